Source: an optimization exercise on an open RTL-to-GDS flow (aim: small area). Production flows keep margins and buffers that such runs may drop.
At most, simulation tests tie the RTL to the original design; equivalence was not proved.
Order is by start time. A run may have started before the one above it ended, and the first run may already hold edits.
Not every run is shown, and edits may drop behaviour that the tests do not exercise.
Function not checked in run 6: the RTL went through the layout flow alone.

<file path="flow/config.mk">
export PLATFORM = sky130hd
export DESIGN_NAME = PongCore
export DESIGN_NICKNAME = PongCore
export VERILOG_FILES = /design/flow/design.v
export SDC_FILE = /design/flow/constraint.sdc
export NUM_CORES = 4
export LEC_CHECK = 0
export CAP_MARGIN = 20
export CORE_MARGIN = 2
export CORE_UTILIZATION = 40
export SLEW_MARGIN = 20
</file>
<file path="flow/constraint.sdc">
create_clock -name core_clock -period 20.0 [get_ports {i_clk}]
set_input_delay 4.0000 -clock core_clock [delete_from_list [all_inputs] [get_ports {i_clk}]]
set_output_delay 4.0000 -clock core_clock [all_outputs]
set_load 0.01 [all_outputs]
</file>
<file path="flow/design.v">
module Lfsr(
	input i_clk,
	input i_rst,
	output reg [2:0] o_data);
	wire w_xnor;
	always @(posedge i_clk)
		if (i_rst)
			o_data <= 3'b000;
		else
			o_data <= {o_data[1:0], w_xnor};
	assign w_xnor = o_data[2] ^~ o_data[1];
endmodule
module BinaryToSevSeg(
	input i_clk,
	input [3:0] i_bin_num,
	output reg [6:0] o_sevseg);
	always @(posedge i_clk)
	begin
		case (i_bin_num)
		4'd0:
			o_sevseg <= ~(7'b0111111);
		4'd1:
			o_sevseg <= ~(7'b0000110);
		4'd2:
			o_sevseg <= ~(7'b1011011);
		4'd3:
			o_sevseg <= ~(7'b1001111);
		4'd4:
			o_sevseg <= ~(7'b1100110);
		4'd5:
			o_sevseg <= ~(7'b1101101);
		4'd6:
			o_sevseg <= ~(7'b1111101);
		4'd7:
			o_sevseg <= ~(7'b0000111);
		4'd8:
			o_sevseg <= ~(7'b1111111);
		4'd9:
			o_sevseg <= ~(7'b1101111);
		4'hA:
			o_sevseg <= ~(7'b1110111);
		4'hF:
			o_sevseg <= ~(7'b1110001);
		default:
			o_sevseg <= ~(7'b0000000);
		endcase
	end
endmodule
module PongStateMachine #(GAME_LIMIT = 11)(
	input i_clk,
	input i_rst,
	input [1:0] i_sw,
	input i_pb,
	input i_frame_tick,
	output [3:0] o_score_p1d1,
	output [3:0] o_score_p1d2,
	output [3:0] o_score_p2d1,
	output [3:0] o_score_p2d2,
	output reg signed [10:0] o_ball_x,
	output reg signed [10:0] o_ball_y,
	output reg signed [10:0] o_paddle1_y,
	output reg signed [10:0] o_paddle2_y,
	output reg o_finish);
	localparam RESET = 3'd0;
	localparam SERVE = 3'd1;
	localparam PLAY = 3'd2;
	localparam INCR_SCORE = 3'd3;
	localparam FINISH = 3'd4;
	localparam SCREEN_WIDTH = 632;
	localparam SCREEN_HEIGHT = 480;
	localparam BALL_WIDTH = 8;
	localparam PADDLE_WIDTH = 8;
	localparam PADDLE_HEIGHT = 80;
	localparam PADDLE1_X = 16;
	localparam PADDLE2_X = 608;
	localparam PADDLE_VEL = 4;
	reg [2:0] r_state;
	reg [($clog2(GAME_LIMIT + 1)):0] r_p1score, r_p2score;
	reg r_pb, r_posedge_pb, r_frame_tick, r_posedge_ftick;
	reg signed [4:0] r_velx;
	reg signed [4:0] r_vely;
	wire [2:0] w_lfsr;
	reg r_scorer;
	reg [5:0] r_blink_counter;
	Lfsr lfsr_inst(
	.i_clk(i_clk),
	.i_rst(i_rst),
	.o_data(w_lfsr));
	always @(posedge i_clk)
	begin
		if (i_rst)
		begin
			r_state <= RESET;
			o_finish <= 1'b0;
			r_p1score <= 0;
			r_p2score <= 0;
			r_velx <= 0;
			r_vely <= 0;
			r_blink_counter <= 0;
			o_ball_x <= (SCREEN_WIDTH - BALL_WIDTH) >> 1;
			o_ball_y <= (SCREEN_HEIGHT - BALL_WIDTH) >> 1;
			o_paddle1_y <= (SCREEN_HEIGHT - PADDLE_HEIGHT) >> 1;
			o_paddle2_y <= (SCREEN_HEIGHT - PADDLE_HEIGHT) >> 1;
		end
		else if(r_posedge_pb && r_state != RESET)
			r_state <= RESET;
		else if (r_posedge_pb && r_state == RESET)
		begin
			r_state <= SERVE;
			r_velx <= w_lfsr[0] ? 3 : -3;
			case (w_lfsr[2:1])
			2'b00: r_vely <=  2;
			2'b01: r_vely <=  1;
			2'b10: r_vely <= -2;
			2'b11: r_vely <= -1;
			endcase
		end
		else
		begin
			case (r_state)
			RESET:
			begin
				o_finish <= 1'b0;
				r_p1score <= 0;
				r_p2score <= 0;
				if (r_posedge_ftick)
				begin
					o_ball_x <= (SCREEN_WIDTH - BALL_WIDTH) >> 1;
					o_ball_y <= (SCREEN_HEIGHT - BALL_WIDTH) >> 1;
					o_paddle1_y <= (SCREEN_HEIGHT - PADDLE_HEIGHT) >> 1;
					o_paddle2_y <= (SCREEN_HEIGHT - PADDLE_HEIGHT) >> 1;
				end
			end
			SERVE:
			begin
				if (r_posedge_ftick)
				begin
					o_ball_x <= (SCREEN_WIDTH - BALL_WIDTH) >> 1;
					o_ball_y <= (SCREEN_HEIGHT - BALL_WIDTH) >> 1;
					r_state <= PLAY;
				end
			end
			PLAY:
			begin
				if (o_ball_x + BALL_WIDTH <= 0)
				begin
					r_p2score <= r_p2score + 1;
					r_state <= INCR_SCORE;
				end
				else if (o_ball_x >= SCREEN_WIDTH)
				begin
					r_p1score <= r_p1score + 1;
					r_state <= INCR_SCORE;
				end
				else if ((o_ball_y <= 0 && r_vely < 0) || (o_ball_y + BALL_WIDTH >= SCREEN_HEIGHT && r_vely > 0))
					r_vely <= -r_vely;
				else if (r_velx < 0 && o_ball_x < PADDLE1_X + PADDLE_WIDTH && o_ball_x + BALL_WIDTH >= PADDLE1_X && o_ball_y + BALL_WIDTH > o_paddle1_y && o_ball_y < o_paddle1_y + PADDLE_HEIGHT)
				begin
					if (o_ball_y  + BALL_WIDTH - o_paddle1_y > 2 && o_paddle1_y + PADDLE_HEIGHT - o_ball_y > 2)
					begin
						r_vely <= (o_ball_y - o_paddle1_y - ((PADDLE_HEIGHT - BALL_WIDTH) / 2)) / 5;
						r_velx <= -r_velx;
					end
				end
				else if (r_velx > 0 && o_ball_x < PADDLE2_X + PADDLE_WIDTH && o_ball_x + BALL_WIDTH >= PADDLE2_X && o_ball_y + BALL_WIDTH > o_paddle2_y && o_ball_y < o_paddle2_y + PADDLE_HEIGHT)
				begin
					if (o_ball_y  + BALL_WIDTH - o_paddle2_y > 2 && o_paddle2_y + PADDLE_HEIGHT - o_ball_y > 2)
					begin
						r_vely <= (o_ball_y - o_paddle2_y - ((PADDLE_HEIGHT - BALL_WIDTH) / 2)) / 5;
						r_velx <= -r_velx;
					end
				end
				if (r_posedge_ftick)
				begin
					o_ball_x <= o_ball_x + r_velx;
					o_ball_y <= o_ball_y + r_vely;
					if (!i_sw[1])
					begin
						if (o_paddle1_y + PADDLE_HEIGHT < SCREEN_HEIGHT)
							o_paddle1_y <= o_paddle1_y + PADDLE_VEL;
						else
							o_paddle1_y <= SCREEN_HEIGHT - PADDLE_HEIGHT;
					end
					if (i_sw[1])
					begin
						if (o_paddle1_y > 0 && o_paddle1_y - PADDLE_VEL >= 0)
							o_paddle1_y <= o_paddle1_y - PADDLE_VEL;
						else
							o_paddle1_y <= 0;
					end
					if (!i_sw[0])
					begin
						if (o_paddle2_y + PADDLE_HEIGHT < SCREEN_HEIGHT)
							o_paddle2_y <= o_paddle2_y + PADDLE_VEL;
						else
							o_paddle2_y <= SCREEN_HEIGHT - PADDLE_HEIGHT;
					end
					if (i_sw[0])
					begin
						if (o_paddle2_y > 0 && o_paddle2_y - PADDLE_VEL >= 0)
							o_paddle2_y <= o_paddle2_y - PADDLE_VEL;
						else
							o_paddle2_y <= 0;
					end
				end
			end
			INCR_SCORE:
			begin
				if (r_p1score == GAME_LIMIT || r_p2score == GAME_LIMIT)
					r_state <= FINISH;
				else
				begin
					if (r_posedge_ftick)
					begin
						r_blink_counter <= r_blink_counter + 1;
						if (r_blink_counter >= 60)
						begin
							r_state <= SERVE;
							r_blink_counter <= 0;
						end
					end
				end
			end
			FINISH:
			begin
				if (r_posedge_ftick)
				begin
					r_blink_counter <= r_blink_counter + 1;
					if (r_blink_counter >= 30)
					begin
						o_finish <= ~o_finish;
						r_blink_counter <= 0;
					end
				end
			end
			endcase
		end
	end
	always @(posedge i_clk)
	begin
		if (i_rst)
		begin
			r_pb <= 1'b0;
			r_posedge_pb <= 1'b0;
			r_frame_tick <= 1'b0;
			r_posedge_ftick <= 1'b0;
		end
		else
		begin
		r_pb <= i_pb;
		if (!r_pb && i_pb)
			r_posedge_pb <= 1'b1;
		else
			r_posedge_pb <= 1'b0;
		r_frame_tick <= i_frame_tick;
		if (!r_frame_tick && i_frame_tick)
			r_posedge_ftick <= 1'b1;
		else
			r_posedge_ftick <= 1'b0;
		end
	end	
	assign o_score_p1d1 = r_p1score / 10;
	assign o_score_p1d2 = r_p1score % 10;
	assign o_score_p2d1 = r_p2score / 10;
	assign o_score_p2d2 = r_p2score % 10;
endmodule
module PongCore(
	input i_clk,
	input i_rst,
	input [1:0] i_sw,
	input i_pb,
	input i_frame_tick,
	output [6:0] o_sevseg_p1d1,
	output [6:0] o_sevseg_p1d2,
	output [6:0] o_sevseg_p2d1,
	output [6:0] o_sevseg_p2d2,
	output signed [10:0] o_ball_x,
	output signed [10:0] o_ball_y,
	output signed [10:0] o_paddle1_y,
	output signed [10:0] o_paddle2_y,
	output o_finish);
	localparam GAME_LIMIT = 5;
	wire [3:0] w_score_p1d1;
	wire [3:0] w_score_p1d2;
	wire [3:0] w_score_p2d1;
	wire [3:0] w_score_p2d2;
	BinaryToSevSeg sevseg_p1d1_inst(
		.i_clk(i_clk),
		.i_bin_num(w_score_p1d1),
		.o_sevseg(o_sevseg_p1d1));
	BinaryToSevSeg sevseg_p1d2_inst(
		.i_clk(i_clk),
		.i_bin_num(w_score_p1d2),
		.o_sevseg(o_sevseg_p1d2));
	BinaryToSevSeg sevseg_p2d1_inst(
		.i_clk(i_clk),
		.i_bin_num(w_score_p2d1),
		.o_sevseg(o_sevseg_p2d1));
	BinaryToSevSeg sevseg_p2d2_inst(
		.i_clk(i_clk),
		.i_bin_num(w_score_p2d2),
		.o_sevseg(o_sevseg_p2d2));
	PongStateMachine #(.GAME_LIMIT(GAME_LIMIT)) statemachine_inst(
		.i_clk(i_clk),
		.i_rst(i_rst),
		.i_sw(i_sw),
		.i_pb(i_pb),
		.i_frame_tick(i_frame_tick),
		.o_score_p1d1(w_score_p1d1),
		.o_score_p1d2(w_score_p1d2),
		.o_score_p2d1(w_score_p2d1),
		.o_score_p2d2(w_score_p2d2),
		.o_ball_x(o_ball_x),
		.o_ball_y(o_ball_y),
		.o_paddle1_y(o_paddle1_y),
		.o_paddle2_y(o_paddle2_y),
		.o_finish(o_finish));
endmodule
</file>
<file path="flow/run.sh">
#!/bin/bash
# synth_recipe.tcl (not shown) runs the flow's synth.tcl, then flattens the netlist and writes it again
# the make line also repeats each setting of config.mk as NAME=value (left out here)
make -C /OpenROAD-flow-scripts/flow DESIGN_CONFIG=/design/flow/config.mk WORK_HOME=/design/flow/orfs CLKGATE_MAP_FILE= SYNTH_SCRIPT=/design/flow/synth_recipe.tcl finish
</file>
==> flow_summary.yaml, run 1 <==
outcome:
  status: "complete, no violations"
synth:
  netlist_top_cells_count: "197 x nor2_1, 140 x ha_1, 139 x nand2_1"
  syn_inst: 1959
  netlist-cell-type-count: 119
  async_reset_ff_share_pct: 0
  ys_warn_count: 3
  ys_seq_elements: 91
  synth_edf_count: 0
  syn_area_sq_um: 14600
  synth_top_cell_area_share_pct: 12.5
  synth_ff_type: "dfxtp_1"
  ys_seq_area_share_pct: 12.5
  synthTopCellsByArea: "dfxtp_1 12%, ha_1 12%, xnor2_1 5.5%"
  synth.most_common_cell: "nor2_1"
  yosysTopAreaCell: "dfxtp_1"
  syn_avg_cell_area_sq_um: 7.45
grt:
  grt_pass1_wl_um: 70800
  grt_usage_pct: 22.3
  antenna_found_initial: 0
  grt-ovfl-total: 0
  grt_max_degree: 48
  grt_pass1_vias: 13900
clock_tree:
  clock_latency_ns: 0.37
  cts-root-buf: "clkbuf_16"
  cts_sinks: 91
  clk_path_buf_depth: 2
  clk_pin_slew_ns: 0.07
  cts-buffers-inserted: 9
  ctsHoldBuffers: 0
  cts_tree: "yes"
  htreeDepth: 3
placed_design:
  finalWeightedCongestion: 0.944
  place_ws_ns: 1.04
  post-dp-hpwl_um: 34300
  port_buffers: 68
routing:
  wl_per_cell_um: 17.9
  drc_errors: 0
  drt_first_pass_iters: 5
  final_antenna_net_count: 0
  vias_per_cell: 6.09
  drt-total-wl_um: 43700
  dr_total_vias: 14900
  first_iter_violations: 1305
final_layout:
  drive_above_1_share_pct: 6.25
  antenna-diode-count: 0
  utilization_pct: 44.7
  fillers: 3634
  nets: 2155
  syn_to_final_growth_pct: 9.36
timing:
  fin_setup_tns_ns: 0
  hold_slack_ns: 0.388
  finalHoldViolations: 0
  finalMaxSlewViolations: 0
  period_share_pct: 93.5
  setup_viol: 0
  max_slew_margin_pct: 24.4
  finClkSkew_ns: 0.0112
  max_slew.worst_pin.slew_ns: 1.12
  finalCriticalPeriod_ns: 18.69
  setup_ws_ns: 1.31
  fmax_mhz: 53.5
  rsz0062_at_grt: "no"
run:
  timing.max_cap.violations: 0
floorplanning:
  boundaryPins: 79
  fp-row-count: 69
  design.core.area_sq_um: 35700
  die_h_um: 195
  initial_utilization_pct: 40.9
  fp.dieArea_sq_um: 38100
  die_x_um: 195
worst_setup_path:
  worst-setup-path-type: "flip-flop to flip-flop"
  path_max_fanout: 15
  end_kind: "flip-flop"
  cp_common_cell: "a21o_1"
  arrival_ns: 18.97
  crit_required_ns: 20.28
  setup.worst_path.start_class: "flip-flop"
  critPathSlowestCell: "or4_1"
  critPathMaxStageDelay_ns: 0.71
min_path:
  hp-class: "flip-flop to flip-flop"
-- worst paths after layout --
kind	from	end	slack, ns	cells after the start
min	statemachine_inst.r_frame_tick	statemachine_inst.r_posedge_ftick	0.39	1
max reg2reg	statemachine_inst.o_ball_y[2]	statemachine_inst.r_vely[2]	1.31	71
min reg2reg	statemachine_inst.r_frame_tick	statemachine_inst.r_posedge_ftick	0.39	1
max	statemachine_inst.o_ball_y[2]	statemachine_inst.r_vely[2]	1.31	71
-- worst max-delay path: cells and delay by family, from the launching register on --
kind,cells,cell delay (ns)
buf+inv,3,0.26
simple gates,21,5.72
mux,5,1.83
xor+xnor,5,1.09
fa+ha+maj,6,1.99
flops,1,0.52
compound gates,31,7.18
-- cell families (layout without fill, tap and decap cells) --
kind of cell,Yosys count,in the layout,share of synthesized area [%]
simple gates,723,723,24.9
compound gates,602,602,29.7
buf+inv,202,218,6.07
fa+ha+maj,169,169,15.9
xor+xnor,133,133,8.13
flops,91,91,12.5
mux,37,37,2.69
other cells,2,12,0.0514
-- registers in the layout, summed over array words and instances (netlist names), 4 cells and up --
name	cells
sevseg_p1d2_inst.o_sevseg	7
statemachine_inst.o_paddle2_y	9
statemachine_inst.o_paddle1_y	9
sevseg_p2d2_inst.o_sevseg	7
statemachine_inst.r_p2score	4
statemachine_inst.r_blink_counter	6
statemachine_inst.o_ball_y	11
statemachine_inst.r_vely	5
statemachine_inst.r_velx	5
statemachine_inst.o_ball_x	11
statemachine_inst.r_p1score	4
-- cell type report --
cell class	instances	area, sq um	area share (%)
Inverter	108	405	2.54
Clock inverter	4	57.6	0.360
Multi-Input combinational cell	1676	12000	75.0
Sequential cell	91	1820	11.4
Clock buffer	11	253	1.58
Timing Repair Buffer	95	878	5.50
Tap cell	461	577	3.61
-- placed cells by master, fill, tap and decap left out, types with 34 or more instances in the layout --
| master | count |
|---|---|
| ha_1 | 140 |
| xnor2_1 | 90 |
| o21ai_0 | 94 |
| clkdlybuf4s50_1 | 67 |
| a21oi_1 | 124 |
| nor2_1 | 197 |
| nand3_1 | 79 |
| inv_1 | 104 |
| xor2_1 | 39 |
| dfxtp_1 | 91 |
| nor3_1 | 72 |
| nand2b_1 | 36 |
| nand2_1 | 139 |
| nand4_1 | 34 |
| a21o_1 | 35 |
-- through the flow --
| step | area, sq um | std cells |
|---|---|---|
| 2_1_floorplan | 14600 | 1969 |
| 5_1_grt | 16000 | 2446 |
| 3_5_place_dp | 15600 | 2423 |
| 6_report | 16000 | 2446 |
| 3_3_place_gp | 15600 | 2423 |
| 4_1_cts | 15900 | 2438 |
-- per-layer routing --
metal	part of all wire [%]	wire [um]	GRT usage, %	vias up
li1	-	-	-	7330
met1	46	20000	28.8	7099
met2	47	20500	38.1	385
met3	4.1	1770	2.44	79
met4	3.3	1420	8.57	0
met5	0	0	0	-
-- repair_timing --
item                                    4_1_cts  5_1_grt
endpoints found under the setup margin        0        5
resized for setup                             0        6
buffers inserted                              0        8
Power of run 1 is not shown: the default activity estimate is doubtful for this run.
==> run 2, diff against run 1 <==
==> flow/design.v (replaced) <==
module Lfsr(
	input i_clk,
	input i_rst,
	output reg [2:0] o_data);
	always @(posedge i_clk)
		if (i_rst)
			o_data <= 3'b000;
		else
			o_data <= {o_data[1:0], o_data[2] ^~ o_data[1]};
endmodule
module BinaryToSevSeg(
	input [2:0] i_bin_num,
	output reg [6:0] o_sevseg);
	always @(*)
		case (i_bin_num)
		3'd0: o_sevseg = ~(7'b0111111);
		3'd1: o_sevseg = ~(7'b0000110);
		3'd2: o_sevseg = ~(7'b1011011);
		3'd3: o_sevseg = ~(7'b1001111);
		3'd4: o_sevseg = ~(7'b1100110);
		3'd5: o_sevseg = ~(7'b1101101);
		default: o_sevseg = 7'bxxxxxxx;
		endcase
endmodule
module PongStateMachine(
	input i_clk,
	input i_rst,
	input [1:0] i_sw,
	input i_pb,
	input i_frame_tick,
	output reg [2:0] o_disp1,
	output reg [2:0] o_disp2,
	output signed [10:0] o_ball_x,
	output signed [10:0] o_ball_y,
	output signed [10:0] o_paddle1_y,
	output signed [10:0] o_paddle2_y,
	output reg o_finish);
	localparam RESET = 3'd0;
	localparam SERVE = 3'd1;
	localparam PLAY = 3'd2;
	localparam INCR_SCORE = 3'd3;
	localparam FINISH = 3'd4;
	reg [2:0] r_state;
	reg [2:0] r_p1score, r_p2score;
	reg r_pb, r_pb_q, r_ftick, r_ftick_q;
	reg r_vxneg;
	reg signed [4:0] r_vely;
	reg [5:0] r_blink_counter;
	reg [10:0] r_bx;
	reg [9:0] r_by;
	reg [6:0] r_p1, r_p2;
	wire [2:0] w_lfsr;
	Lfsr lfsr_inst(
		.i_clk(i_clk),
		.i_rst(i_rst),
		.o_data(w_lfsr));
	wire w_pe_pb = r_pb & ~r_pb_q;
	wire w_tick = r_ftick & ~r_ftick_q;
	assign o_ball_x = r_bx;
	assign o_ball_y = {r_by[9], r_by};
	assign o_paddle1_y = {2'b00, r_p1, 2'b00};
	assign o_paddle2_y = {2'b00, r_p2, 2'b00};
	wire w_out_l = r_bx[10] & ~r_bx[3];
	wire w_out_r = ~r_bx[10] & r_bx[9] & r_bx[6] & r_bx[5] & r_bx[4] & r_bx[3];
	wire w_top = r_by[9] | (r_by == 10'd0);
	wire w_bot = ~r_by[9] & (r_by[8:0] >= 9'd472);
	wire w_vy_neg = r_vely[4];
	wire w_vy_pos = ~r_vely[4] & (r_vely[3:0] != 4'd0);
	wire w_wall = (w_top & w_vy_neg) | (w_bot & w_vy_pos);
	wire w_zone1 = ~r_bx[10] & (r_bx[9:0] >= 10'd8) & (r_bx[9:0] <= 10'd23);
	wire w_zone2 = ~r_bx[10] & (r_bx[9:0] >= 10'd600) & (r_bx[9:0] <= 10'd615);
	wire w_zone = r_vxneg ? w_zone1 : w_zone2;
	wire [6:0] w_psel = r_vxneg ? r_p1 : r_p2;
	wire signed [10:0] w_d = {r_by[9], r_by} - {2'b00, w_psel, 2'b00};
	wire w_hit_ok = (w_d >= -11'sd5) & (w_d <= 11'sd77);
	reg signed [4:0] w_hit_vy;
	always @(*)
		case (w_d[6:0] + 7'd5)
		7'd0, 7'd1: w_hit_vy = -5'sd8;
		7'd2, 7'd3, 7'd4, 7'd5, 7'd6: w_hit_vy = -5'sd7;
		7'd7, 7'd8, 7'd9, 7'd10, 7'd11: w_hit_vy = -5'sd6;
		7'd12, 7'd13, 7'd14, 7'd15, 7'd16: w_hit_vy = -5'sd5;
		7'd17, 7'd18, 7'd19, 7'd20, 7'd21: w_hit_vy = -5'sd4;
		7'd22, 7'd23, 7'd24, 7'd25, 7'd26: w_hit_vy = -5'sd3;
		7'd27, 7'd28, 7'd29, 7'd30, 7'd31: w_hit_vy = -5'sd2;
		7'd32, 7'd33, 7'd34, 7'd35, 7'd36: w_hit_vy = -5'sd1;
		7'd37, 7'd38, 7'd39, 7'd40, 7'd41, 7'd42, 7'd43, 7'd44, 7'd45: w_hit_vy = 5'sd0;
		7'd46, 7'd47, 7'd48, 7'd49, 7'd50: w_hit_vy = 5'sd1;
		7'd51, 7'd52, 7'd53, 7'd54, 7'd55: w_hit_vy = 5'sd2;
		7'd56, 7'd57, 7'd58, 7'd59, 7'd60: w_hit_vy = 5'sd3;
		7'd61, 7'd62, 7'd63, 7'd64, 7'd65: w_hit_vy = 5'sd4;
		7'd66, 7'd67, 7'd68, 7'd69, 7'd70: w_hit_vy = 5'sd5;
		7'd71, 7'd72, 7'd73, 7'd74, 7'd75: w_hit_vy = 5'sd6;
		7'd76, 7'd77, 7'd78, 7'd79, 7'd80: w_hit_vy = 5'sd7;
		7'd81, 7'd82: w_hit_vy = 5'sd8;
		default: w_hit_vy = 5'bxxxxx;
		endcase
	function [6:0] paddle_move(input [6:0] p, input up);
		if (up)
			paddle_move = (p == 7'd0) ? 7'd0 : p - 7'd1;
		else
			paddle_move = (p == 7'd100) ? 7'd100 : p + 7'd1;
	endfunction
	always @(posedge i_clk)
	begin
		r_pb_q <= r_pb;
		r_ftick_q <= r_ftick;
		o_disp1 <= r_p1score;
		o_disp2 <= r_p2score;
		if (i_rst)
		begin
			r_pb <= 1'b0;
			r_ftick <= 1'b0;
		end
		else
		begin
			r_pb <= i_pb;
			r_ftick <= i_frame_tick;
		end
	end
	always @(posedge i_clk)
	begin
		if (i_rst)
		begin
			r_state <= RESET;
			o_finish <= 1'b0;
			r_p1score <= 0;
			r_p2score <= 0;
			r_blink_counter <= 0;
			r_bx <= 11'd312;
			r_by <= 10'd236;
			r_p1 <= 7'd50;
			r_p2 <= 7'd50;
		end
		else if (w_pe_pb && r_state != RESET)
			r_state <= RESET;
		else if (w_pe_pb && r_state == RESET)
		begin
			r_state <= SERVE;
			r_vxneg <= ~w_lfsr[0];
			r_vely <= {{3{w_lfsr[2]}}, w_lfsr[2] | ~w_lfsr[1], w_lfsr[1]};
		end
		else
		begin
			case (r_state)
			RESET:
			begin
				o_finish <= 1'b0;
				r_p1score <= 0;
				r_p2score <= 0;
				if (w_tick)
				begin
					r_bx <= 11'd312;
					r_by <= 10'd236;
					r_p1 <= 7'd50;
					r_p2 <= 7'd50;
				end
			end
			SERVE:
			begin
				if (w_tick)
				begin
					r_bx <= 11'd312;
					r_by <= 10'd236;
					r_state <= PLAY;
				end
			end
			PLAY:
			begin
				if (w_out_l)
				begin
					r_p2score <= r_p2score + 1;
					r_state <= INCR_SCORE;
				end
				else if (w_out_r)
				begin
					r_p1score <= r_p1score + 1;
					r_state <= INCR_SCORE;
				end
				else if (w_wall)
					r_vely <= -r_vely;
				else if (w_zone && w_hit_ok)
				begin
					r_vely <= w_hit_vy;
					r_vxneg <= ~r_vxneg;
				end
				if (w_tick)
				begin
					r_bx <= r_bx + (r_vxneg ? -11'sd3 : 11'sd3);
					r_by <= r_by + {{5{r_vely[4]}}, r_vely};
					r_p1 <= paddle_move(r_p1, i_sw[1]);
					r_p2 <= paddle_move(r_p2, i_sw[0]);
				end
			end
			INCR_SCORE:
			begin
				if (r_p1score == 3'd5 || r_p2score == 3'd5)
					r_state <= FINISH;
				else if (w_tick)
				begin
					r_blink_counter <= r_blink_counter + 1;
					if (r_blink_counter >= 60)
					begin
						r_state <= SERVE;
						r_blink_counter <= 0;
					end
				end
			end
			FINISH:
			begin
				if (w_tick)
				begin
					r_blink_counter <= r_blink_counter + 1;
					if (r_blink_counter >= 30)
					begin
						o_finish <= ~o_finish;
						r_blink_counter <= 0;
					end
				end
			end
			default: ;
			endcase
		end
	end
endmodule
module PongCore(
	input i_clk,
	input i_rst,
	input [1:0] i_sw,
	input i_pb,
	input i_frame_tick,
	output [6:0] o_sevseg_p1d1,
	output [6:0] o_sevseg_p1d2,
	output [6:0] o_sevseg_p2d1,
	output [6:0] o_sevseg_p2d2,
	output signed [10:0] o_ball_x,
	output signed [10:0] o_ball_y,
	output signed [10:0] o_paddle1_y,
	output signed [10:0] o_paddle2_y,
	output o_finish);
	wire [2:0] w_disp1, w_disp2;
	assign o_sevseg_p1d1 = ~(7'b0111111);
	assign o_sevseg_p2d1 = ~(7'b0111111);
	BinaryToSevSeg sevseg_p1d2_inst(
		.i_bin_num(w_disp1),
		.o_sevseg(o_sevseg_p1d2));
	BinaryToSevSeg sevseg_p2d2_inst(
		.i_bin_num(w_disp2),
		.o_sevseg(o_sevseg_p2d2));
	PongStateMachine statemachine_inst(
		.i_clk(i_clk),
		.i_rst(i_rst),
		.i_sw(i_sw),
		.i_pb(i_pb),
		.i_frame_tick(i_frame_tick),
		.o_disp1(w_disp1),
		.o_disp2(w_disp2),
		.o_ball_x(o_ball_x),
		.o_ball_y(o_ball_y),
		.o_paddle1_y(o_paddle1_y),
		.o_paddle2_y(o_paddle2_y),
		.o_finish(o_finish));
endmodule
==> run 2 against run 1 <==
Net effect:
- non-clock buffer count fell by 36
- critical path depth fell by 70
- clock skew fell by 0.0041 ns
- global-route usage fell by 2.3 points
- maximum frequency rose to 3.3 times the previous value
- cell count fell by 62%
- sequential share of layout area rose by 11 points
- hold slack got worse by 0.021 ns
- worst setup slack improved by 13 ns
- synthesized area fell by 62%
- die area fell by 61%
- largest cell class unchanged
==> flow_summary.yaml, run 2 <==
placed_design:
  port_buffers: 56
  placed_area_sq_um: 6070
  post-dp-hpwl_um: 10300
  finalWeightedCongestion: 0.884
synth:
  synthTopCellsByArea: "dfxtp_1 23%, ha_1 10%, a21oi_1 5.5%"
  netlist-cell-type-count: 77
  async_reset_ff_share_pct: 0
  syn_area_sq_um: 5510
  ys_seq_elements: 70
  syn_inst: 703
  yosysTopAreaCell: "dfxtp_1"
  synth_ff_type: "dfxtp_1"
  synth.most_common_cell: "nor2_1"
  ys_warn_count: 3
  synth_top_cell_area_share_pct: 23.3
  ys_seq_area_share_pct: 26.5
  syn_avg_cell_area_sq_um: 7.84
  netlist_top_cells_count: "75 x nor2_1, 64 x dfxtp_1, 61 x a21oi_1"
  synth_edf_count: 6
timing:
  fin_setup_tns_ns: 0
  finalHoldViolations: 0
  fmax_mhz: 178
  max_slew.worst_pin.slew_ns: 0.918
  period_share_pct: 28.1
  max_slew_margin_pct: 38.8
  rsz0062_at_grt: "no"
  setup_viol: 0
  finalCriticalPeriod_ns: 5.61
  finClkSkew_ns: 0.00710
  finalMaxSlewViolations: 0
outcome:
  status: "complete, no violations"
floorplanning:
  die_h_um: 121
  initial_utilization_pct: 41.3
  design.core.area_sq_um: 13300
  die_x_um: 121
  fp-row-count: 42
  fp.dieArea_sq_um: 14700
  boundaryPins: 79
clock_tree:
  ctsHoldBuffers: 0
  cts_tree: "yes"
  postCtsSetupRepairBufs: 0
  clock_latency_ns: 0.34
  clk_path_buf_depth: 2
  cts_sinks: 70
  cts-buffers-inserted: 9
  htreeDepth: 3
  clk_pin_slew_ns: 0.06
  cts-root-buf: "clkbuf_16"
  cts_resized: 0
worst_setup_path:
  path_max_fanout: 14
  end_kind: "output port"
  crit_chain: "clkdlybuf4s50_1"
  worst-setup-path-type: "flip-flop to output port"
  setup.worst_path.start_class: "flip-flop"
  critPathMaxStageDelay_ns: 0.64
  critPathBufInv: 1
  arrival_ns: 1.61
  path_delay_family: "flip-flops"
  crit_required_ns: 16.00
  critPathSlowestCell: "dfxtp_1"
grt:
  grt-ovfl-total: 0
  grt_usage_pct: 20.0
  grt_pass1_vias: 4890
  grt_pass1_wl_um: 23900
  grt_max_degree: 64
  antenna_found_initial: 0
final_layout:
  antenna-diode-count: 0
  final_area_sq_um: 6390
  final_cell_mix: "75 x nor2_1, 64 x dfxtp_1, 61 x a21oi_1"
  largest_reg_flops: 11
  syn_to_final_growth_pct: 16.0
  fillers: 1325
  reg_top3: "statemachine_inst.r_bx (11), statemachine_inst.r_by (10)"
  nets: 791
  drive_above_1_share_pct: 5.11
  top_register: "statemachine_inst.r_bx"
  final_common_cell: "nor2_1"
routing:
  drt_first_pass_iters: 5
  drt-total-wl_um: 14000
  dr_total_vias: 5156
  vias_per_cell: 5.61
  final_antenna_net_count: 0
  first_iter_violations: 391
  drc_errors: 0
  wl_per_cell_um: 15.3
min_path:
  hp-class: "flip-flop to flip-flop"
run:
  timing.max_cap.violations: 0
[run 2: cell count changes in the layout (fill, tap and decap cells not counted), sizes merged, moves of 26 or more]
cell,before,now
xnor2,93,17
nor3,75,30
dfxtp,91,64
xor2,40,14
nand4,34,7
nor2,197,76
inv,109,26
o211ai,30,4
nand2,140,51
o21ai,108,34
nand3,79,10
ha,140,44
a21o,35,8
a21oi,128,63
[run 2: worst paths after layout]
| path | from | end | slack, ns | cells after the start |
|---|---|---|---|---|
| min reg2reg | statemachine_inst.r_ftick | statemachine_inst.r_ftick_q | 0.37 | 0 |
| max | statemachine_inst.r_p2[2] | o_paddle2_y[4] | 14.39 | 1 |
| max reg2reg | statemachine_inst.r_vxneg | statemachine_inst.r_vely[3] | 15.81 | 11 |
| min | statemachine_inst.r_ftick | statemachine_inst.r_ftick_q | 0.37 | 0 |
[run 2: per-stage QoR]
| stage | instances | hold slack [ns] | setup slack [ns] | utilization [%] |
|---|---|---|---|---|
| after global placement | 903 | 0.358 | 14.19 | 45.5 |
| after detailed placement | 903 | 0.364 | 14.15 | 45.5 |
| after floorplan | 723 | 0.345 | 14.74 | - |
| after CTS | 919 | 0.372 | 14.39 | 47.9 |
| final | 919 | 0.366 | 14.39 | 47.9 |
| after global routing | 919 | 0.384 | 14.32 | 47.9 |
[run 2: layout make-up]
| cell class | count | area [sq um] | share of cell area [%] |
|---|---|---|---|
| clock inverter | 7 | 96.3 | 1.51 |
| sequential | 70 | 1460 | 22.9 |
| multi-input combinational | 573 | 3720 | 58.2 |
| tap | 176 | 220 | 3.44 |
| inverter | 25 | 93.8 | 1.47 |
| clock buffer | 9 | 225 | 3.52 |
| timing repair buffer | 59 | 578 | 9.04 |
[run 2: cell families after synthesis]
family,Yosys count,synth area share [%]
AOI/OAI and AO/OA,192,22.5
xor gates and xnor gates,31,5.06
adders and majority gates,47,11.1
buffers and inverters,80,7.38
DFF,70,26.5
muxes,11,2.02
other,2,0.136
and+or+nand+nor,270,25.2
[run 2: routing by layer]
layer | vias to the layer above | part of all wire, % | GRT usage, %
li1 | 2577 | - | -
met1 | 2424 | 48 | 27.2
met2 | 134 | 47 | 32.2
met3 | 21 | 4.0 | 3.05
met4 | 0 | 1.7 | 6.97
met5 | - | 0 | 0
Power of run 2 is not shown: the default activity estimate is doubtful for this run.
==> run 3, diff against run 2 <==
==> flow/flow/run.sh (new file) <==
#!/bin/bash
# Standard ORFS layout, with small port buffers and a small clock tree.
set -euo pipefail
export BUFFER_PORTS_ARGS="-buffer_cell sky130_fd_sc_hd__buf_1"
export CTS_ARGS="-sink_clustering_enable -repair_clock_nets -buf_list sky130_fd_sc_hd__clkbuf_8 -root_buf sky130_fd_sc_hd__clkbuf_8 -dont_use_dummy_load"
bash standard.sh > standard.log 2>&1
==> flow/standard.sh (new file) <==
#!/bin/bash
# synth_recipe.tcl (not shown) runs the flow's synth.tcl, then flattens the netlist and writes it again
# the make line also repeats each setting of config.mk as NAME=value (left out here)
make -C /OpenROAD-flow-scripts/flow DESIGN_CONFIG=/design/flow/config.mk WORK_HOME=/design/flow/orfs CLKGATE_MAP_FILE= SYNTH_SCRIPT=/design/flow/synth_recipe.tcl "${@:-finish}"
removed: flow/run.sh
==> run 3 against run 2 <==
Net effect:
- still clean on timing, DRC and antenna
- critical path depth up 3
- via count down 1.4%
- cell count down 0.65%
- final area down 8.4%
- count of clock-buffer cells in the layout unchanged
- utilization down 4.0 points
- clock skew up 0.018 ns
- global-route usage down 0.59 points
- register-to-register slack better by 0.18 ns
- maximum frequency up 7.3%
- non-clock buffer count up 1
==> flow_summary.yaml, run 3 <==
timing:
  finalCriticalPeriod_ns: 5.23
  setup_ws_ns: 14.77
  finalHoldViolations: 0
  period_share_pct: 26.2
  fin_setup_tns_ns: 0
  fmax_mhz: 191
  max_slew_margin_pct: 43.0
  finalMaxSlewViolations: 0
  hold_slack_ns: 0.342
  finClkSkew_ns: 0.0251
  max_slew.worst_pin.slew_ns: 0.853
  rsz0062_at_grt: "no"
  setup_viol: 0
synth:
  async_reset_ff_share_pct: 0
  yosysTopAreaCell: "dfxtp_1"
  synth_top_cell_area_share_pct: 23.3
  synth_edf_count: 6
  netlist-cell-type-count: 77
  synth_ff_type: "dfxtp_1"
  synthTopCellsByArea: "dfxtp_1 23%, ha_1 10%, a21oi_1 5.5%"
  ys_seq_elements: 70
  netlist_top_cells_count: "75 x nor2_1, 64 x dfxtp_1, 61 x a21oi_1"
  ys_seq_area_share_pct: 26.5
  ys_warn_count: 3
  synth.most_common_cell: "nor2_1"
  syn_inst: 703
  syn_area_sq_um: 5510
  syn_avg_cell_area_sq_um: 7.84
floorplanning:
  design.core.area_sq_um: 13300
  fp.dieArea_sq_um: 14700
  die_h_um: 121
  boundaryPins: 79
  initial_utilization_pct: 41.3
  fp-row-count: 42
  die_x_um: 121
worst_setup_path:
  reg2reg_slack_ns: 15.99
  path_max_fanout: 63
  worst-setup-path-type: "input pin to flip-flop"
  crit_chain: "clkbuf_2 > buf_4 > a21oi_1 > a21boi_0"
  critPathBufInv: 2
  critPathMaxStageDelay_ns: 0.52
  end_kind: "flip-flop"
  crit_required_ns: 19.97
  arrival_ns: 5.20
  setup.worst_path.start_class: "input pin"
  critPathSlowestCell: "a21boi_0"
  path_delay_family: "compound AO/OA/AOI/OAI gates"
clock_tree:
  ctsHoldBuffers: 0
  cts_sinks: 70
  cts-buffers-inserted: 9
  htreeDepth: 3
  cts-root-buf: "clkbuf_8"
  postCtsSetupRepairBufs: 0
  cts_resized: 0
  clk_pin_slew_ns: 0.09
  cts_tree: "yes"
  clk_path_buf_depth: 2
  clock_latency_ns: 0.35
routing:
  final_antenna_net_count: 0
  drt-total-wl_um: 14100
  drt_first_pass_iters: 5
  drc_errors: 0
  dr_total_vias: 5082
  vias_per_cell: 5.57
  first_iter_violations: 338
  wl_per_cell_um: 15.4
grt:
  grt_max_degree: 64
  grt_pass1_wl_um: 23000
  grt_pass1_vias: 4625
  grt_usage_pct: 19.4
  grt-ovfl-total: 0
  antenna_found_initial: 0
final_layout:
  antenna-diode-count: 0
  reg_top3: "statemachine_inst.r_bx (11), statemachine_inst.r_by (10)"
  largest_reg_flops: 11
  multi_input_area_sq_um: 3720
  final-seq-area_sq_um: 1460
  final_common_cell: "nor2_1"
  nets: 792
  drive_above_1_share_pct: 4.34
  fillers: 1358
  utilization_pct: 43.9
  syn_to_final_growth_pct: 6.31
  final_cell_mix: "75 x nor2_1, 64 x dfxtp_1, 61 x a21oi_1"
  top_register: "statemachine_inst.r_bx"
placed_design:
  post-dp-hpwl_um: 10300
  finalWeightedCongestion: 0.814
  port_buffers: 56
  place_ws_ns: 14.42
min_path:
  hp-class: "flip-flop to flip-flop"
run:
  timing.max_cap.violations: 0
outcome:
  status: "complete, no violations"
-- run 3: through the flow --
step	cells	instance area, sq um
after floorplan	723	5590
after global placement	904	5730
after detailed placement	904	5730
after CTS	913	5860
after global routing	913	5860
final	913	5860
-- run 3: path summary, 6_finish.rpt --
path	startpoint	end	depth (start not counted)
worst max-delay path	i_rst	statemachine_inst.r_vely[4]	4
worst min-delay path	statemachine_inst.r_pb	statemachine_inst.r_pb_q	0
worst max register to register	statemachine_inst.r_vxneg	statemachine_inst.r_vely[4]	10
worst min register to register	statemachine_inst.r_pb	statemachine_inst.r_pb_q	0
-- run 3: cell families (layout without fill, tap and decap cells) --
logic type,Yosys count,count (layout),share of synthesized area [%]
AOI/OAI and AO/OA,192,192,22.5
xor gates and xnor gates,31,31,5.06
adders and majority gates,47,47,11.1
buffers and inverters,80,94,7.38
DFF,70,70,26.5
muxes,11,11,2.02
other,2,22,0.136
and+or+nand+nor,270,270,25.2
-- run 3: metal layers --
metal,share of wire (%),track usage (%),vias to the layer above
li1,-,-,2564
met5,0,0,-
met1,49,26.4,2421
met4,0.43,4.89,0
met2,47,32.2,92
met3,3.6,2.96,5
-- run 3: final cells by class --
type	count	share of cell area, %
Sequential cell	70	24.9
Inverter	25	1.60
Timing Repair Buffer	60	4.12
Tap cell	176	3.76
Clock buffer	9	2.11
Multi-Input combinational cell	573	63.5
Power of run 3 is not shown: the default activity estimate is doubtful for this run.
==> run 4, diff against run 3 <==
==> flow/flow/run.sh (replaced) <==
#!/bin/bash
# Layout flow: the standard synthesis, then an area-oriented re-mapping of the
# combinational logic between the registers (the registers keep their names
# and cell types), then the standard ORFS layout with small port buffers and
# a small clock tree.
set -euo pipefail
HERE=$(pwd)
LIB=$FLOW_HOME/platforms/sky130hd/lib/sky130_fd_sc_hd__tt_025C_1v80.lib
RES=$HERE/orfs/results/sky130hd/PongCore/base
YOSYS=$(command -v yosys || echo "$FLOW_HOME/../tools/install/yosys/bin/yosys")

export BUFFER_PORTS_ARGS="-buffer_cell sky130_fd_sc_hd__buf_1"
export REMOVE_ABC_BUFFERS=1
export CTS_ARGS="-sink_clustering_enable -repair_clock_nets -buf_list sky130_fd_sc_hd__clkbuf_8 -root_buf sky130_fd_sc_hd__clkbuf_8 -dont_use_dummy_load"

bash standard.sh synth > synth.log 2>&1
cp "$RES/1_2_yosys.v" "$HERE/standard_synth.v"

DONT_USE=$(sed -n '/export DONT_USE_CELLS/,/^$/p' "$FLOW_HOME/platforms/sky130hd/config.mk" | tr -d '\\' | tr ' ' '\n' | grep sky130 | sed 's/^/-dont_use /' | tr '\n' ' ')
sed "s#@LIB@#$LIB#g; s#@IN@#$HERE/standard_synth.v#; s#@OUT@#$RES/1_2_yosys.v#; s#@DONT_USE@#$DONT_USE#; s#@SCRIPT@#$HERE/flow/area.abc#" \
	flow/reopt.ys.in > reopt.ys
"$YOSYS" -l reopt.log -q reopt.ys > /dev/null 2>&1

bash standard.sh do-1_synth > synth_odb.log 2>&1
bash standard.sh > standard.log 2>&1
==> flow/flow/area.abc (new file) <==
strash
balance -l
resub -K 6 -l
rewrite -l
resub -K 6 -N 2 -l
refactor -l
resub -K 8 -l
balance -l
resub -K 8 -N 2 -l
rewrite -l
resub -K 10 -l
rewrite -z -l
resub -K 10 -N 2 -l
balance -l
resub -K 12 -l
refactor -z -l
resub -K 12 -N 2 -l
rewrite -z -l
balance -l
dch -f
amap
topo
==> flow/flow/reopt.ys.in (new file) <==
read_liberty -ignore_miss_func @LIB@
read_verilog @IN@
hierarchy -top PongCore
setattr -mod -set keep_hierarchy 1 sky130_fd_sc_hd__*df*
flatten
rename -hide w:_*_.*
opt_clean -purge
abc -liberty @LIB@ @DONT_USE@ -script @SCRIPT@ PongCore
opt_clean
hilomap -hicell sky130_fd_sc_hd__conb_1 HI -locell sky130_fd_sc_hd__conb_1 LO PongCore
opt_clean -purge
insbuf -buf sky130_fd_sc_hd__buf_1 A X PongCore
opt_clean -purge
tee -o @OUT@.stat stat -liberty @LIB@ PongCore
select PongCore
write_verilog -noattr -noexpr -nohex -nodec -selected @OUT@
==> run 4 against run 3 <==
Net effect:
- register-to-register slack worse by 0.72 ns
- sequential cell count unchanged
- synthesized cell count is 5.0% lower
- die area down 20%
- first-iteration DRC count shrank 20%
- via count down 6.9%
- critical endpoint is now statemachine_inst.r_by[4]
==> flow_summary.yaml, run 4 <==
outcome:
  status: "complete, no violations"
worst_setup_path:
  setup.worst_path.start_class: "input pin"
  setup.worst_path.start: "i_rst"
  worst-setup-path-type: "input pin to flip-flop"
  arrival_ns: 5.86
  end_kind: "flip-flop"
  crit_required_ns: 20.28
  path_max_fanout: 30
  r2r_start: "statemachine_inst.r_state[2]"
  reg2reg_slack_ns: 15.27
clock_tree:
  cts_resized: 0
  cts-root-buf: "clkbuf_8"
  clock_latency_ns: 0.36
  cts_tree: "yes"
  cts_sinks: 70
  htreeDepth: 3
  postCtsSetupRepairBufs: 0
  clk_pin_slew_ns: 0.08
  ctsHoldBuffers: 0
  clk_path_buf_depth: 2
  cts-buffers-inserted: 9
routing:
  drt-total-wl_um: 12600
  vias_per_cell: 5.47
  drt_first_pass_iters: 5
  first_iter_violations: 269
  wl_per_cell_um: 14.5
  dr_total_vias: 4729
  drc_errors: 0
  final_antenna_net_count: 0
floorplanning:
  fp.dieArea_sq_um: 11700
  die_h_um: 108
  design.core.area_sq_um: 10700
  die_x_um: 108
  boundaryPins: 79
  fp-row-count: 38
  initial_utilization_pct: 40.6
grt:
  grt_usage_pct: 22.8
  grt_pass1_wl_um: 21100
  antenna_found_initial: 0
  grt_pass1_vias: 4482
  grt-ovfl-total: 0
  grt_max_degree: 31
synth:
  ys_warn_count: 3
  syn_inst: 668
  syn_avg_cell_area_sq_um: 6.51
  syn_area_sq_um: 4350
min_path:
  hp-class: "flip-flop to flip-flop"
  worst_hold_startpoint: "statemachine_inst.r_pb"
timing:
  fmax_mhz: 179
  finalHoldViolations: 0
  rsz0062_at_grt: "no"
  max_slew.worst_pin.slew_ns: 0.759
  finalCriticalPeriod_ns: 5.58
  finClkSkew_ns: 0.0253
  max_slew_margin_pct: 49.2
  fin_setup_tns_ns: 0
  setup_viol: 0
  finalMaxSlewViolations: 0
  period_share_pct: 27.9
final_layout:
  largest_reg_flops: 11
  final_cell_mix: "141 x nor2_1, 82 x clkinv_1, 64 x dfxtp_1"
  nets: 733
  final_common_cell: "nor2_1"
  syn_to_final_growth_pct: 11.3
  top_register: "statemachine_inst.r_bx"
  drive_above_1_share_pct: 1.66
  antenna-diode-count: 0
  reg_top3: "statemachine_inst.r_bx (11), statemachine_inst.r_by (10)"
  fillers: 1144
placed_design:
  finalWeightedCongestion: 0.884
  post-dp-hpwl_um: 9700
  port_buffers: 56
run:
  timing.max_cap.violations: 0
run 4: cell types whose count changed in the layout (fill, tap and decap cells not counted), moves of 9 or more:
cell      delta
nor2b_1     -10
mux2i_1     -10
nand2b_1    -16
a21oi_1      -9
inv_1       -25
xnor2_1     -17
ha_1        -44
clkinv_1    +82
xor2_1      -13
o21ai_0     +24
nor2_1      +66
run 4: area by class of cell:
class	count	area [sq um]	area share [%]
multi-input combinational	505	2530	52.4
clock buffer	9	124	2.56
sequential	70	1460	30.2
inverter	82	308	6.36
tap	140	175	3.62
timing repair buffer	59	233	4.81
run 4: metal layers:
layer / wire, um / GRT usage (%) / vias up
li1: - / - / 2417
met1: 5660 / 28.6 / 2134
met2: 5770 / 37.5 / 154
met3: 790 / 5.06 / 24
met4: 331 / 10.1 / 0
met5: 0 / 0 / -
run 4: worst paths after layout:
path,depth (start not counted),end
max,6,statemachine_inst.r_by[4]
min,0,statemachine_inst.r_pb_q
max reg2reg,11,statemachine_inst.r_bx[8]
min reg2reg,0,statemachine_inst.r_pb_q
run 4: worst max-delay path, cell delays in order:
cell and delay, ns:
buf_1 0.07, buf_4 0.24, nor2_1 0.64, clkinv_1 0.48, o21ai_0 0.26, o211a_1 0.16
run 4: per-stage QoR:
step	instances	area (sq um)	setup WS, ns	hold slack [ns]	utilization [%]
5_1_grt	865	4840	14.24	0.363	45.2
4_1_cts	865	4840	14.45	0.357	45.2
6_report	865	4840	14.42	0.355	45.2
2_1_floorplan	657	4300	14.74	0.324	-
3_3_place_gp	856	4710	14.12	0.332	44.0
3_5_place_dp	856	4710	14.11	0.332	44.0
Power of run 4 is not shown: the default activity estimate is doubtful for this run.
==> run 5, diff against run 4 <==
--- a/flow/flow/run.sh
+++ b/flow/flow/run.sh
@@ -11,7 +11,7 @@
 
 export BUFFER_PORTS_ARGS="-buffer_cell sky130_fd_sc_hd__buf_1"
 export REMOVE_ABC_BUFFERS=1
-export CTS_ARGS="-sink_clustering_enable -repair_clock_nets -buf_list sky130_fd_sc_hd__clkbuf_8 -root_buf sky130_fd_sc_hd__clkbuf_8 -dont_use_dummy_load"
+export CTS_ARGS="-sink_clustering_enable -repair_clock_nets -buf_list sky130_fd_sc_hd__clkbuf_4 -root_buf sky130_fd_sc_hd__clkbuf_4 -sink_clustering_size 40 -sink_clustering_max_diameter 200 -dont_use_dummy_load"
 
 bash standard.sh synth > synth.log 2>&1
 cp "$RES/1_2_yosys.v" "$HERE/standard_synth.v"
==> flow/flow/area.abc (replaced) <==
strash
&get -n
&deepsyn -T 60
&put
dch -f
amap
topo
==> run 5 against run 4 <==
Net effect:
- first-iteration DRC count is 40% lower
- wire length is 27% lower
- clock skew is 0.0056 ns higher
- register-to-register slack better by 0.15 ns
- non-clock buffer count is 2 lower
- worst setup slack better by 0.16 ns
- final area is 14% lower
- synthesized cell count is 18% lower
- global-route usage is 4.3 points lower
- synthesized area is 13% lower
- critical path depth is 4 higher
- largest cell class unchanged
==> flow_summary.yaml, run 5 <==
routing:
  drc_errors: 0
  vias_per_cell: 5.35
  first_iter_violations: 162
  dr_total_vias: 3807
  wl_per_cell_um: 12.9
  drt_first_pass_iters: 5
  drt-total-wl_um: 9180
  final_antenna_net_count: 0
synth:
  syn_avg_cell_area_sq_um: 6.91
  ys_warn_count: 3
  syn_inst: 545
  syn_area_sq_um: 3770
timing:
  fmax_mhz: 185
  max_slew.worst_pin.slew_ns: 0.870
  setup_viol: 0
  rsz0062_at_grt: "no"
  max_slew_margin_pct: 41.5
  finalMaxSlewViolations: 0
  setup_ws_ns: 14.59
  fin_setup_tns_ns: 0
  finalHoldViolations: 0
  finClkSkew_ns: 0.0308
  period_share_pct: 27.1
  finalCriticalPeriod_ns: 5.41
worst_setup_path:
  crit_required_ns: 20.32
  end_kind: "flip-flop"
  reg2reg_slack_ns: 15.42
  worst-setup-path-type: "input pin to flip-flop"
  cp_common_cell: "clkinv_1"
  crit_end: "statemachine_inst.r_p1[2]"
  r2r_start: "statemachine_inst.r_vxneg"
  r2r_cells: 15
  crit_chain: "buf_1 > clkinv_1 > o41ai_2 > buf_4 > clkinv_1 > nand2_1 > nor2_1 > clkinv_1 > a21oi_1 > o32ai_1"
  critPathSlowestCell: "buf_1"
  reg2reg_to: "statemachine_inst.r_vxneg"
  setup.worst_path.start: "i_rst"
  path_max_fanout: 21
  critPathMaxStageDelay_ns: 0.33
  setup.worst_path.start_class: "input pin"
  arrival_ns: 5.74
placed_design:
  placed_area_sq_um: 4090
  post-dp-hpwl_um: 7170
  port_buffers: 56
  place_ws_ns: 14.21
  dp.cells: 702
  finalWeightedCongestion: 0.886
clock_tree:
  htreeDepth: 3
  cts-root-buf: "clkbuf_4"
  cts_resized: 0
  cts-buffers-inserted: 9
  clock_latency_ns: 0.41
  cts_tree: "yes"
  clk_pin_slew_ns: 0.11
  cts_sinks: 70
  ctsHoldBuffers: 0
  postCtsSetupRepairBufs: 0
  clk_path_buf_depth: 2
floorplanning:
  design.core.area_sq_um: 9200
  die_h_um: 101
  die_x_um: 101
  fp-row-count: 35
  fp.dieArea_sq_um: 10200
  boundaryPins: 79
  initial_utilization_pct: 41.0
run:
  timing.max_cap.violations: 0
final_layout:
  final_area_sq_um: 4160
  top_register: "statemachine_inst.r_bx"
  reg_top3: "statemachine_inst.r_bx (11), statemachine_inst.r_by (10)"
  multi_input_area_sq_um: 2010
  final_common_cell: "nor2_1"
  antenna-diode-count: 0
  final-seq-area_sq_um: 1460
  final_cell_mix: "113 x nor2_1, 71 x clkinv_1, 64 x dfxtp_1"
  syn_to_final_growth_pct: 10.4
  largest_reg_flops: 11
  instances_no_fill: 711
  nets: 608
  fillers: 972
  drive_above_1_share_pct: 1.83
min_path:
  hp-class: "flip-flop to flip-flop"
grt:
  grt_pass1_wl_um: 15100
  grt_pass1_vias: 3302
  grt-ovfl-total: 0
  grt_usage_pct: 18.5
  antenna_found_initial: 0
  grt_max_degree: 22
outcome:
  status: "complete, no violations"
run 5: metal layers:
metal | vias to the layer above | part of all wire, % | track usage (%)
met3 | 8 | 4.8 | 3.74
li1 | 1970 | - | -
met5 | - | 0 | 0
met4 | 0 | 0.93 | 6.03
met1 | 1723 | 50 | 25.7
met2 | 106 | 45 | 28.6
run 5: worst min path at each step:
stage / from / endpoint / slack [ns] / cells after the start
5_1_grt: statemachine_inst.r_pb / statemachine_inst.r_pb_q / 0.37 / 0
4_1_cts: statemachine_inst.r_pb / statemachine_inst.r_pb_q / 0.36 / 0
2_1_floorplan: statemachine_inst.r_pb / statemachine_inst.r_pb_q / 0.32 / 0
3_3_place_gp: statemachine_inst.r_pb / statemachine_inst.r_pb_q / 0.33 / 0
3_5_place_dp: statemachine_inst.r_pb / statemachine_inst.r_pb_q / 0.34 / 0
6_report: statemachine_inst.r_pb / statemachine_inst.r_pb_q / 0.36 / 0
run 5: critical path, delay by kind of cell:
family / cells / cell delay, ns
compound gates: 3 / 0.36
simple gates: 2 / 0.22
buf+inv: 5 / 1.14
run 5: cell type report:
type,count,share of cell area [%]
Clock buffer,9,1.63
Multi-Input combinational cell,393,48.2
Tap cell,111,3.34
Sequential cell,70,35.1
Timing Repair Buffer,57,5.24
Inverter,71,6.41
run 5: through the flow:
step / utilization (%) / hold WS [ns]
2_1_floorplan: - / 0.324
3_3_place_gp: 44.5 / 0.334
3_5_place_dp: 44.5 / 0.337
4_1_cts: 45.2 / 0.360
5_1_grt: 45.2 / 0.372
6_report: 45.2 / 0.356
Power of run 5 is not shown: the default activity estimate is doubtful for this run.
==> run 6, diff against run 5 <==
--- a/flow/design.v
+++ b/flow/design.v
@@ -41,10 +41,11 @@
 	localparam INCR_SCORE = 3'd3;
 	localparam FINISH = 3'd4;
 	reg [2:0] r_state;
-	reg [2:0] r_p1score, r_p2score;
+	reg r_changed;
 	reg r_pb, r_pb_q, r_ftick, r_ftick_q;
 	reg r_vxneg;
-	reg signed [4:0] r_vely;
+	reg r_vyneg;
+	reg [3:0] r_vymag;
 	reg [5:0] r_blink_counter;
 	reg [10:0] r_bx;
 	reg [9:0] r_by;
@@ -60,53 +61,102 @@
 	assign o_ball_y = {r_by[9], r_by};
 	assign o_paddle1_y = {2'b00, r_p1, 2'b00};
 	assign o_paddle2_y = {2'b00, r_p2, 2'b00};
+	wire w_is_reset = (r_state == RESET);
+	wire w_is_incr = (r_state == INCR_SCORE);
+	wire w_clear = w_is_reset & ~r_changed;
+	wire w_inc1 = w_is_incr & r_changed & ~r_bx[10];
+	wire w_inc2 = w_is_incr & r_changed & r_bx[10];
+	wire [2:0] w_score1 = w_clear ? 3'd0 : o_disp1 + {2'b00, w_inc1};
+	wire [2:0] w_score2 = w_clear ? 3'd0 : o_disp2 + {2'b00, w_inc2};
+	wire w_game_over = (w_score1 == 3'd5) | (w_score2 == 3'd5);
 	wire w_out_l = r_bx[10] & ~r_bx[3];
 	wire w_out_r = ~r_bx[10] & r_bx[9] & r_bx[6] & r_bx[5] & r_bx[4] & r_bx[3];
+	wire w_out = w_out_l | w_out_r;
+	wire w_vy_nz = (r_vymag != 4'd0);
 	wire w_top = r_by[9] | (r_by == 10'd0);
 	wire w_bot = ~r_by[9] & (r_by[8:0] >= 9'd472);
-	wire w_vy_neg = r_vely[4];
-	wire w_vy_pos = ~r_vely[4] & (r_vely[3:0] != 4'd0);
-	wire w_wall = (w_top & w_vy_neg) | (w_bot & w_vy_pos);
-	wire w_zone1 = ~r_bx[10] & (r_bx[9:0] >= 10'd8) & (r_bx[9:0] <= 10'd23);
-	wire w_zone2 = ~r_bx[10] & (r_bx[9:0] >= 10'd600) & (r_bx[9:0] <= 10'd615);
+	wire w_wall = w_vy_nz & (r_vyneg ? w_top : w_bot);
+	wire w_zone1 = (r_bx[9:5] == 5'd0) & (r_bx[4] ^ r_bx[3]);
+	wire w_zone2 = r_bx[9] & ~r_bx[8] & ~r_bx[7] & r_bx[6] & (r_bx[5] ^ r_bx[4]) & (r_bx[4] ~^ r_bx[3]);
 	wire w_zone = r_vxneg ? w_zone1 : w_zone2;
 	wire [6:0] w_psel = r_vxneg ? r_p1 : r_p2;
 	wire signed [10:0] w_d = {r_by[9], r_by} - {2'b00, w_psel, 2'b00};
 	wire w_hit_ok = (w_d >= -11'sd5) & (w_d <= 11'sd77);
-	reg signed [4:0] w_hit_vy;
+	wire w_hit_neg = w_d[10] | (w_d[6:0] < 7'd32);
+	reg [3:0] w_hit_mag;
 	always @(*)
 		case (w_d[6:0] + 7'd5)
-		7'd0, 7'd1: w_hit_vy = -5'sd8;
-		7'd2, 7'd3, 7'd4, 7'd5, 7'd6: w_hit_vy = -5'sd7;
-		7'd7, 7'd8, 7'd9, 7'd10, 7'd11: w_hit_vy = -5'sd6;
-		7'd12, 7'd13, 7'd14, 7'd15, 7'd16: w_hit_vy = -5'sd5;
-		7'd17, 7'd18, 7'd19, 7'd20, 7'd21: w_hit_vy = -5'sd4;
-		7'd22, 7'd23, 7'd24, 7'd25, 7'd26: w_hit_vy = -5'sd3;
-		7'd27, 7'd28, 7'd29, 7'd30, 7'd31: w_hit_vy = -5'sd2;
-		7'd32, 7'd33, 7'd34, 7'd35, 7'd36: w_hit_vy = -5'sd1;
-		7'd37, 7'd38, 7'd39, 7'd40, 7'd41, 7'd42, 7'd43, 7'd44, 7'd45: w_hit_vy = 5'sd0;
-		7'd46, 7'd47, 7'd48, 7'd49, 7'd50: w_hit_vy = 5'sd1;
-		7'd51, 7'd52, 7'd53, 7'd54, 7'd55: w_hit_vy = 5'sd2;
-		7'd56, 7'd57, 7'd58, 7'd59, 7'd60: w_hit_vy = 5'sd3;
-		7'd61, 7'd62, 7'd63, 7'd64, 7'd65: w_hit_vy = 5'sd4;
-		7'd66, 7'd67, 7'd68, 7'd69, 7'd70: w_hit_vy = 5'sd5;
-		7'd71, 7'd72, 7'd73, 7'd74, 7'd75: w_hit_vy = 5'sd6;
-		7'd76, 7'd77, 7'd78, 7'd79, 7'd80: w_hit_vy = 5'sd7;
-		7'd81, 7'd82: w_hit_vy = 5'sd8;
-		default: w_hit_vy = 5'bxxxxx;
+		7'd0, 7'd1: w_hit_mag = 4'd8;
+		7'd2, 7'd3, 7'd4, 7'd5, 7'd6: w_hit_mag = 4'd7;
+		7'd7, 7'd8, 7'd9, 7'd10, 7'd11: w_hit_mag = 4'd6;
+		7'd12, 7'd13, 7'd14, 7'd15, 7'd16: w_hit_mag = 4'd5;
+		7'd17, 7'd18, 7'd19, 7'd20, 7'd21: w_hit_mag = 4'd4;
+		7'd22, 7'd23, 7'd24, 7'd25, 7'd26: w_hit_mag = 4'd3;
+		7'd27, 7'd28, 7'd29, 7'd30, 7'd31: w_hit_mag = 4'd2;
+		7'd32, 7'd33, 7'd34, 7'd35, 7'd36: w_hit_mag = 4'd1;
+		7'd37, 7'd38, 7'd39, 7'd40, 7'd41, 7'd42, 7'd43, 7'd44, 7'd45: w_hit_mag = 4'd0;
+		7'd46, 7'd47, 7'd48, 7'd49, 7'd50: w_hit_mag = 4'd1;
+		7'd51, 7'd52, 7'd53, 7'd54, 7'd55: w_hit_mag = 4'd2;
+		7'd56, 7'd57, 7'd58, 7'd59, 7'd60: w_hit_mag = 4'd3;
+		7'd61, 7'd62, 7'd63, 7'd64, 7'd65: w_hit_mag = 4'd4;
+		7'd66, 7'd67, 7'd68, 7'd69, 7'd70: w_hit_mag = 4'd5;
+		7'd71, 7'd72, 7'd73, 7'd74, 7'd75: w_hit_mag = 4'd6;
+		7'd76, 7'd77, 7'd78, 7'd79, 7'd80: w_hit_mag = 4'd7;
+		7'd81, 7'd82: w_hit_mag = 4'd8;
+		default: w_hit_mag = 4'bxxxx;
 		endcase
 	function [6:0] paddle_move(input [6:0] p, input up);
-		if (up)
-			paddle_move = (p == 7'd0) ? 7'd0 : p - 7'd1;
-		else
-			paddle_move = (p == 7'd100) ? 7'd100 : p + 7'd1;
+		reg [7:0] t;
+		integer i;
+		begin
+			t[0] = up ? (p != 7'd0) : ~(p[6] & p[5] & p[2]);
+			for (i = 0; i < 7; i = i + 1)
+				t[i+1] = t[i] & (p[i] ^ up);
+			paddle_move = p ^ t[6:0];
+		end
+	endfunction
+	function [9:0] ball_y_move(input [9:0] y, input neg, input [3:0] m);
+		reg [10:0] k;
+		reg [3:0] mm;
+		integer i;
+		begin
+			k[0] = 1'b0;
+			mm = m;
+			for (i = 0; i < 10; i = i + 1)
+			begin
+				if (i < 4)
+				begin
+					ball_y_move[i] = y[i] ^ mm[i] ^ k[i];
+					k[i+1] = ((y[i] ^ neg) & mm[i]) | ((y[i] ^ neg) & k[i]) | (mm[i] & k[i]);
+				end
+				else
+				begin
+					ball_y_move[i] = y[i] ^ k[i];
+					k[i+1] = (y[i] ^ neg) & k[i];
+				end
+			end
+		end
+	endfunction
+	function [10:0] ball_x_move(input [10:0] x, input neg);
+		reg [11:0] t;
+		integer i;
+		begin
+			ball_x_move[0] = ~x[0];
+			ball_x_move[1] = x[1] ^ x[0] ^ ~neg;
+			t[2] = neg ? ~(x[1] & x[0]) : (x[1] | x[0]);
+			for (i = 2; i < 11; i = i + 1)
+			begin
+				ball_x_move[i] = x[i] ^ t[i];
+				t[i+1] = t[i] & (x[i] ^ neg);
+			end
+		end
 	endfunction
 	always @(posedge i_clk)
 	begin
 		r_pb_q <= r_pb;
 		r_ftick_q <= r_ftick;
-		o_disp1 <= r_p1score;
-		o_disp2 <= r_p2score;
+		o_disp1 <= w_score1;
+		o_disp2 <= w_score2;
 		if (i_rst)
 		begin
 			r_pb <= 1'b0;
@@ -120,12 +170,11 @@
 	end
 	always @(posedge i_clk)
 	begin
+		r_changed <= 1'b0;
 		if (i_rst)
 		begin
 			r_state <= RESET;
 			o_finish <= 1'b0;
-			r_p1score <= 0;
-			r_p2score <= 0;
 			r_blink_counter <= 0;
 			r_bx <= 11'd312;
 			r_by <= 10'd236;
@@ -133,12 +182,16 @@
 			r_p2 <= 7'd50;
 		end
 		else if (w_pe_pb && r_state != RESET)
+		begin
 			r_state <= RESET;
+			r_changed <= 1'b1;
+		end
 		else if (w_pe_pb && r_state == RESET)
 		begin
 			r_state <= SERVE;
 			r_vxneg <= ~w_lfsr[0];
-			r_vely <= {{3{w_lfsr[2]}}, w_lfsr[2] | ~w_lfsr[1], w_lfsr[1]};
+			r_vyneg <= w_lfsr[2];
+			r_vymag <= {2'b00, ~w_lfsr[1], w_lfsr[1]};
 		end
 		else
 		begin
@@ -146,8 +199,6 @@
 			RESET:
 			begin
 				o_finish <= 1'b0;
-				r_p1score <= 0;
-				r_p2score <= 0;
 				if (w_tick)
 				begin
 					r_bx <= 11'd312;
@@ -167,34 +218,30 @@
 			end
 			PLAY:
 			begin
-				if (w_out_l)
-				begin
-					r_p2score <= r_p2score + 1;
+				if (w_out)
+				begin
+					r_changed <= 1'b1;
 					r_state <= INCR_SCORE;
 				end
-				else if (w_out_r)
-				begin
-					r_p1score <= r_p1score + 1;
-					r_state <= INCR_SCORE;
-				end
 				else if (w_wall)
-					r_vely <= -r_vely;
+					r_vyneg <= ~r_vyneg;
 				else if (w_zone && w_hit_ok)
 				begin
-					r_vely <= w_hit_vy;
+					r_vyneg <= w_hit_neg;
+					r_vymag <= w_hit_mag;
 					r_vxneg <= ~r_vxneg;
 				end
 				if (w_tick)
 				begin
-					r_bx <= r_bx + (r_vxneg ? -11'sd3 : 11'sd3);
-					r_by <= r_by + {{5{r_vely[4]}}, r_vely};
+					r_bx <= ball_x_move(r_bx, r_vxneg);
+					r_by <= ball_y_move(r_by, r_vyneg, r_vymag);
 					r_p1 <= paddle_move(r_p1, i_sw[1]);
 					r_p2 <= paddle_move(r_p2, i_sw[0]);
 				end
 			end
 			INCR_SCORE:
 			begin
-				if (r_p1score == 3'd5 || r_p2score == 3'd5)
+				if (w_game_over)
 					r_state <= FINISH;
 				else if (w_tick)
 				begin
==> flow/flow/run.sh (replaced) <==
#!/bin/bash
# Layout flow: the standard synthesis, then an area-oriented re-mapping of the
# combinational logic between the registers (the registers keep their names
# and cell types), then the standard ORFS layout with small port buffers and
# a small clock tree. Each tool's output goes to a log file in this folder.
set -euo pipefail
HERE=$(pwd)
LIB=$FLOW_HOME/platforms/sky130hd/lib/sky130_fd_sc_hd__tt_025C_1v80.lib
RES=$HERE/orfs/results/sky130hd/PongCore/base
YOSYS=$(command -v yosys || echo "$FLOW_HOME/../tools/install/yosys/bin/yosys")

export BUFFER_PORTS_ARGS="-buffer_cell sky130_fd_sc_hd__buf_1"
export REMOVE_ABC_BUFFERS=1
export SKIP_REPAIR_TIE_FANOUT=${SKIP_REPAIR_TIE_FANOUT:-1}
export CTS_ARGS="-sink_clustering_enable -repair_clock_nets -buf_list sky130_fd_sc_hd__clkbuf_4 -root_buf sky130_fd_sc_hd__clkbuf_4 -dont_use_dummy_load"

bash standard.sh synth > synth.log 2>&1
cp "$RES/1_2_yosys.v" "$HERE/standard_synth.v"

# re-map the logic with a few seeds of ABC's deepsyn, keep the smallest
DONT_USE=$(sed -n '/export DONT_USE_CELLS/,/^$/p' "$FLOW_HOME/platforms/sky130hd/config.mk" | tr -d '\\' | tr ' ' '\n' | grep sky130 | sed 's/^/-dont_use /' | tr '\n' ' ')
for S in 1 2 3; do
	sed "s/@SEED@/$S/; s/@TIME@/${ABC_TIME:-60}/" flow/area.abc.in > area_$S.abc
	sed "s#@LIB@#$LIB#g; s#@IN@#$HERE/standard_synth.v#; s#@OUT@#$HERE/reopt_$S.v#; s#@DONT_USE@#$DONT_USE#; s#@SCRIPT@#$HERE/area_$S.abc#" \
		flow/reopt.ys.in > reopt_$S.ys
	"$YOSYS" -l reopt_$S.log -q reopt_$S.ys > /dev/null 2>&1 &
done
wait
BEST=$(for S in 1 2 3; do echo "$(grep 'Chip area for module' reopt_$S.v.stat | awk '{print $NF}') $S"; done | sort -n | head -1 | awk '{print $2}')
echo "picked seed $BEST" > reopt_pick.log
cat reopt_*.v.stat | grep 'Chip area' >> reopt_pick.log
cp "$HERE/reopt_$BEST.v" "$RES/1_2_yosys.v"

bash standard.sh do-1_synth > synth_odb.log 2>&1
bash standard.sh > standard.log 2>&1
==> flow/flow/area.abc.in (new file) <==
strash
&get -n
&deepsyn -S @SEED@ -T @TIME@
&put
dch -f
amap
topo
--- a/flow/flow/reopt.ys.in
+++ b/flow/flow/reopt.ys.in
@@ -7,7 +7,7 @@
 opt_clean -purge
 abc -liberty @LIB@ @DONT_USE@ -script @SCRIPT@ PongCore
 opt_clean
-hilomap -hicell sky130_fd_sc_hd__conb_1 HI -locell sky130_fd_sc_hd__conb_1 LO PongCore
+hilomap -singleton -hicell sky130_fd_sc_hd__conb_1 HI -locell sky130_fd_sc_hd__conb_1 LO PongCore
 opt_clean -purge
 insbuf -buf sky130_fd_sc_hd__buf_1 A X PongCore
 opt_clean -purge
removed: flow/flow/area.abc
==> run 6 against run 5 <==
Net effect:
- critical endpoint is now statemachine_inst.r_p1[6]
- clock skew fell by 0.010 ns
- maximum frequency down 3.3%
- count of clock-buffer cells in the layout did not move
- hold slack worse by 0.0052 ns
- first-iteration DRC count down 3.7%
==> flow_summary.yaml, run 6 <==
clock_tree:
  postCtsSetupRepairBufs: 0
  clock_latency_ns: 0.42
  cts-buffers-inserted: 9
  cts-root-buf: "clkbuf_4"
  htreeDepth: 3
  cts_sinks: 65
  clk_pin_slew_ns: 0.10
  cts_tree: "yes"
  clk_path_buf_depth: 2
  ctsHoldBuffers: 0
  cts_resized: 0
timing:
  finalHoldViolations: 0
  finalCriticalPeriod_ns: 5.60
  fin_setup_tns_ns: 0
  period_share_pct: 28.0
  finClkSkew_ns: 0.0207
  finalMaxSlewViolations: 0
  max_slew_margin_pct: 53.8
  setup_viol: 0
  fmax_mhz: 179
  max_slew.worst_pin.slew_ns: 0.676
  rsz0062_at_grt: "no"
synth:
  ys_warn_count: 3
  syn_inst: 522
  syn_area_sq_um: 3610
  syn_avg_cell_area_sq_um: 6.92
worst_setup_path:
  r2r_cells: 13
  worst-setup-path-type: "input pin to flip-flop"
  end_kind: "flip-flop"
  arrival_ns: 5.93
  critPathSlowestCell: "a41oi_1"
  setup.worst_path.start_class: "input pin"
  crit_chain: "buf_1 > clkinv_1 > nor2_1 > nand2_1 > nor2_1 > a41oi_1 > o221ai_1 > clkinv_1 > o221ai_1 > clkinv_1 > o21ai_0 > nor2_1 > nor2_1 > nor2_1 > nor3_1"
  path_max_fanout: 4
  crit_required_ns: 20.33
  cp_common_cell: "nor2_1"
  critPathMaxStageDelay_ns: 0.18
run:
  timing.max_cap.violations: 0
placed_design:
  port_buffers: 56
  post-dp-hpwl_um: 6730
  finalWeightedCongestion: 0.850
floorplanning:
  initial_utilization_pct: 41.4
  die_h_um: 99.0
  fp-row-count: 34
  design.core.area_sq_um: 8720
  fp.dieArea_sq_um: 9810
  boundaryPins: 79
  die_x_um: 99.0
final_layout:
  final_cell_mix: "96 x nor2_1, 89 x clkinv_1, 59 x dfxtp_1"
  syn_to_final_growth_pct: 8.31
  final-seq-area_sq_um: 1360
  drive_above_1_share_pct: 1.80
  antenna-diode-count: 0
  fillers: 912
  nets: 564
  largest_reg_flops: 11
  final_common_cell: "nor2_1"
  multi_input_area_sq_um: 1800
  top_register: "statemachine_inst.r_bx"
  reg_top3: "statemachine_inst.r_bx (11), statemachine_inst.r_by (10)"
min_path:
  hp-class: "flip-flop to flip-flop"
  worstHoldPathCells: 0
routing:
  drt-total-wl_um: 8720
  dr_total_vias: 3566
  drc_errors: 0
  first_iter_violations: 156
  vias_per_cell: 5.37
  final_antenna_net_count: 0
  wl_per_cell_um: 13.1
  drt_first_pass_iters: 4
grt:
  globalRouteMet1Util_pct: 24.5
  grt_pass1_vias: 3208
  busiest_layer: "met2"
  grt_usage_pct: 18.3
  grt_pass1_wl_um: 14800
  globalRouteMet2Util_pct: 29.6
  antenna_found_initial: 0
  grtUsageMet3_pct: 3.97
  grt-ovfl-total: 0
  grt_max_degree: 21
outcome:
  status: "complete, no violations"
==> run 6: cell type report <==
class / count / share of cell area, %
multi-input cells: 336 / 45.9
repair buffers: 57 / 5.56
inverters: 89 / 8.54
clock buffers: 9 / 1.73
flip-flops and latches: 65 / 34.8
well taps: 108 / 3.45
==> run 6: per-layer routing <==
layer	vias up	part of all wire (%)
met3	12	4.0
li1	1898	-
met4	0	1.3
met2	48	46
met1	1608	48
met5	-	0
==> run 6: final timing paths <==
kind,from,end,slack (ns)
worst max register to register,statemachine_inst.r_vxneg,statemachine_inst.r_vymag[1],15.07
worst max-delay path,i_sw[1],statemachine_inst.r_p1[6],14.40
worst min-delay path,statemachine_inst.r_ftick,statemachine_inst.r_ftick_q,0.35
worst min register to register,statemachine_inst.r_ftick,statemachine_inst.r_ftick_q,0.35
==> run 6: worst max-delay path, delay by kind of cell <==
family | cells | cell delay (ns)
buf+inv | 4 | 0.57
simple gates | 7 | 0.78
compound gates | 4 | 0.57
==> run 6: metrics by stage <==
step,setup slack [ns],instances,instance area (sq um),utilization [%],hold slack [ns]
3_3_place_gp,14.18,655,3850,44.1,0.330
5_1_grt,14.18,664,3910,44.9,0.365
3_5_place_dp,14.02,655,3850,44.1,0.332
2_1_floorplan,14.48,490,3490,-,0.323
4_1_cts,14.39,664,3910,44.9,0.352
6_report,14.40,664,3910,44.9,0.351
Power of run 6 is not shown: the default activity estimate is doubtful for this run.
==> run 7, diff against run 6 <==
--- a/flow/design.v
+++ b/flow/design.v
@@ -13,12 +13,12 @@
 	output reg [6:0] o_sevseg);
 	always @(*)
 		case (i_bin_num)
-		3'd0: o_sevseg = ~(7'b0111111);
-		3'd1: o_sevseg = ~(7'b0000110);
-		3'd2: o_sevseg = ~(7'b1011011);
-		3'd3: o_sevseg = ~(7'b1001111);
-		3'd4: o_sevseg = ~(7'b1100110);
-		3'd5: o_sevseg = ~(7'b1101101);
+		3'b000: o_sevseg = ~(7'b0111111);
+		3'b001: o_sevseg = ~(7'b0000110);
+		3'b011: o_sevseg = ~(7'b1011011);
+		3'b111: o_sevseg = ~(7'b1001111);
+		3'b110: o_sevseg = ~(7'b1100110);
+		3'b100: o_sevseg = ~(7'b1101101);
 		default: o_sevseg = 7'bxxxxxxx;
 		endcase
 endmodule
@@ -66,9 +66,9 @@
 	wire w_clear = w_is_reset & ~r_changed;
 	wire w_inc1 = w_is_incr & r_changed & ~r_bx[10];
 	wire w_inc2 = w_is_incr & r_changed & r_bx[10];
-	wire [2:0] w_score1 = w_clear ? 3'd0 : o_disp1 + {2'b00, w_inc1};
-	wire [2:0] w_score2 = w_clear ? 3'd0 : o_disp2 + {2'b00, w_inc2};
-	wire w_game_over = (w_score1 == 3'd5) | (w_score2 == 3'd5);
+	wire [2:0] w_score1 = w_clear ? 3'b000 : (w_inc1 ? {o_disp1[1:0], ~o_disp1[2]} : o_disp1);
+	wire [2:0] w_score2 = w_clear ? 3'b000 : (w_inc2 ? {o_disp2[1:0], ~o_disp2[2]} : o_disp2);
+	wire w_game_over = (w_score1 == 3'b100) | (w_score2 == 3'b100);
 	wire w_out_l = r_bx[10] & ~r_bx[3];
 	wire w_out_r = ~r_bx[10] & r_bx[9] & r_bx[6] & r_bx[5] & r_bx[4] & r_bx[3];
 	wire w_out = w_out_l | w_out_r;
@@ -80,29 +80,97 @@
 	wire w_zone2 = r_bx[9] & ~r_bx[8] & ~r_bx[7] & r_bx[6] & (r_bx[5] ^ r_bx[4]) & (r_bx[4] ~^ r_bx[3]);
 	wire w_zone = r_vxneg ? w_zone1 : w_zone2;
 	wire [6:0] w_psel = r_vxneg ? r_p1 : r_p2;
-	wire signed [10:0] w_d = {r_by[9], r_by} - {2'b00, w_psel, 2'b00};
-	wire w_hit_ok = (w_d >= -11'sd5) & (w_d <= 11'sd77);
-	wire w_hit_neg = w_d[10] | (w_d[6:0] < 7'd32);
+	wire signed [7:0] w_u = r_by[9:2] - {1'b0, w_psel};
+	wire [1:0] w_r = r_by[1:0];
+	wire w_hit_ok = ((w_u >= -8'sd1) & (w_u <= 8'sd18)) |
+		((w_u == -8'sd2) & (w_r == 2'd3)) | ((w_u == 8'sd19) & ~w_r[1]);
+	wire w_hit_neg = (w_u <= 8'sd8);
 	reg [3:0] w_hit_mag;
 	always @(*)
-		case (w_d[6:0] + 7'd5)
-		7'd0, 7'd1: w_hit_mag = 4'd8;
-		7'd2, 7'd3, 7'd4, 7'd5, 7'd6: w_hit_mag = 4'd7;
-		7'd7, 7'd8, 7'd9, 7'd10, 7'd11: w_hit_mag = 4'd6;
-		7'd12, 7'd13, 7'd14, 7'd15, 7'd16: w_hit_mag = 4'd5;
-		7'd17, 7'd18, 7'd19, 7'd20, 7'd21: w_hit_mag = 4'd4;
-		7'd22, 7'd23, 7'd24, 7'd25, 7'd26: w_hit_mag = 4'd3;
-		7'd27, 7'd28, 7'd29, 7'd30, 7'd31: w_hit_mag = 4'd2;
-		7'd32, 7'd33, 7'd34, 7'd35, 7'd36: w_hit_mag = 4'd1;
-		7'd37, 7'd38, 7'd39, 7'd40, 7'd41, 7'd42, 7'd43, 7'd44, 7'd45: w_hit_mag = 4'd0;
-		7'd46, 7'd47, 7'd48, 7'd49, 7'd50: w_hit_mag = 4'd1;
-		7'd51, 7'd52, 7'd53, 7'd54, 7'd55: w_hit_mag = 4'd2;
-		7'd56, 7'd57, 7'd58, 7'd59, 7'd60: w_hit_mag = 4'd3;
-		7'd61, 7'd62, 7'd63, 7'd64, 7'd65: w_hit_mag = 4'd4;
-		7'd66, 7'd67, 7'd68, 7'd69, 7'd70: w_hit_mag = 4'd5;
-		7'd71, 7'd72, 7'd73, 7'd74, 7'd75: w_hit_mag = 4'd6;
-		7'd76, 7'd77, 7'd78, 7'd79, 7'd80: w_hit_mag = 4'd7;
-		7'd81, 7'd82: w_hit_mag = 4'd8;
+		case ({w_u[4:0], w_r})
+		7'd123: w_hit_mag = 4'd8;
+		7'd124: w_hit_mag = 4'd8;
+		7'd125: w_hit_mag = 4'd7;
+		7'd126: w_hit_mag = 4'd7;
+		7'd127: w_hit_mag = 4'd7;
+		7'd0: w_hit_mag = 4'd7;
+		7'd1: w_hit_mag = 4'd7;
+		7'd2: w_hit_mag = 4'd6;
+		7'd3: w_hit_mag = 4'd6;
+		7'd4: w_hit_mag = 4'd6;
+		7'd5: w_hit_mag = 4'd6;
+		7'd6: w_hit_mag = 4'd6;
+		7'd7: w_hit_mag = 4'd5;
+		7'd8: w_hit_mag = 4'd5;
+		7'd9: w_hit_mag = 4'd5;
+		7'd10: w_hit_mag = 4'd5;
+		7'd11: w_hit_mag = 4'd5;
+		7'd12: w_hit_mag = 4'd4;
+		7'd13: w_hit_mag = 4'd4;
+		7'd14: w_hit_mag = 4'd4;
+		7'd15: w_hit_mag = 4'd4;
+		7'd16: w_hit_mag = 4'd4;
+		7'd17: w_hit_mag = 4'd3;
+		7'd18: w_hit_mag = 4'd3;
+		7'd19: w_hit_mag = 4'd3;
+		7'd20: w_hit_mag = 4'd3;
+		7'd21: w_hit_mag = 4'd3;
+		7'd22: w_hit_mag = 4'd2;
+		7'd23: w_hit_mag = 4'd2;
+		7'd24: w_hit_mag = 4'd2;
+		7'd25: w_hit_mag = 4'd2;
+		7'd26: w_hit_mag = 4'd2;
+		7'd27: w_hit_mag = 4'd1;
+		7'd28: w_hit_mag = 4'd1;
+		7'd29: w_hit_mag = 4'd1;
+		7'd30: w_hit_mag = 4'd1;
+		7'd31: w_hit_mag = 4'd1;
+		7'd32: w_hit_mag = 4'd0;
+		7'd33: w_hit_mag = 4'd0;
+		7'd34: w_hit_mag = 4'd0;
+		7'd35: w_hit_mag = 4'd0;
+		7'd36: w_hit_mag = 4'd0;
+		7'd37: w_hit_mag = 4'd0;
+		7'd38: w_hit_mag = 4'd0;
+		7'd39: w_hit_mag = 4'd0;
+		7'd40: w_hit_mag = 4'd0;
+		7'd41: w_hit_mag = 4'd1;
+		7'd42: w_hit_mag = 4'd1;
+		7'd43: w_hit_mag = 4'd1;
+		7'd44: w_hit_mag = 4'd1;
+		7'd45: w_hit_mag = 4'd1;
+		7'd46: w_hit_mag = 4'd2;
+		7'd47: w_hit_mag = 4'd2;
+		7'd48: w_hit_mag = 4'd2;
+		7'd49: w_hit_mag = 4'd2;
+		7'd50: w_hit_mag = 4'd2;
+		7'd51: w_hit_mag = 4'd3;
+		7'd52: w_hit_mag = 4'd3;
+		7'd53: w_hit_mag = 4'd3;
+		7'd54: w_hit_mag = 4'd3;
+		7'd55: w_hit_mag = 4'd3;
+		7'd56: w_hit_mag = 4'd4;
+		7'd57: w_hit_mag = 4'd4;
+		7'd58: w_hit_mag = 4'd4;
+		7'd59: w_hit_mag = 4'd4;
+		7'd60: w_hit_mag = 4'd4;
+		7'd61: w_hit_mag = 4'd5;
+		7'd62: w_hit_mag = 4'd5;
+		7'd63: w_hit_mag = 4'd5;
+		7'd64: w_hit_mag = 4'd5;
+		7'd65: w_hit_mag = 4'd5;
+		7'd66: w_hit_mag = 4'd6;
+		7'd67: w_hit_mag = 4'd6;
+		7'd68: w_hit_mag = 4'd6;
+		7'd69: w_hit_mag = 4'd6;
+		7'd70: w_hit_mag = 4'd6;
+		7'd71: w_hit_mag = 4'd7;
+		7'd72: w_hit_mag = 4'd7;
+		7'd73: w_hit_mag = 4'd7;
+		7'd74: w_hit_mag = 4'd7;
+		7'd75: w_hit_mag = 4'd7;
+		7'd76: w_hit_mag = 4'd8;
+		7'd77: w_hit_mag = 4'd8;
 		default: w_hit_mag = 4'bxxxx;
 		endcase
 	function [6:0] paddle_move(input [6:0] p, input up);
@@ -157,16 +225,11 @@
 		r_ftick_q <= r_ftick;
 		o_disp1 <= w_score1;
 		o_disp2 <= w_score2;
+		r_ftick <= i_frame_tick;
 		if (i_rst)
-		begin
 			r_pb <= 1'b0;
-			r_ftick <= 1'b0;
-		end
 		else
-		begin
 			r_pb <= i_pb;
-			r_ftick <= i_frame_tick;
-		end
 	end
 	always @(posedge i_clk)
 	begin
@@ -174,6 +237,9 @@
 		if (i_rst)
 		begin
 			r_state <= RESET;
+			r_vxneg <= 1'b0;
+			r_vyneg <= 1'b0;
+			r_vymag <= 4'd0;
 			o_finish <= 1'b0;
 			r_blink_counter <= 0;
 			r_bx <= 11'd312;
==> run 7 against run 6 <==
Net effect:
- critical endpoint is now statemachine_inst.r_p2[0]
- sequential share of layout area shrank 1.2 points
- highest routed layer unchanged
- utilization decreased by 0.21 points
- non-clock buffer count did not move
==> flow_summary.yaml, run 7 <==
clock_tree:
  cts_resized: 0
  htreeDepth: 3
  cts_tree: "yes"
  cts-root-buf: "clkbuf_4"
  cts_sinks: 65
  clk_path_buf_depth: 2
  postCtsSetupRepairBufs: 0
  cts-buffers-inserted: 9
  clock_latency_ns: 0.41
  clk_pin_slew_ns: 0.12
  ctsHoldBuffers: 0
placed_design:
  placed_area_sq_um: 3810
  place_ws_ns: 13.58
  finalWeightedCongestion: 0.861
  port_buffers: 56
  post-dp-hpwl_um: 7140
worst_setup_path:
  end_kind: "flip-flop"
  r2r_cells: 17
  crit_required_ns: 20.32
  reg2reg_to: "statemachine_inst.r_vymag[2]"
  setup.worst_path.start: "i_rst"
  path_delay_family: "buffers and inverters"
  r2r_start: "statemachine_inst.r_vxneg"
  reg2reg_slack_ns: 15.05
  path_depth: 8
  path_max_fanout: 17
  critPathBufInv: 5
  arrival_ns: 6.32
  crit_end: "statemachine_inst.r_p2[0]"
  worst-setup-path-type: "input pin to flip-flop"
  cp_common_cell: "clkinv_1"
  setup.worst_path.start_class: "input pin"
  critPathSlowestCell: "nor2_1"
  critPathMaxStageDelay_ns: 0.69
  crit_chain: "buf_1 > clkinv_1 > o31ai_2 > buf_4 > clkinv_1 > nor2_1 > clkinv_1 > o221a_1"
timing:
  finalMaxSlewViolations: 0
  fmax_mhz: 167
  max_slew.worst_pin.slew_ns: 0.842
  fin_setup_tns_ns: 0
  rsz0062_at_grt: "no"
  period_share_pct: 30.0
  finClkSkew_ns: 0.0323
  setup_viol: 0
  max_slew_margin_pct: 43.7
  setup_ws_ns: 14.00
  finalCriticalPeriod_ns: 6.00
  finalHoldViolations: 0
synth:
  syn_avg_cell_area_sq_um: 6.79
  syn_area_sq_um: 3570
  ys_warn_count: 3
  syn_inst: 526
final_layout:
  top_register: "statemachine_inst.r_bx"
  nets: 568
  final_area_sq_um: 3880
  reg_top3: "statemachine_inst.r_bx (11), statemachine_inst.r_by (10)"
  antenna-diode-count: 0
  largest_reg_flops: 11
  final_common_cell: "nor2_1"
  syn_to_final_growth_pct: 8.55
  final_cell_mix: "88 x nor2_1, 74 x clkinv_1, 65 x dfxtp_1"
  drive_above_1_share_pct: 1.96
floorplanning:
  initial_utilization_pct: 41.1
  boundaryPins: 79
  design.core.area_sq_um: 8680
  die_x_um: 98.5
  fp.dieArea_sq_um: 9700
  die_h_um: 98.5
  fp-row-count: 34
grt:
  grt_pass1_vias: 3411
  grt_usage_pct: 19.5
  grt_pass1_wl_um: 15700
  antenna_found_initial: 0
  grt-ovfl-total: 0
  grt_max_degree: 21
min_path:
  worstHoldPathCells: 0
  hp-class: "flip-flop to flip-flop"
routing:
  wl_per_cell_um: 13.8
  first_iter_violations: 216
  drt-total-wl_um: 9210
  final_antenna_net_count: 0
  vias_per_cell: 5.46
  drt_first_pass_iters: 5
  dr_total_vias: 3650
  drc_errors: 0
run:
  timing.max_cap.violations: 0
outcome:
  status: "complete, no violations"
-- run 7: how the worst min path moves through the flow --
stage,slack (ns),start,endpoint
after floorplan,0.32,statemachine_inst.r_pb,statemachine_inst.r_pb_q
after global placement,0.33,statemachine_inst.r_pb,statemachine_inst.r_pb_q
after detailed placement,0.34,statemachine_inst.r_pb,statemachine_inst.r_pb_q
after CTS,0.36,statemachine_inst.r_pb,statemachine_inst.r_pb_q
after global routing,0.37,statemachine_inst.r_pb,statemachine_inst.r_pb_q
final,0.35,statemachine_inst.r_pb,statemachine_inst.r_pb_q
-- run 7: cell type report --
cell class | count | area (sq um)
fillers | 952 | 4800
multi-input cells | 355 | 1880
flip-flops and latches | 65 | 1300
inverters | 74 | 278
repair buffers | 57 | 218
well taps | 108 | 135
clock buffers | 9 | 67.6
-- run 7: per-layer routing --
layer | part of all wire [%] | vias up | track usage (%)
met5 | 0 | - | 0
met4 | 0.80 | 0 | 6.01
met3 | 5.3 | 6 | 5.39
met2 | 47 | 92 | 31.2
met1 | 47 | 1628 | 25.7
li1 | - | 1924 | -
-- run 7: worst register-to-register path: cells and delay by family, from the launching register on --
family	cells	cell delay, ns
AOI/OAI and AO/OA	12	3.01
and+or+nand+nor	4	0.60
DFF	1	0.73
buffers and inverters	1	0.52
-- run 7: per-stage QoR --
stage,hold WS [ns],instances,util [%]
3_5_place_dp,0.338,659,43.9
6_report,0.354,668,44.7
5_1_grt,0.370,668,44.7
3_3_place_gp,0.325,659,43.9
4_1_cts,0.358,668,44.7
2_1_floorplan,0.324,494,-
Power of run 7 is not shown: the default activity estimate is doubtful for this run.
==> run 8, diff against run 7 <==
--- a/flow/flow/run.sh
+++ b/flow/flow/run.sh
@@ -12,7 +12,7 @@
 export BUFFER_PORTS_ARGS="-buffer_cell sky130_fd_sc_hd__buf_1"
 export REMOVE_ABC_BUFFERS=1
 export SKIP_REPAIR_TIE_FANOUT=${SKIP_REPAIR_TIE_FANOUT:-1}
-export CTS_ARGS="-sink_clustering_enable -repair_clock_nets -buf_list sky130_fd_sc_hd__clkbuf_4 -root_buf sky130_fd_sc_hd__clkbuf_4 -dont_use_dummy_load"
+export CTS_ARGS="-sink_clustering_enable -repair_clock_nets -buf_list sky130_fd_sc_hd__clkbuf_16 -root_buf sky130_fd_sc_hd__clkbuf_16 -sink_clustering_size 100 -sink_clustering_max_diameter 1000 -dont_use_dummy_load"
 
 bash standard.sh synth > synth.log 2>&1
 cp "$RES/1_2_yosys.v" "$HERE/standard_synth.v"
@@ -20,7 +20,7 @@
 # re-map the logic with a few seeds of ABC's deepsyn, keep the smallest
 DONT_USE=$(sed -n '/export DONT_USE_CELLS/,/^$/p' "$FLOW_HOME/platforms/sky130hd/config.mk" | tr -d '\\' | tr ' ' '\n' | grep sky130 | sed 's/^/-dont_use /' | tr '\n' ' ')
 for S in 1 2 3; do
-	sed "s/@SEED@/$S/; s/@TIME@/${ABC_TIME:-60}/" flow/area.abc.in > area_$S.abc
+	sed "s/@SEED@/$S/; s/@TIME@/10/" flow/area.abc.in > area_$S.abc
 	sed "s#@LIB@#$LIB#g; s#@IN@#$HERE/standard_synth.v#; s#@OUT@#$HERE/reopt_$S.v#; s#@DONT_USE@#$DONT_USE#; s#@SCRIPT@#$HERE/area_$S.abc#" \
 		flow/reopt.ys.in > reopt_$S.ys
 	"$YOSYS" -l reopt_$S.log -q reopt_$S.ys > /dev/null 2>&1 &
==> run 8 against run 7 <==
Net effect:
- sequential cell count did not move
- global-route usage down 0.81 points
- via count is 2.3% higher
- still clean on timing, DRC and antenna
- critical path depth rose by 7
- register-to-register slack worse by 0.05 ns
- final area increased by 4.6%
==> flow_summary.yaml, run 8 <==
outcome:
  status: "complete, no violations"
timing:
  setup_viol: 0
  finalHoldViolations: 0
  fin_setup_tns_ns: 0
  max_slew.worst_pin.slew_ns: 0.915
  fmax_mhz: 164
  period_share_pct: 30.5
  finClkSkew_ns: 0.0156
  finalMaxSlewViolations: 0
  rsz0062_at_grt: "no"
  finalCriticalPeriod_ns: 6.09
  max_slew_margin_pct: 38.8
floorplanning:
  initial_utilization_pct: 41.3
  fp.dieArea_sq_um: 9770
  design.core.area_sq_um: 8720
  fp-row-count: 34
  die_x_um: 98.8
  boundaryPins: 79
  die_h_um: 98.8
run:
  timing.max_cap.violations: 0
placed_design:
  placed_area_sq_um: 3830
  port_buffers: 56
  finalWeightedCongestion: 0.907
  post-dp-hpwl_um: 6850
routing:
  drt-total-wl_um: 8960
  drc_errors: 0
  dr_total_vias: 3734
  first_iter_violations: 199
  wl_per_cell_um: 13.0
  final_antenna_net_count: 0
  vias_per_cell: 5.44
  drt_first_pass_iters: 5
worst_setup_path:
  path_depth: 15
  setup.worst_path.start_class: "input pin"
  critPathMaxStageDelay_ns: 0.37
  cp_common_cell: "nor2_1"
  reg2reg_slack_ns: 15.00
  crit_chain: "buf_1 > nor2_1 > nand2_1 > nor2_1 > o22ai_1 > nor3_1 > nor3_1 > clkinv_1 > nor2_1 > clkinv_1 > nor2_1 > a32oi_1 > a21oi_1 > o21ai_0 > o32ai_1"
  critPathSlowestCell: "nor3_1"
  worst-setup-path-type: "input pin to flip-flop"
  path_max_fanout: 5
  r2r_cells: 16
  path_delay_family: "simple AND/OR/NAND/NOR gates"
  arrival_ns: 6.30
  end_kind: "flip-flop"
  crit_required_ns: 20.21
  critPathBufInv: 3
clock_tree:
  ctsHoldBuffers: 0
  clk_pin_slew_ns: 0.05
  clk_path_buf_depth: 2
  cts_sinks: 65
  clock_latency_ns: 0.33
  postCtsSetupRepairBufs: 0
  cts_tree: "yes"
  cts-buffers-inserted: 9
  cts-root-buf: "clkbuf_16"
  htreeDepth: 3
  cts_resized: 0
synth:
  syn_area_sq_um: 3600
  syn_inst: 545
  syn_avg_cell_area_sq_um: 6.60
  ys_warn_count: 3
final_layout:
  final_cell_mix: "111 x nor2_1, 85 x clkinv_1, 65 x dfxtp_1"
  nets: 587
  antenna-diode-count: 0
  top_register: "statemachine_inst.r_bx"
  final_area_sq_um: 4060
  drive_above_1_share_pct: 1.73
  largest_reg_flops: 11
  final_common_cell: "nor2_1"
  reg_top3: "statemachine_inst.r_bx (11), statemachine_inst.r_by (10)"
  utilization_pct: 46.5
  syn_to_final_growth_pct: 12.7
grt:
  grt_pass1_vias: 3248
  grt_usage_pct: 18.7
  grt_pass1_wl_um: 15100
  antenna_found_initial: 0
  grt-ovfl-total: 0
  grt_max_degree: 21
min_path:
  worstHoldPathCells: 0
  hp-class: "flip-flop to flip-flop"
[run 8: cell types whose count changed in the layout (fill, tap and decap cells not counted), sizes merged, moves of 5 or more]
cell and change:
o21ai -5, nor2 +23, nor2b -5, nand3 -8, clkinv +11, nor3 -11, nand2 +9
[run 8: layer usage]
metal / global-route usage, % / vias to the layer above / wire length [um]
li1: - / 1948 / -
met1: 27.4 / 1649 / 4470
met2: 27.1 / 120 / 3850
met3: 4.04 / 17 / 487
met4: 6.32 / 0 / 146
met5: 0 / - / 0
[run 8: layout make-up]
| class | instances | area (sq um) |
|---|---|---|
| clock buffer | 9 | 225 |
| fill | 891 | 4660 |
| inverter | 85 | 319 |
| multi-input combinational | 363 | 1860 |
| sequential | 65 | 1300 |
| tap | 108 | 135 |
| timing repair buffer | 57 | 218 |
[run 8: final timing paths]
check | from | endpoint
max | i_sw[0] | statemachine_inst.r_p2[6]
min | statemachine_inst.r_ftick | statemachine_inst.r_ftick_q
max reg2reg | statemachine_inst.r_vxneg | statemachine_inst.r_vyneg
min reg2reg | statemachine_inst.r_ftick | statemachine_inst.r_ftick_q
[run 8: worst reg2reg max path: stages (launching register included)]
cell,delay (ns)
dfxtp_1,0.68
clkinv_1,0.49
o22ai_1,0.49
nor2b_1,0.24
o22ai_1,0.13
nand2_1,0.11
o21ai_0,0.11
o21ai_0,0.57
clkinv_1,0.32
nor2_1,0.24
a21o_1,0.14
a31oi_1,0.07
a2111oi_0,0.61
clkinv_1,0.20
o22ai_1,0.20
o21ai_0,0.10
a22o_1,0.19
[run 8: per-stage QoR]
| stage | std cells | worst slack, ns | hold slack, ns |
|---|---|---|---|
| 3_5_place_dp | 678 | 13.65 | 0.335 |
| 2_1_floorplan | 513 | 14.17 | 0.324 |
| 5_1_grt | 687 | 13.64 | 0.356 |
| 4_1_cts | 687 | 13.94 | 0.347 |
| 6_report | 687 | 13.91 | 0.343 |
| 3_3_place_gp | 678 | 13.93 | 0.333 |
Power of run 8 is not shown: the default activity estimate is doubtful for this run.
==> run 9, diff against run 8 <==
--- a/flow/flow/run.sh
+++ b/flow/flow/run.sh
@@ -12,7 +12,7 @@
 export BUFFER_PORTS_ARGS="-buffer_cell sky130_fd_sc_hd__buf_1"
 export REMOVE_ABC_BUFFERS=1
 export SKIP_REPAIR_TIE_FANOUT=${SKIP_REPAIR_TIE_FANOUT:-1}
-export CTS_ARGS="-sink_clustering_enable -repair_clock_nets -buf_list sky130_fd_sc_hd__clkbuf_16 -root_buf sky130_fd_sc_hd__clkbuf_16 -sink_clustering_size 100 -sink_clustering_max_diameter 1000 -dont_use_dummy_load"
+export CTS_ARGS="-sink_clustering_enable -repair_clock_nets -buf_list sky130_fd_sc_hd__clkbuf_8 -root_buf sky130_fd_sc_hd__clkbuf_8 -sink_clustering_size 100 -sink_clustering_max_diameter 1000 -dont_use_dummy_load"
 
 bash standard.sh synth > synth.log 2>&1
 cp "$RES/1_2_yosys.v" "$HERE/standard_synth.v"
==> run 9 against run 8 <==
Net effect:
- cell count unchanged
- global-route usage increased by 0.15 points
- largest cell class unchanged
- synthesized area unchanged
- still clean on timing, DRC and antenna
- maximum frequency increased by 0.95%
- wire length decreased by 0.86%
- sequential share of layout area increased by 0.82 points
- via count decreased by 1.3%
==> flow_summary.yaml, run 9 <==
grt:
  grt_usage_pct: 18.8
  grt-ovfl-total: 0
  grt_max_degree: 21
  grt_pass1_wl_um: 15200
  antenna_found_initial: 0
  grt_pass1_vias: 3278
synth:
  ys_warn_count: 3
  syn_area_sq_um: 3600
  syn_inst: 545
  syn_avg_cell_area_sq_um: 6.60
routing:
  dr_total_vias: 3687
  final_antenna_net_count: 0
  first_iter_violations: 224
  vias_per_cell: 5.37
  drt_first_pass_iters: 4
  drc_errors: 0
  wl_per_cell_um: 12.9
  drt-total-wl_um: 8890
outcome:
  status: "complete, no violations"
clock_tree:
  cts-buffers-inserted: 9
  cts_resized: 0
  htreeDepth: 3
  cts_sinks: 65
  clk_pin_slew_ns: 0.06
  ctsHoldBuffers: 0
  cts_tree: "yes"
  postCtsSetupRepairBufs: 0
  cts-root-buf: "clkbuf_8"
  clk_path_buf_depth: 2
  clock_latency_ns: 0.34
timing:
  setup_viol: 0
  period_share_pct: 30.2
  max_slew.worst_pin.slew_ns: 0.895
  finalCriticalPeriod_ns: 6.04
  finalHoldViolations: 0
  rsz0062_at_grt: "no"
  max_slew_margin_pct: 40.1
  fmax_mhz: 166
  finalMaxSlewViolations: 0
  finClkSkew_ns: 0.0192
  setup_ws_ns: 13.96
  fin_setup_tns_ns: 0
placed_design:
  finalWeightedCongestion: 0.907
  post-dp-hpwl_um: 6850
  place_ws_ns: 13.65
  port_buffers: 56
final_layout:
  final_cell_mix: "111 x nor2_1, 85 x clkinv_1, 65 x dfxtp_1"
  drive_above_1_share_pct: 1.73
  multi_input_area_sq_um: 1860
  largest_reg_flops: 11
  fillers: 907
  top_register: "statemachine_inst.r_bx"
  final-seq-area_sq_um: 1300
  syn_to_final_growth_pct: 9.91
  reg_top3: "statemachine_inst.r_bx (11), statemachine_inst.r_by (10)"
  nets: 587
  antenna-diode-count: 0
  final_common_cell: "nor2_1"
  utilization_pct: 45.4
worst_setup_path:
  crit_required_ns: 20.23
  end_kind: "flip-flop"
  arrival_ns: 6.26
  worst-setup-path-type: "input pin to flip-flop"
  setup.worst_path.start_class: "input pin"
  path_max_fanout: 5
min_path:
  hp-class: "flip-flop to flip-flop"
floorplanning:
  fp.dieArea_sq_um: 9770
  die_x_um: 98.8
  fp-row-count: 34
  design.core.area_sq_um: 8720
  initial_utilization_pct: 41.3
  boundaryPins: 79
  die_h_um: 98.8
run:
  timing.max_cap.violations: 0
run 9: through the flow:
| step | instance area (sq um) | hold WS (ns) | cells |
|---|---|---|---|
| 4_1_cts | 3960 | 0.350 | 687 |
| 6_report | 3960 | 0.347 | 687 |
| 3_3_place_gp | 3830 | 0.333 | 678 |
| 3_5_place_dp | 3830 | 0.335 | 678 |
| 2_1_floorplan | 3480 | 0.324 | 513 |
| 5_1_grt | 3960 | 0.358 | 687 |
run 9: per-layer routing:
layer	global-route usage, %	vias to the layer above	routed length, um
met2	27.1	96	3780
met5	0	-	0
met3	4.11	18	505
li1	-	1944	-
met4	7.59	0	178
met1	27.2	1629	4420
run 9: critical path, stage by stage:
cell	delay, ns
buf_1	0.18
nor2_1	0.08
nand2_1	0.09
nor2_1	0.05
o22ai_1	0.20
nor3_1	0.07
nor3_1	0.36
clkinv_1	0.21
nor2_1	0.22
clkinv_1	0.12
nor2_1	0.18
a32oi_1	0.10
a21oi_1	0.15
o21ai_0	0.12
o32ai_1	0.14
run 9: worst paths after layout:
check	from	to	slack [ns]	cells past startpoint
max	i_sw[0]	statemachine_inst.r_p2[6]	13.96	15
max reg2reg	statemachine_inst.r_vxneg	statemachine_inst.r_vyneg	15.13	16
min	statemachine_inst.r_ftick	statemachine_inst.r_ftick_q	0.35	0
min reg2reg	statemachine_inst.r_ftick	statemachine_inst.r_ftick_q	0.35	0
run 9: layout make-up:
type / instances / area share (%)
inverters: 85 / 8.07
multi-input cells: 363 / 47.0
clock buffers: 9 / 3.13
repair buffers: 57 / 5.50
well taps: 108 / 3.42
flip-flops and latches: 65 / 32.9
Power of run 9 is not shown: the default activity estimate is doubtful for this run.
==> run 10, diff against run 9 <==
==> flow/flow/run.sh (replaced) <==
#!/bin/bash
# Layout flow: the standard synthesis, then an area-oriented re-mapping of the
# combinational logic between the registers (the registers keep their names
# and cell types), then the standard ORFS layout with small port buffers and
# a small clock tree. Each tool's output goes to a log file in this folder.
set -euo pipefail
HERE=$(pwd)
LIB=$FLOW_HOME/platforms/sky130hd/lib/sky130_fd_sc_hd__tt_025C_1v80.lib
RES=$HERE/orfs/results/sky130hd/PongCore/base
YOSYS=$(command -v yosys || echo "$FLOW_HOME/../tools/install/yosys/bin/yosys")
NSEEDS=${NSEEDS:-8}
ABC_TIME=${ABC_TIME:-30}

export BUFFER_PORTS_ARGS="-buffer_cell sky130_fd_sc_hd__buf_1"
export REMOVE_ABC_BUFFERS=1
export SKIP_REPAIR_TIE_FANOUT=1
export CTS_ARGS="-sink_clustering_enable -repair_clock_nets -buf_list sky130_fd_sc_hd__clkbuf_4 -root_buf sky130_fd_sc_hd__clkbuf_4 -dont_use_dummy_load"

bash standard.sh synth > synth.log 2>&1
cp "$RES/1_2_yosys.v" "$HERE/standard_synth.v"

# re-map the logic with several seeds of ABC's deepsyn, keep the smallest
DONT_USE=$(sed -n '/export DONT_USE_CELLS/,/^$/p' "$FLOW_HOME/platforms/sky130hd/config.mk" | tr -d '\\' | tr ' ' '\n' | grep sky130 | sed 's/^/-dont_use /' | tr '\n' ' ')
run_seed() {
	local S=$1
	sed "s/@SEED@/$S/; s/@TIME@/$ABC_TIME/" flow/area.abc.in > area_$S.abc
	sed "s#@LIB@#$LIB#g; s#@IN@#$HERE/standard_synth.v#; s#@OUT@#$HERE/reopt_$S.v#; s#@DONT_USE@#$DONT_USE#; s#@SCRIPT@#$HERE/area_$S.abc#" \
		flow/reopt.ys.in > reopt_$S.ys
	"$YOSYS" -l reopt_$S.log -q reopt_$S.ys > /dev/null 2>&1 || true
}
S=1
while [ $S -le $NSEEDS ]; do
	for J in $(seq 1 ${NUM_CORES:-4}); do
		if [ $S -le $NSEEDS ]; then run_seed $S & fi
		S=$((S + 1))
	done
	wait
done
: > reopt_pick.log
for S in $(seq 1 $NSEEDS); do
	if [ -s reopt_$S.v.stat ] && [ -s reopt_$S.v ]; then
		echo "$(grep 'Chip area for module' reopt_$S.v.stat | awk '{print $NF}') $S" >> reopt_pick.log
	fi
done
BEST=$(sort -n reopt_pick.log | head -1 | awk '{print $2}')
echo "picked seed $BEST" >> reopt_pick.log
cp "$HERE/reopt_$BEST.v" "$RES/1_2_yosys.v"

bash standard.sh do-1_synth > synth_odb.log 2>&1
bash standard.sh > standard.log 2>&1
==> run 10 against run 9 <==
Net effect:
- still clean on timing, DRC and antenna
- count of clock-buffer cells in the layout did not move
- sequential share of layout area rose by 0.81 points
- synthesized area decreased by 1.1%
- wire length is 0.46% higher
- register-to-register slack improved by 0.37 ns
- cell count down 3.3%
- clock skew rose by 0.017 ns
- hold slack improved by 0.0064 ns
- non-clock buffer count is the same
- worst setup slack gained 0.043 ns
- die area down 1.0%
- critical path type unchanged
- largest cell class unchanged
==> flow_summary.yaml, run 10 <==
floorplanning:
  fp.dieArea_sq_um: 9670
  design.core.area_sq_um: 8680
  fp-row-count: 34
  initial_utilization_pct: 41.0
  boundaryPins: 79
  die_x_um: 98.3
  die_h_um: 98.3
final_layout:
  reg_top3: "statemachine_inst.r_bx (11), statemachine_inst.r_by (10)"
  top_register: "statemachine_inst.r_bx"
  antenna-diode-count: 0
  final-seq-area_sq_um: 1300
  instances_no_fill: 664
  multi_input_area_sq_um: 1850
  fillers: 922
  largest_reg_flops: 11
  drive_above_1_share_pct: 1.80
  final_common_cell: "nor2_1"
  final_cell_mix: "82 x nor2_1, 77 x clkinv_1, 65 x dfxtp_1"
  nets: 564
  syn_to_final_growth_pct: 8.44
synth:
  syn_avg_cell_area_sq_um: 6.82
  syn_area_sq_um: 3560
  ys_warn_count: 3
  syn_inst: 522
grt:
  grt_max_degree: 21
  grt_pass1_wl_um: 14900
  grt_usage_pct: 18.6
  grt-ovfl-total: 0
  antenna_found_initial: 0
  grt_pass1_vias: 3327
worst_setup_path:
  arrival_ns: 6.26
  critPathSlowestCell: "clkinv_1"
  path_delay_family: "buffers and inverters"
  path_max_fanout: 18
  crit_chain: "buf_1 > a31oi_1 > clkinv_1 > nand2_1 > clkinv_1 > a31oi_1 > o31ai_1"
  critPathMaxStageDelay_ns: 0.61
  worst-setup-path-type: "input pin to flip-flop"
  critPathBufInv: 3
  setup.worst_path.start_class: "input pin"
  crit_required_ns: 20.27
  end_kind: "flip-flop"
  reg2reg_slack_ns: 15.50
routing:
  vias_per_cell: 5.54
  drt-total-wl_um: 8930
  dr_total_vias: 3679
  wl_per_cell_um: 13.4
  wl_met2_um: 4020
  top_layer: "met4"
  drt_first_pass_iters: 4
  dr_wl_met3_um: 471
  first_iter_violations: 129
  final_antenna_net_count: 0
  drc_errors: 0
  wl_met1_um: 4290
timing:
  finClkSkew_ns: 0.0364
  finalHoldViolations: 0
  finalMaxSlewViolations: 0
  period_share_pct: 30.0
  max_slew.worst_pin.slew_ns: 0.678
  finalCriticalPeriod_ns: 5.99
  rsz0062_at_grt: "no"
  max_slew_margin_pct: 54.3
  setup_viol: 0
  fin_setup_tns_ns: 0
  fmax_mhz: 167
min_path:
  hp-class: "flip-flop to flip-flop"
clock_tree:
  cts-buffers-inserted: 9
  clk_path_buf_depth: 2
  clk_pin_slew_ns: 0.12
  cts_sinks: 65
  clock_latency_ns: 0.41
  htreeDepth: 3
  cts_resized: 0
  cts_tree: "yes"
  postCtsSetupRepairBufs: 0
  cts-root-buf: "clkbuf_4"
  ctsHoldBuffers: 0
outcome:
  status: "complete, no violations"
placed_design:
  finalWeightedCongestion: 0.909
  port_buffers: 56
  dp.cells: 655
  post-dp-hpwl_um: 6830
run:
  timing.max_cap.violations: 0
[run 10: routing by layer]
metal / vias up / global-route usage (%)
li1: 1913 / -
met1: 1651 / 24.7
met2: 99 / 29.5
met3: 16 / 4.65
met4: 0 / 6.95
met5: - / 0
[run 10: cell type report]
cell class / instances / area share (%)
Inverter: 77 / 7.49
Multi-Input combinational cell: 348 / 47.9
Sequential cell: 65 / 33.7
Tap cell: 108 / 3.50
Clock buffer: 9 / 1.75
Timing Repair Buffer: 57 / 5.64
[run 10: worst paths after layout]
check,from,end,cells after the start
hold / removal,statemachine_inst.r_pb,statemachine_inst.r_pb_q,0
hold reg to reg,statemachine_inst.r_pb,statemachine_inst.r_pb_q,0
setup reg to reg,statemachine_inst.r_vxneg,statemachine_inst.r_vymag[0],18
setup / recovery,i_rst,statemachine_inst.r_p1[5],7
[run 10: per-stage QoR]
stage / utilization [%] / instance area, sq um / setup WS [ns] / hold slack (ns)
after detailed placement: 43.7 / 3790 / 13.50 / 0.329
after floorplan: - / 3440 / 14.32 / 0.324
final: 44.5 / 3860 / 14.01 / 0.353
after CTS: 44.5 / 3860 / 13.94 / 0.355
after global placement: 43.7 / 3790 / 13.70 / 0.326
after global routing: 44.5 / 3860 / 13.72 / 0.358
Power of run 10 is not shown: the default activity estimate is doubtful for this run.
==> run 11, diff against run 10 <==
--- a/flow/design.v
+++ b/flow/design.v
@@ -47,8 +47,10 @@
 	reg r_vyneg;
 	reg [3:0] r_vymag;
 	reg [5:0] r_blink_counter;
-	reg [10:0] r_bx;
-	reg [9:0] r_by;
+	reg [9:0] r_bx;
+	reg [8:0] r_by;
+	wire w_bx_neg = r_bx[9] & r_bx[8];
+	wire w_by_neg = &r_by[8:4];
 	reg [6:0] r_p1, r_p2;
 	wire [2:0] w_lfsr;
 	Lfsr lfsr_inst(
@@ -57,30 +59,30 @@
 		.o_data(w_lfsr));
 	wire w_pe_pb = r_pb & ~r_pb_q;
 	wire w_tick = r_ftick & ~r_ftick_q;
-	assign o_ball_x = r_bx;
-	assign o_ball_y = {r_by[9], r_by};
+	assign o_ball_x = {w_bx_neg, r_bx};
+	assign o_ball_y = {w_by_neg, w_by_neg, r_by};
 	assign o_paddle1_y = {2'b00, r_p1, 2'b00};
 	assign o_paddle2_y = {2'b00, r_p2, 2'b00};
 	wire w_is_reset = (r_state == RESET);
 	wire w_is_incr = (r_state == INCR_SCORE);
 	wire w_clear = w_is_reset & ~r_changed;
-	wire w_inc1 = w_is_incr & r_changed & ~r_bx[10];
-	wire w_inc2 = w_is_incr & r_changed & r_bx[10];
+	wire w_inc1 = w_is_incr & r_changed & ~r_bx[8];
+	wire w_inc2 = w_is_incr & r_changed & r_bx[8];
 	wire [2:0] w_score1 = w_clear ? 3'b000 : (w_inc1 ? {o_disp1[1:0], ~o_disp1[2]} : o_disp1);
 	wire [2:0] w_score2 = w_clear ? 3'b000 : (w_inc2 ? {o_disp2[1:0], ~o_disp2[2]} : o_disp2);
 	wire w_game_over = (w_score1 == 3'b100) | (w_score2 == 3'b100);
-	wire w_out_l = r_bx[10] & ~r_bx[3];
-	wire w_out_r = ~r_bx[10] & r_bx[9] & r_bx[6] & r_bx[5] & r_bx[4] & r_bx[3];
+	wire w_out_l = w_bx_neg & ~r_bx[3];
+	wire w_out_r = r_bx[9] & ~r_bx[8] & r_bx[6] & r_bx[5] & r_bx[4] & r_bx[3];
 	wire w_out = w_out_l | w_out_r;
 	wire w_vy_nz = (r_vymag != 4'd0);
-	wire w_top = r_by[9] | (r_by == 10'd0);
-	wire w_bot = ~r_by[9] & (r_by[8:0] >= 9'd472);
+	wire w_top = w_by_neg | (r_by == 9'd0);
+	wire w_bot = ~w_by_neg & (r_by >= 9'd472);
 	wire w_wall = w_vy_nz & (r_vyneg ? w_top : w_bot);
 	wire w_zone1 = (r_bx[9:5] == 5'd0) & (r_bx[4] ^ r_bx[3]);
 	wire w_zone2 = r_bx[9] & ~r_bx[8] & ~r_bx[7] & r_bx[6] & (r_bx[5] ^ r_bx[4]) & (r_bx[4] ~^ r_bx[3]);
 	wire w_zone = r_vxneg ? w_zone1 : w_zone2;
 	wire [6:0] w_psel = r_vxneg ? r_p1 : r_p2;
-	wire signed [7:0] w_u = r_by[9:2] - {1'b0, w_psel};
+	wire signed [7:0] w_u = {w_by_neg, r_by[8:2]} - {1'b0, w_psel};
 	wire [1:0] w_r = r_by[1:0];
 	wire w_hit_ok = ((w_u >= -8'sd1) & (w_u <= 8'sd18)) |
 		((w_u == -8'sd2) & (w_r == 2'd3)) | ((w_u == 8'sd19) & ~w_r[1]);
@@ -183,14 +185,14 @@
 			paddle_move = p ^ t[6:0];
 		end
 	endfunction
-	function [9:0] ball_y_move(input [9:0] y, input neg, input [3:0] m);
-		reg [10:0] k;
+	function [8:0] ball_y_move(input [8:0] y, input neg, input [3:0] m);
+		reg [9:0] k;
 		reg [3:0] mm;
 		integer i;
 		begin
 			k[0] = 1'b0;
 			mm = m;
-			for (i = 0; i < 10; i = i + 1)
+			for (i = 0; i < 9; i = i + 1)
 			begin
 				if (i < 4)
 				begin
@@ -205,14 +207,14 @@
 			end
 		end
 	endfunction
-	function [10:0] ball_x_move(input [10:0] x, input neg);
-		reg [11:0] t;
+	function [9:0] ball_x_move(input [9:0] x, input neg);
+		reg [10:0] t;
 		integer i;
 		begin
 			ball_x_move[0] = ~x[0];
 			ball_x_move[1] = x[1] ^ x[0] ^ ~neg;
 			t[2] = neg ? ~(x[1] & x[0]) : (x[1] | x[0]);
-			for (i = 2; i < 11; i = i + 1)
+			for (i = 2; i < 10; i = i + 1)
 			begin
 				ball_x_move[i] = x[i] ^ t[i];
 				t[i+1] = t[i] & (x[i] ^ neg);
@@ -242,8 +244,8 @@
 			r_vymag <= 4'd0;
 			o_finish <= 1'b0;
 			r_blink_counter <= 0;
-			r_bx <= 11'd312;
-			r_by <= 10'd236;
+			r_bx <= 10'd312;
+			r_by <= 9'd236;
 			r_p1 <= 7'd50;
 			r_p2 <= 7'd50;
 		end
@@ -267,8 +269,8 @@
 				o_finish <= 1'b0;
 				if (w_tick)
 				begin
-					r_bx <= 11'd312;
-					r_by <= 10'd236;
+					r_bx <= 10'd312;
+					r_by <= 9'd236;
 					r_p1 <= 7'd50;
 					r_p2 <= 7'd50;
 				end
@@ -277,8 +279,8 @@
 			begin
 				if (w_tick)
 				begin
-					r_bx <= 11'd312;
-					r_by <= 10'd236;
+					r_bx <= 10'd312;
+					r_by <= 9'd236;
 					r_state <= PLAY;
 				end
 			end
==> run 11 against run 10 <==
Net effect:
- critical path depth fell by 1
- critical endpoint is now o_sevseg_p1d2[0]
- first-iteration DRC count rose by 51%
- still clean
- final area fell by 3.0%
- non-clock buffer count did not move
- worst setup slack improved by 0.26 ns
- register-to-register slack got worse by 0.65 ns
- largest cell class unchanged
- synthesized area fell by 3.0%
==> flow_summary.yaml, run 11 <==
worst_setup_path:
  path_max_fanout: 6
  crit_required_ns: 16.00
  setup.worst_path.start_class: "flip-flop"
  end_kind: "output port"
  worst-setup-path-type: "flip-flop to output port"
  arrival_ns: 1.73
run:
  timing.max_cap.violations: 0
timing:
  max_slew_margin_pct: 44.9
  finClkSkew_ns: 0.0384
  max_slew.worst_pin.slew_ns: 0.818
  fin_setup_tns_ns: 0
  finalMaxSlewViolations: 0
  fmax_mhz: 174
  period_share_pct: 28.7
  rsz0062_at_grt: "no"
  setup_viol: 0
  finalHoldViolations: 0
  finalCriticalPeriod_ns: 5.73
grt:
  grt_usage_pct: 18.8
  antenna_found_initial: 0
  grt_max_degree: 21
  grt-ovfl-total: 0
  grt_pass1_vias: 3014
  grt_pass1_wl_um: 14700
routing:
  drc_errors: 0
  wl_per_cell_um: 13.5
  first_iter_violations: 195
  dr_total_vias: 3565
  drt_first_pass_iters: 5
  vias_per_cell: 5.54
  drt-total-wl_um: 8660
  final_antenna_net_count: 0
clock_tree:
  cts_resized: 0
  htreeDepth: 3
  clk_pin_slew_ns: 0.11
  cts-root-buf: "clkbuf_4"
  clk_path_buf_depth: 2
  clock_latency_ns: 0.40
  cts-buffers-inserted: 9
  cts_sinks: 63
  cts_tree: "yes"
  ctsHoldBuffers: 0
  postCtsSetupRepairBufs: 0
final_layout:
  final_cell_mix: "96 x nor2_1, 76 x clkinv_1, 63 x dfxtp_1"
  syn_to_final_growth_pct: 8.48
  largest_reg_flops: 10
  final_common_cell: "nor2_1"
  top_register: "statemachine_inst.r_bx"
  drive_above_1_share_pct: 1.86
  reg_top3: "statemachine_inst.r_bx (10), statemachine_inst.r_by (9)"
  antenna-diode-count: 0
  nets: 547
floorplanning:
  initial_utilization_pct: 41.6
  fp.dieArea_sq_um: 9390
  fp-row-count: 33
  boundaryPins: 79
  die_x_um: 96.9
  design.core.area_sq_um: 8300
  die_h_um: 96.9
min_path:
  hp-class: "flip-flop to flip-flop"
placed_design:
  post-dp-hpwl_um: 6780
  port_buffers: 56
  finalWeightedCongestion: 0.871
synth:
  ys_warn_count: 3
  syn_avg_cell_area_sq_um: 6.82
  syn_area_sq_um: 3450
  syn_inst: 506
outcome:
  status: "complete, no violations"
-- run 11: through the flow --
step	utilization (%)	std cells	setup slack (ns)	hold WS [ns]	cell area (sq um)
3_5_place_dp	44.3	635	14.16	0.335	3680
3_3_place_gp	44.3	635	14.24	0.330	3680
4_1_cts	45.1	644	14.24	0.358	3740
2_1_floorplan	-	473	14.53	0.324	3330
6_report	45.1	644	14.27	0.355	3740
5_1_grt	45.1	644	14.05	0.361	3740
-- run 11: cell type report --
type	instances	area, sq um
Fill cell	915	4550
Multi-Input combinational cell	334	1780
Sequential cell	63	1260
Inverter	76	285
Timing Repair Buffer	57	218
Tap cell	105	131
Clock buffer	9	67.6
-- run 11: layer usage --
layer | share of wire, % | vias up | track usage, %
li1 | - | 1835 | -
met1 | 50 | 1604 | 28.3
met2 | 42 | 112 | 26.7
met3 | 5.9 | 14 | 4.62
met4 | 1.6 | 0 | 4.88
met5 | 0 | - | 0
-- run 11: final timing paths --
kind                                startpoint                      endpoint  slack, ns  depth (start not counted)
setup / recovery  statemachine_inst.o_disp1[0]              o_sevseg_p1d2[0]      14.27                          6
hold / removal          statemachine_inst.r_pb      statemachine_inst.r_pb_q       0.35                          0
setup reg to reg     statemachine_inst.r_vxneg  statemachine_inst.r_vymag[0]      14.85                         21
hold reg to reg         statemachine_inst.r_pb      statemachine_inst.r_pb_q       0.35                          0
-- run 11: critical path, stage by stage (launching register included) --
cell      delay [ns]
dfxtp_1         0.35
clkinv_1        0.16
nor2_1          0.19
nor2_1          0.06
a21oi_1         0.16
nor3b_1         0.25
buf_1           0.18
Power of run 11 is not shown: the default activity estimate is doubtful for this run.
==> run 12, diff against run 11 <==
--- a/flow/flow/run.sh
+++ b/flow/flow/run.sh
@@ -8,13 +8,13 @@
 LIB=$FLOW_HOME/platforms/sky130hd/lib/sky130_fd_sc_hd__tt_025C_1v80.lib
 RES=$HERE/orfs/results/sky130hd/PongCore/base
 YOSYS=$(command -v yosys || echo "$FLOW_HOME/../tools/install/yosys/bin/yosys")
-NSEEDS=${NSEEDS:-8}
+NSEEDS=${NSEEDS:-4}
 ABC_TIME=${ABC_TIME:-30}
 
 export BUFFER_PORTS_ARGS="-buffer_cell sky130_fd_sc_hd__buf_1"
 export REMOVE_ABC_BUFFERS=1
 export SKIP_REPAIR_TIE_FANOUT=1
-export CTS_ARGS="-sink_clustering_enable -repair_clock_nets -buf_list sky130_fd_sc_hd__clkbuf_4 -root_buf sky130_fd_sc_hd__clkbuf_4 -dont_use_dummy_load"
+export CTS_ARGS="-sink_clustering_enable -repair_clock_nets -buf_list sky130_fd_sc_hd__clkbuf_4 -root_buf sky130_fd_sc_hd__clkbuf_8 -sink_clustering_size 10 -sink_clustering_max_diameter 60 -dont_use_dummy_load"
 
 bash standard.sh synth > synth.log 2>&1
 cp "$RES/1_2_yosys.v" "$HERE/standard_synth.v"
==> run 12 against run 11 <==
Net effect:
- wire length grew 1.4%
- largest cell class unchanged
- utilization shrank 0.36 points
- register-to-register slack gained 0.69 ns
- cell count grew 1.7%
==> flow_summary.yaml, run 12 <==
clock_tree:
  postCtsSetupRepairBufs: 0
  htreeDepth: 3
  ctsHoldBuffers: 0
  cts-buffers-inserted: 9
  cts_sinks: 63
  cts-root-buf: "clkbuf_8"
  clock_latency_ns: 0.35
  clk_path_buf_depth: 2
  cts_resized: 0
  clk_pin_slew_ns: 0.07
  cts_tree: "yes"
outcome:
  status: "complete, no violations"
worst_setup_path:
  path_max_fanout: 4
  setup.worst_path.start_class: "input pin"
  crit_chain: "buf_1 > clkinv_1 > nor2_1 > nand2_1 > or2_0 > nor4b_1 > a311oi_1 > o221ai_1 > nor2_1 > clkinv_1 > or3_1 > a21oi_1 > nor2_1"
  crit_required_ns: 20.24
  end_kind: "flip-flop"
  cp_common_cell: "nor2_1"
  critPathMaxStageDelay_ns: 0.32
  critPathSlowestCell: "a311oi_1"
  arrival_ns: 6.02
  reg2reg_slack_ns: 15.54
  worst-setup-path-type: "input pin to flip-flop"
timing:
  finalMaxSlewViolations: 0
  period_share_pct: 28.9
  finalHoldViolations: 0
  rsz0062_at_grt: "no"
  finClkSkew_ns: 0.0263
  fin_setup_tns_ns: 0
  max_slew_margin_pct: 44.5
  fmax_mhz: 173
  finalCriticalPeriod_ns: 5.78
  max_slew.worst_pin.slew_ns: 0.823
  setup_viol: 0
floorplanning:
  fp-row-count: 34
  boundaryPins: 79
  die_h_um: 97.5
  fp.dieArea_sq_um: 9500
  design.core.area_sq_um: 8590
  initial_utilization_pct: 40.7
  die_x_um: 97.5
grt:
  grt-ovfl-total: 0
  grt_pass1_vias: 3196
  antenna_found_initial: 0
  grt_max_degree: 21
  grt_usage_pct: 18.9
  grt_pass1_wl_um: 14900
final_layout:
  top_register: "statemachine_inst.r_bx"
  fillers: 914
  drive_above_1_share_pct: 1.83
  nets: 555
  largest_reg_flops: 10
  instances_no_fill: 655
  syn_to_final_growth_pct: 10.1
  antenna-diode-count: 0
  reg_top3: "statemachine_inst.r_bx (10), statemachine_inst.r_by (9)"
  final_common_cell: "nor2_1"
  final_cell_mix: "90 x nor2_1, 73 x clkinv_1, 63 x dfxtp_1"
synth:
  ys_warn_count: 3
  syn_area_sq_um: 3490
  syn_inst: 514
  syn_avg_cell_area_sq_um: 6.80
routing:
  wl_per_cell_um: 13.4
  drt-total-wl_um: 8780
  first_iter_violations: 144
  drt_first_pass_iters: 4
  dr_total_vias: 3572
  final_antenna_net_count: 0
  vias_per_cell: 5.45
  drc_errors: 0
min_path:
  hp-class: "flip-flop to flip-flop"
placed_design:
  dp.cells: 646
  port_buffers: 56
  finalWeightedCongestion: 0.890
  post-dp-hpwl_um: 6700
run:
  timing.max_cap.violations: 0
-- run 12: cell type report --
type	instances	area [sq um]	share of cell area, %
multi-input cells	345	1830	47.7
well taps	108	135	3.51
flip-flops and latches	63	1260	32.8
repair buffers	57	218	5.66
clock buffers	9	124	3.22
inverters	73	274	7.12
-- run 12: stage by stage --
stage / setup slack (ns) / area (sq um) / hold WS, ns / util [%]
finish: 14.22 / 3850 / 0.354 / 44.8
detailed placement: 13.87 / 3720 / 0.337 / 43.3
global route: 13.98 / 3850 / 0.361 / 44.8
CTS: 14.23 / 3850 / 0.355 / 44.8
global placement: 13.92 / 3720 / 0.345 / 43.3
floorplan: 14.23 / 3370 / 0.324 / -
-- run 12: worst paths after layout --
| check | startpoint | to | cells after the start |
|---|---|---|---|
| setup / recovery | i_sw[1] | statemachine_inst.r_p1[6] | 13 |
| hold / removal | statemachine_inst.r_pb | statemachine_inst.r_pb_q | 0 |
| setup reg to reg | statemachine_inst.r_vxneg | statemachine_inst.r_vymag[2] | 14 |
| hold reg to reg | statemachine_inst.r_pb | statemachine_inst.r_pb_q | 0 |
-- run 12: routing by layer --
layer / global-route usage [%] / vias to the layer above / wire length [um]
li1: - / 1870 / -
met3: 3.96 / 10 / 373
met2: 30.6 / 81 / 3990
met1: 25.0 / 1611 / 4310
met5: 0 / - / 0
met4: 6.84 / 0 / 108
-- run 12: worst max-delay path: cells and delay by family --
kind                   cells  cell delay (ns)
AOI/OAI and AO/OA          3             0.71
and+or+nand+nor            7             0.98
buffers and inverters      3             0.32
Power of run 12 is not shown: the default activity estimate is doubtful for this run.
==> run 13, diff against run 12 <==
--- a/flow/flow/run.sh
+++ b/flow/flow/run.sh
@@ -8,13 +8,13 @@
 LIB=$FLOW_HOME/platforms/sky130hd/lib/sky130_fd_sc_hd__tt_025C_1v80.lib
 RES=$HERE/orfs/results/sky130hd/PongCore/base
 YOSYS=$(command -v yosys || echo "$FLOW_HOME/../tools/install/yosys/bin/yosys")
-NSEEDS=${NSEEDS:-4}
+NSEEDS=${NSEEDS:-8}
 ABC_TIME=${ABC_TIME:-30}
 
 export BUFFER_PORTS_ARGS="-buffer_cell sky130_fd_sc_hd__buf_1"
 export REMOVE_ABC_BUFFERS=1
 export SKIP_REPAIR_TIE_FANOUT=1
-export CTS_ARGS="-sink_clustering_enable -repair_clock_nets -buf_list sky130_fd_sc_hd__clkbuf_4 -root_buf sky130_fd_sc_hd__clkbuf_8 -sink_clustering_size 10 -sink_clustering_max_diameter 60 -dont_use_dummy_load"
+export CTS_ARGS="-sink_clustering_enable -repair_clock_nets -buf_list sky130_fd_sc_hd__clkbuf_4 -root_buf sky130_fd_sc_hd__clkbuf_4 -dont_use_dummy_load"
 
 bash standard.sh synth > synth.log 2>&1
 cp "$RES/1_2_yosys.v" "$HERE/standard_synth.v"
@@ -43,8 +43,12 @@
 	fi
 done
 BEST=$(sort -n reopt_pick.log | head -1 | awk '{print $2}')
-echo "picked seed $BEST" >> reopt_pick.log
-cp "$HERE/reopt_$BEST.v" "$RES/1_2_yosys.v"
+if [ -n "$BEST" ]; then
+	echo "picked seed $BEST" >> reopt_pick.log
+	cp "$HERE/reopt_$BEST.v" "$RES/1_2_yosys.v"
+else
+	echo "no re-mapped netlist; keeping the standard synthesis" >> reopt_pick.log
+fi
 
 bash standard.sh do-1_synth > synth_odb.log 2>&1
 bash standard.sh > standard.log 2>&1
==> run 13 against run 12 <==
Net effect:
- synthesized area is 1.2% lower
- die area is 1.1% lower
- synthesized cell count is 1.6% lower
- clock skew is 0.012 ns higher
- final area is 2.6% lower
- highest routed layer unchanged
- worst setup slack better by 0.048 ns
- maximum frequency is 0.84% higher
- critical path depth is 7 lower
==> flow_summary.yaml, run 13 <==
clock_tree:
  postCtsSetupRepairBufs: 0
  cts_resized: 0
  htreeDepth: 3
  clk_path_buf_depth: 2
  clock_latency_ns: 0.40
  clk_pin_slew_ns: 0.11
  cts-root-buf: "clkbuf_4"
  cts_sinks: 63
  cts_tree: "yes"
  cts-buffers-inserted: 9
  ctsHoldBuffers: 0
grt:
  grt_max_degree: 21
  grt_pass1_vias: 3014
  grt_pass1_wl_um: 14700
  grt-ovfl-total: 0
  antenna_found_initial: 0
  grt_usage_pct: 18.8
floorplanning:
  initial_utilization_pct: 41.6
  fp.dieArea_sq_um: 9390
  die_x_um: 96.9
  fp-row-count: 33
  design.core.area_sq_um: 8300
  die_h_um: 96.9
  boundaryPins: 79
worst_setup_path:
  reg2reg_slack_ns: 14.85
  cp_common_cell: "nor2_1"
  crit_chain: "clkinv_1 > nor2_1 > nor2_1 > a21oi_1 > nor3b_1 > buf_1"
  reg2reg_to: "statemachine_inst.r_vymag[0]"
  path_max_fanout: 6
  r2r_start: "statemachine_inst.r_vxneg"
  critPathSlowestCell: "dfxtp_1"
  setup.worst_path.start_class: "flip-flop"
  worst-setup-path-type: "flip-flop to output port"
  r2r_cells: 21
  crit_required_ns: 16.00
  critPathMaxStageDelay_ns: 0.35
  end_kind: "output port"
  arrival_ns: 1.73
final_layout:
  final-seq-area_sq_um: 1260
  multi_input_area_sq_um: 1780
  top_register: "statemachine_inst.r_bx"
  final_cell_mix: "96 x nor2_1, 76 x clkinv_1, 63 x dfxtp_1"
  reg_top3: "statemachine_inst.r_bx (10), statemachine_inst.r_by (9)"
  final_common_cell: "nor2_1"
  syn_to_final_growth_pct: 8.48
  drive_above_1_share_pct: 1.86
  fillers: 915
  antenna-diode-count: 0
  nets: 547
  largest_reg_flops: 10
timing:
  fmax_mhz: 174
  finClkSkew_ns: 0.0384
  rsz0062_at_grt: "no"
  period_share_pct: 28.7
  finalHoldViolations: 0
  setup_viol: 0
  finalCriticalPeriod_ns: 5.73
  finalMaxSlewViolations: 0
  max_slew_margin_pct: 44.9
  max_slew.worst_pin.slew_ns: 0.818
  fin_setup_tns_ns: 0
run:
  timing.max_cap.violations: 0
synth:
  syn_area_sq_um: 3450
  syn_inst: 506
  ys_warn_count: 3
  syn_avg_cell_area_sq_um: 6.82
routing:
  final_antenna_net_count: 0
  vias_per_cell: 5.54
  wl_per_cell_um: 13.5
  dr_total_vias: 3565
  drc_errors: 0
  drt-total-wl_um: 8660
  first_iter_violations: 195
  drt_first_pass_iters: 5
outcome:
  status: "complete, no violations"
placed_design:
  port_buffers: 56
  post-dp-hpwl_um: 6780
  finalWeightedCongestion: 0.871
min_path:
  worstHoldPathCells: 0
  worst_hold_startpoint: "statemachine_inst.r_pb"
  hp-class: "flip-flop to flip-flop"
  hold_path_end: "statemachine_inst.r_pb_q"
[run 13: layout make-up]
cell class / count / share of cell area, %
Sequential cell: 63 / 33.7
Timing Repair Buffer: 57 / 5.81
Inverter: 76 / 7.62
Clock buffer: 9 / 1.80
Tap cell: 105 / 3.51
Multi-Input combinational cell: 334 / 47.6
[run 13: metal layers]
layer	global-route usage, %	vias to the layer above	part of all wire (%)
met5	0	-	0
met4	4.88	0	1.6
met3	4.62	14	5.9
met2	26.7	112	42
met1	28.3	1604	50
li1	-	1835	-
[run 13: worst max path at each step]
stage | from | to | slack (ns) | cells past startpoint
after floorplan | statemachine_inst.o_disp2[0] | o_sevseg_p2d2[0] | 14.53 | 3
after global placement | i_rst | statemachine_inst.r_p2[6] | 14.24 | 8
after detailed placement | i_sw[1] | statemachine_inst.r_p1[6] | 14.16 | 11
after CTS | statemachine_inst.o_disp1[0] | o_sevseg_p1d2[0] | 14.24 | 6
after global routing | statemachine_inst.o_disp1[0] | o_sevseg_p1d2[0] | 14.05 | 6
final | statemachine_inst.o_disp1[0] | o_sevseg_p1d2[0] | 14.27 | 6
[run 13: through the flow]
stage	hold WS (ns)	util [%]	instances	worst slack, ns	instance area [sq um]
final	0.355	45.1	644	14.27	3740
after global routing	0.361	45.1	644	14.05	3740
after CTS	0.358	45.1	644	14.24	3740
after detailed placement	0.335	44.3	635	14.16	3680
after global placement	0.330	44.3	635	14.24	3680
after floorplan	0.324	-	473	14.53	3330
[run 13: worst max-delay path, delay by kind of cell (launching register included)]
family | cells | cell delay [ns]
AOI/OAI and AO/OA | 1 | 0.16
buffers and inverters | 2 | 0.34
DFF | 1 | 0.35
and+or+nand+nor | 3 | 0.50
Power of run 13 is not shown: the default activity estimate is doubtful for this run.
==> run 14, diff against run 13 <==
--- a/flow/design.v
+++ b/flow/design.v
@@ -35,12 +35,11 @@
 	output signed [10:0] o_paddle1_y,
 	output signed [10:0] o_paddle2_y,
 	output reg o_finish);
-	localparam RESET = 3'd0;
-	localparam SERVE = 3'd1;
-	localparam PLAY = 3'd2;
-	localparam INCR_SCORE = 3'd3;
-	localparam FINISH = 3'd4;
-	reg [2:0] r_state;
+	localparam RESET = 2'd0;
+	localparam SERVE = 2'd1;
+	localparam PLAY = 2'd2;
+	localparam INCR_SCORE = 2'd3;
+	reg [1:0] r_state;
 	reg r_changed;
 	reg r_pb, r_pb_q, r_ftick, r_ftick_q;
 	reg r_vxneg;
@@ -71,6 +70,7 @@
 	wire [2:0] w_score1 = w_clear ? 3'b000 : (w_inc1 ? {o_disp1[1:0], ~o_disp1[2]} : o_disp1);
 	wire [2:0] w_score2 = w_clear ? 3'b000 : (w_inc2 ? {o_disp2[1:0], ~o_disp2[2]} : o_disp2);
 	wire w_game_over = (w_score1 == 3'b100) | (w_score2 == 3'b100);
+	wire w_finish = ~r_changed & ((o_disp1 == 3'b100) | (o_disp2 == 3'b100));
 	wire w_out_l = w_bx_neg & ~r_bx[3];
 	wire w_out_r = r_bx[9] & ~r_bx[8] & r_bx[6] & r_bx[5] & r_bx[4] & r_bx[3];
 	wire w_out = w_out_l | w_out_r;
@@ -309,31 +309,28 @@
 			end
 			INCR_SCORE:
 			begin
-				if (w_game_over)
-					r_state <= FINISH;
-				else if (w_tick)
+				if (w_finish)
 				begin
-					r_blink_counter <= r_blink_counter + 1;
-					if (r_blink_counter >= 60)
+					if (w_tick)
 					begin
-						r_state <= SERVE;
-						r_blink_counter <= 0;
+						r_blink_counter <= r_blink_counter + 1;
+						if (r_blink_counter >= 30)
+						begin
+							o_finish <= ~o_finish;
+							r_blink_counter <= 0;
+						end
 					end
 				end
-			end
-			FINISH:
-			begin
-				if (w_tick)
+				else if (!w_game_over && w_tick)
 				begin
 					r_blink_counter <= r_blink_counter + 1;
-					if (r_blink_counter >= 30)
+					if (r_blink_counter >= 60)
 					begin
-						o_finish <= ~o_finish;
+						r_state <= SERVE;
 						r_blink_counter <= 0;
 					end
 				end
 			end
-			default: ;
 			endcase
 		end
 	end
==> run 14 against run 13 <==
Net effect:
- synthesized area is 1.3% lower
- die area is 1.3% lower
- non-clock buffer count stayed put
- global-route usage is 1.4 points higher
- final area is 1.0% lower
- via count is 0.45% lower
- clock skew is 0.0058 ns lower
- cell count is 0.16% higher
- wire length is 1.7% higher
- critical endpoint is now o_ball_y[10]
- largest cell class unchanged
==> flow_summary.yaml, run 14 <==
final_layout:
  reg_top3: "statemachine_inst.r_bx (10), statemachine_inst.r_by (9)"
  syn_to_final_growth_pct: 8.82
  final_cell_mix: "98 x nor2_1, 79 x clkinv_1, 62 x dfxtp_1"
  antenna-diode-count: 0
  top_register: "statemachine_inst.r_bx"
  utilization_pct: 45.1
  final_common_cell: "nor2_1"
  nets: 548
  largest_reg_flops: 10
  fillers: 864
  instances_no_fill: 645
  drive_above_1_share_pct: 1.85
worst_setup_path:
  worst-setup-path-type: "flip-flop to output port"
  setup.worst_path.start_class: "flip-flop"
  cp_common_cell: "nor2_1"
  path_delay_family: "simple AND/OR/NAND/NOR gates"
  setup.worst_path.start: "statemachine_inst.r_by[6]"
  end_kind: "output port"
  critPathSlowestCell: "dfxtp_1"
  crit_required_ns: 16.00
  critPathMaxStageDelay_ns: 0.42
  crit_chain: "clkinv_1 > nor2_1 > nand2_1 > nor2_1 > buf_1"
  r2r_start: "statemachine_inst.r_vxneg"
  critPathBufInv: 2
  arrival_ns: 1.75
  path_max_fanout: 6
clock_tree:
  cts-buffers-inserted: 9
  cts_tree: "yes"
  clk_path_buf_depth: 2
  ctsHoldBuffers: 0
  cts_resized: 0
  clock_latency_ns: 0.42
  clk_pin_slew_ns: 0.10
  cts-root-buf: "clkbuf_4"
  cts_sinks: 62
  postCtsSetupRepairBufs: 0
  htreeDepth: 3
routing:
  wl_per_cell_um: 13.7
  first_iter_violations: 242
  final_antenna_net_count: 0
  top_layer: "met4"
  wl_met1_um: 4270
  wl_met2_um: 3920
  vias_per_cell: 5.50
  drt-total-wl_um: 8810
  dr_wl_met3_um: 444
  dr_total_vias: 3549
  drt_first_pass_iters: 5
  drc_errors: 0
floorplanning:
  initial_utilization_pct: 41.4
  fp.dieArea_sq_um: 9270
  fp-row-count: 33
  die_h_um: 96.3
  boundaryPins: 79
  die_x_um: 96.3
  design.core.area_sq_um: 8220
placed_design:
  post-dp-hpwl_um: 6760
  finalWeightedCongestion: 0.893
  dp.cells: 636
  port_buffers: 56
synth:
  ys_warn_count: 3
  syn_avg_cell_area_sq_um: 6.74
  syn_area_sq_um: 3410
  syn_inst: 505
timing:
  finalCriticalPeriod_ns: 5.75
  max_slew_margin_pct: 40.9
  fin_setup_tns_ns: 0
  rsz0062_at_grt: "no"
  fmax_mhz: 174
  finClkSkew_ns: 0.0326
  finalHoldViolations: 0
  period_share_pct: 28.8
  setup_viol: 0
  hold_slack_ns: 0.317
  finalMaxSlewViolations: 0
  max_slew.worst_pin.slew_ns: 0.865
grt:
  grt_pass1_vias: 3117
  antenna_found_initial: 0
  grt_pass1_wl_um: 14600
  grt-ovfl-total: 0
  grt_max_degree: 21
  grt_usage_pct: 20.2
run:
  timing.max_cap.violations: 0
min_path:
  hp-class: "flip-flop to flip-flop"
  worst_hold_startpoint: "statemachine_inst.r_ftick"
outcome:
  status: "complete, no violations"
## run 14: cell count changes in the layout (fill, tap and decap cells not counted), moves of 3 or more
cell / before / now
o221ai_1: 13 / 16
a311o_1: 3 / 0
nor3_1: 18 / 21
o21ai_0: 43 / 48
a21oi_1: 35 / 30
nand4_1: 0 / 4
nor4_1: 2 / 6
nand3_1: 10 / 5
clkinv_1: 76 / 79
## run 14: metrics by stage
stage / setup slack (ns) / instance area (sq um)
after floorplan: 14.48 / 3290
after global placement: 14.11 / 3640
after detailed placement: 13.98 / 3640
after CTS: 14.24 / 3710
after global routing: 14.00 / 3710
final: 14.25 / 3710
## run 14: worst paths after layout
kind / to / slack [ns] / cells past startpoint
hold / removal: statemachine_inst.r_ftick_q / 0.32 / 0
hold reg to reg: statemachine_inst.r_ftick_q / 0.32 / 0
setup reg to reg: statemachine_inst.r_vymag[1] / 15.57 / 17
setup / recovery: o_ball_y[10] / 14.25 / 5
## run 14: layout make-up
cell class	count	area (sq um)	area share, %
Multi-Input combinational cell	333	1750	47.3
Sequential cell	62	1240	33.5
Inverter	79	297	8.00
Timing Repair Buffer	57	218	5.87
Tap cell	105	131	3.54
Clock buffer	9	67.6	1.82
## run 14: metal layers
layer / GRT usage, % / up-vias
li1: - / 1844
met3: 4.70 / 15
met4: 8.33 / 0
met2: 30.4 / 102
met1: 27.8 / 1588
met5: 0 / -
Power of run 14 is not shown: the default activity estimate is doubtful for this run.
==> run 15, diff against run 14 <==
--- a/flow/flow/run.sh
+++ b/flow/flow/run.sh
@@ -8,13 +8,13 @@
 LIB=$FLOW_HOME/platforms/sky130hd/lib/sky130_fd_sc_hd__tt_025C_1v80.lib
 RES=$HERE/orfs/results/sky130hd/PongCore/base
 YOSYS=$(command -v yosys || echo "$FLOW_HOME/../tools/install/yosys/bin/yosys")
-NSEEDS=${NSEEDS:-8}
-ABC_TIME=${ABC_TIME:-30}
+NSEEDS=${NSEEDS:-2}
+ABC_TIME=${ABC_TIME:-10}
 
 export BUFFER_PORTS_ARGS="-buffer_cell sky130_fd_sc_hd__buf_1"
 export REMOVE_ABC_BUFFERS=1
 export SKIP_REPAIR_TIE_FANOUT=1
-export CTS_ARGS="-sink_clustering_enable -repair_clock_nets -buf_list sky130_fd_sc_hd__clkbuf_4 -root_buf sky130_fd_sc_hd__clkbuf_4 -dont_use_dummy_load"
+export CTS_ARGS="-repair_clock_nets -buf_list sky130_fd_sc_hd__clkbuf_4 -root_buf sky130_fd_sc_hd__clkbuf_4 -dont_use_dummy_load"
 
 bash standard.sh synth > synth.log 2>&1
 cp "$RES/1_2_yosys.v" "$HERE/standard_synth.v"
==> run 15 against run 14 <==
Net effect:
- hold slack better by 0.042 ns
- non-clock buffer count is 1 higher
- utilization grew 0.094 points
- worst setup slack worse by 0.25 ns
- register-to-register slack worse by 0.70 ns
- via count up 0.31%
- critical endpoint is now o_ball_y[9]
- critical path depth is the same
==> flow_summary.yaml, run 15 <==
worst_setup_path:
  r2r_cells: 18
  reg2reg_to: "statemachine_inst.r_vymag[0]"
  reg2reg_slack_ns: 14.87
  crit_required_ns: 16.00
  end_kind: "output port"
  path_max_fanout: 7
  r2r_start: "statemachine_inst.r_vxneg"
  arrival_ns: 2.00
  worst-setup-path-type: "flip-flop to output port"
  setup.worst_path.start_class: "flip-flop"
timing:
  finalHoldViolations: 0
  finClkSkew_ns: 0.0290
  setup_viol: 0
  period_share_pct: 30.0
  fmax_mhz: 167
  max_slew.worst_pin.slew_ns: 0.694
  fin_setup_tns_ns: 0
  rsz0062_at_grt: "no"
  max_slew_margin_pct: 53.6
  finalCriticalPeriod_ns: 6.00
  finalMaxSlewViolations: 0
clock_tree:
  cts-root-buf: "clkbuf_4"
  postCtsSetupRepairBufs: 0
  cts_sinks: 62
  cts_tree: "yes"
  ctsHoldBuffers: 0
  cts_resized: 0
  clk_pin_slew_ns: 0.10
  clock_latency_ns: 0.42
  cts-buffers-inserted: 9
  htreeDepth: 3
  clk_path_buf_depth: 2
grt:
  grt_pass1_wl_um: 15400
  grt_max_degree: 21
  grt-ovfl-total: 0
  grt_usage_pct: 19.5
  antenna_found_initial: 0
  grt_pass1_vias: 3344
min_path:
  hold_path_end: "statemachine_inst.r_pb_q"
  worst_hold_startpoint: "statemachine_inst.r_pb"
  hp-class: "flip-flop to flip-flop"
  worstHoldPathCells: 0
routing:
  dr_total_vias: 3560
  drt-total-wl_um: 8900
  first_iter_violations: 252
  drc_errors: 0
  drt_first_pass_iters: 5
  wl_per_cell_um: 13.7
  vias_per_cell: 5.49
  final_antenna_net_count: 0
floorplanning:
  die_x_um: 96.8
  boundaryPins: 79
  fp-row-count: 33
  design.core.area_sq_um: 8300
  die_h_um: 96.8
  fp.dieArea_sq_um: 9370
  initial_utilization_pct: 41.5
synth:
  syn_avg_cell_area_sq_um: 6.79
  syn_inst: 507
  syn_area_sq_um: 3440
  ys_warn_count: 3
final_layout:
  reg_top3: "statemachine_inst.r_bx (10), statemachine_inst.r_by (9)"
  drive_above_1_share_pct: 2.03
  syn_to_final_growth_pct: 8.94
  nets: 551
  largest_reg_flops: 10
  final_common_cell: "nor2_1"
  final_cell_mix: "97 x nor2_1, 78 x clkinv_1, 62 x dfxtp_1"
  top_register: "statemachine_inst.r_bx"
  antenna-diode-count: 0
placed_design:
  finalWeightedCongestion: 0.844
  post-dp-hpwl_um: 7010
  port_buffers: 56
outcome:
  status: "complete, no violations"
run:
  timing.max_cap.violations: 0
==> run 15: changes by cell type in the layout (fill, tap and decap cells not counted), sizes merged, moves of 2 or more <==
cell     change
a21oi        -7
a22oi        +2
a41o         +2
nand2        -2
nand4        -3
nor2b        +4
nor3         +2
o2111ai      -2
o21ai        +3
o22ai        +4
or3          +2
==> run 15: per-stage QoR <==
step / hold slack [ns] / util [%] / cells / setup slack (ns) / area, sq um
floorplan: 0.324 / - / 476 / 14.45 / 3330
global placement: 0.331 / 44.4 / 639 / 14.15 / 3680
detailed placement: 0.337 / 44.4 / 639 / 14.03 / 3680
CTS: 0.356 / 45.2 / 648 / 13.98 / 3750
global route: 0.367 / 45.2 / 648 / 13.88 / 3750
finish: 0.359 / 45.2 / 648 / 14.00 / 3750
==> run 15: area by class of cell <==
class,count,area (sq um)
timing repair buffer,58,225
multi-input combinational,336,1790
sequential,62,1240
clock buffer,9,67.6
fill,880,4550
tap,105,131
inverter,78,293
==> run 15: per-layer routing <==
layer	up-vias	global-route usage, %	share of wire (%)
li1	1867	-	-
met3	8	4.84	5.0
met5	-	0	0
met1	1591	26.7	48
met2	94	30.9	46
met4	0	5.20	1.1
==> run 15: worst max-delay path: stages (launching register included) <==
cell and delay (ns):
dfxtp_1 0.45, clkinv_1 0.17, nor2_1 0.16, nand2_1 0.09
nor3_1 0.52, buf_1 0.21
==> run 15: worst max-delay path by stage <==
stage                         startpoint                         to  slack (ns)  depth (start not counted)
2_1_floorplan                    i_sw[0]  statemachine_inst.r_p2[5]       14.45                         13
3_3_place_gp                     i_sw[0]  statemachine_inst.r_p2[5]       14.15                         14
3_5_place_dp                     i_sw[0]  statemachine_inst.r_p2[5]       14.03                         14
4_1_cts        statemachine_inst.r_by[6]                o_ball_y[9]       13.98                          5
5_1_grt        statemachine_inst.r_by[6]               o_ball_y[10]       13.88                          5
6_report       statemachine_inst.r_by[6]                o_ball_y[9]       14.00                          5
Power of run 15 is not shown: the default activity estimate is doubtful for this run.
==> run 16, diff against run 15 <==
--- a/flow/design.v
+++ b/flow/design.v
@@ -81,7 +81,7 @@
 	wire w_zone1 = (r_bx[9:5] == 5'd0) & (r_bx[4] ^ r_bx[3]);
 	wire w_zone2 = r_bx[9] & ~r_bx[8] & ~r_bx[7] & r_bx[6] & (r_bx[5] ^ r_bx[4]) & (r_bx[4] ~^ r_bx[3]);
 	wire w_zone = r_vxneg ? w_zone1 : w_zone2;
-	wire [6:0] w_psel = r_vxneg ? r_p1 : r_p2;
+	wire [6:0] w_psel = ({7{w_zone1}} & r_p1) | ({7{w_zone2}} & r_p2);
 	wire signed [7:0] w_u = {w_by_neg, r_by[8:2]} - {1'b0, w_psel};
 	wire [1:0] w_r = r_by[1:0];
 	wire w_hit_ok = ((w_u >= -8'sd1) & (w_u <= 8'sd18)) |
--- a/flow/flow/run.sh
+++ b/flow/flow/run.sh
@@ -8,13 +8,13 @@
 LIB=$FLOW_HOME/platforms/sky130hd/lib/sky130_fd_sc_hd__tt_025C_1v80.lib
 RES=$HERE/orfs/results/sky130hd/PongCore/base
 YOSYS=$(command -v yosys || echo "$FLOW_HOME/../tools/install/yosys/bin/yosys")
-NSEEDS=${NSEEDS:-2}
-ABC_TIME=${ABC_TIME:-10}
+NSEEDS=${NSEEDS:-12}
+ABC_TIME=${ABC_TIME:-30}
 
 export BUFFER_PORTS_ARGS="-buffer_cell sky130_fd_sc_hd__buf_1"
 export REMOVE_ABC_BUFFERS=1
 export SKIP_REPAIR_TIE_FANOUT=1
-export CTS_ARGS="-repair_clock_nets -buf_list sky130_fd_sc_hd__clkbuf_4 -root_buf sky130_fd_sc_hd__clkbuf_4 -dont_use_dummy_load"
+export CTS_ARGS="-sink_clustering_enable -repair_clock_nets -buf_list sky130_fd_sc_hd__clkbuf_4 -root_buf sky130_fd_sc_hd__clkbuf_4 -dont_use_dummy_load"
 
 bash standard.sh synth > synth.log 2>&1
 cp "$RES/1_2_yosys.v" "$HERE/standard_synth.v"
==> run 16 against run 15 <==
Net effect:
- die area decreased by 0.91%
- final area down 0.87%
- hold slack lost 0.0078 ns
- synthesized cell count decreased by 1.2%
- first-iteration DRC count decreased by 35%
- count of clock-buffer cells in the layout is the same
- sequential share of layout area grew 0.29 points
- wire length is 3.4% lower
- sequential cell count stayed put
- worst setup slack improved by 0.033 ns
- highest routed layer unchanged
==> flow_summary.yaml, run 16 <==
grt:
  antenna_found_initial: 0
  grt_usage_pct: 19.8
  grt_pass1_wl_um: 14200
  grt_max_degree: 21
  grt-ovfl-total: 0
  grt_pass1_vias: 3054
clock_tree:
  cts_resized: 0
  clk_pin_slew_ns: 0.10
  htreeDepth: 3
  cts-root-buf: "clkbuf_4"
  postCtsSetupRepairBufs: 0
  ctsHoldBuffers: 0
  cts_sinks: 62
  cts_tree: "yes"
  cts-buffers-inserted: 9
  clock_latency_ns: 0.41
  clk_path_buf_depth: 2
timing:
  fmax_mhz: 168
  max_slew_margin_pct: 53.4
  hold_slack_ns: 0.351
  finalHoldViolations: 0
  finalCriticalPeriod_ns: 5.97
  finalMaxSlewViolations: 0
  period_share_pct: 29.9
  finClkSkew_ns: 0.0473
  fin_setup_tns_ns: 0
  rsz0062_at_grt: "no"
  max_slew.worst_pin.slew_ns: 0.692
  setup_viol: 0
routing:
  drt_first_pass_iters: 7
  first_iter_violations: 164
  wl_per_cell_um: 13.4
  dr_total_vias: 3521
  final_antenna_net_count: 0
  drc_errors: 0
  drt-total-wl_um: 8600
  vias_per_cell: 5.48
floorplanning:
  initial_utilization_pct: 41.3
  die_x_um: 96.3
  fp.dieArea_sq_um: 9280
  boundaryPins: 79
  design.core.area_sq_um: 8260
  die_h_um: 96.3
  fp-row-count: 33
final_layout:
  antenna-diode-count: 0
  final_cell_mix: "85 x nor2_1, 78 x clkinv_1, 62 x dfxtp_1"
  drive_above_1_share_pct: 2.05
  utilization_pct: 45.0
  final_common_cell: "nor2_1"
  largest_reg_flops: 10
  top_register: "statemachine_inst.r_bx"
  syn_to_final_growth_pct: 9.02
  final_area_sq_um: 3720
  reg_top3: "statemachine_inst.r_bx (10), statemachine_inst.r_by (9)"
  nets: 545
placed_design:
  port_buffers: 56
  placed_area_sq_um: 3650
  finalWeightedCongestion: 0.943
  post-dp-hpwl_um: 6650
worst_setup_path:
  critPathSlowestCell: "dfxtp_1"
  setup.worst_path.start_class: "flip-flop"
  critPathMaxStageDelay_ns: 0.51
  arrival_ns: 1.97
  path_max_fanout: 8
  end_kind: "output port"
  crit_chain: "clkinv_1 > nor3_1 > nand2_1 > nor2_1 > buf_1"
  worst-setup-path-type: "flip-flop to output port"
  crit_required_ns: 16.00
synth:
  ys_warn_count: 3
  syn_area_sq_um: 3410
  syn_avg_cell_area_sq_um: 6.81
  syn_inst: 501
min_path:
  hp-class: "flip-flop to flip-flop"
outcome:
  status: "complete, no violations"
run:
  timing.max_cap.violations: 0
run 16: stage by stage:
stage / setup slack, ns / instances
after floorplan: 14.38 / 470
after detailed placement: 13.98 / 633
after CTS: 13.98 / 642
final: 14.03 / 642
after global placement: 14.05 / 633
after global routing: 13.84 / 642
run 16: critical path: cells and delay by family (launching register included):
family	cells	cell delay, ns
and+or+nand+nor	3	0.66
buffers and inverters	2	0.40
DFF	1	0.51
run 16: path summary, 6_finish.rpt:
check,slack (ns),endpoint,start,depth (start not counted)
worst min register to register,0.35,statemachine_inst.r_ftick_q,statemachine_inst.r_ftick,0
worst max register to register,14.59,statemachine_inst.r_vymag[1],statemachine_inst.r_bx[3],22
worst min-delay path,0.35,statemachine_inst.r_ftick_q,statemachine_inst.r_ftick,0
worst max-delay path,14.03,o_ball_y[10],statemachine_inst.r_by[4],5
run 16: area by class of cell:
| class | count | area (sq um) |
|---|---|---|
| fillers | 887 | 4540 |
| multi-input cells | 330 | 1760 |
| flip-flops and latches | 62 | 1240 |
| inverters | 78 | 293 |
| repair buffers | 58 | 225 |
| well taps | 105 | 131 |
| clock buffers | 9 | 67.6 |
run 16: metal layers:
layer  part of all wire, %  vias to the layer above  wire (um)  global-route usage (%)
li1                      -                     1825          -                       -
met1                    47                     1591       4050                    25.1
met3                   5.2                       10        444                    5.25
met4                   1.5                        0        128                    5.28
met2                    46                       95       3980                    33.2
met5                     0                        -          0                       0
Power of run 16 is not shown: the default activity estimate is doubtful for this run.
==> run 17, diff against run 16 <==
--- a/flow/flow/run.sh
+++ b/flow/flow/run.sh
@@ -8,7 +8,7 @@
 LIB=$FLOW_HOME/platforms/sky130hd/lib/sky130_fd_sc_hd__tt_025C_1v80.lib
 RES=$HERE/orfs/results/sky130hd/PongCore/base
 YOSYS=$(command -v yosys || echo "$FLOW_HOME/../tools/install/yosys/bin/yosys")
-NSEEDS=${NSEEDS:-12}
+NSEEDS=${NSEEDS:-16}
 ABC_TIME=${ABC_TIME:-30}
 
 export BUFFER_PORTS_ARGS="-buffer_cell sky130_fd_sc_hd__buf_1"
==> run 17 against run 16 <==
Net effect:
- sequential share of layout area up 0.16 points
- synthesized cell count fell by 1.0%
- count of clock-buffer cells in the layout stayed put
- largest cell class unchanged
- global-route usage fell by 0.73 points
- critical path depth stayed put
- critical path type unchanged
- final area fell by 0.47%
- clock skew shrank 0.0079 ns
==> flow_summary.yaml, run 17 <==
outcome:
  status: "complete, no violations"
worst_setup_path:
  reg2reg_slack_ns: 14.87
  r2r_cells: 24
  r2r_start: "statemachine_inst.r_bx[3]"
  worst-setup-path-type: "flip-flop to output port"
  arrival_ns: 1.83
  path_max_fanout: 6
  end_kind: "output port"
  reg2reg_to: "statemachine_inst.r_vxneg"
  setup.worst_path.start_class: "flip-flop"
  crit_required_ns: 16.00
final_layout:
  reg_top3: "statemachine_inst.r_bx (10), statemachine_inst.r_by (9)"
  largest_reg_flops: 10
  utilization_pct: 45.0
  syn_to_final_growth_pct: 9.31
  antenna-diode-count: 0
  fillers: 874
  drive_above_1_share_pct: 2.25
  nets: 541
  top_register: "statemachine_inst.r_bx"
  final_common_cell: "nor2_1"
  final_cell_mix: "79 x nor2_1, 77 x clkinv_1, 62 x dfxtp_1"
grt:
  grt_max_degree: 21
  grt_pass1_vias: 2979
  grt_usage_pct: 19.1
  grt-ovfl-total: 0
  antenna_found_initial: 0
  grt_pass1_wl_um: 13700
floorplanning:
  fp.dieArea_sq_um: 9220
  design.core.area_sq_um: 8220
  die_h_um: 96
  boundaryPins: 79
  initial_utilization_pct: 41.2
  die_x_um: 96
  fp-row-count: 33
min_path:
  hold_path_end: "statemachine_inst.r_pb_q"
  worst_hold_startpoint: "statemachine_inst.r_pb"
  hp-class: "flip-flop to flip-flop"
  worstHoldPathCells: 0
timing:
  rsz0062_at_grt: "no"
  finalCriticalPeriod_ns: 5.83
  fmax_mhz: 172
  finClkSkew_ns: 0.0393
  finalMaxSlewViolations: 0
  max_slew.worst_pin.slew_ns: 0.639
  finalHoldViolations: 0
  period_share_pct: 29.1
  fin_setup_tns_ns: 0
  setup_viol: 0
  max_slew_margin_pct: 57.0
clock_tree:
  cts-buffers-inserted: 9
  ctsHoldBuffers: 0
  cts_tree: "yes"
  clk_pin_slew_ns: 0.08
  cts_sinks: 62
  postCtsSetupRepairBufs: 0
  htreeDepth: 3
  cts_resized: 0
  clk_path_buf_depth: 2
  clock_latency_ns: 0.41
  cts-root-buf: "clkbuf_4"
routing:
  vias_per_cell: 5.44
  wl_met2_um: 3860
  wl_per_cell_um: 13.2
  top_layer: "met4"
  first_iter_violations: 121
  drt-total-wl_um: 8390
  dr_total_vias: 3472
  wl_met1_um: 4020
  drc_errors: 0
  drt_first_pass_iters: 4
  dr_wl_met3_um: 445
  final_antenna_net_count: 0
synth:
  syn_avg_cell_area_sq_um: 6.83
  ys_warn_count: 3
  syn_inst: 496
  syn_area_sq_um: 3390
placed_design:
  post-dp-hpwl_um: 6510
  port_buffers: 56
  finalWeightedCongestion: 0.850
run:
  timing.max_cap.violations: 0
## run 17: cell type report
class,count,area [sq um],area share [%]
Multi-Input combinational cell,326,1740,47.0
Sequential cell,62,1240,33.5
Inverter,77,289,7.81
Timing Repair Buffer,59,233,6.29
Tap cell,105,131,3.55
Clock buffer,9,67.6,1.83
## run 17: worst max-delay path by stage
stage	from	end	slack [ns]	cells after the start
after floorplan	i_sw[0]	statemachine_inst.r_p2[5]	14.40	10
after global placement	i_sw[0]	statemachine_inst.r_p2[5]	14.12	11
after detailed placement	i_sw[0]	statemachine_inst.r_p2[5]	13.92	11
after CTS	statemachine_inst.r_by[6]	o_ball_y[9]	14.16	5
after global routing	statemachine_inst.r_by[6]	o_ball_y[10]	13.98	5
final	statemachine_inst.r_by[6]	o_ball_y[10]	14.17	5
## run 17: per-layer routing
layer	vias to the layer above	global-route usage, %
met5	-	0
met4	0	6.79
met3	7	3.76
met2	86	31.3
met1	1551	24.8
li1	1828	-
## run 17: through the flow
stage | cell area [sq um] | hold WS, ns | worst slack (ns) | std cells
global placement | 3630 | 0.331 | 14.12 | 629
finish | 3700 | 0.340 | 14.17 | 638
CTS | 3700 | 0.342 | 14.16 | 638
floorplan | 3270 | 0.324 | 14.40 | 465
global route | 3700 | 0.360 | 13.98 | 638
detailed placement | 3630 | 0.336 | 13.92 | 629
## run 17: critical path: stages (launching register included)
cell and delay, ns:
dfxtp_1 0.43, clkinv_1 0.18, nor2_1 0.15, nand2_1 0.09
nor3_1 0.40, buf_1 0.20
Power of run 17 is not shown: the default activity estimate is doubtful for this run.
==> run 18, diff against run 17 <==
--- a/flow/flow/run.sh
+++ b/flow/flow/run.sh
@@ -8,8 +8,8 @@
 LIB=$FLOW_HOME/platforms/sky130hd/lib/sky130_fd_sc_hd__tt_025C_1v80.lib
 RES=$HERE/orfs/results/sky130hd/PongCore/base
 YOSYS=$(command -v yosys || echo "$FLOW_HOME/../tools/install/yosys/bin/yosys")
-NSEEDS=${NSEEDS:-16}
-ABC_TIME=${ABC_TIME:-30}
+NSEEDS=${NSEEDS:-4}
+ABC_TIME=${ABC_TIME:-10}
 
 export BUFFER_PORTS_ARGS="-buffer_cell sky130_fd_sc_hd__buf_1"
 export REMOVE_ABC_BUFFERS=1
--- a/flow/config.mk
+++ b/flow/config.mk
@@ -5,7 +5,7 @@
 export SDC_FILE = /design/flow/constraint.sdc
 export NUM_CORES = 4
 export LEC_CHECK = 0
-export CAP_MARGIN = 20
+export CAP_MARGIN = 0
 export CORE_MARGIN = 2
 export CORE_UTILIZATION = 40
-export SLEW_MARGIN = 20
+export SLEW_MARGIN = 0
==> run 18 against run 17 <==
Net effect:
- count of clock-buffer cells in the layout is the same
- cell count up 1.7%
- sequential cell count unchanged
- final area up 1.0%
- synthesized cell count up 2.0%
- first-iteration DRC count is 110% higher
- synthesized area grew 0.92%
- still clean
- sequential share of layout area fell by 0.35 points
- clock skew shrank 0.012 ns
- critical path depth rose by 8
- utilization up 0.24 points
==> flow_summary.yaml, run 18 <==
outcome:
  status: "complete, no violations"
synth:
  syn_area_sq_um: 3420
  ys_warn_count: 3
  syn_inst: 506
  syn_avg_cell_area_sq_um: 6.75
grt:
  grt_pass1_wl_um: 14600
  grt_max_degree: 21
  grt_usage_pct: 20.1
  antenna_found_initial: 0
  grt_pass1_vias: 3151
  grt-ovfl-total: 0
clock_tree:
  cts_resized: 0
  postCtsSetupRepairBufs: 0
  cts-root-buf: "clkbuf_4"
  cts_sinks: 62
  clock_latency_ns: 0.42
  htreeDepth: 3
  ctsHoldBuffers: 0
  cts-buffers-inserted: 9
  clk_pin_slew_ns: 0.12
  clk_path_buf_depth: 2
  cts_tree: "yes"
worst_setup_path:
  path_max_fanout: 3
  cp_common_cell: "nor2_1"
  worst-setup-path-type: "input pin to flip-flop"
  crit_required_ns: 20.32
  crit_chain: "buf_1 > clkinv_1 > a311oi_1 > o221ai_1 > clkinv_1 > o21ai_0 > a221oi_1 > nand2_1 > nor2_1 > nor2_1 > nor2_1 > a21oi_1 > or2_0"
  arrival_ns: 6.13
  reg2reg_slack_ns: 15.26
  end_kind: "flip-flop"
  critPathBufInv: 3
  critPathSlowestCell: "a311oi_1"
  path_delay_family: "compound AO/OA/AOI/OAI gates"
  setup.worst_path.start_class: "input pin"
  critPathMaxStageDelay_ns: 0.36
timing:
  finalCriticalPeriod_ns: 5.80
  finalHoldViolations: 0
  finalMaxSlewViolations: 0
  period_share_pct: 29.0
  setup_viol: 0
  fin_setup_tns_ns: 0
  rsz0062_at_grt: "no"
  max_slew.worst_pin.slew_ns: 0.656
  fmax_mhz: 172
  max_slew_margin_pct: 55.1
  hold_slack_ns: 0.338
  finClkSkew_ns: 0.0276
  setup_ws_ns: 14.20
final_layout:
  nets: 552
  drive_above_1_share_pct: 2.39
  antenna-diode-count: 0
  fillers: 880
  largest_reg_flops: 10
  instances_no_fill: 649
  final_common_cell: "nor2_1"
  multi_input_area_sq_um: 1780
  reg_top3: "statemachine_inst.r_bx (10), statemachine_inst.r_by (9)"
  syn_to_final_growth_pct: 9.45
  top_register: "statemachine_inst.r_bx"
  final_cell_mix: "95 x nor2_1, 74 x clkinv_1, 62 x dfxtp_1"
  final-seq-area_sq_um: 1240
routing:
  dr_total_vias: 3577
  drt_first_pass_iters: 5
  drt-total-wl_um: 8860
  final_antenna_net_count: 0
  drc_errors: 0
  vias_per_cell: 5.51
  wl_per_cell_um: 13.7
  first_iter_violations: 251
placed_design:
  port_buffers: 56
  finalWeightedCongestion: 0.840
  post-dp-hpwl_um: 6730
  place_ws_ns: 13.85
  dp.cells: 640
floorplanning:
  die_h_um: 96.4
  initial_utilization_pct: 41.4
  die_x_um: 96.4
  design.core.area_sq_um: 8260
  fp-row-count: 33
  boundaryPins: 79
  fp.dieArea_sq_um: 9300
run:
  timing.max_cap.violations: 0
min_path:
  hp-class: "flip-flop to flip-flop"
[run 18: final timing paths]
kind                              from                           end  cells past startpoint
max                            i_sw[0]     statemachine_inst.r_p2[5]                     13
min          statemachine_inst.r_ftick   statemachine_inst.r_ftick_q                      0
max reg2reg  statemachine_inst.r_bx[3]  statemachine_inst.r_vymag[2]                     24
min reg2reg  statemachine_inst.r_ftick   statemachine_inst.r_ftick_q                      0
[run 18: area by class of cell]
cell class	count	share of cell area (%)
Clock buffer	9	1.81
Sequential cell	62	33.2
Timing Repair Buffer	60	6.42
Tap cell	105	3.51
Multi-Input combinational cell	339	47.6
Inverter	74	7.43
[run 18: through the flow]
| step | util, % | cell area (sq um) |
|---|---|---|
| detailed placement | 44.5 | 3670 |
| global route | 45.3 | 3740 |
| global placement | 44.5 | 3670 |
| finish | 45.3 | 3740 |
| floorplan | - | 3300 |
| CTS | 45.3 | 3740 |
[run 18: layer usage]
layer	global-route usage, %	part of all wire, %	vias up
li1	-	-	1849
met1	25.7	46	1610
met2	33.0	46	102
met3	4.89	5.7	16
met4	7.51	1.8	0
met5	0	0	-
Power of run 18 is not shown: the default activity estimate is doubtful for this run.
==> run 19, diff against run 18 <==
--- a/flow/config.mk
+++ b/flow/config.mk
@@ -8,4 +8,5 @@
 export CAP_MARGIN = 0
 export CORE_MARGIN = 2
 export CORE_UTILIZATION = 40
+export GPL_TIMING_DRIVEN = 0
 export SLEW_MARGIN = 0
==> run 19 against run 18 <==
Net effect:
- still clean on timing, DRC and antenna
- maximum frequency decreased by 11%
- utilization fell by 0.24 points
- wire length fell by 3.2%
- synthesized cell count is the same
==> flow_summary.yaml, run 19 <==
worst_setup_path:
  reg2reg_slack_ns: 14.17
  crit_chain: "buf_1 > clkinv_1 > o21ai_1 > buf_6 > clkinv_1 > nor2_1 > clkinv_1 > o21ai_0 > a21oi_1"
  critPathMaxStageDelay_ns: 0.75
  cp_common_cell: "clkinv_1"
  arrival_ns: 6.77
  path_max_fanout: 11
  worst-setup-path-type: "input pin to flip-flop"
  setup.worst_path.start_class: "input pin"
  crit_required_ns: 20.27
  critPathSlowestCell: "nor2_1"
  end_kind: "flip-flop"
  critPathBufInv: 5
  path_delay_family: "buffers and inverters"
synth:
  syn_area_sq_um: 3420
  syn_avg_cell_area_sq_um: 6.75
  ys_warn_count: 3
  syn_inst: 506
final_layout:
  top_register: "statemachine_inst.r_bx"
  multi_input_area_sq_um: 1770
  fillers: 904
  nets: 549
  drive_above_1_share_pct: 1.85
  syn_to_final_growth_pct: 8.90
  largest_reg_flops: 10
  antenna-diode-count: 0
  final_cell_mix: "97 x nor2_1, 76 x clkinv_1, 62 x dfxtp_1"
  reg_top3: "statemachine_inst.r_bx (10), statemachine_inst.r_by (9)"
  final-seq-area_sq_um: 1240
  final_common_cell: "nor2_1"
routing:
  drt_first_pass_iters: 5
  final_antenna_net_count: 0
  dr_total_vias: 3525
  first_iter_violations: 175
  vias_per_cell: 5.46
  drc_errors: 0
  wl_per_cell_um: 13.3
  drt-total-wl_um: 8570
clock_tree:
  cts_sinks: 62
  cts-buffers-inserted: 9
  postCtsSetupRepairBufs: 0
  clock_latency_ns: 0.41
  htreeDepth: 3
  ctsHoldBuffers: 0
  clk_path_buf_depth: 2
  cts_resized: 0
  cts_tree: "yes"
  clk_pin_slew_ns: 0.09
  cts-root-buf: "clkbuf_4"
grt:
  grt_max_degree: 21
  grt-ovfl-total: 0
  grt_usage_pct: 19.5
  antenna_found_initial: 0
  grt_pass1_vias: 3016
  grt_pass1_wl_um: 14100
timing:
  rsz0062_at_grt: "no"
  finalMaxSlewViolations: 0
  max_slew.worst_pin.slew_ns: 1.06
  fin_setup_tns_ns: 0
  finalCriticalPeriod_ns: 6.50
  fmax_mhz: 154
  finClkSkew_ns: 0.0376
  max_slew_margin_pct: 29.1
  setup_viol: 0
  finalHoldViolations: 0
  period_share_pct: 32.5
floorplanning:
  fp.dieArea_sq_um: 9290
  boundaryPins: 79
  design.core.area_sq_um: 8260
  initial_utilization_pct: 41.4
  die_x_um: 96.4
  die_h_um: 96.4
  fp-row-count: 33
min_path:
  hp-class: "flip-flop to flip-flop"
placed_design:
  port_buffers: 56
  finalWeightedCongestion: 0.831
  post-dp-hpwl_um: 6630
run:
  timing.max_cap.violations: 0
outcome:
  status: "complete, no violations"
-- run 19: worst paths after layout --
kind | start | end | depth (start not counted)
max | i_rst | statemachine_inst.r_p1[2] | 9
min | statemachine_inst.r_ftick | statemachine_inst.r_ftick_q | 0
max reg2reg | statemachine_inst.r_bx[3] | statemachine_inst.r_vyneg | 21
min reg2reg | statemachine_inst.r_ftick | statemachine_inst.r_ftick_q | 0
-- run 19: layout make-up --
cell class                 instances  area share, %
tap                              105           3.53
multi-input combinational        337           47.7
timing repair buffer              57           5.95
inverter                          76           7.67
clock buffer                       9           1.82
sequential                        62           33.4
-- run 19: through the flow --
stage	utilization (%)	worst slack, ns	hold WS [ns]	instance area (sq um)	std cells
floorplan	-	14.13	0.323	3300	475
global placement	44.1	12.14	0.329	3640	636
detailed placement	44.2	13.00	0.333	3650	637
CTS	45.0	13.43	0.342	3720	646
global route	45.0	13.13	0.358	3720	646
finish	45.0	13.50	0.342	3720	646
-- run 19: routing by layer --
layer	up-vias	GRT usage, %	share of wire, %
met5	-	0	0
met2	93	31.6	45
met3	8	3.80	5.7
met1	1579	25.9	48
met4	0	7.28	1.6
li1	1845	-	-
Power of run 19 is not shown: the default activity estimate is doubtful for this run.
==> run 20, diff against run 19 <==
==> flow/config.mk (replaced) <==
export PLATFORM = sky130hd
export DESIGN_NAME = PongCore
export DESIGN_NICKNAME = PongCore
export VERILOG_FILES = /design/flow/design.v
export SDC_FILE = /design/flow/constraint.sdc
export NUM_CORES = 4
export LEC_CHECK = 0
export CAP_MARGIN = 20
export CORE_MARGIN = 2
export CORE_UTILIZATION = 60
export GPL_TIMING_DRIVEN = 0
export SLEW_MARGIN = 20
==> run 20 against run 19 <==
Net effect:
- final area fell by 0.98%
- clock skew down 0.0092 ns
- via count rose by 1.2%
- critical path depth rose by 3
- wire length down 2.6%
- non-clock buffer count decreased by 1
- utilization up 22 points
- cell count down 5.1%
- first-iteration DRC count rose by 32%
- register-to-register slack worse by 0.06 ns
- synthesized area is 0.37% higher
- largest cell class unchanged
==> flow_summary.yaml, run 20 <==
final_layout:
  antenna-diode-count: 0
  largest_reg_flops: 10
  final_common_cell: "nor2_1"
  nets: 549
  top_register: "statemachine_inst.r_bx"
  drive_above_1_share_pct: 1.85
  reg_top3: "statemachine_inst.r_bx (10), statemachine_inst.r_by (9)"
  syn_to_final_growth_pct: 7.45
  final_cell_mix: "101 x nor2_1, 68 x clkinv_1, 62 x dfxtp_1"
routing:
  drc_errors: 0
  drt_first_pass_iters: 5
  dr_total_vias: 3568
  final_antenna_net_count: 0
  vias_per_cell: 5.82
  drt-total-wl_um: 8350
  wl_per_cell_um: 13.6
  first_iter_violations: 231
worst_setup_path:
  end_kind: "flip-flop"
  crit_required_ns: 20.32
  setup.worst_path.start_class: "input pin"
  worst-setup-path-type: "input pin to flip-flop"
  path_max_fanout: 5
  arrival_ns: 6.23
synth:
  syn_area_sq_um: 3430
  syn_inst: 507
  syn_avg_cell_area_sq_um: 6.76
  ys_warn_count: 3
grt:
  grt_pass1_wl_um: 13800
  grt_pass1_vias: 3151
  antenna_found_initial: 0
  grt_max_degree: 21
  grt-ovfl-total: 0
  grt_usage_pct: 27.8
run:
  timing.max_cap.violations: 0
timing:
  finalCriticalPeriod_ns: 5.92
  fmax_mhz: 169
  max_slew.worst_pin.slew_ns: 0.962
  max_slew_margin_pct: 35.2
  finalHoldViolations: 0
  rsz0062_at_grt: "no"
  finalMaxSlewViolations: 0
  finClkSkew_ns: 0.0284
  setup_viol: 0
  period_share_pct: 29.6
  fin_setup_tns_ns: 0
clock_tree:
  cts_sinks: 62
  cts-root-buf: "clkbuf_4"
  clock_latency_ns: 0.40
  htreeDepth: 3
  postCtsSetupRepairBufs: 0
  ctsHoldBuffers: 0
  cts-buffers-inserted: 9
  cts_tree: "yes"
  cts_resized: 0
  clk_pin_slew_ns: 0.09
  clk_path_buf_depth: 2
floorplanning:
  boundaryPins: 79
  design.core.area_sq_um: 5510
  initial_utilization_pct: 62.3
  die_x_um: 79.6
  die_h_um: 79.6
  fp.dieArea_sq_um: 6330
  fp-row-count: 27
min_path:
  hp-class: "flip-flop to flip-flop"
placed_design:
  finalWeightedCongestion: 0.908
  post-dp-hpwl_um: 6240
  port_buffers: 56
outcome:
  status: "complete, no violations"
## run 20: cell count changes in the layout (fill, tap and decap cells not counted), moves of 4 or more
cell      change
a211oi_1      -8
clkinv_1      -8
nand3_1       -4
nor2_1        +4
## run 20: layout make-up
cell class | instances | area [sq um]
Clock buffer | 9 | 67.6
Fill cell | 546 | 1820
Inverter | 68 | 255
Multi-Input combinational cell | 346 | 1820
Sequential cell | 62 | 1240
Tap cell | 72 | 90.1
Timing Repair Buffer | 56 | 210
## run 20: critical path: stages
cell      delay (ns)
buf_1           0.10
clkinv_1        0.11
or3_1           0.41
or3_1           0.39
nor4_1          0.18
a311oi_1        0.13
clkinv_1        0.12
a21oi_1         0.07
nand2_1         0.10
o21ai_0         0.11
a311o_1         0.37
o21ai_0         0.13
## run 20: worst paths after layout
path	startpoint	end	slack (ns)	depth (start not counted)
max	i_sw[1]	statemachine_inst.r_p1[6]	14.08	12
min	statemachine_inst.r_pb	statemachine_inst.r_pb_q	0.34	0
max reg2reg	statemachine_inst.r_bx[3]	statemachine_inst.r_vymag[2]	14.11	24
min reg2reg	statemachine_inst.r_pb	statemachine_inst.r_pb_q	0.34	0
## run 20: per-stage QoR
step | setup slack (ns) | utilization, % | std cells | hold WS (ns) | instance area (sq um)
finish | 14.08 | 66.9 | 613 | 0.344 | 3680
global route | 13.45 | 66.9 | 613 | 0.367 | 3680
CTS | 14.10 | 66.9 | 613 | 0.348 | 3680
detailed placement | 13.69 | 65.7 | 604 | 0.337 | 3620
global placement | 13.46 | 65.6 | 604 | 0.331 | 3610
floorplan | 14.05 | - | 476 | 0.324 | 3310
## run 20: routing by layer
metal  vias up  track usage [%]  routed length, um
met4         0             8.10                 76
met1      1602             34.6               3830
met2       122             47.4               3950
met5         -                0                  0
li1       1836                -                  -
met3         8             6.90                494
Power of run 20 is not shown: the default activity estimate is doubtful for this run.
==> run 21, diff against run 20 <==
--- a/flow/config.mk
+++ b/flow/config.mk
@@ -8,5 +8,4 @@
 export CAP_MARGIN = 20
 export CORE_MARGIN = 2
 export CORE_UTILIZATION = 60
-export GPL_TIMING_DRIVEN = 0
 export SLEW_MARGIN = 20
==> run 21 against run 20 <==
Net effect:
- clock skew shrank 0.0011 ns
- die area shrank 0.35%
- via count grew 1.2%
- synthesized cell count shrank 0.20%
- hold slack gained 0.012 ns
- synthesized area shrank 0.36%
- register-to-register slack gained 0.88 ns
- maximum frequency grew 1.7%
- sequential cell count is the same
- cell count grew 0.33%
- critical path type is now flip-flop to output port
- highest routed layer unchanged
==> flow_summary.yaml, run 21 <==
grt:
  grt_max_degree: 21
  grt_pass1_wl_um: 14200
  grt-ovfl-total: 0
  grt_pass1_vias: 3112
  grt_usage_pct: 28.5
  antenna_found_initial: 0
synth:
  syn_inst: 506
  ys_warn_count: 3
  syn_area_sq_um: 3420
  syn_avg_cell_area_sq_um: 6.75
clock_tree:
  clk_path_buf_depth: 2
  cts-buffers-inserted: 9
  cts-root-buf: "clkbuf_4"
  postCtsSetupRepairBufs: 0
  htreeDepth: 3
  ctsHoldBuffers: 0
  cts_resized: 0
  cts_sinks: 62
  cts_tree: "yes"
  clock_latency_ns: 0.40
  clk_pin_slew_ns: 0.11
timing:
  fmax_mhz: 172
  period_share_pct: 29.1
  max_slew_margin_pct: 36.2
  finalMaxSlewViolations: 0
  finalHoldViolations: 0
  rsz0062_at_grt: "no"
  finClkSkew_ns: 0.0273
  fin_setup_tns_ns: 0
  finalCriticalPeriod_ns: 5.82
  max_slew.worst_pin.slew_ns: 0.932
  setup_viol: 0
min_path:
  hp-class: "flip-flop to flip-flop"
  worstHoldPathCells: 0
  worst_hold_startpoint: "statemachine_inst.r_pb"
  hold_path_end: "statemachine_inst.r_pb_q"
floorplanning:
  fp.dieArea_sq_um: 6310
  design.core.area_sq_um: 5510
  initial_utilization_pct: 62.0
  boundaryPins: 79
  die_h_um: 79.5
  die_x_um: 79.5
  fp-row-count: 27
run:
  timing.max_cap.violations: 0
placed_design:
  post-dp-hpwl_um: 6530
  port_buffers: 56
  finalWeightedCongestion: 0.917
worst_setup_path:
  arrival_ns: 1.82
  worst-setup-path-type: "flip-flop to output port"
  reg2reg_slack_ns: 14.99
  end_kind: "output port"
  r2r_cells: 23
  path_max_fanout: 5
  r2r_start: "statemachine_inst.r_bx[3]"
  setup.worst_path.start_class: "flip-flop"
  reg2reg_to: "statemachine_inst.r_vyneg"
  crit_required_ns: 16.00
final_layout:
  largest_reg_flops: 10
  top_register: "statemachine_inst.r_bx"
  drive_above_1_share_pct: 2.21
  final_common_cell: "nor2_1"
  reg_top3: "statemachine_inst.r_bx (10), statemachine_inst.r_by (9)"
  nets: 551
  syn_to_final_growth_pct: 8.02
  antenna-diode-count: 0
  final_cell_mix: "97 x nor2_1, 76 x clkinv_1, 62 x dfxtp_1"
routing:
  wl_per_cell_um: 13.8
  first_iter_violations: 162
  drc_errors: 0
  drt-total-wl_um: 8480
  vias_per_cell: 5.87
  final_antenna_net_count: 0
  drt_first_pass_iters: 4
  dr_total_vias: 3611
outcome:
  status: "complete, no violations"
run 21: layer usage:
layer  vias to the layer above  global-route usage (%)  part of all wire [%]
met3                        14                    4.75                   4.9
met4                         0                    10.9                   1.5
met1                      1640                    37.1                    47
met2                       114                    47.1                    46
li1                       1843                       -                     -
met5                         -                       0                     0
run 21: layout make-up:
cell class	instances	area [sq um]
Sequential cell	62	1240
Tap cell	72	90.1
Fill cell	506	1820
Inverter	76	285
Timing Repair Buffer	59	233
Clock buffer	9	67.6
Multi-Input combinational cell	337	1770
run 21: stage by stage:
stage                     instances  util, %  hold slack (ns)  cell area [sq um]  setup slack (ns)
after floorplan                 475        -            0.323               3300             14.13
after global placement          606     65.8            0.329               3620             14.11
after detailed placement        606     65.8            0.336               3620             13.98
after CTS                       615     67.0            0.359               3690             14.18
after global routing            615     67.0            0.367               3690             13.99
final                           615     67.0            0.355               3690             14.18
run 21: worst max path at each step:
stage,from,endpoint,cells after the start
after floorplan,i_rst,statemachine_inst.r_p1[0],7
after global placement,i_sw[0],statemachine_inst.r_p2[6],12
after detailed placement,i_sw[0],statemachine_inst.r_p2[6],12
after CTS,statemachine_inst.r_by[7],o_ball_y[9],5
after global routing,statemachine_inst.r_by[6],o_ball_y[10],5
final,statemachine_inst.r_by[7],o_ball_y[10],5
run 21: worst max-delay path, stage by stage, from the launching register on:
cell and delay [ns]:
dfxtp_1 0.43, clkinv_1 0.15, nor2_1 0.15, nand2_1 0.08, nor3_1 0.42, buf_1 0.20
Power of run 21 is not shown: the default activity estimate is doubtful for this run.
==> run 22, diff against run 21 <==
--- a/flow/flow/run.sh
+++ b/flow/flow/run.sh
@@ -8,8 +8,8 @@
 LIB=$FLOW_HOME/platforms/sky130hd/lib/sky130_fd_sc_hd__tt_025C_1v80.lib
 RES=$HERE/orfs/results/sky130hd/PongCore/base
 YOSYS=$(command -v yosys || echo "$FLOW_HOME/../tools/install/yosys/bin/yosys")
-NSEEDS=${NSEEDS:-4}
-ABC_TIME=${ABC_TIME:-10}
+NSEEDS=${NSEEDS:-16}
+ABC_TIME=${ABC_TIME:-30}
 
 export BUFFER_PORTS_ARGS="-buffer_cell sky130_fd_sc_hd__buf_1"
 export REMOVE_ABC_BUFFERS=1
--- a/flow/config.mk
+++ b/flow/config.mk
@@ -8,4 +8,5 @@
 export CAP_MARGIN = 20
 export CORE_MARGIN = 2
 export CORE_UTILIZATION = 60
+export GPL_TIMING_DRIVEN = 0
 export SLEW_MARGIN = 20
==> run 22 against run 21 <==
Net effect:
- critical endpoint unchanged
- sequential share of layout area is 0.29 points higher
- highest routed layer unchanged
- still clean on timing, DRC and antenna
- critical path depth stayed put
- sequential cell count stayed put
- maximum frequency is 0.15% higher
- via count is 2.7% lower
==> flow_summary.yaml, run 22 <==
outcome:
  status: "complete, no violations"
timing:
  period_share_pct: 29.0
  max_slew_margin_pct: 49.5
  fin_setup_tns_ns: 0
  finalMaxSlewViolations: 0
  finClkSkew_ns: 0.0435
  setup_viol: 0
  max_slew.worst_pin.slew_ns: 0.758
  finalHoldViolations: 0
  fmax_mhz: 172
  rsz0062_at_grt: "no"
  finalCriticalPeriod_ns: 5.81
grt:
  globalRouteMet2Util_pct: 44.7
  globalRouteMet1Util_pct: 32.5
  grt_usage_pct: 26.6
  grt_pass1_wl_um: 13300
  antenna_found_initial: 0
  grt_max_degree: 21
  grtUsageMet3_pct: 6.82
  grt-ovfl-total: 0
  grt_pass1_vias: 3077
  busiest_layer: "met2"
floorplanning:
  initial_utilization_pct: 61.9
  die_h_um: 79.1
  boundaryPins: 79
  fp-row-count: 27
  design.core.area_sq_um: 5470
  fp.dieArea_sq_um: 6260
  die_x_um: 79.1
worst_setup_path:
  critPathBufInv: 2
  critPathSlowestCell: "dfxtp_1"
  arrival_ns: 1.81
  crit_required_ns: 16.00
  crit_chain: "clkinv_1 > nor2_1 > nand2_1 > nor3_1 > buf_1"
  path_max_fanout: 6
  setup.worst_path.start_class: "flip-flop"
  worst-setup-path-type: "flip-flop to output port"
  path_delay_family: "simple AND/OR/NAND/NOR gates"
  end_kind: "output port"
  critPathMaxStageDelay_ns: 0.44
clock_tree:
  clk_pin_slew_ns: 0.07
  cts-buffers-inserted: 9
  ctsHoldBuffers: 0
  cts-root-buf: "clkbuf_4"
  postCtsSetupRepairBufs: 0
  cts_resized: 0
  cts_sinks: 62
  clock_latency_ns: 0.41
  cts_tree: "yes"
  clk_path_buf_depth: 2
  htreeDepth: 3
routing:
  drc_errors: 0
  wl_per_cell_um: 13.0
  final_antenna_net_count: 0
  vias_per_cell: 5.83
  first_iter_violations: 172
  dr_total_vias: 3513
  drt_first_pass_iters: 4
  drt-total-wl_um: 7850
final_layout:
  reg_top3: "statemachine_inst.r_bx (10), statemachine_inst.r_by (9)"
  fillers: 508
  syn_to_final_growth_pct: 8.06
  final_common_cell: "nor2_1"
  nets: 539
  final_area_sq_um: 3660
  final_cell_mix: "79 x nor2_1, 77 x clkinv_1, 62 x dfxtp_1"
  largest_reg_flops: 10
  drive_above_1_share_pct: 2.45
  antenna-diode-count: 0
  top_register: "statemachine_inst.r_bx"
synth:
  syn_inst: 496
  syn_avg_cell_area_sq_um: 6.83
  syn_area_sq_um: 3390
  ys_warn_count: 3
placed_design:
  port_buffers: 56
  post-dp-hpwl_um: 6000
  finalWeightedCongestion: 0.935
  placed_area_sq_um: 3580
min_path:
  hp-class: "flip-flop to flip-flop"
run:
  timing.max_cap.violations: 0
-- run 22: path summary, 6_finish.rpt --
| path | from | end | depth (start not counted) | slack [ns] |
|---|---|---|---|---|
| max reg2reg | statemachine_inst.r_bx[3] | statemachine_inst.r_vxneg | 23 | 14.70 |
| min reg2reg | statemachine_inst.r_pb | statemachine_inst.r_pb_q | 0 | 0.35 |
| max | statemachine_inst.r_by[6] | o_ball_y[10] | 5 | 14.19 |
| min | statemachine_inst.r_pb | statemachine_inst.r_pb_q | 0 | 0.35 |
-- run 22: layer usage --
layer | share of wire, % | vias to the layer above
met4 | 1.4 | 0
met1 | 46 | 1581
met3 | 5.1 | 12
met5 | 0 | -
met2 | 48 | 101
li1 | - | 1819
-- run 22: final cells by class --
| type | instances | area [sq um] | share of cell area (%) |
|---|---|---|---|
| Sequential cell | 62 | 1240 | 33.9 |
| Clock buffer | 9 | 67.6 | 1.85 |
| Inverter | 77 | 289 | 7.90 |
| Timing Repair Buffer | 57 | 215 | 5.88 |
| Multi-Input combinational cell | 326 | 1760 | 48.0 |
| Tap cell | 72 | 90.1 | 2.46 |
-- run 22: metrics by stage --
step                hold WS (ns)  std cells  setup WS (ns)  utilization (%)
global placement           0.331        593          13.41             65.2
CTS                        0.349        603          14.18             66.7
detailed placement         0.336        594          13.95             65.5
finish                     0.347        603          14.19             66.8
global route               0.364        603          14.05             66.8
floorplan                  0.324        465          14.40                -
Power of run 22 is not shown: the default activity estimate is doubtful for this run.
==> run 23, diff against run 22 <==
--- a/flow/flow/run.sh
+++ b/flow/flow/run.sh
@@ -8,7 +8,7 @@
 LIB=$FLOW_HOME/platforms/sky130hd/lib/sky130_fd_sc_hd__tt_025C_1v80.lib
 RES=$HERE/orfs/results/sky130hd/PongCore/base
 YOSYS=$(command -v yosys || echo "$FLOW_HOME/../tools/install/yosys/bin/yosys")
-NSEEDS=${NSEEDS:-16}
+NSEEDS=${NSEEDS:-32}
 ABC_TIME=${ABC_TIME:-30}
 
 export BUFFER_PORTS_ARGS="-buffer_cell sky130_fd_sc_hd__buf_1"
==> run 23 against run 22 <==
Net effect:
- first-iteration DRC count unchanged
- non-clock buffer count stayed put
- critical path depth did not move
- highest routed layer unchanged
- cell count stayed put
- critical endpoint unchanged
- global-route usage did not move
- wire length did not move
==> flow_summary.yaml, run 23 <==
routing:
  wl_per_cell_um: 13.0
  drc_errors: 0
  dr_total_vias: 3513
  final_antenna_net_count: 0
  drt_first_pass_iters: 4
  first_iter_violations: 172
  vias_per_cell: 5.83
  drt-total-wl_um: 7850
placed_design:
  port_buffers: 56
  placed_area_sq_um: 3580
  finalWeightedCongestion: 0.935
  post-dp-hpwl_um: 6000
clock_tree:
  cts_sinks: 62
  cts_tree: "yes"
  cts_resized: 0
  clock_latency_ns: 0.41
  postCtsSetupRepairBufs: 0
  htreeDepth: 3
  ctsHoldBuffers: 0
  cts-root-buf: "clkbuf_4"
  cts-buffers-inserted: 9
  clk_path_buf_depth: 2
  clk_pin_slew_ns: 0.07
final_layout:
  syn_to_final_growth_pct: 8.06
  reg_top3: "statemachine_inst.r_bx (10), statemachine_inst.r_by (9)"
  final_common_cell: "nor2_1"
  final_area_sq_um: 3660
  top_register: "statemachine_inst.r_bx"
  antenna-diode-count: 0
  drive_above_1_share_pct: 2.45
  final_cell_mix: "79 x nor2_1, 77 x clkinv_1, 62 x dfxtp_1"
  multi_input_area_sq_um: 1760
  fillers: 508
  nets: 539
  final-seq-area_sq_um: 1240
  largest_reg_flops: 10
grt:
  globalRouteMet1Util_pct: 32.5
  grt_pass1_vias: 3077
  grt-ovfl-total: 0
  busiest_layer: "met2"
  grt_pass1_wl_um: 13300
  globalRouteMet2Util_pct: 44.7
  antenna_found_initial: 0
  grtUsageMet3_pct: 6.82
  grt_usage_pct: 26.6
  grt_max_degree: 21
timing:
  finalMaxSlewViolations: 0
  fmax_mhz: 172
  finalHoldViolations: 0
  finClkSkew_ns: 0.0435
  fin_setup_tns_ns: 0
  max_slew_margin_pct: 49.5
  finalCriticalPeriod_ns: 5.81
  period_share_pct: 29.0
  setup_viol: 0
  max_slew.worst_pin.slew_ns: 0.758
  hold_slack_ns: 0.347
  rsz0062_at_grt: "no"
worst_setup_path:
  worst-setup-path-type: "flip-flop to output port"
  setup.worst_path.start_class: "flip-flop"
  path_max_fanout: 6
  arrival_ns: 1.81
  crit_required_ns: 16.00
  end_kind: "output port"
floorplanning:
  initial_utilization_pct: 61.9
  design.core.area_sq_um: 5470
  fp-row-count: 27
  boundaryPins: 79
  fp.dieArea_sq_um: 6260
  die_h_um: 79.1
  die_x_um: 79.1
run:
  timing.max_cap.violations: 0
outcome:
  status: "complete, no violations"
synth:
  syn_area_sq_um: 3390
  ys_warn_count: 3
  syn_inst: 496
  syn_avg_cell_area_sq_um: 6.83
min_path:
  hp-class: "flip-flop to flip-flop"
run 23: final timing paths:
path / cells past startpoint / startpoint / end / slack (ns)
max reg2reg: 23 / statemachine_inst.r_bx[3] / statemachine_inst.r_vxneg / 14.70
max: 5 / statemachine_inst.r_by[6] / o_ball_y[10] / 14.19
min reg2reg: 0 / statemachine_inst.r_pb / statemachine_inst.r_pb_q / 0.35
min: 0 / statemachine_inst.r_pb / statemachine_inst.r_pb_q / 0.35
run 23: metal layers:
metal / vias to the layer above / part of all wire [%]
li1: 1819 / -
met1: 1581 / 46
met2: 101 / 48
met3: 12 / 5.1
met4: 0 / 1.4
met5: - / 0
run 23: critical path, stage by stage, from the launching register on:
cell	delay (ns)
dfxtp_1	0.44
clkinv_1	0.18
nor2_1	0.16
nand2_1	0.09
nor3_1	0.36
buf_1	0.19
run 23: final cells by class:
class                           count  share of cell area [%]
Inverter                           77                    7.90
Sequential cell                    62                    33.9
Tap cell                           72                    2.46
Clock buffer                        9                    1.85
Multi-Input combinational cell    326                    48.0
Timing Repair Buffer               57                    5.88
run 23: per-stage QoR:
step	instances	setup slack, ns	util (%)
CTS	603	14.18	66.7
detailed placement	594	13.95	65.5
global placement	593	13.41	65.2
floorplan	465	14.40	-
global route	603	14.05	66.8
finish	603	14.19	66.8
Power of run 23 is not shown: the default activity estimate is doubtful for this run.

afterwards: timing with drivers on the ports:
The results above use ideal ports. As a check the final layouts listed here were re-extracted and re-timed, cells and wires unchanged.
Step 1 (the two cells are an assumption about what drives the block):
set clk [get_ports {i_clk}]
set_driving_cell -lib_cell sky130_fd_sc_hd__clkbuf_16 $clk
set_driving_cell -lib_cell sky130_fd_sc_hd__buf_2 [delete_from_list [all_inputs] $clk]
Step 2 moves the port delays by t, midway between the first and last clock arrival at a register: inputs arrive t later, outputs are due t later. That takes back most of the time a late clock gives input paths.
Slacks: ideal / step 1 / step 2; pairs: ideal / step 1.
run	t, ns	slack for setup (ns)	hold WS [ns]	worst setup path after step 2	worst slew at a driven data input, ns
run 1	0.406	1.307 / 1.307 / 1.307	0.388 / 0.388 / 0.388	register to register	0.03
run 2	0.379	14.386 / 14.345 / 14.145	0.366 / 0.366 / 0.366	input to register	0.03
run 3	0.378	14.769 / 14.781 / 14.406	0.342 / 0.342 / 0.342	input to register	0.03
run 4	0.379	14.422 / 14.433 / 14.054	0.355 / 0.355 / 0.355	input to register	0.04
run 5	0.423	14.585 / 14.590 / 14.167	0.356 / 0.356 / 0.356	input to register	0.03
run 6	0.427	14.399 / 14.394 / 13.971	0.351 / 0.351 / 0.351	input to register	0.03
run 7	0.422	13.997 / 14.002 / 13.580	0.354 / 0.354 / 0.354	input to register	0.03
run 8	0.351	13.907 / 13.919 / 13.568	0.343 / 0.343 / 0.343	input to register	0.03
run 9	0.366	13.964 / 13.974 / 13.607	0.347 / 0.347 / 0.347	input to register	0.03
run 10	0.420	14.007 / 14.017 / 13.597	0.353 / 0.353 / 0.353	input to register	0.03
run 11	0.413	14.268 / 14.239 / 14.097	0.355 / 0.355 / 0.355	input to register	0.03
run 12	0.369	14.220 / 14.235 / 13.865	0.354 / 0.354 / 0.354	input to register	0.03
run 13	0.413	14.268 / 14.239 / 14.097	0.355 / 0.355 / 0.355	input to register	0.03
run 14	0.429	14.248 / 14.219 / 13.897	0.317 / 0.317 / 0.317	input to register	0.04
run 15	0.424	13.997 / 13.974 / 13.971	0.359 / 0.359 / 0.359	input to register	0.03
run 16	0.421	14.030 / 14.000 / 13.941	0.351 / 0.351 / 0.351	input to register	0.03
run 17	0.420	14.174 / 14.143 / 13.855	0.340 / 0.340 / 0.340	input to register	0.03
run 18	0.425	14.195 / 14.202 / 13.776	0.338 / 0.338 / 0.338	input to register	0.03
run 19	0.420	13.501 / 13.507 / 13.087	0.342 / 0.342 / 0.342	input to register	0.04
run 20	0.420	14.084 / 14.093 / 13.673	0.344 / 0.344 / 0.344	input to register	0.03
run 21	0.414	14.182 / 14.158 / 13.921	0.355 / 0.355 / 0.355	input to register	0.03
run 22	0.418	14.191 / 14.164 / 13.911	0.347 / 0.347 / 0.347	input to register	0.03
run 23	0.418	14.191 / 14.164 / 13.911	0.347 / 0.347 / 0.347	input to register	0.03
After both steps setup and hold are still met in every run listed. For run 6, which loses most, drivers alone change the setup slack by -0.005 ns; drivers and shift together by -0.428 ns.
